Background: an optimization exercise with open tools, aiming at small area, a short achievable clock period and few clock cycles. Do not read the settings as production practice. In this exercise RTL edits were held to simulation tests only and were not proved equivalent to the original. Runs are listed by start time; runs that overlapped did not see each other's results, and the first one shown may already differ from the original design. Not every run is shown, and edits may drop behaviour that the tests do not exercise. Power is estimated from default activity; no workload was simulated.

## design/flow/config.mk

```make
export PLATFORM = sky130hd
export DESIGN_NAME = MISP
export DESIGN_NICKNAME = MISP
export VERILOG_FILES = /design/flow/design.v
export SDC_FILE = /design/flow/constraint.sdc
export NUM_CORES = 4
export LEC_CHECK = 0
export CAP_MARGIN = 20
export CORE_MARGIN = 2
export CORE_UTILIZATION = 40
export SLEW_MARGIN = 20
```

## design/flow/design.v

```verilog
module Controlunit (
    input [5:0] Opcode,
    input [5:0] Func,
    input Zero,
    output reg MemtoReg,
    output reg ALUSrc,
    output reg RegDst,
    output reg RegWrite,
    output reg Jump,
    output PCSrc,
    output reg [3:0] ALUControl
);
    reg [7:0] temp;
    reg Branch;
    reg MemWrite; 
    always @(*) begin
        temp = 8'b00000000;
        ALUControl = 4'b0000;
        MemWrite = 0;
        case (Opcode)
            6'b000000: begin  
                temp = 8'b11000000;  
                case (Func)
                    6'b100000, 6'b100001: ALUControl = 4'b0000;  
                    6'b100010, 6'b100011: ALUControl = 4'b0001;  
                    6'b100100: ALUControl = 4'b0010;  
                    6'b100101: ALUControl = 4'b0011;  
                    6'b100110: ALUControl = 4'b0100;  
                    6'b100111: ALUControl = 4'b1010;  
                    6'b101010: ALUControl = 4'b1000;  
                    6'b101011: ALUControl = 4'b1001;  
                    6'b000000: ALUControl = 4'b0101;  
                    6'b000010: ALUControl = 4'b0110;  
                    6'b000011: ALUControl = 4'b0111;  
                    6'b000100: ALUControl = 4'b1011;  
                    6'b000110: ALUControl = 4'b1100;  
                    6'b000111: ALUControl = 4'b1101;  
                    default: ALUControl = 4'b0000;
                endcase
            end
            6'b100011: begin  
                temp = 8'b10100100;  
                ALUControl = 4'b0000;
            end
            6'b101011: begin  
                temp = 8'b00101000;  
                MemWrite = 1;
                ALUControl = 4'b0000;
            end
            6'b000100: begin  
                temp = 8'b00010000;  
                ALUControl = 4'b0001;
            end
            6'b000101: begin  
                temp = 8'b00010001;  
                ALUControl = 4'b0001;
            end
            6'b001000, 6'b001001: begin  
                temp = 8'b10100000;  
                ALUControl = 4'b0000;
            end
            6'b001100: begin  
                temp = 8'b10100000;  
                ALUControl = 4'b0010;
            end
            6'b001101: begin  
                temp = 8'b10100000;  
                ALUControl = 4'b0011;
            end
            6'b001110: begin  
                temp = 8'b10100000;  
                ALUControl = 4'b0100;
            end
            6'b001010: begin  
                temp = 8'b10100000;  
                ALUControl = 4'b1000;
            end
            6'b001011: begin  
                temp = 8'b10100000;  
                ALUControl = 4'b1001;
            end
            6'b000010: begin  
                temp = 8'b00000010;  
                ALUControl = 4'b0000;
            end
            6'b001111: begin  
                temp = 8'b10100000;  
                ALUControl = 4'b1110;
            end
            default: temp = 8'b00000000;
        endcase
        {RegWrite, RegDst, ALUSrc, Branch, MemWrite, MemtoReg, Jump} = temp[7:1];
    end
    assign PCSrc = Branch & ((Opcode == 6'b000100) ? Zero : ~Zero);  
endmodule
module alu32 (
    input [31:0] a,
    input [31:0] b,
    input [3:0] f,
    input [4:0] shamt,
    output reg [31:0] y,
    output reg zero
);
    always @(*) begin
        case (f)
            4'b0000: y = a + b;
            4'b0001: y = a - b;
            4'b0010: y = a & b;
            4'b0011: y = a | b;
            4'b0100: y = a ^ b;
            4'b0101: y = b << shamt;
            4'b0110: y = b >> shamt;
            4'b0111: y = $signed($signed(b) >>> shamt);
            4'b1000: y = $signed(a) < $signed(b) ? 1 : 0;
            4'b1001: y = a < b ? 1 : 0;
            4'b1010: y = ~(a | b);
            4'b1011: y = b << a;
            4'b1100: y = b >> a;
            4'b1101: y = $signed($signed(b) >>> a);
            4'b1110: y = {b[15:0], 16'b0};
            default: y = 32'b0;
        endcase
        zero = (y == 32'b0);
    end
endmodule
module flopr_param #(
    parameter n = 32  
) (
    input clk,         
    input rst,         
    output reg [n-1:0] q,  
    input [n-1:0] d    
);
    always @(posedge clk) begin
        if (rst) begin
            q <= 0;  
        end else begin
            q <= d;  
        end
    end
endmodule
module signext (
    input [15:0] a,
    output [31:0] y
);
    assign y = {{16{a[15]}}, a};
endmodule
module sl2 (
    input [31:0] a,
    output [31:0] y
);
    assign y = a << 2;
endmodule
module registerfile32 (
    input clk,
    input we,
    input reset,
    input [4:0] ra1,
    input [4:0] ra2,
    input [4:0] wa,
    input [31:0] wd,
    output [31:0] rd1,
    output [31:0] rd2
);
    reg [31:0] register [31:0];
    integer i;
    always @(posedge clk) begin
        register[0] <= 32'd0;  
        if (reset) begin
            for (i = 0; i < 32; i = i + 1) register[i] <= 32'd0;
        end
        else if (we && wa != 0) begin
            register[wa] <= wd;
        end
    end
    assign rd1 = (we && wa != 0 && wa == ra1) ? wd : register[ra1];
    assign rd2 = (we && wa != 0 && wa == ra2) ? wd : register[ra2];
endmodule
module HazardUnit (
    input [4:0] Rs_ID, Rt_ID,       
    input [4:0] Rt_EX,              
    input MemRead_EX,               
    input Branch_ID, Jump_ID,       
    output reg Stall,               
    output reg PCWrite,             
    output reg IF_IDWrite           
);
    always @(*) begin
        if (MemRead_EX && 
            ((Rt_EX == Rs_ID) || (Rt_EX == Rt_ID)) &&
            (Rt_EX != 0)) begin
            Stall = 1'b1;
            PCWrite = 1'b0;
            IF_IDWrite = 1'b0;
        end
        else begin
            Stall = 1'b0;
            PCWrite = 1'b1;
            IF_IDWrite = 1'b1;
        end
    end
endmodule
module ForwardingUnit (
    input [4:0] Rs_EX, Rt_EX,       
    input [4:0] WriteReg_MEM,       
    input [4:0] WriteReg_WB,        
    input RegWrite_MEM,             
    input RegWrite_WB,              
    output reg [1:0] ForwardA,      
    output reg [1:0] ForwardB       
);
    always @(*) begin
        if (RegWrite_MEM && (WriteReg_MEM != 0) && 
            (WriteReg_MEM == Rs_EX)) begin
            ForwardA = 2'b10;  
        end
        else if (RegWrite_WB && (WriteReg_WB != 0) && 
                 (WriteReg_WB == Rs_EX)) begin
            ForwardA = 2'b01;  
        end
        else begin
            ForwardA = 2'b00;  
        end
        if (RegWrite_MEM && (WriteReg_MEM != 0) && 
            (WriteReg_MEM == Rt_EX)) begin
            ForwardB = 2'b10;  
        end
        else if (RegWrite_WB && (WriteReg_WB != 0) && 
                 (WriteReg_WB == Rt_EX)) begin
            ForwardB = 2'b01;  
        end
        else begin
            ForwardB = 2'b00;  
        end
    end
endmodule
module IF_ID_Register (
    input clk,
    input reset,
    input stall,           
    input flush,           
    input [31:0] PC_in,
    input [31:0] Instr_in,
    output reg [31:0] PC_out,
    output reg [31:0] Instr_out
);
    always @(posedge clk) begin
        if (reset || (flush && !stall)) begin
            PC_out <= 32'b0;
            Instr_out <= 32'b0;
        end
        else if (!stall) begin
            PC_out <= PC_in;
            Instr_out <= Instr_in;
        end
    end
endmodule
module ID_EX_Register (
    input clk,
    input reset,
    input flush,
    input RegWrite_in, MemtoReg_in, MemWrite_in,
    input ALUSrc_in, RegDst_in, Branch_in, Jump_in, Bne_in,
    input [3:0] ALUControl_in,
    input [31:0] PC_in,
    input [31:0] ReadData1_in, ReadData2_in,
    input [31:0] SignImm_in,
    input [4:0] Rs_in, Rt_in, Rd_in,
    input [4:0] Shamt_in,
    output reg RegWrite_out, MemtoReg_out, MemWrite_out,
    output reg ALUSrc_out, RegDst_out, Branch_out, Jump_out, Bne_out,
    output reg [3:0] ALUControl_out,
    output reg [31:0] PC_out,
    output reg [31:0] ReadData1_out, ReadData2_out,
    output reg [31:0] SignImm_out,
    output reg [4:0] Rs_out, Rt_out, Rd_out,
    output reg [4:0] Shamt_out
);
    always @(posedge clk) begin
        if (reset || flush) begin
            RegWrite_out <= 1'b0;
            MemtoReg_out <= 1'b0;
            MemWrite_out <= 1'b0;
            ALUSrc_out <= 1'b0;
            RegDst_out <= 1'b0;
            Branch_out <= 1'b0;
            Jump_out <= 1'b0;
            Bne_out <= 1'b0;
            ALUControl_out <= 4'b0;
            PC_out <= 32'b0;
            ReadData1_out <= 32'b0;
            ReadData2_out <= 32'b0;
            SignImm_out <= 32'b0;
            Rs_out <= 5'b0;
            Rt_out <= 5'b0;
            Rd_out <= 5'b0;
            Shamt_out <= 5'b0;
        end
        else begin
            RegWrite_out <= RegWrite_in;
            MemtoReg_out <= MemtoReg_in;
            MemWrite_out <= MemWrite_in;
            ALUSrc_out <= ALUSrc_in;
            RegDst_out <= RegDst_in;
            Branch_out <= Branch_in;
            Jump_out <= Jump_in;
            Bne_out <= Bne_in;
            ALUControl_out <= ALUControl_in;
            PC_out <= PC_in;
            ReadData1_out <= ReadData1_in;
            ReadData2_out <= ReadData2_in;
            SignImm_out <= SignImm_in;
            Rs_out <= Rs_in;
            Rt_out <= Rt_in;
            Rd_out <= Rd_in;
            Shamt_out <= Shamt_in;
        end
    end
endmodule
module EX_MEM_Register (
    input clk,
    input reset,
    input RegWrite_in, MemtoReg_in, MemWrite_in, Branch_in,
    input [31:0] BranchTarget_in,
    input [31:0] ALUResult_in,
    input [31:0] WriteData_in,
    input [4:0] WriteReg_in,
    input Zero_in,
    output reg RegWrite_out, MemtoReg_out, MemWrite_out, Branch_out,
    output reg [31:0] BranchTarget_out,
    output reg [31:0] ALUResult_out,
    output reg [31:0] WriteData_out,
    output reg [4:0] WriteReg_out,
    output reg Zero_out
);
    always @(posedge clk) begin
        if (reset) begin
            RegWrite_out <= 1'b0;
            MemtoReg_out <= 1'b0;
            MemWrite_out <= 1'b0;
            Branch_out <= 1'b0;
            BranchTarget_out <= 32'b0;
            ALUResult_out <= 32'b0;
            WriteData_out <= 32'b0;
            WriteReg_out <= 5'b0;
            Zero_out <= 1'b0;
        end
        else begin
            RegWrite_out <= RegWrite_in;
            MemtoReg_out <= MemtoReg_in;
            MemWrite_out <= MemWrite_in;
            Branch_out <= Branch_in;
            BranchTarget_out <= BranchTarget_in;
            ALUResult_out <= ALUResult_in;
            WriteData_out <= WriteData_in;
            WriteReg_out <= WriteReg_in;
            Zero_out <= Zero_in;
        end
    end
endmodule
module MEM_WB_Register (
    input clk,
    input reset,
    input RegWrite_in, MemtoReg_in,
    input [31:0] ReadData_in,
    input [31:0] ALUResult_in,
    input [4:0] WriteReg_in,
    output reg RegWrite_out, MemtoReg_out,
    output reg [31:0] ReadData_out,
    output reg [31:0] ALUResult_out,
    output reg [4:0] WriteReg_out
);
    always @(posedge clk) begin
        if (reset) begin
            RegWrite_out <= 1'b0;
            MemtoReg_out <= 1'b0;
            ReadData_out <= 32'b0;
            ALUResult_out <= 32'b0;
            WriteReg_out <= 5'b0;
        end
        else begin
            RegWrite_out <= RegWrite_in;
            MemtoReg_out <= MemtoReg_in;
            ReadData_out <= ReadData_in;
            ALUResult_out <= ALUResult_in;
            WriteReg_out <= WriteReg_in;
        end
    end
endmodule
module Datapath_Pipeline (
    input clk,
    input reset,
    output [31:0] MemAddr,       
    output [31:0] WriteData,     
    output MemRead,              
    output MemWrite,             
    input [31:0] Instr,
    output [31:0] PC,
    input [31:0] ReadData        
);
    wire [31:0] PC_IF, PCNext_IF, PCPlus4_IF, Instr_IF;
    wire PCWrite, IF_IDWrite;
    wire [31:0] PC_ID, Instr_ID;
    wire [31:0] ReadData1_ID, ReadData2_ID, SignImm_ID;
    wire [4:0] Rs_ID, Rt_ID, Rd_ID;
    wire RegWrite_ID, MemtoReg_ID, MemWrite_ID, ALUSrc_ID, RegDst_ID;
    wire Branch_ID, Jump_ID, Bne_ID;
    wire [3:0] ALUControl_ID;
    wire Stall, ID_EXFlush;
    wire [31:0] PC_EX, ReadData1_EX, ReadData2_EX, SignImm_EX;
    wire [31:0] ALUOut_EX, ALUSrcA_EX, ALUSrcB_EX, WriteData_EX;
    wire [4:0] Rs_EX, Rt_EX, Rd_EX, Shamt_EX, WriteReg_EX;
    wire RegWrite_EX, MemtoReg_EX, MemWrite_EX, ALUSrc_EX, RegDst_EX;
    wire Branch_EX, Jump_EX, Zero_EX, Bne_EX;
    wire [3:0] ALUControl_EX;
    wire [1:0] ForwardA, ForwardB;
    wire [31:0] BranchTarget_EX;
    wire [31:0] BranchTarget_MEM, ALUResult_MEM, WriteData_MEM;
    wire [4:0] WriteReg_MEM;
    wire RegWrite_MEM, MemtoReg_MEM, MemWrite_MEM, Branch_MEM, Zero_MEM;
    wire [31:0] ReadData_WB, ALUResult_WB, Result_WB;
    wire [4:0] WriteReg_WB;
    wire RegWrite_WB, MemtoReg_WB;
    assign PC = PC_IF;
    assign Instr_IF = Instr;
    flopr_param #(32) PC_reg (
        .clk(clk),
        .rst(reset),
        .d(PCNext_IF),
        .q(PC_IF)
    );
    assign PCPlus4_IF = PC_IF + 32'd4;
    wire PCSrc_actual = Branch_MEM & Zero_MEM;
    wire [31:0] jump_addr = {PCPlus4_IF[31:28], Instr_ID[25:0], 2'b00};
    assign PCNext_IF = PCSrc_actual ? BranchTarget_MEM :
                       ~PCWrite ? PC_IF :
                       Jump_ID ? jump_addr : PCPlus4_IF;
    IF_ID_Register IF_ID_reg (
        .clk(clk),
        .reset(reset),
        .stall(~IF_IDWrite),
        .flush(PCSrc_actual || Jump_ID),
        .PC_in(PCPlus4_IF),
        .Instr_in(Instr_IF),
        .PC_out(PC_ID),
        .Instr_out(Instr_ID)
    );
    assign Rs_ID = Instr_ID[25:21];
    assign Rt_ID = Instr_ID[20:16]; 
    assign Rd_ID = Instr_ID[15:11];
    Controlunit control (
        .Opcode(Instr_ID[31:26]),
        .Func(Instr_ID[5:0]),
        .Zero(1'b0),  
        .RegWrite(RegWrite_ID),
        .MemtoReg(MemtoReg_ID),
        .ALUSrc(ALUSrc_ID),
        .RegDst(RegDst_ID),
        .Jump(Jump_ID),
        .PCSrc(),
        .ALUControl(ALUControl_ID)
    );
    assign Branch_ID = (Instr_ID[31:26] == 6'b000100) || (Instr_ID[31:26] == 6'b000101);
    assign Bne_ID = (Instr_ID[31:26] == 6'b000101);
    assign MemWrite_ID = (Instr_ID[31:26] == 6'b101011);
    registerfile32 regfile (
        .clk(clk),
        .we(RegWrite_WB),
        .reset(reset),
        .ra1(Rs_ID),
        .ra2(Rt_ID),
        .wa(WriteReg_WB),
        .wd(Result_WB),
        .rd1(ReadData1_ID),
        .rd2(ReadData2_ID)
    );
    signext sign_extend (
        .a(Instr_ID[15:0]),
        .y(SignImm_ID)
    );
    HazardUnit hazard_unit (
        .Rs_ID(Rs_ID),
        .Rt_ID(Rt_ID),
        .Rt_EX(Rt_EX),
        .MemRead_EX(MemtoReg_EX),  
        .Branch_ID(Branch_ID),
        .Jump_ID(Jump_ID),
        .Stall(Stall),
        .PCWrite(PCWrite),
        .IF_IDWrite(IF_IDWrite)
    );
    assign ID_EXFlush = Stall;
    ID_EX_Register ID_EX_reg (
        .clk(clk),
        .reset(reset),
        .flush(ID_EXFlush),
        .RegWrite_in(RegWrite_ID),
        .MemtoReg_in(MemtoReg_ID),
        .MemWrite_in(MemWrite_ID),
        .ALUSrc_in(ALUSrc_ID),
        .RegDst_in(RegDst_ID),
        .Branch_in(Branch_ID),
        .Jump_in(Jump_ID),
        .Bne_in(Bne_ID),
        .ALUControl_in(ALUControl_ID),
        .PC_in(PC_ID),
        .ReadData1_in(ReadData1_ID),
        .ReadData2_in(ReadData2_ID),
        .SignImm_in(SignImm_ID),
        .Rs_in(Rs_ID),
        .Rt_in(Rt_ID),
        .Rd_in(Rd_ID),
        .Shamt_in(Instr_ID[10:6]),
        .RegWrite_out(RegWrite_EX),
        .MemtoReg_out(MemtoReg_EX),
        .MemWrite_out(MemWrite_EX),
        .ALUSrc_out(ALUSrc_EX),
        .RegDst_out(RegDst_EX),
        .Branch_out(Branch_EX),
        .Jump_out(Jump_EX),
        .Bne_out(Bne_EX),
        .ALUControl_out(ALUControl_EX),
        .PC_out(PC_EX),
        .ReadData1_out(ReadData1_EX),
        .ReadData2_out(ReadData2_EX),
        .SignImm_out(SignImm_EX),
        .Rs_out(Rs_EX),
        .Rt_out(Rt_EX),
        .Rd_out(Rd_EX),
        .Shamt_out(Shamt_EX)
    );
    assign WriteReg_EX = RegDst_EX ? Rd_EX : Rt_EX;
    ForwardingUnit forward_unit (
        .Rs_EX(Rs_EX),
        .Rt_EX(Rt_EX),
        .WriteReg_MEM(WriteReg_MEM),
        .WriteReg_WB(WriteReg_WB),
        .RegWrite_MEM(RegWrite_MEM),
        .RegWrite_WB(RegWrite_WB),
        .ForwardA(ForwardA),
        .ForwardB(ForwardB)
    );
    assign ALUSrcA_EX = (ForwardA == 2'b00) ? ReadData1_EX :
                        (ForwardA == 2'b01) ? Result_WB : ALUResult_MEM;
    assign WriteData_EX = (ForwardB == 2'b00) ? ReadData2_EX :
                          (ForwardB == 2'b01) ? Result_WB : ALUResult_MEM;
    assign ALUSrcB_EX = ALUSrc_EX ? SignImm_EX : WriteData_EX;
    alu32 alu (
        .a(ALUSrcA_EX),
        .b(ALUSrcB_EX),
        .f(ALUControl_EX),
        .shamt(Shamt_EX),
        .y(ALUOut_EX),
        .zero(Zero_EX)
    );
    wire [31:0] SignImm_shifted;
    sl2 branch_shift (
        .a(SignImm_EX),
        .y(SignImm_shifted)
    );
    assign BranchTarget_EX = PC_EX + SignImm_shifted;
    EX_MEM_Register EX_MEM_reg (
        .clk(clk),
        .reset(reset),
        .RegWrite_in(RegWrite_EX),
        .MemtoReg_in(MemtoReg_EX),
        .MemWrite_in(MemWrite_EX),
        .Branch_in(Branch_EX),
        .BranchTarget_in(BranchTarget_EX),
        .ALUResult_in(ALUOut_EX),
        .WriteData_in(WriteData_EX),
        .WriteReg_in(WriteReg_EX),
        .Zero_in(Zero_EX ^ Bne_EX),  
        .RegWrite_out(RegWrite_MEM),
        .MemtoReg_out(MemtoReg_MEM),
        .MemWrite_out(MemWrite_MEM),
        .Branch_out(Branch_MEM),
        .BranchTarget_out(BranchTarget_MEM),
        .ALUResult_out(ALUResult_MEM),
        .WriteData_out(WriteData_MEM),
        .WriteReg_out(WriteReg_MEM),
        .Zero_out(Zero_MEM)
    );
    assign MemAddr = ALUResult_MEM;
    assign WriteData = WriteData_MEM;
    assign MemRead = MemtoReg_MEM;  
    assign MemWrite = MemWrite_MEM;  
    MEM_WB_Register MEM_WB_reg (
        .clk(clk),
        .reset(reset),
        .RegWrite_in(RegWrite_MEM),
        .MemtoReg_in(MemtoReg_MEM),
        .ReadData_in(ReadData),
        .ALUResult_in(ALUResult_MEM),
        .WriteReg_in(WriteReg_MEM),
        .RegWrite_out(RegWrite_WB),
        .MemtoReg_out(MemtoReg_WB),
        .ReadData_out(ReadData_WB),
        .ALUResult_out(ALUResult_WB),
        .WriteReg_out(WriteReg_WB)
    );
    assign Result_WB = MemtoReg_WB ? ReadData_WB : ALUResult_WB;
endmodule
module MISP(
    input           clk,
    input           reset,
    output [31:0]   imem_addr,
    input  [31:0]   imem_data,
    output [31:0]   dmem_addr,
    output [31:0]   dmem_wdata,
    output          dmem_we,
    output          dmem_re,
    input  [31:0]   dmem_rdata
);
    Datapath_Pipeline datapath (
        .clk(clk),
        .reset(reset),
        .MemAddr(dmem_addr),
        .WriteData(dmem_wdata),
        .MemRead(dmem_re),
        .MemWrite(dmem_we),
        .Instr(imem_data),
        .PC(imem_addr),
        .ReadData(dmem_rdata)
    );
endmodule
```

## design/flow/constraint.sdc

```tcl
create_clock -name core_clock -period 7.0 [get_ports {clk}]
set_input_delay 1.4000 -clock core_clock [delete_from_list [all_inputs] [get_ports {clk}]]
set_output_delay 1.4000 -clock core_clock [all_outputs]
set_load 0.01 [all_outputs]
```

## design/flow/run.sh

```bash
#!/bin/bash
# synth_recipe.tcl (not shown) runs the flow's synth.tcl, then flattens the netlist and writes it again
# the make line also repeats each setting of config.mk as NAME=value (left out here)
make -C /OpenROAD-flow-scripts/flow DESIGN_CONFIG=/design/flow/config.mk WORK_HOME=/design/flow/orfs CLKGATE_MAP_FILE= SYNTH_SCRIPT=/design/flow/synth_recipe.tcl finish
```

==> impl_metrics.env, run 1 <==
export IMPL_crit_slowest_cell="or4_4"
export IMPL_drv_slew=0
export IMPL_synth_compound_area_share_pct=9.56
export IMPL_cts_setup_buffers=0
export IMPL_synth_edf_count=992
export IMPL_finish_net_count=7346
export IMPL_rrSetupSlack_ns=0.21
export IMPL_finalSetupTns_ns=0
export IMPL_syn2layout_area_growth_pct=14.9
export IMPL_ys_flop_type="edfxtp_1"
export IMPL_drv_cap=0
export IMPL_finalSetupViolations=0
export IMPL_crit_path_end="datapath.EX_MEM_reg.Zero_out"
export IMPL_worstPathRequired_ns=7.74
export IMPL_path_cells="or4_4 > o211a_1 > and3_2 > buf_4 > buf_4 > and3_1 > a221oi_2 > inv_1 > ha_1 > nor4_1 > nor2b_1 > and2_1 > o211ai_1 > a31oi_2 > a211oi_1 > o41a_1 > a221oi_1 > o31ai_1 > a211oi_1 > nand2_1 > or4_1 > or3_1 > mux2_4"
export IMPL_cts_tree="built"
export IMPL_synth_top_family_by_area="multiplexers"
export IMPL_power_leakage_uw=0.0325
export IMPL_yosys_area_share_simple_pct=13.4
export IMPL_synthDistinctLibCells=116
export IMPL_drc=0
export IMPL_power_density_nw_per_um2=246
export IMPL_die_y_um=452
export IMPL_synth_avg_cell_area_um2=11.6
export IMPL_clkTransAtPathRegs_ns=0.07
export IMPL_coreArea_um2=200000
export IMPL_synth_xor_area_share_pct=1.06
export IMPL_startpoint="datapath.EX_MEM_reg.WriteReg_out[3]"
export IMPL_io_pins=164
export IMPL_gr_usage_all_layers_pct=30.6
export IMPL_cp_arrival_ns=7.54
export IMPL_async_reset_ff_share_pct=0
export IMPL_clk_path_buf_depth=3
export IMPL_r2r_start="datapath.EX_MEM_reg.WriteReg_out[3]"
export IMPL_antenna_found_initial=13
export IMPL_port_buffers=163
export IMPL_fin_skew_ns=0.0503
export IMPL_grt_max_degree=123
export IMPL_syn_cell_area_um2=80400
export IMPL_drt_total_wl_mm=317
export IMPL_rows=164
export IMPL_hold_violations=0
export IMPL_synthCells=6959
export IMPL_drive_gt1_share_pct=22.7
export IMPL_cts_max_level=4
export IMPL_grt_overflow=0
export IMPL_drt_antenna_violating_nets=0
export IMPL_place_area_um2=87200
export IMPL_status="timing/DRC/antenna clean"
export IMPL_ctsRootBufferMaster="clkbuf_16"
export IMPL_synthMuxAreaShare_pct=21.9
export IMPL_hold_path_class="reg2reg"
export IMPL_via_count=62500
export IMPL_cts_buffers=157
export IMPL_drt_first_pass_iters=6
export IMPL_r2r_end="datapath.EX_MEM_reg.Zero_out"
export IMPL_numClockSinks=1434
export IMPL_insertion_delay_ns=0.87
export IMPL_endpoint_kind="flip-flop"
export IMPL_cp_max_fo=16
export IMPL_critPathMaxStageDelay_ns=0.53
export IMPL_initial_utilization_pct=40.2
export IMPL_critPathKind="reg2reg"
export IMPL_maxSlewHeadroom_pct=13.4
export IMPL_ys_seq_elements=1434
export IMPL_avgViaCountPerCell=6.29
export IMPL_synthAdderAreaFrac_pct=2.24
export IMPL_grt_pass1_wl_mm=453
export IMPL_drt_iter0_drc=7915
export IMPL_die_area_um2=205000
export IMPL_gp_congestion=1.06
export IMPL_finalCriticalPeriod_ns=6.79
export IMPL_finalInstanceArea_um2=92400
export IMPL_grt_pass1_vias=62300
export IMPL_vdd_drop_max_v=0.000297
export IMPL_worst_pin_slew_ns=1.29
export IMPL_start_kind="flip-flop"
export IMPL_synth_seq_area_share_pct=48.0
export IMPL_wl_per_cell_um=31.9
export IMPL_die_w_um=452
export IMPL_r2r_worst_path_cells=23
export IMPL_nFillCells=18000
export IMPL_dpl_hpwl_mm=216
export IMPL_synth_warnings=10
export IMPL_timing_fmax_ghz=0.147
export IMPL_finalCritPeriodShare_pct=97.1
## per-stage QoR
stage | total power, uW | utilization [%] | worst slack, ns | hold slack (ns) | std cells
after floorplan | 12400 | - | 0.713 | 0.414 | 6990
after global placement | 14400 | 43.6 | 0.259 | 0.425 | 9634
after global routing | 23400 | 46.2 | -0.0101 | 0.450 | 9922
after detailed placement | 14500 | 43.6 | 0.191 | 0.426 | 9635
final | 22800 | 46.2 | 0.206 | 0.437 | 9932
after CTS | 22700 | 46.2 | 0.180 | 0.440 | 9922
## registers in the layout (all words and copies together) (netlist names), 4 cells and up, named ones only
name and count:
datapath.regfile.register 1024, datapath.EX_MEM_reg.ALUResult_out 32, datapath.EX_MEM_reg.BranchTarget_out 32, datapath.EX_MEM_reg.WriteData_out 32
datapath.ID_EX_reg.PC_out 32, datapath.ID_EX_reg.ReadData1_out 32, datapath.ID_EX_reg.ReadData2_out 32, datapath.IF_ID_reg.Instr_out 32
datapath.IF_ID_reg.PC_out 32, datapath.MEM_WB_reg.ALUResult_out 32, datapath.MEM_WB_reg.ReadData_out 32, datapath.PC_reg.q 32
datapath.ID_EX_reg.SignImm_out 16, datapath.EX_MEM_reg.WriteReg_out 5, datapath.ID_EX_reg.Rs_out 5, datapath.ID_EX_reg.Rt_out 5
datapath.MEM_WB_reg.WriteReg_out 5, datapath.ID_EX_reg.ALUControl_out 4
## worst min path at each step
stage,start,to,slack (ns),cells after the start
after floorplan,datapath.ID_EX_reg.PC_out[0],datapath.EX_MEM_reg.BranchTarget_out[0],0.41,1
after global placement,datapath.ID_EX_reg.Branch_out,datapath.EX_MEM_reg.Branch_out,0.42,1
after detailed placement,datapath.ID_EX_reg.PC_out[0],datapath.EX_MEM_reg.BranchTarget_out[0],0.43,1
after CTS,datapath.ID_EX_reg.PC_out[0],datapath.EX_MEM_reg.BranchTarget_out[0],0.44,1
after global routing,datapath.ID_EX_reg.PC_out[0],datapath.EX_MEM_reg.BranchTarget_out[0],0.45,1
final,datapath.ID_EX_reg.Branch_out,datapath.EX_MEM_reg.Branch_out,0.44,1
## cells in the mapped netlist, drive strengths merged (10+ instances only)
master,number,area [um^2]
a221o,21,210
o211ai,50,380
inv,109,414
edfxtp,992,29800
a21o,32,240
xor2,35,307
or3,17,106
a2111oi,10,95.1
a211o,16,140
nand2b,53,332
nor2b,119,744
a211oi,157,1190
clkbuf,480,1800
a31oi,47,330
nor2,1474,5550
o2111ai,17,149
nand2,399,1510
a21oi,244,1260
nor4,39,250
mux2,99,1120
o22ai,49,307
xnor2,62,543
a22oi,16,120
mux4,641,14400
a221oi,56,546
nand3,75,380
and3,64,410
dfxtp,442,8850
ha,139,1740
and2,66,413
nand4,29,181
nor3,106,546
o221ai,17,155
mux2i,199,2040
o21a,37,278
o21ai,210,1080
or2,14,87.6
a21boi,10,86.3
o31ai,30,225
buf,152,807
## cell usage in the layout, fill, tap and decap left out, types with 34 or more instances in the layout
cell / synthesis / layout
and3_1: 62 / 61
mux4_2: 641 / 641
mux2i_4: 3 / 36
nand2_1: 396 / 363
nor3_1: 103 / 97
a31oi_1: 44 / 43
edfxtp_1: 992 / 992
o21a_1: 37 / 37
inv_1: 96 / 96
o22ai_1: 49 / 49
a211oi_1: 155 / 155
xnor2_1: 62 / 62
nor2_1: 1471 / 1467
nor4_1: 38 / 34
clkbuf_16: 0 / 159
nand2_2: 2 / 35
ha_1: 139 / 139
buf_4: 23 / 447
a21oi_1: 239 / 239
a221oi_1: 49 / 48
and2_1: 64 / 63
dfxtp_1: 442 / 429
mux2_2: 96 / 96
o21ai_0: 171 / 170
clkbuf_1: 480 / 42
mux2i_1: 193 / 162
clkdlybuf4s50_1: 0 / 162
xor2_1: 35 / 35
o211ai_1: 49 / 49
nand3_1: 74 / 73
nor2b_1: 119 / 119
## metal layers
metal	global-route usage [%]	routed length, um
met1	38.1	117000
met2	50.0	150000
met3	6.24	29500
met4	17.1	20000
met5	0	111
## layout make-up
class                   instances  area [um^2]  share of cell area, %
inverters                     110          419                  0.454
flip-flops and latches       1434        38700                   41.8
clock buffers                 220         4390                   4.75
repair buffers                621         5220                   5.65
clock inverters                67          758                  0.820
diodes                         10         25.0                 0.0271
multi-input cells            4814        39600                   42.9
well taps                    2656         3320                   3.60
## repair_timing
action                     CTS  global route
setup endpoints to repair    0             1
hold endpoints to repair     0             0
hold buffers                 0             0
gates resized for setup      0             6
## power breakdown
group | switching (uW) | total [uW] | leakage, uW | internal, uW
registers | 355 | 9770 | 0.0139 | 9420
clock network | 3670 | 8330 | 0.00249 | 4660
logic | 2840 | 4650 | 0.0161 | 1810
total | 6870 | 22800 | 0.0325 | 15900
## worst max-delay path: cells and delay by family, from the launching register on
| kind | cells | cell delay, ns |
|---|---|---|
| buffers and inverters | 3 | 0.47 |
| adder cells (fa/ha/maj) | 1 | 0.32 |
| AO/OA/AOI/OAI | 9 | 2.55 |
| AND/OR/NAND/NOR | 9 | 2.72 |
| flip-flops | 1 | 0.31 |
| multiplexers | 1 | 0.30 |
## cells by family (layout without fill, tap and decap cells)
kind of cell	Yosys count	count (layout)
AND/OR/NAND/NOR	2490	2490
buffers and inverters	742	1018
multiplexers	939	939
flip-flops	1434	1434
XOR/XNOR	97	97
adder cells (fa/ha/maj)	142	142
other	1	42
AO/OA/AOI/OAI	1114	1114
Testbench counts, summed over its fixed seeds: cycles 453,325.
==> run 2: changes to the inputs <==
==> design/flow/design.v (replaced) <==
module alu32 (
    input  [31:0] a,
    input  [31:0] b,         
    input  [31:0] bt,        
    input  [15:0] imm,
    input         sub,       
    input         r_add, r_logic, r_slt, r_sltu, r_shift, r_lui,
    input  [1:0]  lop,       
    input         sh_var, sh_left, sh_arith,
    output [31:0] sum,       
    output        eq,        
    output [31:0] y
);
    wire [31:0] bx = b ^ {32{sub}};
    wire [33:0] s34 = {1'b0, a, 1'b1} + {1'b0, bx, sub};
    assign sum = s34[32:1];
    wire borrow = ~s34[33];                  
    wire lt_s = borrow ^ a[31] ^ b[31];      
    wire [31:0] x_and = a & b;
    wire [31:0] x_or  = a | b;
    wire [31:0] x_xor = a ^ b;
    reg  [31:0] lg;
    always @(*) begin
        case (lop)
            2'd0: lg = x_and;
            2'd1: lg = x_or;
            2'd2: lg = x_xor;
            default: lg = ~x_or;
        endcase
    end
    assign eq = (a == bt);
    wire [4:0] amt = sh_var ? a[4:0] : imm[10:6];
    wire big = sh_var & (|a[31:5]);
    wire fill = sh_arith & bt[31];
    reg [31:0] sv, s0, s1, s2, s3, s4, sr;
    integer i;
    always @(*) begin
        for (i = 0; i < 32; i = i + 1) sv[i] = sh_left ? bt[31 - i] : bt[i];
        s0 = amt[0] ? {fill, sv[31:1]} : sv;
        s1 = amt[1] ? {{2{fill}}, s0[31:2]} : s0;
        s2 = amt[2] ? {{4{fill}}, s1[31:4]} : s1;
        s3 = amt[3] ? {{8{fill}}, s2[31:8]} : s2;
        s4 = amt[4] ? {{16{fill}}, s3[31:16]} : s3;
        if (big) s4 = {32{fill}};
        for (i = 0; i < 32; i = i + 1) sr[i] = sh_left ? s4[31 - i] : s4[i];
    end
    assign y = ({32{r_add}}   & sum)
             | ({32{r_logic}} & lg)
             | ({32{r_shift}} & sr)
             | {31'd0, (r_slt & lt_s) | (r_sltu & borrow)}
             | ({32{r_lui}}   & {imm, 16'd0});
endmodule
module registerfile32 (
    input         clk,
    input         reset,
    input         we,
    input  [4:0]  wa,
    input  [31:0] wd,
    input  [4:0]  ra1,
    input  [4:0]  ra2,
    output [31:0] rd1,
    output [31:0] rd2
);
    reg [31:0] r [1:31];
    wire [31:0] wdg = reset ? 32'd0 : wd;
    genvar i;
    generate
        for (i = 1; i < 32; i = i + 1) begin : g_reg
            wire en = reset | (we & (wa == i));
            always @(posedge clk)
                if (en) r[i] <= wdg;
        end
    endgenerate
    reg [31:0] o1, o2;
    integer k;
    always @(*) begin
        o1 = 32'd0;
        o2 = 32'd0;
        for (k = 1; k < 32; k = k + 1) begin
            o1 = o1 | (r[k] & {32{ra1 == k}});
            o2 = o2 | (r[k] & {32{ra2 == k}});
        end
    end
    assign rd1 = o1;
    assign rd2 = o2;
endmodule
module MISP(
    input           clk,
    input           reset,
    output [31:0]   imem_addr,
    input  [31:0]   imem_data,
    output [31:0]   dmem_addr,
    output [31:0]   dmem_wdata,
    output          dmem_we,
    output          dmem_re,
    input  [31:0]   dmem_rdata
);
    reg  [31:0] pc;
    reg         pend;        
    reg  [16:0] boff;        
    wire [31:0] ins = imem_data;
    wire [5:0]  op  = ins[31:26];
    wire [5:0]  fn  = ins[5:0];
    wire [4:0]  rs  = ins[25:21];
    wire [4:0]  rt  = ins[20:16];
    wire [4:0]  rd  = ins[15:11];
    wire [31:0] pc_inc = pend ? {{13{boff[16]}}, boff, 2'b00} : 32'd4;
    wire [31:0] pc_add = pc + pc_inc;
    wire        is_j   = (op == 6'b000010);
    wire [31:0] pc_nxt = (is_j & ~pend) ? {pc_add[31:28], ins[25:0], 2'b00} : pc_add;
    wire is_r   = (op == 6'b000000);
    wire is_ia  = (op[5:3] == 3'b001);
    wire is_lw  = (op == 6'b100011);
    wire is_sw  = (op == 6'b101011);
    wire is_beq = (op == 6'b000100);
    wire is_bne = (op == 6'b000101);
    wire [4:0] d_wa  = is_r ? rd : rt;
    wire       d_wen = (is_r | is_ia | is_lw) & (d_wa != 5'd0);
    wire       d_sub    = is_r ? (fn[5] & fn[1] & ~fn[2]) : is_ia & (op[2:1] == 2'b01);
    wire       d_radd   = is_r ? (fn[5:2] == 4'b1000) : (is_lw | is_sw | (op[3:1] == 3'b100));
    wire       d_rlogic = is_r ? (fn[5:2] == 4'b1001) : (op[3:2] == 2'b11) & ~(op[1] & op[0]);
    wire [1:0] d_lop    = is_r ? fn[1:0] : op[1:0];
    wire       d_rslt   = is_r ? (fn == 6'b101010) : (op[3:0] == 4'b1010);
    wire       d_rsltu  = is_r ? (fn == 6'b101011) : (op[3:0] == 4'b1011);
    wire       d_rshift = is_r & ~fn[5];
    wire       d_rlui   = (op[3:0] == 4'b1111);
    reg [31:0] e_a, e_b;
    reg [15:0] e_imm;
    reg [4:0]  e_wa;
    reg        e_wen, e_load, e_store, e_beq, e_bne;
    reg        e_useimm, e_sub, e_radd, e_rlogic, e_rslt, e_rsltu, e_rshift, e_rlui;
    reg [1:0]  e_lop;
    reg        e_shvar, e_shleft, e_sharith;
    wire [31:0] e_sum, e_y;
    wire        e_eq;
    alu32 alu (
        .a(e_a), .b(e_useimm ? {{16{e_imm[15]}}, e_imm} : e_b), .bt(e_b),
        .imm(e_imm), .sub(e_sub),
        .r_add(e_radd), .r_logic(e_rlogic), .r_slt(e_rslt), .r_sltu(e_rsltu),
        .r_shift(e_rshift), .r_lui(e_rlui), .lop(e_lop),
        .sh_var(e_shvar), .sh_left(e_shleft), .sh_arith(e_sharith),
        .sum(e_sum), .eq(e_eq), .y(e_y)
    );
    wire [31:0] e_res = e_load ? dmem_rdata : e_y;
    wire        e_taken = (e_beq & e_eq) | (e_bne & ~e_eq);
    wire [31:0] rd1, rd2;
    registerfile32 rf (
        .clk(clk), .reset(reset),
        .we(e_wen), .wa(e_wa), .wd(e_res),
        .ra1(rs), .ra2(rt), .rd1(rd1), .rd2(rd2)
    );
    wire [31:0] d_a = (e_wen && e_wa == rs) ? e_res : rd1;
    wire [31:0] d_b = (e_wen && e_wa == rt) ? e_res : rd2;
    always @(posedge clk) begin
        pc   <= reset ? 32'd0 : pc_nxt;
        pend <= ~reset & e_taken;
        boff <= {e_imm[15], e_imm} - 17'd1;
        e_a   <= d_a;
        e_b   <= d_b;
        e_imm <= ins[15:0];
        e_wa  <= d_wa;
        e_wen   <= ~reset & d_wen;
        e_load  <= ~reset & is_lw;
        e_store <= ~reset & is_sw;
        e_beq   <= ~reset & is_beq;
        e_bne   <= ~reset & is_bne;
        e_useimm  <= ~is_r;
        e_sub     <= d_sub;
        e_radd    <= d_radd;
        e_rlogic  <= d_rlogic;
        e_lop     <= d_lop;
        e_rslt    <= d_rslt;
        e_rsltu   <= d_rsltu;
        e_rshift  <= d_rshift;
        e_rlui    <= d_rlui;
        e_shvar   <= fn[2];
        e_shleft  <= ~fn[1];
        e_sharith <= fn[0];
    end
    assign imem_addr  = pc;
    assign dmem_addr  = e_sum;
    assign dmem_wdata = e_b;
    assign dmem_we    = e_store;
    assign dmem_re    = e_load;
endmodule
==> run 2 against run 1 <==
Still clean on timing, DRC and antenna. Critical path depth shrank 8. Final cell count shrank 32%. Sequential power shrank 11%. Critical endpoint is now dmem_addr[31]. Largest cell class is now registers.
==> impl_metrics.env, run 2 <==
export IMPL_layout_common_cells="992 x edfxtp_1, 372 x a221oi_1, 355 x a22o_1"
export IMPL_cts_setup_buffers=0
export IMPL_power_density_nw_per_um2=281
export IMPL_finalCriticalPeriod_ns=6.77
export IMPL_worst_pin_slew_ns=1.39
export IMPL_multiInputGateArea_um2=22500
export IMPL_gr_usage_all_layers_pct=39.4
export IMPL_nFillCells=12400
export IMPL_finish_net_count=4942
export IMPL_grt_overflow=0
export IMPL_start_kind="flip-flop"
export IMPL_final_util_pct=47.0
export IMPL_rsz0062_at_grt="false"
export IMPL_synth_avg_cell_area_um2=12.3
export IMPL_port_buffers=161
export IMPL_syn2layout_area_growth_pct=16.5
export IMPL_numClockSinks=1141
export IMPL_clkTransAtPathRegs_ns=0.08
export IMPL_rows=137
export IMPL_synthTopCellsByArea="edfxtp_1 53%, a221oi_1 5.8%, a22o_1 5.5%, dfxtp_1 5.3%, ha_1 2.8%"
export IMPL_status="timing/DRC/antenna clean"
export IMPL_finalSetupTns_ns=0
export IMPL_cts_tree="built"
export IMPL_r2r_worst_path_cells=14
export IMPL_seq_area_um2=32800
export IMPL_synth_most_common_cell="edfxtp_1"
export IMPL_drt_first_pass_iters=13
export IMPL_drt_total_wl_mm=291
export IMPL_critPathKind="reg2out"
export IMPL_dp_cells=6506
export IMPL_avgViaCountPerCell=7.55
export IMPL_dpl_hpwl_mm=182
export IMPL_grt_max_degree=54
export IMPL_fin_skew_ns=0.0564
export IMPL_clk_path_buf_depth=3
export IMPL_antenna_found_initial=15
export IMPL_synth_warnings=4
export IMPL_initial_utilization_pct=40.3
export IMPL_gp_congestion=1.03
export IMPL_drv_slew=0
export IMPL_drv_cap=0
export IMPL_largest_reg_flops=992
export IMPL_die_y_um=379
export IMPL_cp_arrival_ns=5.37
export IMPL_synthCells=4560
export IMPL_synthDistinctLibCells=86
export IMPL_io_pins=164
export IMPL_endpoint_kind="output pin"
export IMPL_synth_top_cell_by_area="edfxtp_1"
export IMPL_syn_cell_area_um2=56300
export IMPL_cts_max_level=3
export IMPL_cp_max_fo=17
export IMPL_power_leakage_uw=0.0237
export IMPL_drt_antenna_violating_nets=0
export IMPL_synth_seq_area_share_pct=58.2
export IMPL_regMostFlops="rf.r"
export IMPL_vdd_drop_max_v=0.000209
export IMPL_grt_pass1_vias=46900
export IMPL_cts_buffers=114
export IMPL_maxSlewHeadroom_pct=6.60
export IMPL_die_area_um2=144000
export IMPL_grt_pass1_wl_mm=388
export IMPL_synth_edf_count=992
export IMPL_finalCritPeriodShare_pct=96.7
export IMPL_hold_path_class="reg2reg"
export IMPL_drt_iter0_drc=11900
export IMPL_drc=0
export IMPL_coreArea_um2=140000
export IMPL_fin_cells=6735
export IMPL_timing_fmax_ghz=0.148
export IMPL_async_reset_ff_share_pct=0
export IMPL_hold_violations=0
export IMPL_ctsHoldBuffers=0
export IMPL_yosysTopAreaCellShare_pct=52.9
export IMPL_die_w_um=379
export IMPL_ys_seq_elements=1141
export IMPL_via_count=50900
export IMPL_worstHoldPathCells=2
export IMPL_worstPathRequired_ns=5.60
export IMPL_fin_ws_ns=0.232
export IMPL_layout_commonest_cell="edfxtp_1"
export IMPL_ctsRootBufferMaster="clkbuf_16"
export IMPL_reg_largest_list="rf.r (992), e_a (32), e_b (32)"
export IMPL_yosys_top_cells_count="992 x edfxtp_1, 372 x a221oi_1, 355 x a22o_1, 289 x clkbuf_1, 261 x nand2_1"
export IMPL_finalSetupViolations=0
export IMPL_pre_cts_ws_ns=0.566
export IMPL_insertion_delay_ns=0.77
export IMPL_wl_per_cell_um=43.2
export IMPL_ys_flop_type="edfxtp_1"
export IMPL_drive_gt1_share_pct=12.7
run 2: changes by cell type after synthesis, moves of 77 or more:
cell / delta
a22o_1: +353
mux2i_1: -77
a221oi_1: +323
nand4_1: +103
mux2_2: -86
a22oi_1: +190
a211oi_1: -139
nor2_1: -1265
nand2_1: -135
clkbuf_1: -191
nor2b_1: -109
dfxtp_1: -293
mux4_2: -614
run 2: repair_timing:
action,4_1_cts,5_1_grt
hold endpoints to repair,0,0
endpoints found under the setup margin,2,3
gates resized for setup,2,2
cloned,0,0
run 2: logic make-up after synthesis:
| logic type | count (synthesis) | synth area share, % |
|---|---|---|
| buffers and inverters | 466 | 3.20 |
| xor gates and xnor gates | 136 | 2.12 |
| DFF | 1141 | 58.2 |
| adders and majority gates | 127 | 2.84 |
| AOI/OAI and AO/OA | 1575 | 21.9 |
| other | 1 | 0.00666 |
| and+or+nand+nor | 957 | 8.25 |
| muxes | 157 | 3.49 |
run 2: final timing paths:
kind	start	to	slack (ns)
hold / removal	e_bne	pend	0.47
setup / recovery	e_useimm	dmem_addr[31]	0.23
setup reg to reg	e_useimm	rf.r[24][15]	1.19
hold reg to reg	e_bne	pend	0.47
run 2: per-stage QoR:
stage	hold slack, ns	area, um^2	total power (uW)
after floorplan	0.437	56300	10300
after global placement	0.450	61700	12100
after detailed placement	0.457	61700	12100
after CTS	0.472	65500	18200
after global routing	0.538	65600	18800
final	0.468	65600	18400
run 2: where the power goes:
group | internal [uW] | leakage (uW) | switching (uW) | total, uW
logic | 1120 | 0.0104 | 2320 | 3430
clock network | 3430 | 0.00186 | 2810 | 6230
registers | 8160 | 0.0114 | 581 | 8740
total | 12700 | 0.0237 | 5700 | 18400
run 2: cell type report:
type	count	share of cell area [%]
Antenna cell	11	0.0420
Clock buffer	143	4.80
Clock inverter	72	0.922
Inverter	127	0.729
Multi-Input combinational cell	2954	34.4
Sequential cell	1141	50.0
Tap cell	1876	3.58
Timing Repair Buffer	411	5.55
run 2: worst max-delay path: stages (launching register included):
cell,delay (ns)
dfxtp_2,0.50
clkinv_2,0.31
nor2_1,0.20
buf_4,0.25
a21oi_1,0.13
xnor2_1,0.19
ha_1,0.37
a21o_1,0.22
a21oi_1,0.20
o21ai_0,0.18
a41oi_1,0.41
nor2_1,0.10
a2111o_1,0.39
or3_1,0.44
inv_1,0.13
clkdlybuf4s50_1,0.55
run 2: routing by layer:
layer  vias to the layer above  wire length, um  global-route usage (%)
met3                      1760            47100                    17.1
met2                      5524           119000                    56.5
met4                        28            29500                    30.7
met5                         -              209                       0
met1                     24400            95500                    46.0
li1                      19100                -                       -
Testbench counts for the RTL of run 2, summed over its fixed seeds: cycles 408,638.
==> run 3: changes to the inputs <==
--- a/design/flow/design.v
+++ b/design/flow/design.v
@@ -52,2 +52,33 @@
 endmodule
+module rf_aoi222 (input a1, a2, b1, b2, c1, c2, output y);
+    assign y = ~((a1 & a2) | (b1 & b2) | (c1 & c2));
+endmodule
+module rf_nand2 (input a, b, output y);
+    assign y = ~(a & b);
+endmodule
+module rf_nand3 (input a, b, c, output y);
+    assign y = ~(a & b & c);
+endmodule
+module rf_nand4 (input a, b, c, d, output y);
+    assign y = ~(a & b & c & d);
+endmodule
+module rf_or3 (input a, b, c, output y);
+    assign y = a | b | c;
+endmodule
+module rf_rbit (input [30:0] d, input [30:0] s, output y);
+    wire [10:0] t;
+    genvar g;
+    generate
+        for (g = 0; g < 10; g = g + 1) begin : g_aoi
+            rf_aoi222 u (.a1(d[3*g]), .a2(s[3*g]), .b1(d[3*g+1]), .b2(s[3*g+1]),
+                         .c1(d[3*g+2]), .c2(s[3*g+2]), .y(t[g]));
+        end
+    endgenerate
+    rf_nand2 u_n2 (.a(d[30]), .b(s[30]), .y(t[10]));
+    wire u0, u1, u2;
+    rf_nand4 u_a (.a(t[0]), .b(t[1]), .c(t[2]), .d(t[3]), .y(u0));
+    rf_nand4 u_b (.a(t[4]), .b(t[5]), .c(t[6]), .d(t[7]), .y(u1));
+    rf_nand3 u_c (.a(t[8]), .b(t[9]), .c(t[10]), .y(u2));
+    rf_or3   u_o (.a(u0), .b(u1), .c(u2), .y(y));
+endmodule
 module registerfile32 (
@@ -65,3 +96,4 @@
     wire [31:0] wdg = reset ? 32'd0 : wd;
-    genvar i;
+    wire [30:0] s1, s2;
+    genvar i, j;
     generate
@@ -71,16 +103,14 @@
                 if (en) r[i] <= wdg;
+            assign s1[i-1] = (ra1 == i);
+            assign s2[i-1] = (ra2 == i);
+        end
+        for (j = 0; j < 32; j = j + 1) begin : g_bit
+            wire [30:0] d;
+            for (i = 1; i < 32; i = i + 1) begin : g_d
+                assign d[i-1] = r[i][j];
+            end
+            rf_rbit u1 (.d(d), .s(s1), .y(rd1[j]));
+            rf_rbit u2 (.d(d), .s(s2), .y(rd2[j]));
         end
     endgenerate
-    reg [31:0] o1, o2;
-    integer k;
-    always @(*) begin
-        o1 = 32'd0;
-        o2 = 32'd0;
-        for (k = 1; k < 32; k = k + 1) begin
-            o1 = o1 | (r[k] & {32{ra1 == k}});
-            o2 = o2 | (r[k] & {32{ra2 == k}});
-        end
-    end
-    assign rd1 = o1;
-    assign rd2 = o2;
 endmodule
@@ -100,2 +130,3 @@
     reg  [16:0] boff;        
+    wire        stall;       
     wire [31:0] ins = imem_data;
@@ -109,3 +140,4 @@
     wire        is_j   = (op == 6'b000010);
-    wire [31:0] pc_nxt = (is_j & ~pend) ? {pc_add[31:28], ins[25:0], 2'b00} : pc_add;
+    wire [31:0] pc_nxt = stall ? pc :
+                         (is_j & ~pend) ? {pc_add[31:28], ins[25:0], 2'b00} : pc_add;
     wire is_r   = (op == 6'b000000);
@@ -122,6 +154,7 @@
     wire [1:0] d_lop    = is_r ? fn[1:0] : op[1:0];
-    wire       d_rslt   = is_r ? (fn == 6'b101010) : (op[3:0] == 4'b1010);
-    wire       d_rsltu  = is_r ? (fn == 6'b101011) : (op[3:0] == 4'b1011);
+    wire       d_rslt   = is_r ? (fn == 6'b101010) : is_ia & (op[2:0] == 3'b010);
+    wire       d_rsltu  = is_r ? (fn == 6'b101011) : is_ia & (op[2:0] == 3'b011);
     wire       d_rshift = is_r & ~fn[5];
     wire       d_rlui   = (op[3:0] == 4'b1111);
+    wire       uses_rt  = is_r | is_sw | is_beq | is_bne;
     reg [31:0] e_a, e_b;
@@ -143,4 +176,8 @@
     );
-    wire [31:0] e_res = e_load ? dmem_rdata : e_y;
     wire        e_taken = (e_beq & e_eq) | (e_bne & ~e_eq);
+    assign stall = e_load & e_wen & ~is_j & ((e_wa == rs) | (uses_rt & (e_wa == rt)));
+    reg [31:0] m_val, m_wd;
+    reg [4:0]  m_wa;
+    reg        m_wen, m_load, m_store;
+    wire [31:0] m_res = m_load ? dmem_rdata : m_val;
     wire [31:0] rd1, rd2;
@@ -148,11 +185,18 @@
         .clk(clk), .reset(reset),
-        .we(e_wen), .wa(e_wa), .wd(e_res),
+        .we(m_wen), .wa(m_wa), .wd(m_res),
         .ra1(rs), .ra2(rt), .rd1(rd1), .rd2(rd2)
     );
-    wire [31:0] d_a = (e_wen && e_wa == rs) ? e_res : rd1;
-    wire [31:0] d_b = (e_wen && e_wa == rt) ? e_res : rd2;
+    wire [31:0] d_a = (e_wen && e_wa == rs) ? e_y : (m_wen && m_wa == rs) ? m_res : rd1;
+    wire [31:0] d_b = (e_wen && e_wa == rt) ? e_y : (m_wen && m_wa == rt) ? m_res : rd2;
+    wire        bub = reset | stall;
     always @(posedge clk) begin
         pc   <= reset ? 32'd0 : pc_nxt;
-        pend <= ~reset & e_taken;
-        boff <= {e_imm[15], e_imm} - 17'd1;
+        pend <= ~reset & (stall ? pend : e_taken);
+        if (~pend) boff <= {e_imm[15], e_imm} - 17'd1;
+        m_val   <= e_y;
+        m_wd    <= e_b;
+        m_wa    <= e_wa;
+        m_wen   <= ~reset & e_wen;
+        m_load  <= ~reset & e_load;
+        m_store <= ~reset & e_store;
         e_a   <= d_a;
@@ -161,7 +205,7 @@
         e_wa  <= d_wa;
-        e_wen   <= ~reset & d_wen;
-        e_load  <= ~reset & is_lw;
-        e_store <= ~reset & is_sw;
-        e_beq   <= ~reset & is_beq;
-        e_bne   <= ~reset & is_bne;
+        e_wen   <= ~bub & d_wen;
+        e_load  <= ~bub & is_lw;
+        e_store <= ~bub & is_sw;
+        e_beq   <= ~bub & is_beq;
+        e_bne   <= ~bub & is_bne;
         e_useimm  <= ~is_r;
@@ -180,6 +224,6 @@
     assign imem_addr  = pc;
-    assign dmem_addr  = e_sum;
-    assign dmem_wdata = e_b;
-    assign dmem_we    = e_store;
-    assign dmem_re    = e_load;
-endmodule
+    assign dmem_addr  = m_val;
+    assign dmem_wdata = m_wd;
+    assign dmem_we    = m_store;
+    assign dmem_re    = m_load;
+endmodule
--- a/design/flow/config.mk
+++ b/design/flow/config.mk
@@ -10,2 +10,4 @@
 export CORE_UTILIZATION = 40
+export SETUP_SLACK_MARGIN = 3.0
 export SLEW_MARGIN = 20
+export SYNTH_HIERARCHICAL = 1
==> run 3 against run 2 <==
Final cell count is 0.76% lower. Sequential power is 4.9% higher. Combinational power decreased by 11%. Final area increased by 3.3%. Register-to-register slack gained 1.8 ns. Die area grew 1.1%. Critical path type is now in2reg.
==> impl_metrics.env, run 3 <==
export IMPL_pre_cts_ws_ns=1.78
export IMPL_initial_utilization_pct=40.2
export IMPL_die_y_um=381
export IMPL_cts_buffers=133
export IMPL_m1WireLength_mm=86.5
export IMPL_grt_max_degree=86
export IMPL_largest_reg_flops=992
export IMPL_drt_total_wl_mm=247
export IMPL_via_count=47500
export IMPL_cp_max_fo=18
export IMPL_coreArea_um2=141000
export IMPL_die_w_um=381
export IMPL_cts_tree="built"
export IMPL_top_layer_used="met5"
export IMPL_die_area_um2=145000
export IMPL_finalCriticalPeriod_ns=4.07
export IMPL_numClockSinks=1213
export IMPL_finalCritPeriodShare_pct=58.1
export IMPL_status="timing/DRC/antenna clean"
export IMPL_crit_slowest_cell="nor2_4"
export IMPL_drc=0
export IMPL_fin_ws_ns=2.93
export IMPL_vdd_drop_max_v=0.000201
export IMPL_grt_overflow=0
export IMPL_finalSetupTns_ns=0
export IMPL_start_kind="input pin"
export IMPL_syn_cell_area_um2=56900
export IMPL_cts_max_level=4
export IMPL_nFillCells=12300
export IMPL_maxSlewHeadroom_pct=12.9
export IMPL_layout_commonest_cell="edfxtp_1"
export IMPL_worst_pin_slew_ns=1.31
export IMPL_regMostFlops="rf.r"
export IMPL_drt_antenna_violating_nets=0
export IMPL_path_cells="dlygate4sd2_1 > buf_6 > or3b_4 > nor2_4 > buf_4 > a222oi_1 > nand4_1 > or3_1 > mux2i_1 > o21ai_0"
export IMPL_synth_warnings=10
export IMPL_gr_usage_all_layers_pct=32.5
export IMPL_avgViaCountPerCell=7.11
export IMPL_drv_slew=0
export IMPL_drv_cap=0
export IMPL_drt_iter0_drc=11600
export IMPL_timing_fmax_ghz=0.246
export IMPL_fin_skew_ns=0.0297
export IMPL_critPathTopFamily="simple AND/OR/NAND/NOR gates"
export IMPL_ctsRootBufferMaster="clkbuf_16"
export IMPL_drive_gt1_share_pct=16.0
export IMPL_gp_congestion=0.998
export IMPL_critPathKind="in2reg"
export IMPL_dpl_hpwl_mm=152
export IMPL_wl_met2_mm=103
export IMPL_layout_common_cells="1009 x edfxtp_1, 650 x a222oi_1, 319 x nand2_1"
export IMPL_total_power_uw=19400
export IMPL_clkTransAtPathRegs_ns=0.06
export IMPL_cp_arrival_ns=4.78
export IMPL_rsz0062_at_grt="true"
export IMPL_critPathMaxStageDelay_ns=0.72
export IMPL_dr_wl_met3_mm=37.3
export IMPL_multiInputGateArea_um2=22500
export IMPL_worstPathRequired_ns=7.71
export IMPL_place_area_um2=62200
export IMPL_wl_per_cell_um=36.9
export IMPL_cp_num_buf_inv=3
export IMPL_insertion_delay_ns=0.80
export IMPL_port_buffers=161
export IMPL_clk_path_buf_depth=3
export IMPL_rows=138
export IMPL_endpoint_kind="flip-flop"
export IMPL_drt_first_pass_iters=14
export IMPL_finalInstanceArea_um2=67700
export IMPL_hold_path_class="reg2reg"
export IMPL_power_leakage_uw=0.0244
export IMPL_synth_avg_cell_area_um2=13.2
export IMPL_io_pins=164
export IMPL_ctsHoldBuffers=0
export IMPL_finish_net_count=4854
export IMPL_finalSetupViolations=0
export IMPL_grt_pass1_vias=43800
export IMPL_antenna_found_initial=13
export IMPL_syn2layout_area_growth_pct=19.0
export IMPL_grt_pass1_wl_mm=336
export IMPL_hold_violations=0
export IMPL_synthCells=4300
export IMPL_seq_area_um2=34400
export IMPL_power_density_nw_per_um2=286
-- run 3: stage by stage --
| stage | hold WS [ns] | utilization [%] | std cells |
|---|---|---|---|
| detailed placement | 0.393 | 44.0 | 6370 |
| CTS | 0.409 | 47.4 | 6635 |
| global placement | 0.399 | 43.9 | 6369 |
| finish | 0.406 | 47.9 | 6684 |
| global route | 0.418 | 47.9 | 6673 |
| floorplan | 0.373 | - | 4301 |
-- run 3: area by class of cell --
type | count | share of cell area, %
Antenna cell | 11 | 0.0407
Inverter | 144 | 0.802
Clock buffer | 174 | 5.39
Timing Repair Buffer | 380 | 5.07
Multi-Input combinational cell | 2802 | 33.2
Tap cell | 1890 | 3.49
Sequential cell | 1213 | 50.8
Clock inverter | 70 | 1.18
-- run 3: path summary, 6_finish.rpt --
kind / slack [ns] / cells after the start / endpoint / from
worst max-delay path: 2.93 / 10 / e_a[29] / imem_data[21]
worst min-delay path: 0.41 / 0 / m_wa[4] / e_wa[4]
worst max register to register: 2.98 / 16 / e_b[25] / e_useimm
worst min register to register: 0.41 / 0 / m_wa[4] / e_wa[4]
-- run 3: metal layers --
layer	vias up	global-route usage, %
met5	-	0
met4	6	21.8
met3	889	11.5
met2	4299	46.9
met1	23300	41.0
li1	19100	-
-- run 3: timing repair --
action / CTS / global route
setup endpoints to repair: 92 / 62
cloned: 5 / 4
resized for setup: 69 / 72
pin swaps: 11 / 36
setup buffers: 16 / 31
-- run 3: where the power goes --
group	leakage, uW	switching [uW]	internal (uW)	total [uW]
Combinational	0.0102	1980	1060	3040
Sequential	0.0121	584	8580	9170
Clock	0.00215	3020	4130	7150
Total	0.0244	5590	13800	19400
Testbench counts for the RTL of run 3, summed over its fixed seeds: cycles 410,342.
==> run 4: changes to the inputs <==
--- a/design/flow/design.v
+++ b/design/flow/design.v
@@ -2,10 +2,7 @@
     input  [31:0] a,
-    input  [31:0] b,         
-    input  [31:0] bt,        
-    input  [15:0] imm,
+    input  [31:0] b,
     input         sub,       
-    input         r_add, r_logic, r_slt, r_sltu, r_shift, r_lui,
+    input         r_add, r_logic, r_slt, r_sltu, r_shift,
     input  [1:0]  lop,       
-    input         sh_var, sh_left, sh_arith,
-    output [31:0] sum,       
+    input         sh_left, sh_arith,
     output        eq,        
@@ -15,3 +12,3 @@
     wire [33:0] s34 = {1'b0, a, 1'b1} + {1'b0, bx, sub};
-    assign sum = s34[32:1];
+    wire [31:0] sum = s34[32:1];
     wire borrow = ~s34[33];                  
@@ -30,23 +27,26 @@
     end
-    assign eq = (a == bt);
-    wire [4:0] amt = sh_var ? a[4:0] : imm[10:6];
-    wire big = sh_var & (|a[31:5]);
-    wire fill = sh_arith & bt[31];
-    reg [31:0] sv, s0, s1, s2, s3, s4, sr;
-    integer i;
+    assign eq = (a == b);
+    wire fill = sh_arith & b[31];
+    wire big = |a[31:5];
+    reg [31:0] x [0:5];
+    integer k, i, s;
     always @(*) begin
-        for (i = 0; i < 32; i = i + 1) sv[i] = sh_left ? bt[31 - i] : bt[i];
-        s0 = amt[0] ? {fill, sv[31:1]} : sv;
-        s1 = amt[1] ? {{2{fill}}, s0[31:2]} : s0;
-        s2 = amt[2] ? {{4{fill}}, s1[31:4]} : s1;
-        s3 = amt[3] ? {{8{fill}}, s2[31:8]} : s2;
-        s4 = amt[4] ? {{16{fill}}, s3[31:16]} : s3;
-        if (big) s4 = {32{fill}};
-        for (i = 0; i < 32; i = i + 1) sr[i] = sh_left ? s4[31 - i] : s4[i];
+        x[0] = b;
+        for (k = 0; k < 5; k = k + 1) begin
+            s = 1 << k;
+            for (i = 0; i < 32; i = i + 1) begin
+                if (!a[k])
+                    x[k+1][i] = x[k][i];
+                else if (sh_left)
+                    x[k+1][i] = (i >= s) ? x[k][i-s] : 1'b0;
+                else
+                    x[k+1][i] = (i + s < 32) ? x[k][i+s] : fill;
+            end
+        end
     end
+    wire [31:0] sh = big ? {32{fill}} : x[5];
     assign y = ({32{r_add}}   & sum)
              | ({32{r_logic}} & lg)
-             | ({32{r_shift}} & sr)
-             | {31'd0, (r_slt & lt_s) | (r_sltu & borrow)}
-             | ({32{r_lui}}   & {imm, 16'd0});
+             | ({32{r_shift}} & sh)
+             | {31'd0, (r_slt & lt_s) | (r_sltu & borrow)};
 endmodule
@@ -127,5 +127,5 @@
 );
-    reg  [31:0] pc;
+    reg  [9:0]  pc;
     reg         pend;        
-    reg  [16:0] boff;        
+    reg  [9:0]  boff;        
     wire        stall;       
@@ -137,7 +137,6 @@
     wire [4:0]  rd  = ins[15:11];
-    wire [31:0] pc_inc = pend ? {{13{boff[16]}}, boff, 2'b00} : 32'd4;
-    wire [31:0] pc_add = pc + pc_inc;
+    wire [15:0] imm = ins[15:0];
+    wire [9:0]  pc_add = pc + (pend ? boff : 10'd1);
     wire        is_j   = (op == 6'b000010);
-    wire [31:0] pc_nxt = stall ? pc :
-                         (is_j & ~pend) ? {pc_add[31:28], ins[25:0], 2'b00} : pc_add;
+    wire [9:0]  pc_nxt = stall ? pc : (is_j & ~pend) ? ins[9:0] : pc_add;
     wire is_r   = (op == 6'b000000);
@@ -148,2 +147,4 @@
     wire is_bne = (op == 6'b000101);
+    wire is_lui = (op == 6'b001111);
+    wire is_csh = is_r & (fn[5:2] == 4'b0000);       
     wire [4:0] d_wa  = is_r ? rd : rt;
@@ -151,4 +152,4 @@
     wire       d_sub    = is_r ? (fn[5] & fn[1] & ~fn[2]) : is_ia & (op[2:1] == 2'b01);
-    wire       d_radd   = is_r ? (fn[5:2] == 4'b1000) : (is_lw | is_sw | (op[3:1] == 3'b100));
-    wire       d_rlogic = is_r ? (fn[5:2] == 4'b1001) : (op[3:2] == 2'b11) & ~(op[1] & op[0]);
+    wire       d_radd   = is_r ? (fn[5:2] == 4'b1000) : (is_lw | is_sw | is_lui | (is_ia & (op[2:1] == 2'b00)));
+    wire       d_rlogic = is_r ? (fn[5:2] == 4'b1001) : is_ia & (op[2:1] != 2'b01) & (op[2] & ~(op[1] & op[0]));
     wire [1:0] d_lop    = is_r ? fn[1:0] : op[1:0];
@@ -157,20 +158,18 @@
     wire       d_rshift = is_r & ~fn[5];
-    wire       d_rlui   = (op[3:0] == 4'b1111);
     wire       uses_rt  = is_r | is_sw | is_beq | is_bne;
-    reg [31:0] e_a, e_b;
-    reg [15:0] e_imm;
+    wire       use_imm  = ~(is_r | is_beq | is_bne);
+    reg [31:0] e_a, e_b, e_aux;      
     reg [4:0]  e_wa;
     reg        e_wen, e_load, e_store, e_beq, e_bne;
-    reg        e_useimm, e_sub, e_radd, e_rlogic, e_rslt, e_rsltu, e_rshift, e_rlui;
+    reg        e_sub, e_radd, e_rlogic, e_rslt, e_rsltu, e_rshift;
     reg [1:0]  e_lop;
-    reg        e_shvar, e_shleft, e_sharith;
-    wire [31:0] e_sum, e_y;
+    reg        e_shleft, e_sharith;
+    wire [31:0] e_y;
     wire        e_eq;
     alu32 alu (
-        .a(e_a), .b(e_useimm ? {{16{e_imm[15]}}, e_imm} : e_b), .bt(e_b),
-        .imm(e_imm), .sub(e_sub),
+        .a(e_a), .b(e_b), .sub(e_sub),
         .r_add(e_radd), .r_logic(e_rlogic), .r_slt(e_rslt), .r_sltu(e_rsltu),
-        .r_shift(e_rshift), .r_lui(e_rlui), .lop(e_lop),
-        .sh_var(e_shvar), .sh_left(e_shleft), .sh_arith(e_sharith),
-        .sum(e_sum), .eq(e_eq), .y(e_y)
+        .r_shift(e_rshift), .lop(e_lop),
+        .sh_left(e_shleft), .sh_arith(e_sharith),
+        .eq(e_eq), .y(e_y)
     );
@@ -188,11 +187,22 @@
     );
-    wire [31:0] d_a = (e_wen && e_wa == rs) ? e_y : (m_wen && m_wa == rs) ? m_res : rd1;
-    wire [31:0] d_b = (e_wen && e_wa == rt) ? e_y : (m_wen && m_wa == rt) ? m_res : rd2;
+    wire a_e  = e_wen & (e_wa == rs);
+    wire a_m  = ~a_e & m_wen & (m_wa == rs);
+    wire a_rf = ~a_e & ~a_m;
+    wire b_e  = e_wen & (e_wa == rt);
+    wire b_m  = ~b_e & m_wen & (m_wa == rt);
+    wire b_rf = ~b_e & ~b_m;
+    wire a_reg = ~(is_csh | is_lui);     
+    wire [31:0] d_rs = ({32{a_e}} & e_y) | ({32{a_m}} & m_res) | ({32{a_rf}} & rd1);
+    wire [31:0] d_rt = ({32{b_e}} & e_y) | ({32{b_m}} & m_res) | ({32{b_rf}} & rd2);
+    wire [31:0] immx = is_lui ? {imm, 16'd0} : {{16{imm[15]}}, imm};
+    wire [31:0] d_a   = a_reg ? d_rs : {27'd0, ins[10:6] & {5{is_csh}}};
+    wire [31:0] d_b   = use_imm ? immx : d_rt;
+    wire [31:0] d_aux = is_sw ? d_rt : {16'd0, imm};
     wire        bub = reset | stall;
     always @(posedge clk) begin
-        pc   <= reset ? 32'd0 : pc_nxt;
+        pc   <= reset ? 10'd0 : pc_nxt;
         pend <= ~reset & (stall ? pend : e_taken);
-        if (~pend) boff <= {e_imm[15], e_imm} - 17'd1;
+        if (~pend) boff <= e_aux[9:0] - 10'd1;
         m_val   <= e_y;
-        m_wd    <= e_b;
+        m_wd    <= e_aux;
         m_wa    <= e_wa;
@@ -203,3 +213,3 @@
         e_b   <= d_b;
-        e_imm <= ins[15:0];
+        e_aux <= d_aux;
         e_wa  <= d_wa;
@@ -210,3 +220,2 @@
         e_bne   <= ~bub & is_bne;
-        e_useimm  <= ~is_r;
         e_sub     <= d_sub;
@@ -218,4 +227,2 @@
         e_rshift  <= d_rshift;
-        e_rlui    <= d_rlui;
-        e_shvar   <= fn[2];
         e_shleft  <= ~fn[1];
@@ -223,3 +230,3 @@
     end
-    assign imem_addr  = pc;
+    assign imem_addr  = {20'd0, pc, 2'b00};
     assign dmem_addr  = m_val;
--- a/design/flow/config.mk
+++ b/design/flow/config.mk
@@ -10,3 +10,4 @@
 export CORE_UTILIZATION = 40
-export SETUP_SLACK_MARGIN = 3.0
+export PLACE_DENSITY = 0.5
+export SETUP_SLACK_MARGIN = 3.6
 export SLEW_MARGIN = 20
==> run 4 against run 3 <==
Clock skew grew 0.0061 ns. Register-to-register slack improved by 0.17 ns. Worst setup slack better by 0.21 ns. Largest power group unchanged. Highest routed layer unchanged. Synthesized cell count down 1.1%.
==> impl_metrics.env, run 4 <==
export IMPL_antenna_found_initial=21
export IMPL_via_count=47800
export IMPL_largest_reg_flops=992
export IMPL_internal_power_uw=13200
export IMPL_sw_frac_of_total_pct=29.4
export IMPL_syn_cell_area_um2=56000
export IMPL_drt_first_pass_iters=12
export IMPL_die_area_um2=143000
export IMPL_coreArea_um2=139000
export IMPL_synth_seq_area_share_pct=60.8
export IMPL_finalSetupViolations=0
export IMPL_finalInstanceArea_um2=70600
export IMPL_power_frac_seq_pct=46.1
export IMPL_rows=137
export IMPL_cp_arrival_ns=4.54
export IMPL_power_switching_uw=5500
export IMPL_rsz0062_at_grt="true"
export IMPL_cp_max_fo=8
export IMPL_hold_path_class="reg2reg"
export IMPL_timing_fmax_ghz=0.259
export IMPL_cts_buffers=135
export IMPL_crit_slowest_cell="nand4_1"
export IMPL_drv_cap=0
export IMPL_layout_common_cells="1002 x edfxtp_1, 643 x a222oi_1, 315 x buf_4"
export IMPL_gr_usage_all_layers_pct=37.2
export IMPL_pre_cts_ws_ns=1.36
export IMPL_grt_max_degree=68
export IMPL_yosys_top_cells_count="1002 x edfxtp_1, 643 x a222oi_1, 293 x nand2_1, 199 x dfxtp_1, 177 x nor2_1"
export IMPL_grt_overflow=0
export IMPL_critPathKind="in2reg"
export IMPL_finalCritPeriodShare_pct=55.1
export IMPL_initial_utilization_pct=40.3
export IMPL_path_common_cell="buf_12"
export IMPL_critPathMaxStageDelay_ns=0.68
export IMPL_drv_slew=0
export IMPL_avgViaCountPerCell=7.02
export IMPL_numClockSinks=1201
export IMPL_ys_flop_type="edfxtp_1"
export IMPL_fin_cells=6806
export IMPL_async_reset_ff_share_pct=0
export IMPL_drt_total_wl_mm=274
export IMPL_cp_num_buf_inv=6
export IMPL_drt_antenna_violating_nets=0
export IMPL_cts_tree="built"
export IMPL_final_util_pct=50.7
export IMPL_seq_area_um2=34100
export IMPL_synthTopCellsByArea="edfxtp_1 54%, a222oi_1 11%, dfxtp_1 7.1%, ha_1 2.4%, mux2i_1 2.1%"
export IMPL_synth_warnings=11
export IMPL_ctsRootBufferMaster="clkbuf_16"
export IMPL_synth_most_common_cell="edfxtp_1"
export IMPL_die_y_um=378
export IMPL_vdd_drop_max_v=0.000201
export IMPL_finalSetupTns_ns=0
export IMPL_start_kind="input pin"
export IMPL_ys_seq_elements=1201
export IMPL_clkPwrFrac_pct=36.5
export IMPL_synthCells=4253
export IMPL_synth_edf_count=1002
export IMPL_worstPathRequired_ns=7.68
export IMPL_dp_cells=6280
export IMPL_grt_pass1_vias=44500
export IMPL_regMostFlops="rf.r"
export IMPL_place_area_um2=61400
export IMPL_endpoint_kind="flip-flop"
export IMPL_clk_path_buf_depth=3
export IMPL_critPathTopFamily="simple AND/OR/NAND/NOR gates"
export IMPL_nFillCells=12100
export IMPL_layout_commonest_cell="edfxtp_1"
export IMPL_path_cells="buf_6 > buf_12 > nand2b_4 > buf_12 > buf_6 > nor3_4 > buf_12 > buf_12 > a222oi_1 > nand4_1 > or3_4 > mux2i_1 > o21ai_1 > mux2_2"
export IMPL_finalCriticalPeriod_ns=3.86
export IMPL_hold_violations=0
export IMPL_power_density_nw_per_um2=265
export IMPL_multiInputGateArea_um2=23100
export IMPL_worst_pin_slew_ns=1.14
export IMPL_finish_net_count=4992
export IMPL_wl_per_cell_um=40.3
export IMPL_fin_skew_ns=0.0359
export IMPL_synthDistinctLibCells=87
export IMPL_insertion_delay_ns=0.81
export IMPL_gp_congestion=0.985
export IMPL_port_buffers=141
export IMPL_cts_max_level=4
export IMPL_die_w_um=378
export IMPL_p_comb_share_pct=17.4
export IMPL_drive_gt1_share_pct=23.4
export IMPL_clkTransAtPathRegs_ns=0.06
export IMPL_syn2layout_area_growth_pct=26.0
export IMPL_synth_top_cell_by_area="edfxtp_1"
export IMPL_grt_pass1_wl_mm=368
export IMPL_maxSlewHeadroom_pct=23.8
export IMPL_power_leakage_uw=0.0255
export IMPL_fin_ws_ns=3.14
export IMPL_io_pins=164
export IMPL_status="timing/DRC/antenna clean"
export IMPL_yosysTopAreaCellShare_pct=53.7
export IMPL_synth_avg_cell_area_um2=13.2
export IMPL_dpl_hpwl_mm=175
export IMPL_drc=0
export IMPL_drt_iter0_drc=9860
-- run 4: final cells by class --
cell class | count | share of cell area, %
tap | 1876 | 3.33
antenna | 5 | 0.0177
sequential | 1201 | 48.3
multi-input combinational | 2767 | 32.7
inverter | 119 | 0.649
clock buffer | 179 | 5.15
clock inverter | 65 | 0.792
timing repair buffer | 594 | 8.98
-- run 4: metrics by stage --
step	hold WS [ns]	power [uW]
2_1_floorplan	0.310	10100
6_report	0.333	18700
4_1_cts	0.331	18500
3_3_place_gp	0.311	11400
5_1_grt	0.349	19200
3_5_place_dp	0.312	11400
-- run 4: power by group through the flow --
stage | clock, uW | combinational [uW] | sequential (uW)
finish | 6830 | 3250 | 8610
global route | 7150 | 3370 | 8640
detailed placement | 0 | 2640 | 8740
CTS | 6890 | 3030 | 8590
floorplan | 0 | 1510 | 8570
global placement | 0 | 2640 | 8740
-- run 4: cells by family (layout without fill, tap and decap cells) --
group	Yosys count	in the layout	synth area share, %
and+or+nand+nor	1021	1033	9.17
AOI/OAI and AO/OA	1302	1302	19.2
other	1	27	0.00669
adders and majority gates	108	108	2.43
muxes	215	215	4.57
DFF	1201	1201	60.8
xor gates and xnor gates	87	87	1.36
buffers and inverters	318	957	2.48
-- run 4: layer usage --
layer	share of wire, %	wire (um)	global-route usage [%]	vias up
met4	8.5	23200	26.0	16
met3	12	32000	10.1	800
met1	35	96500	44.9	23900
met2	45	123000	57.8	3747
met5	0.036	99	0	-
li1	-	-	-	19300
-- run 4: final timing paths --
kind	cells after the start	from	slack, ns	to
hold reg to reg	0	e_aux[30]	0.33	m_wd[30]
setup reg to reg	15	e_sub	3.15	e_b[27]
hold / removal	0	e_aux[30]	0.33	m_wd[30]
setup / recovery	14	imem_data[19]	3.14	e_aux[6]
-- run 4: worst reg2reg max path, delay by kind of cell, from the launching register on --
kind	cells	cell delay, ns
AOI/OAI and AO/OA	9	2.08
xor gates and xnor gates	1	0.21
adders and majority gates	1	0.35
buffers and inverters	1	0.19
DFF	1	0.45
and+or+nand+nor	3	0.46
-- run 4: per-module statistics from Yosys (local to each module, per instance), a selection --
module	cells inside	cell area (um^2)	flip-flops and latches
MISP	839	8490	209
rf_nand4	1	6.26	0
rf_aoi222	1	10.0	0
rf_or3	1	6.26	0
rf_nand2	1	3.75	0
alu32	1281	8520	0
registerfile32	1173	30800	992
rf_nand3	1	5.00	0
-- run 4: repair_timing --
item	in CTS	in global routing
buffers inserted	181	67
gates cloned	24	5
resized for setup	401	127
setup endpoints to repair	144	116
hold buffers	0	0
pin swaps	168	110
Testbench counts for the RTL of run 4, summed over its fixed seeds: cycles 410,342.
==> run 5: changes to the inputs <==
--- a/design/flow/config.mk
+++ b/design/flow/config.mk
@@ -11,3 +11,3 @@
 export PLACE_DENSITY = 0.5
-export SETUP_SLACK_MARGIN = 3.6
+export SETUP_SLACK_MARGIN = 4.0
 export SLEW_MARGIN = 20
==> run 5 against run 4 <==
Still clean on timing, DRC and antenna. Final area grew 1.5%. Sequential power is essentially flat. Count of clock-buffer cells in the layout shrank 3. Register-to-register slack gained 0.06 ns. Maximum frequency grew 1.7%. Global-route usage shrank 0.32 points. Clock skew shrank 0.013 ns. First-iteration DRC count grew 7.4%. Critical path depth grew 1. Via count grew 1.3%.
==> impl_metrics.env, run 5 <==
export IMPL_status="timing/DRC/antenna clean"
export IMPL_ctsRootBufferMaster="clkbuf_16"
export IMPL_drive_gt1_share_pct=25.0
export IMPL_critPathTopFamily="compound AO/OA/AOI/OAI gates"
export IMPL_drt_iter0_drc=10600
export IMPL_antenna_found_initial=21
export IMPL_whs_ns=0.326
export IMPL_pre_cts_ws_ns=1.16
export IMPL_crit_slowest_cell="mux2i_2"
export IMPL_synth_edf_count=1002
export IMPL_r2r_start="e_sub"
export IMPL_grt_max_degree=64
export IMPL_cts_tree="built"
export IMPL_start_kind="flip-flop"
export IMPL_regMostFlops="rf.r"
export IMPL_place_area_um2=61300
export IMPL_grt_pass1_wl_mm=365
export IMPL_async_reset_ff_share_pct=0
export IMPL_worstPathRequired_ns=7.65
export IMPL_clkTransAtPathRegs_ns=0.06
export IMPL_power_density_nw_per_um2=263
export IMPL_clk_path_buf_depth=3
export IMPL_fin_cells=6890
export IMPL_synth_warnings=11
export IMPL_coreArea_um2=139000
export IMPL_critPathMaxStageDelay_ns=0.44
export IMPL_die_area_um2=143000
export IMPL_rows=137
export IMPL_synth_avg_cell_area_um2=13.2
export IMPL_synthTopCellsByArea="edfxtp_1 54%, a222oi_1 11%, dfxtp_1 7.1%, ha_1 2.4%, mux2i_1 2.1%"
export IMPL_rrSetupSlack_ns=3.21
export IMPL_ys_flop_type="edfxtp_1"
export IMPL_syn2layout_area_growth_pct=27.8
export IMPL_dpl_hpwl_mm=169
export IMPL_timing_fmax_ghz=0.264
export IMPL_die_w_um=378
export IMPL_endpoint_kind="flip-flop"
export IMPL_die_y_um=378
export IMPL_finalSetupViolations=0
export IMPL_io_pins=164
export IMPL_synthDistinctLibCells=87
export IMPL_cp_num_buf_inv=1
export IMPL_grt_overflow=0
export IMPL_finalInstanceArea_um2=71600
export IMPL_insertion_delay_ns=0.78
export IMPL_synth_top_family_by_area="compound AO/OA/AOI/OAI gates"
export IMPL_initial_utilization_pct=40.3
export IMPL_largest_reg_flops=992
export IMPL_synth_top_cell_by_area="edfxtp_1"
export IMPL_wl_per_cell_um=39.6
export IMPL_r2r_worst_path_cells=15
export IMPL_drt_antenna_violating_nets=0
export IMPL_drv_slew=0
export IMPL_holdPathEnd="m_wd[12]"
export IMPL_port_buffers=141
export IMPL_synthCells=4253
export IMPL_vdd_drop_max_v=0.000204
export IMPL_cts_max_level=4
export IMPL_drc=0
export IMPL_synth_seq_area_share_pct=60.8
export IMPL_finalCriticalPeriod_ns=3.79
export IMPL_hold_path_class="reg2reg"
export IMPL_synth_compound_area_share_pct=19.2
export IMPL_yosys_area_share_simple_pct=9.17
export IMPL_fin_skew_ns=0.0234
export IMPL_finish_net_count=5063
export IMPL_dp_cells=6263
export IMPL_drt_first_pass_iters=13
export IMPL_via_count=48400
export IMPL_cp_arrival_ns=4.44
export IMPL_worstHoldPathCells=0
export IMPL_yosys_top_cells_count="1002 x edfxtp_1, 643 x a222oi_1, 293 x nand2_1, 199 x dfxtp_1, 177 x nor2_1"
export IMPL_numClockSinks=1201
export IMPL_ys_seq_elements=1201
export IMPL_min_delay_start="e_aux[12]"
export IMPL_fin_ws_ns=3.21
export IMPL_path_common_cell="o211ai_1"
export IMPL_critPathKind="reg2reg"
export IMPL_synthAdderAreaFrac_pct=2.43
export IMPL_finalSetupTns_ns=0
export IMPL_avgViaCountPerCell=7.03
export IMPL_layout_commonest_cell="edfxtp_1"
export IMPL_path_cells="buf_12 > xor2_1 > ha_2 > o211ai_1 > o21a_1 > a211o_1 > a31oi_4 > a21oi_4 > a211oi_4 > o211ai_1 > mux2i_2 > nand3_4 > nand2_2 > o21ai_2 > mux2_4"
export IMPL_drt_total_wl_mm=273
export IMPL_finalCritPeriodShare_pct=54.2
export IMPL_hold_violations=0
export IMPL_yosysTopAreaCellShare_pct=53.7
export IMPL_r2r_end="e_aux[0]"
export IMPL_syn_cell_area_um2=56000
export IMPL_cts_buffers=134
export IMPL_synth_xor_area_share_pct=1.36
export IMPL_cp_max_fo=14
export IMPL_layout_common_cells="1002 x edfxtp_1, 643 x a222oi_1, 330 x buf_4"
export IMPL_grt_pass1_vias=44300
export IMPL_gr_usage_all_layers_pct=36.9
export IMPL_rsz0062_at_grt="true"
export IMPL_worst_pin_slew_ns=1.18
export IMPL_synthMuxAreaShare_pct=4.57
export IMPL_power_leakage_uw=0.0263
export IMPL_drv_cap=0
export IMPL_synth_most_common_cell="edfxtp_1"
export IMPL_gp_congestion=1.00
export IMPL_maxSlewHeadroom_pct=21.2
run 5: cell counts after synthesis:
Identical to the previous run, type by type.
run 5: final cells by class:
cell class / instances / area, um^2
diodes: 25 / 62.6
clock buffers: 176 / 3590
clock inverters: 60 / 657
fillers: 12000 / 67600
inverters: 119 / 452
multi-input cells: 2768 / 23300
flip-flops and latches: 1201 / 34200
well taps: 1876 / 2350
repair buffers: 665 / 7060
run 5: repair_timing:
action,CTS,global route
pin swaps,243,132
setup buffers,249,87
gates cloned,27,3
hold buffers,0,0
resized for setup,590,155
setup endpoints to repair,222,136
run 5: worst register-to-register path, delay by kind of cell, from the launching register on:
family,cells,cell delay (ns)
AOI/OAI and AO/OA,8,1.50
muxes,2,0.73
adders and majority gates,1,0.38
DFF,1,0.36
and+or+nand+nor,2,0.30
xor gates and xnor gates,1,0.24
buffers and inverters,1,0.16
run 5: layer usage:
metal | track usage, % | vias up | part of all wire, %
met4 | 23.8 | 10 | 7.7
met3 | 11.0 | 733 | 13
met5 | 0 | - | 0.023
met2 | 53.0 | 3904 | 42
li1 | - | 19500 | -
met1 | 48.3 | 24300 | 37
run 5: worst max path at each step:
stage	startpoint	to	slack, ns	depth (start not counted)
finish	e_sub	e_aux[0]	3.21	15
global route	e_sub	e_b[31]	3.15	17
CTS	e_sub	e_aux[0]	3.21	16
detailed placement	imem_data[19]	e_aux[3]	1.16	10
global placement	imem_data[19]	e_aux[3]	1.20	9
floorplan	imem_data[16]	e_b[30]	3.68	9
run 5: through the flow:
stage	utilization, %	total power, uW
5_1_grt	51.4	19300
3_3_place_gp	44.0	11300
6_report	51.5	18800
2_1_floorplan	-	10100
3_5_place_dp	44.0	11300
4_1_cts	50.4	18600
run 5: logic make-up after synthesis:
family	after synthesis
adders and majority gates	108
muxes	215
and+or+nand+nor	1021
other	1
DFF	1201
AOI/OAI and AO/OA	1302
buffers and inverters	318
xor gates and xnor gates	87
run 5: Yosys stat by module, one instance, submodules excluded, a selection:
module,flops+latches,cells,cell area [um^2]
rf_nand3,0,1,5.00
registerfile32,992,1173,30800
rf_or3,0,1,6.26
rf_aoi222,0,1,10.0
alu32,0,1281,8520
rf_nand4,0,1,6.26
MISP,209,839,8490
rf_nand2,0,1,3.75
run 5: where the power goes:
part	internal, uW	total (uW)	switching, uW	leakage (uW)
clock	3970	6930	2960	0.00206
sequential	8230	8610	375	0.0120
combinational	1210	3270	2060	0.0122
==> run 6: changes to the inputs <==
--- a/design/flow/design.v
+++ b/design/flow/design.v
@@ -1 +1,10 @@
+module ao21x32 (input [31:0] a, input [31:0] b, input [31:0] c, output [31:0] y);
+    assign y = (a & b) | c;
+endmodule
+module add32 (input [31:0] a, input [31:0] b, input sub, output [31:0] sum, output borrow);
+    wire [31:0] bx = b ^ {32{sub}};
+    wire [33:0] s34 = {1'b0, a, 1'b1} + {1'b0, bx, sub};
+    assign sum = s34[32:1];
+    assign borrow = ~s34[33];
+endmodule
 module alu32 (
@@ -10,6 +19,5 @@
 );
-    wire [31:0] bx = b ^ {32{sub}};
-    wire [33:0] s34 = {1'b0, a, 1'b1} + {1'b0, bx, sub};
-    wire [31:0] sum = s34[32:1];
-    wire borrow = ~s34[33];                  
+    wire [31:0] sum;
+    wire borrow;                             
+    add32 u_add (.a(a), .b(b), .sub(sub), .sum(sum), .borrow(borrow));
     wire lt_s = borrow ^ a[31] ^ b[31];      
@@ -47,6 +55,6 @@
     wire [31:0] sh = big ? {32{fill}} : x[5];
-    assign y = ({32{r_add}}   & sum)
-             | ({32{r_logic}} & lg)
-             | ({32{r_shift}} & sh)
-             | {31'd0, (r_slt & lt_s) | (r_sltu & borrow)};
+    wire [31:0] other = ({32{r_logic}} & lg) | ({32{r_shift}} & sh);
+    wire [31:0] y_hi;
+    ao21x32 u_y (.a(sum), .b({32{r_add}}), .c(other), .y(y_hi));
+    assign y = {y_hi[31:1], y_hi[0] | (r_slt & lt_s) | (r_sltu & borrow)};
 endmodule
@@ -194,8 +202,15 @@
     wire a_reg = ~(is_csh | is_lui);     
-    wire [31:0] d_rs = ({32{a_e}} & e_y) | ({32{a_m}} & m_res) | ({32{a_rf}} & rd1);
-    wire [31:0] d_rt = ({32{b_e}} & e_y) | ({32{b_m}} & m_res) | ({32{b_rf}} & rd2);
     wire [31:0] immx = is_lui ? {imm, 16'd0} : {{16{imm[15]}}, imm};
-    wire [31:0] d_a   = a_reg ? d_rs : {27'd0, ins[10:6] & {5{is_csh}}};
-    wire [31:0] d_b   = use_imm ? immx : d_rt;
-    wire [31:0] d_aux = is_sw ? d_rt : {16'd0, imm};
+    wire        a_es = a_reg & a_e;
+    wire        b_es = ~use_imm & b_e;
+    wire        x_es = is_sw & b_e;
+    wire [31:0] m_rs = ({32{a_m}} & m_res) | ({32{a_rf}} & rd1);
+    wire [31:0] m_rt = ({32{b_m}} & m_res) | ({32{b_rf}} & rd2);
+    wire [31:0] a_rest = a_reg ? m_rs : {27'd0, ins[10:6] & {5{is_csh}}};
+    wire [31:0] b_rest = use_imm ? immx : m_rt;
+    wire [31:0] x_rest = is_sw ? m_rt : {16'd0, imm};
+    wire [31:0] d_a, d_b, d_aux;
+    ao21x32 u_ba (.a(e_y), .b({32{a_es}}), .c(a_rest), .y(d_a));
+    ao21x32 u_bb (.a(e_y), .b({32{b_es}}), .c(b_rest), .y(d_b));
+    ao21x32 u_bx (.a(e_y), .b({32{x_es}}), .c(x_rest), .y(d_aux));
     wire        bub = reset | stall;
--- a/design/flow/config.mk
+++ b/design/flow/config.mk
@@ -11,3 +11,3 @@
 export PLACE_DENSITY = 0.5
-export SETUP_SLACK_MARGIN = 4.0
+export SETUP_SLACK_MARGIN = 3.6
 export SLEW_MARGIN = 20
==> run 6 against run 5 <==
Register-to-register slack gained 0.23 ns. Flip-flop and latch count is the same. Worst setup slack gained 0.14 ns. Via count grew 2.2%. Final area shrank 1.0%. Routed wire length grew 6.2%. Worst hold slack lost 0.0017 ns. Utilization shrank 1.4 points. Die area grew 1.9%. Critical path type is now in2reg.
==> impl_metrics.env, run 6 <==
export IMPL_insertion_delay_ns=0.81
export IMPL_rrSetupSlack_ns=3.44
export IMPL_dp_cells=6394
export IMPL_avgViaCountPerCell=7.15
export IMPL_cp_depth=12
export IMPL_hold_path_class="reg2reg"
export IMPL_r2r_worst_path_cells=12
export IMPL_drt_total_wl_mm=290
export IMPL_status="timing/DRC/antenna clean"
export IMPL_worstPathRequired_ns=7.65
export IMPL_worstHoldPathCells=0
export IMPL_finish_net_count=5079
export IMPL_start_kind="input pin"
export IMPL_grt_overflow=0
export IMPL_nFillCells=12400
export IMPL_vdd_drop_max_v=0.000210
export IMPL_synth_warnings=11
export IMPL_path_common_cell="buf_6"
export IMPL_largest_reg_flops=992
export IMPL_die_w_um=382
export IMPL_layout_commonest_cell="edfxtp_1"
export IMPL_antenna_found_initial=29
export IMPL_drv_cap=0
export IMPL_worst_pin_slew_ns=1.22
export IMPL_drt_antenna_violating_nets=0
export IMPL_grt_pass1_wl_mm=384
export IMPL_cp_arrival_ns=4.31
export IMPL_wl_per_cell_um=41.9
export IMPL_clk_path_buf_depth=3
export IMPL_regMostFlops="rf.r"
export IMPL_path_cells="buf_6 > buf_8 > nand2b_4 > buf_6 > nor2_4 > buf_12 > a222oi_1 > nand4_1 > or3_1 > mux2i_1 > nor2_1 > a21o_1"
export IMPL_numClockSinks=1201
export IMPL_ctsRootBufferMaster="clkbuf_16"
export IMPL_hold_violations=0
export IMPL_drc=0
export IMPL_cp_max_fo=6
export IMPL_cp_num_buf_inv=4
export IMPL_synth_seq_area_share_pct=59.7
export IMPL_rows=138
export IMPL_finalSetupViolations=0
export IMPL_grt_max_degree=71
export IMPL_synth_top_cell_by_area="edfxtp_1"
export IMPL_syn_cell_area_um2=57100
export IMPL_finalSetupTns_ns=0
export IMPL_r2r_end="e_b[0]"
export IMPL_finalCriticalPeriod_ns=3.66
export IMPL_holdPathEnd="m_wd[21]"
export IMPL_yosys_top_cells_count="1002 x edfxtp_1, 641 x a222oi_1, 243 x nand2_1, 224 x nor2_1, 199 x dfxtp_1"
export IMPL_fin_cells=6915
export IMPL_power_leakage_uw=0.0262
export IMPL_multiInputGateArea_um2=23900
export IMPL_power_density_nw_per_um2=268
export IMPL_cts_buffers=136
export IMPL_synthTopCellsByArea="edfxtp_1 53%, a222oi_1 11%, dfxtp_1 7.0%, mux2i_1 2.5%, ha_1 2.3%"
export IMPL_timing_fmax_ghz=0.273
export IMPL_synth_edf_count=1002
export IMPL_rsz0062_at_grt="true"
export IMPL_layout_common_cells="1002 x edfxtp_1, 641 x a222oi_1, 301 x buf_4"
export IMPL_cts_max_level=4
export IMPL_yosysTopAreaCellShare_pct=52.7
export IMPL_cts_tree="built"
export IMPL_drt_iter0_drc=10900
export IMPL_critPathKind="in2reg"
export IMPL_maxSlewHeadroom_pct=18.4
export IMPL_gp_congestion=1.02
export IMPL_io_pins=164
export IMPL_synthCells=4384
export IMPL_finalCritPeriodShare_pct=52.3
export IMPL_die_y_um=382
export IMPL_grt_pass1_vias=45500
export IMPL_fin_skew_ns=0.0300
export IMPL_die_area_um2=146000
export IMPL_dpl_hpwl_mm=183
export IMPL_synth_most_common_cell="edfxtp_1"
export IMPL_gr_usage_all_layers_pct=37.9
export IMPL_critPathTopFamily="simple AND/OR/NAND/NOR gates"
export IMPL_via_count=49500
export IMPL_port_buffers=141
export IMPL_synth_avg_cell_area_um2=13.0
export IMPL_ys_seq_elements=1201
export IMPL_ys_flop_type="edfxtp_1"
export IMPL_critPathMaxStageDelay_ns=0.64
export IMPL_clkTransAtPathRegs_ns=0.05
export IMPL_syn2layout_area_growth_pct=24.1
export IMPL_async_reset_ff_share_pct=0
export IMPL_drive_gt1_share_pct=21.3
export IMPL_coreArea_um2=142000
export IMPL_initial_utilization_pct=40.3
export IMPL_endpoint_kind="flip-flop"
export IMPL_min_delay_start="e_aux[21]"
export IMPL_crit_slowest_cell="nand4_1"
export IMPL_synthDistinctLibCells=99
export IMPL_seq_area_um2=34100
export IMPL_r2r_start="e_sub"
export IMPL_drt_first_pass_iters=12
export IMPL_drv_slew=0
==> run 6: stage by stage <==
step                setup slack (ns)  utilization, %  total power [uW]  cell area [um^2]  hold WS, ns
detailed placement              1.34            43.8             11600             62000        0.315
global route                    3.38            50.1             19400             70900        0.331
global placement                1.39            43.8             11600             62000        0.311
CTS                             3.39            48.8             18800             69100        0.327
floorplan                       3.61               -             10200             57500        0.310
finish                          3.34            50.1             19000             70900        0.325
==> run 6: worst max path at each step <==
| stage | from | end | slack [ns] |
|---|---|---|---|
| after floorplan | imem_data[30] | e_a[12] | 3.61 |
| after global routing | e_sub | e_b[0] | 3.38 |
| final | imem_data[18] | e_aux[20] | 3.34 |
| after detailed placement | imem_data[20] | e_aux[15] | 1.34 |
| after CTS | e_sub | e_b[0] | 3.39 |
| after global placement | imem_data[21] | e_a[0] | 1.39 |
==> run 6: cell families after synthesis <==
family	Yosys count	share of synthesized area [%]
XOR/XNOR	92	1.41
flip-flops	1201	59.7
buffers and inverters	303	2.60
AO/OA/AOI/OAI	1433	20.6
AND/OR/NAND/NOR	1040	9.23
other	1	0.00657
adder cells (fa/ha/maj)	107	2.36
multiplexers	207	4.11
==> run 6: area by class of cell <==
cell class	count	share of cell area [%]
clock inverters	75	0.948
diodes	13	0.0459
repair buffers	548	8.23
flip-flops and latches	1201	48.1
clock buffers	169	5.03
multi-input cells	2920	33.7
inverters	99	0.533
well taps	1890	3.34
==> run 6: report_power, final <==
| part | total [uW] | internal (uW) | switching [uW] |
|---|---|---|---|
| Combinational | 3420 | 1110 | 2310 |
| Sequential | 8600 | 8230 | 369 |
| Clock | 6960 | 3820 | 3150 |
| Total | 19000 | 13200 | 5820 |
==> run 6: Yosys stat by module, one instance, submodules excluded, a selection <==
module	flip-flops and latches	copies in the design	area, um^2	cells inside
add32	0	1	2160	311
rf_or3	0	64	6.26	1
rf_aoi222	0	640	10.0	1
alu32	0	1	7180	1065
MISP	209	1	7800	747
rf_nand3	0	64	5.00	1
==> run 6: repair_timing <==
item | 4_1_cts | 5_1_grt
setup buffers | 116 | 106
hold buffers | 0 | 0
resized for setup | 352 | 160
gates cloned | 30 | 12
pin swaps | 129 | 114
endpoints found under the setup margin | 142 | 103
==> run 6: metal layers <==
layer,up-vias,share of wire [%],GRT usage (%)
met3,864,11,9.20
met1,24800,35,46.4
met4,10,8.6,25.9
met2,3851,45,59.3
met5,-,0.022,0
li1,19900,-,-
Testbench counts for the RTL of run 6, summed over its fixed seeds: cycles 410,342.
==> run 7: changes to the inputs <==
--- a/design/flow/design.v
+++ b/design/flow/design.v
@@ -72,6 +72,6 @@
 endmodule
-module rf_or3 (input a, b, c, output y);
-    assign y = a | b | c;
-endmodule
-module rf_rbit (input [30:0] d, input [30:0] s, output y);
+module rf_nor3 (input a, b, c, output y);
+    assign y = ~(a | b | c);
+endmodule
+module rf_rbit (input [30:0] d, input [30:0] s, output yn);
     wire [10:0] t;
@@ -89,3 +89,3 @@
     rf_nand3 u_c (.a(t[8]), .b(t[9]), .c(t[10]), .y(u2));
-    rf_or3   u_o (.a(u0), .b(u1), .c(u2), .y(y));
+    rf_nor3  u_o (.a(u0), .b(u1), .c(u2), .y(yn));
 endmodule
@@ -99,4 +99,4 @@
     input  [4:0]  ra2,
-    output [31:0] rd1,
-    output [31:0] rd2
+    output [31:0] rd1n,      
+    output [31:0] rd2n
 );
@@ -119,4 +119,4 @@
             end
-            rf_rbit u1 (.d(d), .s(s1), .y(rd1[j]));
-            rf_rbit u2 (.d(d), .s(s2), .y(rd2[j]));
+            rf_rbit u1 (.d(d), .s(s1), .yn(rd1n[j]));
+            rf_rbit u2 (.d(d), .s(s2), .yn(rd2n[j]));
         end
@@ -136,6 +136,12 @@
     reg  [9:0]  pc;
-    reg         pend;        
-    reg  [9:0]  boff;        
+    reg  [31:0] f_ins;       
+    reg         f_v;         
     wire        stall;       
-    wire [31:0] ins = imem_data;
+    wire        e_taken;
+    reg  [31:0] e_aux;
+    wire        f_j    = (imem_data[31:26] == 6'b000010);
+    wire [9:0]  pc_seq = pc + 10'd1;
+    wire [9:0]  pc_br  = pc + e_aux[9:0];
+    wire [9:0]  pc_nxt = e_taken ? pc_br : stall ? pc : f_j ? imem_data[9:0] : pc_seq;
+    wire [31:0] ins = f_ins;
     wire [5:0]  op  = ins[31:26];
@@ -146,5 +152,3 @@
     wire [15:0] imm = ins[15:0];
-    wire [9:0]  pc_add = pc + (pend ? boff : 10'd1);
-    wire        is_j   = (op == 6'b000010);
-    wire [9:0]  pc_nxt = stall ? pc : (is_j & ~pend) ? ins[9:0] : pc_add;
+    wire        is_j = (op == 6'b000010);
     wire is_r   = (op == 6'b000000);
@@ -168,3 +172,3 @@
     wire       use_imm  = ~(is_r | is_beq | is_bne);
-    reg [31:0] e_a, e_b, e_aux;      
+    reg [31:0] e_a, e_b;             
     reg [4:0]  e_wa;
@@ -183,3 +187,3 @@
     );
-    wire        e_taken = (e_beq & e_eq) | (e_bne & ~e_eq);
+    assign      e_taken = (e_beq & e_eq) | (e_bne & ~e_eq);
     assign stall = e_load & e_wen & ~is_j & ((e_wa == rs) | (uses_rt & (e_wa == rt)));
@@ -189,3 +193,5 @@
     wire [31:0] m_res = m_load ? dmem_rdata : m_val;
-    wire [31:0] rd1, rd2;
+    wire [31:0] rd1n, rd2n;
+    wire [31:0] rd1 = ~rd1n;
+    wire [31:0] rd2 = ~rd2n;
     registerfile32 rf (
@@ -193,3 +199,3 @@
         .we(m_wen), .wa(m_wa), .wd(m_res),
-        .ra1(rs), .ra2(rt), .rd1(rd1), .rd2(rd2)
+        .ra1(rs), .ra2(rt), .rd1n(rd1n), .rd2n(rd2n)
     );
@@ -210,3 +216,3 @@
     wire [31:0] b_rest = use_imm ? immx : m_rt;
-    wire [31:0] x_rest = is_sw ? m_rt : {16'd0, imm};
+    wire [31:0] x_rest = is_sw ? m_rt : {22'd0, imm[9:0] - 10'd1};
     wire [31:0] d_a, d_b, d_aux;
@@ -215,7 +221,9 @@
     ao21x32 u_bx (.a(e_y), .b({32{x_es}}), .c(x_rest), .y(d_aux));
-    wire        bub = reset | stall;
+    wire        bub = reset | stall | ~f_v;
     always @(posedge clk) begin
         pc   <= reset ? 10'd0 : pc_nxt;
-        pend <= ~reset & (stall ? pend : e_taken);
-        if (~pend) boff <= e_aux[9:0] - 10'd1;
+        if (~stall | reset) begin
+            f_ins <= imem_data;
+            f_v   <= ~reset;
+        end
         m_val   <= e_y;
--- a/design/flow/config.mk
+++ b/design/flow/config.mk
@@ -11,3 +11,3 @@
 export PLACE_DENSITY = 0.5
-export SETUP_SLACK_MARGIN = 3.6
+export SETUP_SLACK_MARGIN = 4.0
 export SLEW_MARGIN = 20
==> run 7 against run 6 <==
Now fails the layout checks on antenna rules. Worst setup slack worse by 0.053 ns. First-iteration DRC count is 3.7% lower. Via count rose by 1.2%. Global-route usage decreased by 2.8 points. Final area rose by 3.4%. Register-to-register slack got worse by 0.15 ns. Sequential share of layout area fell by 0.54 points. Synthesized cell count grew 1.5%. Sequential power grew 2%. Synthesized area increased by 2.4%. Utilization up 0.33 points. Critical path type is now reg2reg. Critical endpoint is now e_b[24]. Largest cell class unchanged.
==> impl_metrics.env, run 7 <==
export IMPL_status="complete, but fails checks"
export IMPL_violations="antenna rules"
export IMPL_cts_max_level=4
export IMPL_coreArea_um2=145000
export IMPL_hold_path_class="reg2reg"
export IMPL_syn2layout_area_growth_pct=25.3
export IMPL_antenna_found_initial=10
export IMPL_regMostFlops="rf.r"
export IMPL_total_power_uw=19200
export IMPL_grt_pass1_vias=46500
export IMPL_worstPathRequired_ns=7.68
export IMPL_pre_cts_ws_ns=2.50
export IMPL_cp_arrival_ns=4.39
export IMPL_rsz0062_at_grt="true"
export IMPL_finish_net_count=5167
export IMPL_yosysTopAreaCellShare_pct=52.6
export IMPL_critPathKind="reg2reg"
export IMPL_port_buffers=141
export IMPL_async_reset_ff_share_pct=0
export IMPL_drv_cap=0
export IMPL_grt_overflow=0
export IMPL_die_area_um2=149000
export IMPL_final_util_pct=50.4
export IMPL_ctsRootBufferMaster="clkbuf_16"
export IMPL_synthDistinctLibCells=109
export IMPL_synth_edf_count=1025
export IMPL_largest_reg_flops=992
export IMPL_finalInstanceArea_um2=73300
export IMPL_maxSlewHeadroom_pct=23.2
export IMPL_rows=140
export IMPL_wl_per_cell_um=39.7
export IMPL_synth_top_cell_by_area="edfxtp_1"
export IMPL_initial_utilization_pct=40.2
export IMPL_drt_total_wl_mm=278
export IMPL_drt_first_pass_iters=14
export IMPL_die_y_um=386
export IMPL_clk_path_buf_depth=3
export IMPL_synth_warnings=11
export IMPL_cp_max_fo=7
export IMPL_power_density_nw_per_um2=262
export IMPL_layout_commonest_cell="edfxtp_1"
export IMPL_synth_avg_cell_area_um2=13.1
export IMPL_nFillCells=12600
export IMPL_grt_pass1_wl_mm=368
export IMPL_timing_fmax_ghz=0.269
export IMPL_place_area_um2=63400
export IMPL_numClockSinks=1223
export IMPL_synth_seq_area_share_pct=59.4
export IMPL_finalCriticalPeriod_ns=3.71
export IMPL_clkTransAtPathRegs_ns=0.06
export IMPL_avgViaCountPerCell=7.13
export IMPL_endpoint_kind="flip-flop"
export IMPL_fin_ws_ns=3.29
export IMPL_gp_congestion=1.04
export IMPL_layout_common_cells="1025 x edfxtp_1, 641 x a222oi_1, 270 x buf_4"
export IMPL_yosys_top_cells_count="1025 x edfxtp_1, 641 x a222oi_1, 231 x nand2_1, 216 x nor2_1, 198 x dfxtp_1"
export IMPL_drt_iter0_drc=10500
export IMPL_power_leakage_uw=0.0276
export IMPL_drt_antenna_violating_nets=1
export IMPL_finalSetupTns_ns=0
export IMPL_syn_cell_area_um2=58500
export IMPL_drv_slew=0
export IMPL_seq_area_um2=34900
export IMPL_start_kind="flip-flop"
export IMPL_drive_gt1_share_pct=24.5
export IMPL_dpl_hpwl_mm=173
export IMPL_synthTopCellsByArea="edfxtp_1 53%, a222oi_1 11%, dfxtp_1 6.8%, ha_1 2.3%, mux2i_1 2.1%"
export IMPL_ys_seq_elements=1223
export IMPL_multiInputGateArea_um2=24800
export IMPL_synthCells=4448
export IMPL_vdd_drop_max_v=0.000202
export IMPL_finalSetupViolations=0
export IMPL_worst_pin_slew_ns=1.15
export IMPL_via_count=50100
export IMPL_finalCritPeriodShare_pct=53.0
export IMPL_cts_tree="built"
export IMPL_drc=0
export IMPL_grt_max_degree=88
export IMPL_io_pins=164
export IMPL_fin_skew_ns=0.0377
export IMPL_insertion_delay_ns=0.78
export IMPL_hold_violations=0
export IMPL_die_w_um=386
export IMPL_cts_buffers=135
export IMPL_ys_flop_type="edfxtp_1"
export IMPL_synth_most_common_cell="edfxtp_1"
export IMPL_gr_usage_all_layers_pct=35.1
run 7: changes by cell type in the layout (fill, tap and decap cells not counted), moves of 17 or more:
cell / before / now
nor3_2: 4 / 51
buf_6: 29 / 62
or3_4: 39 / 4
clkdlybuf4s50_1: 123 / 64
dlygate4sd2_1: 4 / 74
dfxtp_1: 175 / 143
inv_1: 96 / 138
o21ai_0: 129 / 85
nor3_4: 21 / 38
or3_1: 33 / 6
buf_4: 301 / 270
edfxtp_1: 1002 / 1025
clkbuf_16: 144 / 167
dfxtp_4: 9 / 26
run 7: where the power goes:
| group | total, uW | switching [uW] | internal (uW) |
|---|---|---|---|
| combinational | 3410 | 2180 | 1230 |
| clock | 7010 | 2990 | 4030 |
| sequential | 8780 | 410 | 8370 |
| total | 19200 | 5580 | 13600 |
run 7: final cells by class:
type,instances,area share (%)
well taps,1917,3.27
inverters,149,0.777
repair buffers,582,8.65
flip-flops and latches,1223,47.6
clock buffers,179,5.10
diodes,12,0.0410
clock inverters,60,0.763
multi-input cells,2900,33.8
run 7: final timing paths:
kind	startpoint	end	slack [ns]	cells after the start
worst max-delay path	f_ins[16]	e_b[24]	3.29	12
worst min register to register	e_aux[26]	m_wd[26]	0.33	0
worst min-delay path	e_aux[26]	m_wd[26]	0.33	0
worst max register to register	f_ins[16]	e_b[24]	3.29	12
run 7: layer usage:
layer  vias to the layer above  track usage [%]  share of wire, %  wire (um)
li1                      20100                -                 -          -
met1                     25500             48.0                39     108000
met2                      3723             53.4                44     123000
met3                       667             8.86                13      35000
met4                         4             13.9               4.6      12700
met5                         -                0             0.011         31
run 7: modules after synthesis (local to each module, per instance), a selection:
| module | cell area (um^2) | cells inside | copies in the design | flip-flops and latches |
|---|---|---|---|---|
| alu32 | 7180 | 1065 | 1 | 0 |
| add32 | 2160 | 311 | 1 | 0 |
| rf_aoi222 | 10.0 | 1 | 640 | 0 |
| MISP | 8920 | 811 | 1 | 231 |
| rf_nand4 | 6.26 | 1 | 128 | 0 |
| rf_nand2 | 3.75 | 1 | 64 | 0 |
| registerfile32 | 30800 | 1173 | 1 | 992 |
| ao21x32 | 240 | 32 | 4 | 0 |
run 7: cell families after synthesis:
group | after synthesis | share of synthesized area [%]
compound gates | 1424 | 20.4
flops | 1223 | 59.4
simple gates | 1035 | 9.51
buf+inv | 349 | 2.78
mux | 204 | 4.00
fa+ha+maj | 110 | 2.37
xor+xnor | 102 | 1.53
other cells | 1 | 0.00641
run 7: timing repair:
action / 4_1_cts / 5_1_grt
pin swaps: 129 / 234
setup buffers: 119 / 132
gates cloned: 9 / 27
resized for setup: 432 / 318
hold buffers: 0 / 0
setup endpoints to repair: 645 / 181
run 7: through the flow:
stage | cells | hold slack, ns
floorplan | 4469 | 0.310
global placement | 6484 | 0.313
detailed placement | 6484 | 0.314
CTS | 6851 | 0.327
global route | 7010 | 0.331
finish | 7022 | 0.326
run 7: critical path, stage by stage (launching register included):
cell      delay, ns
edfxtp_1       0.39
buf_12         0.18
buf_12         0.17
buf_6          0.12
nor3_4         0.05
buf_12         0.15
a222oi_1       0.51
nand4_1        0.72
nor3_4         0.47
inv_1          0.07
mux2_4         0.28
a221o_1        0.36
a21o_1         0.15
Testbench counts for the RTL of run 7, summed over its fixed seeds: cycles 410,726.
==> run 8: changes to the inputs <==
--- a/design/flow/design.v
+++ b/design/flow/design.v
@@ -3,7 +3,39 @@
 endmodule
+module xor32 (input [31:0] a, input [31:0] b, output [31:0] y);
+    assign y = a ^ b;
+endmodule
+module and32 (input [31:0] a, input [31:0] b, output [31:0] y);
+    assign y = a & b;
+endmodule
+module ks32 (input [31:0] g, input [31:0] p, input ci, output [32:0] c);
+    reg [31:0] G [0:5];
+    reg [31:0] P [0:5];
+    integer k, i;
+    always @(*) begin
+        G[0] = g;
+        P[0] = p;
+        G[0][0] = g[0] | (p[0] & ci);
+        for (k = 0; k < 5; k = k + 1) begin
+            for (i = 0; i < 32; i = i + 1) begin
+                if (i >= (1 << k)) begin
+                    G[k+1][i] = G[k][i] | (P[k][i] & G[k][i - (1 << k)]);
+                    P[k+1][i] = P[k][i] & P[k][i - (1 << k)];
+                end else begin
+                    G[k+1][i] = G[k][i];
+                    P[k+1][i] = P[k][i];
+                end
+            end
+        end
+    end
+    assign c = {G[5], ci};
+endmodule
 module add32 (input [31:0] a, input [31:0] b, input sub, output [31:0] sum, output borrow);
-    wire [31:0] bx = b ^ {32{sub}};
-    wire [33:0] s34 = {1'b0, a, 1'b1} + {1'b0, bx, sub};
-    assign sum = s34[32:1];
-    assign borrow = ~s34[33];
+    wire [31:0] bx, t, g;
+    wire [32:0] c;
+    xor32 u_bx (.a(b), .b({32{sub}}), .y(bx));
+    xor32 u_t  (.a(a), .b(bx), .y(t));
+    and32 u_g  (.a(a), .b(bx), .y(g));
+    ks32  u_c  (.g(g), .p(t), .ci(sub), .c(c));
+    xor32 u_s  (.a(t), .b(c[31:0]), .y(sum));
+    assign borrow = ~c[32];
 endmodule
==> run 8 against run 7 <==
The run now finishes clean. Synthesized area shrank 0.94%. Largest power group unchanged. Final area down 0.18%. Critical path depth is 1 higher. First-iteration DRC count fell by 1.7%. Die area down 0.94%. Count of clock-buffer cells in the layout is 9 lower.
==> impl_metrics.env, run 8 <==
export IMPL_gp_congestion=0.994
export IMPL_clk_path_buf_depth=3
export IMPL_hold_violations=0
export IMPL_cts_buffers=137
export IMPL_power_density_nw_per_um2=263
export IMPL_wl_per_cell_um=38.2
export IMPL_timing_fmax_ghz=0.272
export IMPL_synthAdderAreaFrac_pct=1.70
export IMPL_synthMuxAreaShare_pct=3.50
export IMPL_yosysTopAreaCellShare_pct=53.1
export IMPL_port_buffers=141
export IMPL_r2r_worst_path_cells=13
export IMPL_largest_reg_flops=992
export IMPL_insertion_delay_ns=0.79
export IMPL_worst_pin_slew_ns=1.00
export IMPL_path_cells="buf_12 > buf_4 > buf_8 > buf_8 > nor3_4 > buf_12 > a222oi_1 > nand4_1 > nor3_2 > inv_2 > mux2_4 > a221o_1 > a21o_1"
export IMPL_die_area_um2=148000
export IMPL_vdd_drop_max_v=0.000183
export IMPL_async_reset_ff_share_pct=0
export IMPL_grt_pass1_vias=45900
export IMPL_r2r_start="f_ins[16]"
export IMPL_numClockSinks=1223
export IMPL_cts_tree="built"
export IMPL_finalCriticalPeriod_ns=3.68
export IMPL_endpoint_kind="flip-flop"
export IMPL_avgViaCountPerCell=6.99
export IMPL_hold_path_class="reg2reg"
export IMPL_coreArea_um2=144000
export IMPL_synth_edf_count=1025
export IMPL_ctsRootBufferMaster="clkbuf_16"
export IMPL_synth_xor_area_share_pct=2.15
export IMPL_syn2layout_area_growth_pct=26.3
export IMPL_drt_iter0_drc=10300
export IMPL_syn_cell_area_um2=57900
export IMPL_initial_utilization_pct=40.3
export IMPL_via_count=48800
export IMPL_critPathKind="reg2reg"
export IMPL_finalCritPeriodShare_pct=52.6
export IMPL_io_pins=164
export IMPL_r2r_end="e_b[27]"
export IMPL_drv_slew=0
export IMPL_synthDistinctLibCells=107
export IMPL_worstPathRequired_ns=7.67
export IMPL_drt_first_pass_iters=22
export IMPL_fin_skew_ns=0.0301
export IMPL_die_w_um=385
export IMPL_cts_max_level=4
export IMPL_drc=0
export IMPL_yosys_top_cells_count="1025 x edfxtp_1, 640 x a222oi_1, 223 x nand2_1, 219 x nor2_1, 198 x dfxtp_1"
export IMPL_ys_seq_elements=1223
export IMPL_rows=139
export IMPL_cp_arrival_ns=4.35
export IMPL_total_power_uw=19300
export IMPL_synthTopCellsByArea="edfxtp_1 53%, a222oi_1 11%, dfxtp_1 6.8%, a21o_1 2.2%, mux2i_1 2.1%"
export IMPL_layout_commonest_cell="edfxtp_1"
export IMPL_synth_seq_area_share_pct=60.0
export IMPL_drt_antenna_violating_nets=0
export IMPL_die_y_um=385
export IMPL_antenna_found_initial=3
export IMPL_layout_common_cells="1025 x edfxtp_1, 640 x a222oi_1, 332 x buf_4"
export IMPL_start_kind="flip-flop"
export IMPL_ys_flop_type="edfxtp_1"
export IMPL_yosys_area_share_simple_pct=9.52
export IMPL_finish_net_count=5104
export IMPL_cp_max_fo=32
export IMPL_rsz0062_at_grt="true"
export IMPL_grt_overflow=0
export IMPL_drive_gt1_share_pct=26.3
export IMPL_gr_usage_all_layers_pct=34.4
export IMPL_whs_ns=0.326
export IMPL_maxSlewHeadroom_pct=33.2
export IMPL_synth_top_family_by_area="compound AO/OA/AOI/OAI gates"
export IMPL_rrSetupSlack_ns=3.32
export IMPL_clkTransAtPathRegs_ns=0.06
export IMPL_synth_warnings=14
export IMPL_synth_avg_cell_area_um2=13.3
export IMPL_drt_total_wl_mm=267
export IMPL_status="timing/DRC/antenna clean"
export IMPL_grt_pass1_wl_mm=359
export IMPL_finalSetupTns_ns=0
export IMPL_ctsHoldBuffers=0
export IMPL_grt_max_degree=79
export IMPL_synth_compound_area_share_pct=20.5
export IMPL_synthCells=4361
export IMPL_power_leakage_uw=0.0277
export IMPL_min_delay_start="e_aux[14]"
export IMPL_finalSetupViolations=0
export IMPL_regMostFlops="rf.r"
export IMPL_dpl_hpwl_mm=165
export IMPL_startpoint="f_ins[16]"
export IMPL_critPathMaxStageDelay_ns=0.61
export IMPL_synth_most_common_cell="edfxtp_1"
export IMPL_crit_slowest_cell="nand4_1"
export IMPL_synth_top_cell_by_area="edfxtp_1"
export IMPL_drv_cap=0
export IMPL_worstHoldPathCells=0
export IMPL_holdPathEnd="m_wd[14]"
==> run 8: changes by cell type in the layout (fill, tap and decap cells not counted), sizes merged, moves of 25 or more <==
cell,previous run,this run
a21oi,148,115
buf,415,462
a22oi,34,9
clkbuf,206,180
a211oi,45,88
xor2,65,116
and2,16,43
ha,109,77
==> run 8: kinds of logic (layout without fill, tap and decap cells) <==
kind of cell / count (synthesis) / count (layout)
buffers and inverters: 309 / 992
muxes: 183 / 183
other: 1 / 27
and+or+nand+nor: 1022 / 1025
adders and majority gates: 78 / 78
DFF: 1223 / 1223
xor gates and xnor gates: 142 / 142
AOI/OAI and AO/OA: 1403 / 1403
==> run 8: layout make-up <==
cell class,count,area (um^2)
timing repair buffer,621,6320
sequential,1223,35000
clock buffer,170,3670
antenna,5,12.5
fill,12400,70500
tap,1903,2380
inverter,124,500
multi-input combinational,2853,24600
clock inverter,77,764
==> run 8: report_power, final <==
part | switching [uW] | internal, uW
Sequential | 375 | 8370
Clock | 3050 | 4120
Combinational | 2140 | 1210
==> run 8: per-stage QoR <==
stage               instances  utilization, %  area, um^2  worst slack (ns)
finish                   6976            50.9       73200              3.32
global route             6971            50.9       73200              3.37
CTS                      6840            49.2       70700              3.61
detailed placement       6398            43.7       62800              2.81
global placement         6398            43.7       62800              2.82
floorplan                4382               -       58200              3.95
==> run 8: critical path: cells and delay by family (launching register included) <==
family | cells | cell delay [ns]
AOI/OAI and AO/OA | 3 | 1.03
buffers and inverters | 6 | 0.77
DFF | 1 | 0.39
muxes | 1 | 0.30
and+or+nand+nor | 3 | 1.03
==> run 8: worst max path at each step <==
| stage | to | slack (ns) | cells past startpoint |
|---|---|---|---|
| 2_1_floorplan | rf.r[11][0] | 3.95 | 3 |
| 3_3_place_gp | pc[9] | 2.82 | 12 |
| 3_5_place_dp | pc[9] | 2.81 | 12 |
| 4_1_cts | e_b[25] | 3.61 | 12 |
| 5_1_grt | e_b[11] | 3.37 | 14 |
| 6_report | e_b[27] | 3.32 | 13 |
==> run 8: metal layers <==
| layer | vias up | part of all wire [%] | track usage [%] |
|---|---|---|---|
| met5 | - | 0 | 0 |
| met4 | 0 | 4.5 | 14.1 |
| met3 | 563 | 12 | 9.87 |
| met2 | 3485 | 44 | 51.6 |
| met1 | 24800 | 39 | 46.8 |
| li1 | 19900 | - | - |
==> run 8: timing repair <==
| action | CTS | global route |
|---|---|---|
| resized for setup | 512 | 243 |
| cloned | 15 | 10 |
| pin swaps | 165 | 191 |
| setup endpoints to repair | 248 | 217 |
| setup buffers | 180 | 121 |
==> run 8: Yosys stat by module (local to each module, per instance), a selection <==
module | cell area, um^2 | flip-flops and latches | cells inside
MISP | 8920 | 231 | 803
xor32 | 280 | 0 | 32
ao21x32 | 240 | 0 | 32
and32 | 200 | 0 | 32
rf_aoi222 | 10.0 | 0 | 1
rf_nor3 | 10.0 | 0 | 1
Testbench counts for the RTL of run 8, summed over its fixed seeds: cycles 410,726.
==> run 9: changes to the inputs <==
--- a/design/flow/design.v
+++ b/design/flow/design.v
@@ -30,2 +30,8 @@
     assign c = {G[5], ci};
+endmodule
+module ao211x32 (input [31:0] a1, input [31:0] a2, input [31:0] b, input [31:0] c, output [31:0] y);
+    assign y = (a1 & a2) | b | c;
+endmodule
+module nor2x32 (input [31:0] a, input [31:0] b, output [31:0] y);
+    assign y = ~(a | b);
 endmodule
@@ -225,5 +231,3 @@
     wire [31:0] m_res = m_load ? dmem_rdata : m_val;
-    wire [31:0] rd1n, rd2n;
-    wire [31:0] rd1 = ~rd1n;
-    wire [31:0] rd2 = ~rd2n;
+    wire [31:0] rd1n, rd2n;      
     registerfile32 rf (
@@ -241,14 +245,16 @@
     wire [31:0] immx = is_lui ? {imm, 16'd0} : {{16{imm[15]}}, imm};
-    wire        a_es = a_reg & a_e;
-    wire        b_es = ~use_imm & b_e;
-    wire        x_es = is_sw & b_e;
-    wire [31:0] m_rs = ({32{a_m}} & m_res) | ({32{a_rf}} & rd1);
-    wire [31:0] m_rt = ({32{b_m}} & m_res) | ({32{b_rf}} & rd2);
-    wire [31:0] a_rest = a_reg ? m_rs : {27'd0, ins[10:6] & {5{is_csh}}};
-    wire [31:0] b_rest = use_imm ? immx : m_rt;
-    wire [31:0] x_rest = is_sw ? m_rt : {22'd0, imm[9:0] - 10'd1};
+    wire        a_es = a_reg & a_e,   a_ms = a_reg & a_m,   a_rs = a_reg & a_rf;
+    wire        b_es = ~use_imm & b_e, b_ms = ~use_imm & b_m, b_rs = ~use_imm & b_rf;
+    wire        x_es = is_sw & b_e,   x_ms = is_sw & b_m,   x_rs = is_sw & b_rf;
+    wire [31:0] a_oth = ({32{a_ms}} & m_res) | {27'd0, ins[10:6] & {5{is_csh}}};
+    wire [31:0] b_oth = ({32{b_ms}} & m_res) | (immx & {32{use_imm}});
+    wire [31:0] x_oth = ({32{x_ms}} & m_res) | ({22'd0, imm[9:0] - 10'd1} & {32{~is_sw}});
+    wire [31:0] a_reg_v, b_reg_v, x_reg_v;
+    nor2x32 u_ra (.a(rd1n), .b({32{~a_rs}}), .y(a_reg_v));
+    nor2x32 u_rb (.a(rd2n), .b({32{~b_rs}}), .y(b_reg_v));
+    nor2x32 u_rx (.a(rd2n), .b({32{~x_rs}}), .y(x_reg_v));
     wire [31:0] d_a, d_b, d_aux;
-    ao21x32 u_ba (.a(e_y), .b({32{a_es}}), .c(a_rest), .y(d_a));
-    ao21x32 u_bb (.a(e_y), .b({32{b_es}}), .c(b_rest), .y(d_b));
-    ao21x32 u_bx (.a(e_y), .b({32{x_es}}), .c(x_rest), .y(d_aux));
+    ao211x32 u_ba (.a1(e_y), .a2({32{a_es}}), .b(a_reg_v), .c(a_oth), .y(d_a));
+    ao211x32 u_bb (.a1(e_y), .a2({32{b_es}}), .b(b_reg_v), .c(b_oth), .y(d_b));
+    ao211x32 u_bx (.a1(e_y), .a2({32{x_es}}), .b(x_reg_v), .c(x_oth), .y(d_aux));
     wire        bub = reset | stall | ~f_v;
==> run 9 against run 8 <==
Still clean. First-iteration DRC count fell by 3.6%. Via count is essentially flat. Synthesized cell count rose by 1.1%. Clock power rose by 2%. Count of clock-buffer cells in the layout grew 18. Combinational power rose by 1%. Non-clock buffer count decreased by 66. Worst setup slack better by 0.38 ns. Routed wire length grew 2.4%. Critical path depth grew 3. Largest cell class unchanged.
==> impl_metrics.env, run 9 <==
export IMPL_drt_total_wl_mm=273
export IMPL_numClockSinks=1223
export IMPL_die_area_um2=147000
export IMPL_drc=0
export IMPL_gr_usage_all_layers_pct=35.6
export IMPL_power_density_nw_per_um2=268
export IMPL_syn_cell_area_um2=57600
export IMPL_synth_top_cell_by_area="edfxtp_1"
export IMPL_worst_pin_slew_ns=1.22
export IMPL_drt_antenna_violating_nets=0
export IMPL_yosys_top_cells_count="1025 x edfxtp_1, 640 x a222oi_1, 351 x nor2_1, 238 x nand2_1, 198 x dfxtp_1"
export IMPL_critPathTopFamily="compound AO/OA/AOI/OAI gates"
export IMPL_finalInstanceArea_um2=72700
export IMPL_hold_path_class="reg2reg"
export IMPL_path_cells="buf_12 > xor2_2 > xor2_1 > buf_4 > and4_1 > a21o_1 > o21a_4 > o21ai_4 > a31oi_4 > nor2_4 > buf_6 > buf_6 > o21ai_2 > xor2_1 > a21o_1 > a211o_1"
export IMPL_hold_violations=0
export IMPL_cts_max_level=4
export IMPL_endpoint_kind="flip-flop"
export IMPL_p_comb_share_pct=17.3
export IMPL_fin_skew_ns=0.0647
export IMPL_grt_overflow=0
export IMPL_drt_first_pass_iters=11
export IMPL_cp_arrival_ns=3.98
export IMPL_finalSetupViolations=0
export IMPL_clk_path_buf_depth=3
export IMPL_grt_pass1_vias=45400
export IMPL_synth_warnings=14
export IMPL_die_w_um=383
export IMPL_initial_utilization_pct=40.2
export IMPL_drive_gt1_share_pct=23.4
export IMPL_antenna_found_initial=5
export IMPL_cp_num_buf_inv=4
export IMPL_ys_seq_elements=1223
export IMPL_drv_cap=0
export IMPL_largest_reg_flops=992
export IMPL_synthTopCellsByArea="edfxtp_1 53%, a222oi_1 11%, dfxtp_1 6.9%, mux2i_1 2.4%, nor2_1 2.3%"
export IMPL_ctsRootBufferMaster="clkbuf_16"
export IMPL_internal_power_uw=13800
export IMPL_cts_buffers=137
export IMPL_die_y_um=383
export IMPL_finish_net_count=5098
export IMPL_port_buffers=141
export IMPL_power_switching_uw=5760
export IMPL_io_pins=164
export IMPL_finalCriticalPeriod_ns=3.31
export IMPL_finalSetupTns_ns=0
export IMPL_synth_most_common_cell="edfxtp_1"
export IMPL_layout_commonest_cell="edfxtp_1"
export IMPL_finalCritPeriodShare_pct=47.2
export IMPL_sw_frac_of_total_pct=29.5
export IMPL_nFillCells=12500
export IMPL_timing_fmax_ghz=0.302
export IMPL_coreArea_um2=143000
export IMPL_maxSlewHeadroom_pct=18.5
export IMPL_crit_slowest_cell="dfxtp_4"
export IMPL_power_frac_seq_pct=45.3
export IMPL_drt_iter0_drc=9926
export IMPL_worstPathRequired_ns=7.67
export IMPL_power_leakage_uw=0.0271
export IMPL_synth_edf_count=1025
export IMPL_grt_max_degree=65
export IMPL_synthDistinctLibCells=106
export IMPL_ys_flop_type="edfxtp_1"
export IMPL_cp_max_fo=8
export IMPL_async_reset_ff_share_pct=0
export IMPL_clkPwrFrac_pct=37.4
export IMPL_gp_congestion=0.970
export IMPL_place_area_um2=62500
export IMPL_drv_slew=0
export IMPL_via_count=48800
export IMPL_yosysTopAreaCellShare_pct=53.4
export IMPL_ctsHoldBuffers=0
export IMPL_synth_seq_area_share_pct=60.3
export IMPL_syn2layout_area_growth_pct=26.1
export IMPL_rows=139
export IMPL_regMostFlops="rf.r"
export IMPL_wl_per_cell_um=39.1
export IMPL_status="timing/DRC/antenna clean"
export IMPL_avgViaCountPerCell=6.99
export IMPL_dpl_hpwl_mm=169
export IMPL_vdd_drop_max_v=0.000223
export IMPL_critPathKind="reg2reg"
export IMPL_start_kind="flip-flop"
export IMPL_grt_pass1_wl_mm=368
export IMPL_cts_tree="built"
export IMPL_rsz0062_at_grt="true"
export IMPL_clkTransAtPathRegs_ns=0.06
export IMPL_insertion_delay_ns=0.81
export IMPL_layout_common_cells="1025 x edfxtp_1, 640 x a222oi_1, 268 x nor2_1"
export IMPL_critPathMaxStageDelay_ns=0.40
export IMPL_synth_avg_cell_area_um2=13.1
export IMPL_synthCells=4411
run 9: routing by layer:
layer	GRT usage (%)	up-vias	share of wire, %
met4	18.6	4	6.0
met5	0.0975	-	0.0077
met2	52.8	3485	43
met3	9.40	550	12
met1	47.8	24800	39
li1	-	19900	-
run 9: what timing repair did:
action	4_1_cts	5_1_grt
buffers inserted	165	71
pin swaps	256	167
gates cloned	23	10
endpoints found under the setup margin	290	157
resized for setup	519	196
run 9: cells by family after synthesis:
kind of cell,share of synthesized area [%]
buffers and inverters,2.53
other,0.00651
and+or+nand+nor,10.3
muxes,2.90
adders and majority gates,1.71
xor gates and xnor gates,2.08
DFF,60.3
AOI/OAI and AO/OA,20.2
run 9: worst paths after layout:
path                                start         to  slack [ns]  cells past startpoint
worst max-delay path                e_sub  e_aux[23]        3.69                     16
worst min-delay path            e_aux[20]   m_wd[20]        0.33                      0
worst max register to register      e_sub  e_aux[23]        3.69                     16
worst min register to register  e_aux[20]   m_wd[20]        0.33                      0
run 9: area by class of cell:
| type | instances | area (um^2) | area share [%] |
|---|---|---|---|
| clock inverter | 63 | 733 | 1.01 |
| sequential | 1223 | 34900 | 48.0 |
| multi-input combinational | 2912 | 24300 | 33.4 |
| antenna | 3 | 7.51 | 0.0103 |
| inverter | 125 | 488 | 0.672 |
| timing repair buffer | 555 | 6120 | 8.43 |
| clock buffer | 188 | 3770 | 5.19 |
| tap | 1903 | 2380 | 3.28 |
run 9: metrics by stage:
stage | worst slack (ns) | hold WS [ns] | instances | util [%] | power, uW
after floorplan | 3.95 | 0.310 | 4432 | - | 10300
after global placement | 2.74 | 0.317 | 6447 | 43.6 | 11600
after detailed placement | 2.86 | 0.314 | 6449 | 43.6 | 11600
after CTS | 3.72 | 0.327 | 6888 | 49.5 | 19300
after global routing | 3.62 | 0.342 | 6969 | 50.7 | 20000
final | 3.69 | 0.328 | 6972 | 50.7 | 19500
run 9: per-module statistics from Yosys (local to each module, per instance), a selection:
module    area [um^2]  copies in the design  cells inside
MISP             8110                     1           757
rf_nand3         5.00                    64             1
alu32            6920                     1          1029
and32             200                     1            32
rf_nor3          10.0                    64             1
rf_nand4         6.26                   128             1
run 9: power by group through the flow:
stage	clock, uW	sequential, uW	combinational [uW]
2_1_floorplan	0	8780	1560
3_3_place_gp	0	8950	2630
3_5_place_dp	0	8970	2610
4_1_cts	7370	8810	3100
5_1_grt	7640	8880	3490
6_report	7290	8840	3380
Testbench counts for the RTL of run 9, summed over its fixed seeds: cycles 410,726.
==> run 10: changes to the inputs <==
--- a/design/flow/design.v
+++ b/design/flow/design.v
@@ -174,12 +174,6 @@
     reg  [9:0]  pc;
-    reg  [31:0] f_ins;       
-    reg         f_v;         
+    reg         pend;        
+    reg  [9:0]  boff;        
     wire        stall;       
-    wire        e_taken;
-    reg  [31:0] e_aux;
-    wire        f_j    = (imem_data[31:26] == 6'b000010);
-    wire [9:0]  pc_seq = pc + 10'd1;
-    wire [9:0]  pc_br  = pc + e_aux[9:0];
-    wire [9:0]  pc_nxt = e_taken ? pc_br : stall ? pc : f_j ? imem_data[9:0] : pc_seq;
-    wire [31:0] ins = f_ins;
+    wire [31:0] ins = imem_data;
     wire [5:0]  op  = ins[31:26];
@@ -190,3 +184,5 @@
     wire [15:0] imm = ins[15:0];
-    wire        is_j = (op == 6'b000010);
+    wire [9:0]  pc_add = pc + (pend ? boff : 10'd1);
+    wire        is_j   = (op == 6'b000010);
+    wire [9:0]  pc_nxt = stall ? pc : (is_j & ~pend) ? ins[9:0] : pc_add;
     wire is_r   = (op == 6'b000000);
@@ -210,3 +206,3 @@
     wire       use_imm  = ~(is_r | is_beq | is_bne);
-    reg [31:0] e_a, e_b;             
+    reg [31:0] e_a, e_b, e_aux;      
     reg [4:0]  e_wa;
@@ -225,3 +221,3 @@
     );
-    assign      e_taken = (e_beq & e_eq) | (e_bne & ~e_eq);
+    wire        e_taken = (e_beq & e_eq) | (e_bne & ~e_eq);
     assign stall = e_load & e_wen & ~is_j & ((e_wa == rs) | (uses_rt & (e_wa == rt)));
@@ -250,3 +246,3 @@
     wire [31:0] b_oth = ({32{b_ms}} & m_res) | (immx & {32{use_imm}});
-    wire [31:0] x_oth = ({32{x_ms}} & m_res) | ({22'd0, imm[9:0] - 10'd1} & {32{~is_sw}});
+    wire [31:0] x_oth = ({32{x_ms}} & m_res) | ({16'd0, imm} & {32{~is_sw}});
     wire [31:0] a_reg_v, b_reg_v, x_reg_v;
@@ -259,9 +255,7 @@
     ao211x32 u_bx (.a1(e_y), .a2({32{x_es}}), .b(x_reg_v), .c(x_oth), .y(d_aux));
-    wire        bub = reset | stall | ~f_v;
+    wire        bub = reset | stall;
     always @(posedge clk) begin
         pc   <= reset ? 10'd0 : pc_nxt;
-        if (~stall | reset) begin
-            f_ins <= imem_data;
-            f_v   <= ~reset;
-        end
+        pend <= ~reset & (stall ? pend : e_taken);
+        if (~pend) boff <= e_aux[9:0] - 10'd1;
         m_val   <= e_y;
==> run 10 against run 9 <==
Clock power is 0.8% lower. Final area down 0.76%. Largest cell class unchanged. Worst hold slack improved by 0.042 ns. Still clean. Flip-flop and latch count decreased by 22.
==> impl_metrics.env, run 10 <==
export IMPL_status="timing/DRC/antenna clean"
export IMPL_rrSetupSlack_ns=3.62
export IMPL_grt_pass1_wl_mm=375
export IMPL_drive_gt1_share_pct=23.5
export IMPL_synth_avg_cell_area_um2=13.0
export IMPL_drt_first_pass_iters=13
export IMPL_clkTransAtPathRegs_ns=0.06
export IMPL_place_area_um2=61900
export IMPL_crit_path_end="e_b[2]"
export IMPL_ys_flop_type="edfxtp_1"
export IMPL_rsz0062_at_grt="true"
export IMPL_gp_congestion=0.973
export IMPL_dpl_hpwl_mm=166
export IMPL_grt_max_degree=76
export IMPL_fin_skew_ns=0.0364
export IMPL_clk_path_buf_depth=3
export IMPL_finalCriticalPeriod_ns=3.48
export IMPL_sw_frac_of_total_pct=29.2
export IMPL_final_util_pct=51.0
export IMPL_endpoint_kind="flip-flop"
export IMPL_synthCells=4374
export IMPL_largest_reg_flops=992
export IMPL_internal_power_uw=13600
export IMPL_drt_iter0_drc=10300
export IMPL_finalSetupTns_ns=0
export IMPL_synthTopCellsByArea="edfxtp_1 53%, a222oi_1 11%, dfxtp_1 7.0%, mux2i_1 2.4%, nor2_1 2.2%"
export IMPL_synth_most_common_cell="edfxtp_1"
export IMPL_antenna_found_initial=6
export IMPL_avgViaCountPerCell=7.06
export IMPL_coreArea_um2=141000
export IMPL_synth_seq_area_share_pct=60.0
export IMPL_timing_fmax_ghz=0.288
export IMPL_cts_buffers=135
export IMPL_drt_total_wl_mm=277
export IMPL_cp_max_fo=7
export IMPL_rows=138
export IMPL_maxSlewHeadroom_pct=22.8
export IMPL_wl_per_cell_um=39.6
export IMPL_finalCritPeriodShare_pct=49.6
export IMPL_nFillCells=12400
export IMPL_drt_antenna_violating_nets=0
export IMPL_port_buffers=141
export IMPL_via_count=49400
export IMPL_drv_slew=0
export IMPL_numClockSinks=1201
export IMPL_critPathKind="in2reg"
export IMPL_vdd_drop_max_v=0.000211
export IMPL_drv_cap=0
export IMPL_finalSetupViolations=0
export IMPL_p_comb_share_pct=17.1
export IMPL_layout_commonest_cell="edfxtp_1"
export IMPL_synth_top_cell_by_area="edfxtp_1"
export IMPL_synth_warnings=14
export IMPL_die_w_um=381
export IMPL_finish_net_count=5133
export IMPL_worst_pin_slew_ns=1.16
export IMPL_regMostFlops="rf.r"
export IMPL_die_area_um2=145000
export IMPL_syn2layout_area_growth_pct=26.9
export IMPL_ys_seq_elements=1201
export IMPL_yosys_top_cells_count="1002 x edfxtp_1, 640 x a222oi_1, 337 x nor2_1, 247 x nand2_1, 199 x dfxtp_1"
export IMPL_power_density_nw_per_um2=266
export IMPL_r2r_start="e_sub"
export IMPL_synth_edf_count=1002
export IMPL_startpoint="imem_data[16]"
export IMPL_io_pins=164
export IMPL_start_kind="input pin"
export IMPL_power_leakage_uw=0.0272
export IMPL_clkPwrFrac_pct=37.8
export IMPL_finalInstanceArea_um2=72100
export IMPL_power_frac_seq_pct=45.1
export IMPL_r2r_worst_path_cells=13
export IMPL_initial_utilization_pct=40.2
export IMPL_hold_path_class="reg2reg"
export IMPL_dp_cells=6409
export IMPL_grt_overflow=0
export IMPL_fin_cells=7002
export IMPL_ctsHoldBuffers=0
export IMPL_cts_tree="built"
export IMPL_worstPathRequired_ns=7.68
export IMPL_drc=0
export IMPL_cp_arrival_ns=4.15
export IMPL_total_power_uw=19200
export IMPL_ctsRootBufferMaster="clkbuf_16"
export IMPL_layout_common_cells="1002 x edfxtp_1, 640 x a222oi_1, 316 x buf_4"
export IMPL_r2r_end="e_b[0]"
export IMPL_yosysTopAreaCellShare_pct=53.0
export IMPL_cts_max_level=4
export IMPL_insertion_delay_ns=0.80
export IMPL_async_reset_ff_share_pct=0
export IMPL_hold_violations=0
export IMPL_syn_cell_area_um2=56800
export IMPL_synthDistinctLibCells=105
export IMPL_die_y_um=381
export IMPL_power_switching_uw=5590
export IMPL_gr_usage_all_layers_pct=36.7
export IMPL_grt_pass1_vias=46700
[run 10: critical path: stages]
cell	delay [ns]
buf_12	0.11
buf_12	0.13
or3b_4	0.25
buf_12	0.12
buf_4	0.11
nor2_4	0.08
a222oi_1	0.53
nand4_1	0.68
nor3_2	0.41
nor2_1	0.08
a211o_1	0.24
[run 10: final cells by class]
type                    count  area (um^2)  area share [%]
multi-input cells        2907        24000            33.3
well taps                1890         2360            3.28
inverters                 132          498           0.691
flip-flops and latches   1201        34100            47.3
repair buffers            615         6590            9.14
diodes                      8         20.0          0.0278
clock inverters            65          679           0.942
clock buffers             184         3800            5.27
[run 10: routing by layer]
| metal | vias to the layer above | GRT usage [%] | routed length (um) |
|---|---|---|---|
| met1 | 24900 | 46.0 | 101000 |
| met5 | - | 2.02 | 430 |
| li1 | 19900 | - | - |
| met2 | 3840 | 56.3 | 123000 |
| met3 | 778 | 9.61 | 33000 |
| met4 | 6 | 22.9 | 20200 |
[run 10: through the flow]
step	hold WS, ns	worst slack [ns]
2_1_floorplan	0.310	3.74
3_3_place_gp	0.357	1.51
3_5_place_dp	0.353	1.45
4_1_cts	0.364	3.70
5_1_grt	0.373	3.53
6_report	0.369	3.52
[run 10: how the worst min path moves through the flow]
stage                   start        to  slack (ns)  cells past startpoint
floorplan           e_aux[10]  m_wd[10]        0.31                      0
global placement    e_aux[10]  m_wd[10]        0.36                      0
detailed placement  e_aux[10]  m_wd[10]        0.35                      0
CTS                 e_aux[10]  m_wd[10]        0.36                      0
global route        e_aux[10]  m_wd[10]        0.37                      0
finish              e_aux[10]  m_wd[10]        0.37                      0
[run 10: modules after synthesis, one instance, submodules excluded, a selection]
module | flip-flops and latches | cells inside | area [um^2] | copies in the design
rf_nand2 | 0 | 1 | 3.75 | 64
ao21x32 | 0 | 32 | 240 | 1
alu32 | 0 | 1029 | 6920 | 1
MISP | 209 | 720 | 7310 | 1
ks32 | 0 | 139 | 825 | 1
rf_nand4 | 0 | 1 | 6.26 | 128
nor2x32 | 0 | 32 | 120 | 3
add32 | 0 | 1 | 3.75 | 1
and32 | 0 | 32 | 200 | 1
registerfile32 | 992 | 1173 | 30800 | 1
ao211x32 | 0 | 32 | 280 | 3
[run 10: power by group through the flow]
stage               Combinational (uW)  Sequential, uW  Clock, uW
CTS                               3010            8610       7300
finish                            3280            8640       7230
global placement                  2560            8760          0
detailed placement                2550            8770          0
global route                      3390            8680       7570
floorplan                         1550            8600          0
[run 10: logic make-up after synthesis]
logic type | after synthesis | synth area share (%)
compound gates | 1358 | 20.4
flops | 1201 | 60.0
simple gates | 1150 | 10.4
buf+inv | 304 | 2.60
mux | 154 | 2.95
xor+xnor | 131 | 2.02
fa+ha+maj | 75 | 1.67
other cells | 1 | 0.00660
[run 10: what timing repair did]
item	4_1_cts	5_1_grt
pin swaps	280	159
buffers inserted	236	58
gates cloned	37	5
endpoints found under the setup margin	222	124
resized for setup	549	118
Testbench counts for the RTL of run 10, summed over its fixed seeds: cycles 410,342.
==> run 11: changes to the inputs <==
--- a/design/flow/design.v
+++ b/design/flow/design.v
@@ -174,6 +174,12 @@
     reg  [9:0]  pc;
-    reg         pend;        
-    reg  [9:0]  boff;        
+    reg  [31:0] f_ins;       
+    reg         f_v;         
     wire        stall;       
-    wire [31:0] ins = imem_data;
+    wire        e_taken;
+    reg  [31:0] e_aux;
+    wire        f_j    = (imem_data[31:26] == 6'b000010);
+    wire [9:0]  pc_seq = pc + 10'd1;
+    wire [9:0]  pc_br  = pc + e_aux[9:0];
+    wire [9:0]  pc_nxt = e_taken ? pc_br : stall ? pc : f_j ? imem_data[9:0] : pc_seq;
+    wire [31:0] ins = f_ins;
     wire [5:0]  op  = ins[31:26];
@@ -184,5 +190,3 @@
     wire [15:0] imm = ins[15:0];
-    wire [9:0]  pc_add = pc + (pend ? boff : 10'd1);
-    wire        is_j   = (op == 6'b000010);
-    wire [9:0]  pc_nxt = stall ? pc : (is_j & ~pend) ? ins[9:0] : pc_add;
+    wire        is_j = (op == 6'b000010);
     wire is_r   = (op == 6'b000000);
@@ -206,3 +210,3 @@
     wire       use_imm  = ~(is_r | is_beq | is_bne);
-    reg [31:0] e_a, e_b, e_aux;      
+    reg [31:0] e_a, e_b;             
     reg [4:0]  e_wa;
@@ -221,3 +225,3 @@
     );
-    wire        e_taken = (e_beq & e_eq) | (e_bne & ~e_eq);
+    assign      e_taken = (e_beq & e_eq) | (e_bne & ~e_eq);
     assign stall = e_load & e_wen & ~is_j & ((e_wa == rs) | (uses_rt & (e_wa == rt)));
@@ -246,3 +250,3 @@
     wire [31:0] b_oth = ({32{b_ms}} & m_res) | (immx & {32{use_imm}});
-    wire [31:0] x_oth = ({32{x_ms}} & m_res) | ({16'd0, imm} & {32{~is_sw}});
+    wire [31:0] x_oth = ({32{x_ms}} & m_res) | ({22'd0, imm[9:0] - 10'd1} & {32{~is_sw}});
     wire [31:0] a_reg_v, b_reg_v, x_reg_v;
@@ -255,7 +259,9 @@
     ao211x32 u_bx (.a1(e_y), .a2({32{x_es}}), .b(x_reg_v), .c(x_oth), .y(d_aux));
-    wire        bub = reset | stall;
+    wire        bub = reset | stall | ~f_v;
     always @(posedge clk) begin
         pc   <= reset ? 10'd0 : pc_nxt;
-        pend <= ~reset & (stall ? pend : e_taken);
-        if (~pend) boff <= e_aux[9:0] - 10'd1;
+        if (~stall | reset) begin
+            f_ins <= imem_data;
+            f_v   <= ~reset;
+        end
         m_val   <= e_y;
--- a/design/flow/config.mk
+++ b/design/flow/config.mk
@@ -9,4 +9,4 @@
 export CORE_MARGIN = 2
-export CORE_UTILIZATION = 40
-export PLACE_DENSITY = 0.5
+export CORE_UTILIZATION = 55
+export PLACE_DENSITY = 0.62
 export SETUP_SLACK_MARGIN = 4.0
==> run 11 against run 10 <==
Flip-flop and latch count rose by 22. Final area fell by 3.4%. Die area fell by 26%. Register-to-register slack got worse by 0.07 ns. Clock power fell by 8.4%. Still clean on timing, DRC and antenna. Non-clock buffer count fell by 136. Highest routed layer unchanged. Largest cell class unchanged.
==> impl_metrics.env, run 11 <==
export IMPL_power_density_nw_per_um2=268
export IMPL_dpl_hpwl_mm=149
export IMPL_worst_pin_slew_ns=1.20
export IMPL_fin_skew_ns=0.0891
export IMPL_layout_common_cells="1025 x edfxtp_1, 640 x a222oi_1, 291 x nor2_1"
export IMPL_endpoint_kind="flip-flop"
export IMPL_cp_max_fo=7
export IMPL_rsz0062_at_grt="true"
export IMPL_gr_usage_all_layers_pct=44.6
export IMPL_drive_gt1_share_pct=20.9
export IMPL_drc=0
export IMPL_clkTransAtPathRegs_ns=0.06
export IMPL_synth_top_family_by_area="compound AO/OA/AOI/OAI gates"
export IMPL_cts_buffers=121
export IMPL_grt_pass1_vias=45600
export IMPL_drv_slew=0
export IMPL_async_reset_ff_share_pct=0
export IMPL_synth_edf_count=1025
export IMPL_synthMuxAreaShare_pct=2.90
export IMPL_hold_path_class="reg2reg"
export IMPL_die_y_um=328
export IMPL_synth_xor_area_share_pct=2.08
export IMPL_rows=118
export IMPL_grt_overflow=0
export IMPL_synthAdderAreaFrac_pct=1.71
export IMPL_coreArea_um2=104000
export IMPL_synthCells=4411
export IMPL_layout_commonest_cell="edfxtp_1"
export IMPL_syn2layout_area_growth_pct=20.9
export IMPL_cp_arrival_ns=4.09
export IMPL_ctsHoldBuffers=0
export IMPL_die_area_um2=107000
export IMPL_grt_pass1_wl_mm=340
export IMPL_cts_tree="built"
export IMPL_drv_cap=0
export IMPL_finalSetupTns_ns=0
export IMPL_antenna_found_initial=7
export IMPL_synth_seq_area_share_pct=60.3
export IMPL_critPathKind="reg2reg"
export IMPL_vdd_drop_max_v=0.000234
export IMPL_synth_warnings=14
export IMPL_avgViaCountPerCell=7.78
export IMPL_maxSlewHeadroom_pct=19.8
export IMPL_timing_fmax_ghz=0.290
export IMPL_status="timing/DRC/antenna clean"
export IMPL_wl_per_cell_um=39.1
export IMPL_finalInstanceArea_um2=69600
export IMPL_finalSetupViolations=0
export IMPL_syn_cell_area_um2=57600
export IMPL_drt_first_pass_iters=14
export IMPL_seq_area_um2=34900
export IMPL_grt_max_degree=65
export IMPL_drt_iter0_drc=12300
export IMPL_drt_antenna_violating_nets=0
export IMPL_yosys_area_share_simple_pct=10.3
export IMPL_synth_top_cell_by_area="edfxtp_1"
export IMPL_clk_path_buf_depth=3
export IMPL_multiInputGateArea_um2=23900
export IMPL_io_pins=164
export IMPL_die_w_um=328
export IMPL_synth_most_common_cell="edfxtp_1"
export IMPL_synthTopCellsByArea="edfxtp_1 53%, a222oi_1 11%, dfxtp_1 6.9%, mux2i_1 2.4%, nor2_1 2.3%"
export IMPL_gp_congestion=1.03
export IMPL_place_area_um2=61700
export IMPL_cts_max_level=3
export IMPL_ys_flop_type="edfxtp_1"
export IMPL_nFillCells=7628
export IMPL_synth_avg_cell_area_um2=13.1
export IMPL_synthDistinctLibCells=106
export IMPL_start_kind="flip-flop"
export IMPL_ctsRootBufferMaster="clkbuf_16"
export IMPL_yosys_top_cells_count="1025 x edfxtp_1, 640 x a222oi_1, 351 x nor2_1, 238 x nand2_1, 198 x dfxtp_1"
export IMPL_via_count=49500
export IMPL_hold_violations=0
export IMPL_synth_compound_area_share_pct=20.2
export IMPL_numClockSinks=1223
export IMPL_finish_net_count=5012
export IMPL_finalCriticalPeriod_ns=3.45
export IMPL_yosysTopAreaCellShare_pct=53.4
export IMPL_worstPathRequired_ns=7.63
export IMPL_regMostFlops="rf.r"
export IMPL_finalCritPeriodShare_pct=49.3
export IMPL_ys_seq_elements=1223
export IMPL_initial_utilization_pct=55.6
export IMPL_power_leakage_uw=0.0262
export IMPL_drt_total_wl_mm=249
export IMPL_port_buffers=141
export IMPL_largest_reg_flops=992
export IMPL_insertion_delay_ns=0.78
## run 11: final cells by class
| type | count | share of cell area (%) |
|---|---|---|
| clock buffers | 149 | 4.63 |
| well taps | 1380 | 2.48 |
| clock inverters | 79 | 1.20 |
| diodes | 8 | 0.0287 |
| flip-flops and latches | 1223 | 50.1 |
| repair buffers | 479 | 6.56 |
| inverters | 125 | 0.688 |
| multi-input cells | 2918 | 34.4 |
## run 11: logic make-up (layout without fill, tap and decap cells)
logic type / after synthesis / in the layout
AO/OA/AOI/OAI: 1364 / 1364
XOR/XNOR: 137 / 137
adder cells (fa/ha/maj): 78 / 78
buffers and inverters: 299 / 832
flip-flops: 1223 / 1223
multiplexers: 154 / 155
other: 1 / 30
AND/OR/NAND/NOR: 1155 / 1162
## run 11: Yosys stat by module, one instance, submodules excluded, a selection
module,area (um^2),cells inside,copies in the design,flip-flops and latches
xor32,280,32,3,0
alu32,6920,1029,1,0
ks32,825,139,1,0
ao211x32,280,32,3,0
and32,200,32,1,0
rf_nand3,5.00,1,64,0
rf_nor3,10.0,1,64,0
registerfile32,30800,1173,1,992
add32,3.75,1,1,0
rf_aoi222,10.0,1,640,0
rf_nand2,3.75,1,64,0
## run 11: worst paths after layout
check | startpoint | to | slack (ns) | cells past startpoint
worst min register to register | e_aux[17] | m_wd[17] | 0.33 | 0
worst max-delay path | e_sub | e_b[0] | 3.55 | 14
worst min-delay path | e_aux[17] | m_wd[17] | 0.33 | 0
worst max register to register | e_sub | e_b[0] | 3.55 | 14
## run 11: metrics by stage
step	setup WS [ns]	utilization, %	power [uW]	hold WS (ns)	cells
3_5_place_dp	2.55	59.5	11500	0.312	5911
2_1_floorplan	3.95	-	10300	0.310	4432
5_1_grt	3.45	67.2	19100	0.325	6358
4_1_cts	3.70	65.6	18300	0.326	6249
6_report	3.55	67.2	18600	0.325	6361
3_3_place_gp	2.61	59.5	11500	0.310	5911
## run 11: metal layers
metal | track usage [%] | vias to the layer above | part of all wire, %
met5 | 1.06 | - | 0.066
met2 | 66.4 | 4649 | 44
met3 | 15.4 | 910 | 16
met1 | 56.6 | 24200 | 33
li1 | - | 19700 | -
met4 | 26.2 | 2 | 6.9
## run 11: where the power goes
group / internal [uW] / switching (uW)
clock network: 3730 / 2890
registers: 8410 / 417
logic: 1090 / 2110
total: 13200 / 5420
## run 11: timing repair
| action | 4_1_cts | 5_1_grt |
|---|---|---|
| endpoints found under the setup margin | 204 | 138 |
| gates cloned | 9 | 8 |
| buffers inserted | 101 | 96 |
| resized for setup | 334 | 171 |
| pin swaps | 93 | 81 |
## run 11: critical path: stages (launching register included)
cell and delay [ns]:
dfxtp_4 0.36, buf_6 0.13, buf_12 0.19, xor2_1 0.21, xor2_1 0.27, a21o_1 0.17, a311oi_2 0.12, a2bb2oi_2 0.17
buf_4 0.17, a31oi_4 0.34, nor2_4 0.12, o21ai_4 0.32, inv_2 0.11, a211o_1 0.35, a211o_1 0.31
Testbench counts for the RTL of run 11, summed over its fixed seeds: cycles 410,726.
==> run 12: changes to the inputs <==
--- a/design/flow/config.mk
+++ b/design/flow/config.mk
@@ -9,5 +9,5 @@
 export CORE_MARGIN = 2
-export CORE_UTILIZATION = 55
-export PLACE_DENSITY = 0.62
-export SETUP_SLACK_MARGIN = 4.0
+export CORE_UTILIZATION = 40
+export PLACE_DENSITY = 0.5
+export SETUP_SLACK_MARGIN = 4.5
 export SLEW_MARGIN = 20
==> run 12 against run 11 <==
Still clean. Register-to-register slack improved by 0.14 ns. Utilization fell by 15 points. Count of clock-buffer cells in the layout rose by 37. Power rose by 5.6%. Worst hold slack improved by 0.0085 ns. Maximum frequency rose by 4.2%. Routed wire length rose by 16%. Via count rose by 1.8%. Combinational power rose by 19%. Sequential power barely moved. First-iteration DRC count fell by 9.8%. Critical path type unchanged.
==> impl_metrics.env, run 12 <==
export IMPL_wl_met2_mm=122
export IMPL_drt_antenna_violating_nets=0
export IMPL_synth_seq_area_share_pct=60.3
export IMPL_yosys_top_cells_count="1025 x edfxtp_1, 640 x a222oi_1, 351 x nor2_1, 238 x nand2_1, 198 x dfxtp_1"
export IMPL_drt_iter0_drc=11100
export IMPL_synthCells=4411
export IMPL_die_y_um=383
export IMPL_m1WireLength_mm=110
export IMPL_dr_wl_met3_mm=37.8
export IMPL_drv_slew=0
export IMPL_synth_avg_cell_area_um2=13.1
export IMPL_via_count=50400
export IMPL_total_power_uw=19700
export IMPL_yosysTopAreaCellShare_pct=53.4
export IMPL_syn2layout_area_growth_pct=30.8
export IMPL_avgViaCountPerCell=7.09
export IMPL_timing_fmax_ghz=0.302
export IMPL_endpoint_kind="flip-flop"
export IMPL_whs_ns=0.334
export IMPL_r2r_worst_path_cells=13
export IMPL_finalSetupViolations=0
export IMPL_ctsRootBufferMaster="clkbuf_16"
export IMPL_port_buffers=141
export IMPL_finalSetupTns_ns=0
export IMPL_insertion_delay_ns=0.79
export IMPL_vdd_drop_max_v=0.000205
export IMPL_clkTransAtPathRegs_ns=0.06
export IMPL_layout_commonest_cell="edfxtp_1"
export IMPL_coreArea_um2=143000
export IMPL_cts_tree="built"
export IMPL_grt_pass1_vias=46300
export IMPL_wl_per_cell_um=40.8
export IMPL_status="timing/DRC/antenna clean"
export IMPL_grt_pass1_wl_mm=384
export IMPL_synthDistinctLibCells=106
export IMPL_synth_top_cell_by_area="edfxtp_1"
export IMPL_die_area_um2=147000
export IMPL_finalCritPeriodShare_pct=47.3
export IMPL_syn_cell_area_um2=57600
export IMPL_largest_reg_flops=992
export IMPL_drv_cap=0
export IMPL_cp_arrival_ns=3.98
export IMPL_drive_gt1_share_pct=30.0
export IMPL_cp_max_fo=6
export IMPL_synth_edf_count=1025
export IMPL_critPathKind="reg2reg"
export IMPL_ys_seq_elements=1223
export IMPL_cts_max_level=4
export IMPL_top_layer_used="met5"
export IMPL_async_reset_ff_share_pct=0
export IMPL_drt_total_wl_mm=290
export IMPL_drt_first_pass_iters=12
export IMPL_cts_buffers=137
export IMPL_hold_path_class="reg2reg"
export IMPL_fin_skew_ns=0.0464
export IMPL_antenna_found_initial=11
export IMPL_min_delay_start="e_aux[28]"
export IMPL_ys_flop_type="edfxtp_1"
export IMPL_maxSlewHeadroom_pct=35.8
export IMPL_grt_max_degree=74
export IMPL_ctsHoldBuffers=0
export IMPL_gr_usage_all_layers_pct=37.5
export IMPL_io_pins=164
export IMPL_regMostFlops="rf.r"
export IMPL_finalCriticalPeriod_ns=3.31
export IMPL_power_leakage_uw=0.0279
export IMPL_dpl_hpwl_mm=170
export IMPL_synth_most_common_cell="edfxtp_1"
export IMPL_layout_common_cells="1025 x edfxtp_1, 640 x a222oi_1, 312 x buf_4"
export IMPL_worstHoldPathCells=0
export IMPL_start_kind="flip-flop"
export IMPL_die_w_um=383
export IMPL_drc=0
export IMPL_startpoint="e_sub"
export IMPL_hold_violations=0
export IMPL_rows=139
export IMPL_initial_utilization_pct=40.2
export IMPL_rsz0062_at_grt="true"
export IMPL_finish_net_count=5231
export IMPL_clk_path_buf_depth=3
export IMPL_numClockSinks=1223
export IMPL_gp_congestion=0.991
export IMPL_worstPathRequired_ns=7.66
export IMPL_holdPathEnd="m_wd[28]"
export IMPL_worst_pin_slew_ns=0.961
export IMPL_r2r_end="e_aux[28]"
export IMPL_rrSetupSlack_ns=3.69
export IMPL_r2r_start="e_sub"
export IMPL_synthTopCellsByArea="edfxtp_1 53%, a222oi_1 11%, dfxtp_1 6.9%, mux2i_1 2.4%, nor2_1 2.3%"
export IMPL_power_density_nw_per_um2=261
export IMPL_synth_warnings=14
export IMPL_grt_overflow=0
-- run 12: worst max-delay path, cell delays in order, from the launching register on --
cell and delay [ns]:
dfxtp_4 0.38, buf_8 0.14, buf_16 0.15, xor2_4 0.20, xor2_2 0.20, a21o_1 0.24
a311oi_4 0.33, a2bb2oi_4 0.22, a31oi_4 0.15, nor2_4 0.25, o21ai_2 0.08, xor2_1 0.20
a21o_1 0.27, a211o_1 0.36
-- run 12: final cells by class --
cell class | count | area, um^2
multi-input cells | 2933 | 25600
diodes | 1 | 2.50
flip-flops and latches | 1223 | 35000
inverters | 125 | 513
clock inverters | 64 | 622
well taps | 1903 | 2380
repair buffers | 667 | 7490
clock buffers | 186 | 3700
fillers | 12200 | 68000
-- run 12: per-module statistics from Yosys (local to each module, per instance), excerpt --
module,cells inside,cell area [um^2],copies in the design
MISP,757,8110,1
add32,1,3.75,1
alu32,1029,6920,1
and32,32,200,1
ao211x32,32,280,3
ao21x32,32,240,1
ks32,139,825,1
nor2x32,32,120,3
registerfile32,1173,30800,1
rf_aoi222,1,10.0,640
rf_nand2,1,3.75,64
rf_nand3,1,5.00,64
rf_nand4,1,6.26,128
rf_nor3,1,10.0,64
xor32,32,280,3
-- run 12: logic make-up after synthesis --
group           share of synthesized area [%]
buf+inv                                  2.53
xor+xnor                                 2.08
simple gates                             10.3
mux                                      2.90
flops                                    60.3
fa+ha+maj                                1.71
compound gates                           20.2
other cells                           0.00651
-- run 12: report_power, final --
| group | internal [uW] | switching [uW] |
|---|---|---|
| sequential | 8410 | 434 |
| combinational | 1410 | 2400 |
| clock | 3910 | 3120 |
-- run 12: worst max path at each step --
stage / depth (start not counted) / slack, ns / endpoint
3_5_place_dp: 8 / 2.69 / e_a[10]
5_1_grt: 15 / 3.64 / e_a[20]
6_report: 13 / 3.69 / e_aux[28]
4_1_cts: 13 / 3.76 / e_aux[28]
2_1_floorplan: 12 / 4.07 / e_a[31]
3_3_place_gp: 8 / 2.65 / e_a[10]
-- run 12: through the flow --
| stage | cells | setup slack, ns | cell area [um^2] | utilization, % |
|---|---|---|---|---|
| floorplan | 4432 | 4.07 | 58500 | - |
| global placement | 6444 | 2.65 | 62700 | 43.8 |
| detailed placement | 6445 | 2.69 | 62800 | 43.8 |
| CTS | 7004 | 3.76 | 73300 | 51.2 |
| global route | 7101 | 3.64 | 75300 | 52.6 |
| finish | 7102 | 3.69 | 75300 | 52.6 |
-- run 12: timing repair --
action,in CTS,in global routing
endpoints found under the setup margin,1448,740
resized for setup,1106,190
gates cloned,42,14
buffers inserted,267,83
pin swaps,341,157
-- run 12: routing by layer --
layer / global-route usage (%) / vias up
met5: 0 / -
met4: 20.4 / 6
met3: 9.71 / 712
met2: 54.7 / 3949
met1: 51.0 / 25500
li1: - / 20200
==> run 13: changes to the inputs <==
--- a/design/flow/config.mk
+++ b/design/flow/config.mk
@@ -9,5 +9,5 @@
 export CORE_MARGIN = 2
-export CORE_UTILIZATION = 40
-export PLACE_DENSITY = 0.5
-export SETUP_SLACK_MARGIN = 4.5
+export CORE_UTILIZATION = 48
+export PLACE_DENSITY = 0.55
+export SETUP_SLACK_MARGIN = 4.0
 export SLEW_MARGIN = 20
==> run 13 against run 12 <==
Worst hold slack got worse by 0.018 ns. Power fell by 2.8%. Utilization increased by 6.9 points. Clock skew rose by 0.029 ns. Non-clock buffer count shrank 159. Synthesized cell count stayed put. Final area shrank 5.7%. Combinational power down 14%. Still clean on timing, DRC and antenna. Routed wire length shrank 12%. Critical path type unchanged. Critical path depth stayed put. Sequential power about the same. Highest routed layer unchanged. Die area is 17% lower.
==> impl_metrics.env, run 13 <==
export IMPL_drv_slew=0
export IMPL_synthDistinctLibCells=106
export IMPL_insertion_delay_ns=0.80
export IMPL_io_pins=164
export IMPL_initial_utilization_pct=48.2
export IMPL_synthMuxAreaShare_pct=2.90
export IMPL_grt_pass1_wl_mm=346
export IMPL_grtUsageMet2_pct=60.3
export IMPL_cp_max_fo=7
export IMPL_syn2layout_area_growth_pct=23.3
export IMPL_holdPathEnd="m_wd[29]"
export IMPL_fin_cells=6625
export IMPL_via_count=48700
export IMPL_finalCritPeriodShare_pct=48.4
export IMPL_port_buffers=141
export IMPL_drt_iter0_drc=10600
export IMPL_gr_usage_all_layers_pct=40.0
export IMPL_finalCriticalPeriod_ns=3.39
export IMPL_rows=127
export IMPL_synth_edf_count=1025
export IMPL_synth_top_family_by_area="compound AO/OA/AOI/OAI gates"
export IMPL_grt_overflow=0
export IMPL_die_w_um=350
export IMPL_rsz0062_at_grt="true"
export IMPL_syn_cell_area_um2=57600
export IMPL_hold_violations=0
export IMPL_cts_tree="built"
export IMPL_coreArea_um2=119000
export IMPL_start_kind="flip-flop"
export IMPL_r2r_start="e_sub"
export IMPL_fin_skew_ns=0.0752
export IMPL_yosys_area_share_simple_pct=10.3
export IMPL_synth_warnings=14
export IMPL_synth_top_cell_by_area="edfxtp_1"
export IMPL_nFillCells=9594
export IMPL_ys_flop_type="edfxtp_1"
export IMPL_synth_compound_area_share_pct=20.2
export IMPL_dpl_hpwl_mm=153
export IMPL_synth_seq_area_share_pct=60.3
export IMPL_die_y_um=350
export IMPL_avgViaCountPerCell=7.35
export IMPL_hold_path_class="reg2reg"
export IMPL_drive_gt1_share_pct=22.2
export IMPL_layout_common_cells="1025 x edfxtp_1, 640 x a222oi_1, 288 x nor2_1"
export IMPL_die_area_um2=123000
export IMPL_worst_pin_slew_ns=1.15
export IMPL_r2r_worst_path_cells=13
export IMPL_yosysTopAreaCellShare_pct=53.4
export IMPL_drt_first_pass_iters=14
export IMPL_async_reset_ff_share_pct=0
export IMPL_numClockSinks=1223
export IMPL_synthTopCellsByArea="edfxtp_1 53%, a222oi_1 11%, dfxtp_1 6.9%, mux2i_1 2.4%, nor2_1 2.3%"
export IMPL_vdd_drop_max_v=0.000248
export IMPL_clkTransAtPathRegs_ns=0.08
export IMPL_synth_avg_cell_area_um2=13.1
export IMPL_clk_path_buf_depth=3
export IMPL_gp_congestion=1.04
export IMPL_antenna_found_initial=11
export IMPL_worstPathRequired_ns=7.64
export IMPL_ys_seq_elements=1223
export IMPL_regMostFlops="rf.r"
export IMPL_grt_max_degree=74
export IMPL_maxSlewHeadroom_pct=23.6
export IMPL_synth_most_common_cell="edfxtp_1"
export IMPL_dp_cells=6155
export IMPL_drt_antenna_violating_nets=0
export IMPL_worstHoldPathCells=0
export IMPL_met3_usage_pct=11.4
export IMPL_synthCells=4411
export IMPL_cts_buffers=134
export IMPL_drv_cap=0
export IMPL_yosys_top_cells_count="1025 x edfxtp_1, 640 x a222oi_1, 351 x nor2_1, 238 x nand2_1, 198 x dfxtp_1"
export IMPL_r2r_end="e_aux[0]"
export IMPL_power_density_nw_per_um2=269
export IMPL_power_leakage_uw=0.0265
export IMPL_finalSetupTns_ns=0
export IMPL_finish_net_count=5049
export IMPL_ctsRootBufferMaster="clkbuf_16"
export IMPL_drt_total_wl_mm=256
export IMPL_grt_busiest_layer="met2"
export IMPL_status="timing/DRC/antenna clean"
export IMPL_synthAdderAreaFrac_pct=1.71
export IMPL_wl_per_cell_um=38.6
export IMPL_grt_pass1_vias=45300
export IMPL_finalSetupViolations=0
export IMPL_largest_reg_flops=992
export IMPL_min_delay_start="e_aux[29]"
export IMPL_endpoint_kind="flip-flop"
export IMPL_grt_use_met1_pct=52.3
export IMPL_critPathKind="reg2reg"
export IMPL_synth_xor_area_share_pct=2.08
export IMPL_ctsHoldBuffers=0
export IMPL_timing_fmax_ghz=0.295
export IMPL_layout_commonest_cell="edfxtp_1"
export IMPL_rrSetupSlack_ns=3.61
export IMPL_cp_arrival_ns=4.03
export IMPL_cts_max_level=4
export IMPL_drc=0
[run 13: cell counts after synthesis]
Identical to the previous run, type by type.
[run 13: worst max-delay path by stage]
stage | slack [ns] | depth (start not counted) | end | startpoint
4_1_cts | 3.74 | 13 | e_b[28] | e_sub
5_1_grt | 3.59 | 13 | e_a[0] | e_sub
3_3_place_gp | 2.65 | 8 | e_a[21] | e_a[20]
3_5_place_dp | 2.65 | 10 | e_b[0] | e_a[0]
6_report | 3.61 | 13 | e_aux[0] | e_sub
2_1_floorplan | 3.95 | 3 | rf.r[11][0] | reset
[run 13: metal layers]
layer,up-vias,wire length [um]
met5,-,40
met3,822,33600
met4,6,16300
met2,3888,113000
met1,24200,92400
li1,19800,-
[run 13: worst max-delay path, stage by stage (launching register included)]
cell	delay (ns)
dfxtp_4	0.48
buf_6	0.16
xor2_2	0.20
xor2_2	0.25
nand3_1	0.15
a21boi_2	0.28
o21a_1	0.24
o21ai_4	0.10
a31oi_4	0.35
nor2_4	0.10
o21ai_4	0.24
inv_4	0.09
a211o_1	0.32
a211o_1	0.27
[run 13: modules after synthesis, one instance, submodules excluded, excerpt]
module,copies in the design,flip-flops and latches,area (um^2)
ao21x32,1,0,240
rf_nor3,64,0,10.0
and32,1,0,200
rf_nand3,64,0,5.00
rf_nand4,128,0,6.26
xor32,3,0,280
ks32,1,0,825
add32,1,0,3.75
rf_aoi222,640,0,10.0
registerfile32,1,992,30800
ao211x32,3,0,280
nor2x32,3,0,120
rf_nand2,64,0,3.75
alu32,1,0,6920
MISP,1,231,8110
[run 13: final cells by class]
class,instances,area [um^2],area share (%)
tap,1612,2020,2.84
sequential,1223,34900,49.2
multi-input combinational,2913,24300,34.2
clock buffer,169,3630,5.11
clock inverter,68,692,0.974
inverter,125,488,0.687
timing repair buffer,508,4980,7.02
antenna,7,17.5,0.0247
[run 13: kinds of logic after synthesis]
logic type | count (synthesis)
compound gates | 1364
flops | 1223
simple gates | 1155
buf+inv | 299
mux | 154
xor+xnor | 137
fa+ha+maj | 78
other cells | 1
[run 13: stage by stage]
| step | instance area (um^2) | hold WS [ns] | util [%] | total power (uW) | setup slack (ns) |
|---|---|---|---|---|---|
| 2_1_floorplan | 57800 | 0.310 | - | 10300 | 3.95 |
| 3_3_place_gp | 62000 | 0.311 | 51.9 | 11500 | 2.65 |
| 3_5_place_dp | 62100 | 0.313 | 52.0 | 11500 | 2.65 |
| 4_1_cts | 69100 | 0.317 | 57.8 | 18800 | 3.74 |
| 5_1_grt | 71000 | 0.333 | 59.4 | 19600 | 3.59 |
| 6_report | 71000 | 0.316 | 59.4 | 19100 | 3.61 |
[run 13: report_power, final]
group	internal (uW)	switching, uW
combinational	1150	2150
clock	4030	3010
sequential	8410	400
total	13600	5550
[run 13: repair_timing]
action / 4_1_cts / 5_1_grt
resized for setup: 412 / 235
cloned: 4 / 12
endpoints found under the setup margin: 250 / 142
setup buffers: 130 / 80
pin swaps: 110 / 126
==> run 14: changes to the inputs <==
--- a/design/flow/config.mk
+++ b/design/flow/config.mk
@@ -9,5 +9,5 @@
 export CORE_MARGIN = 2
-export CORE_UTILIZATION = 48
-export PLACE_DENSITY = 0.55
-export SETUP_SLACK_MARGIN = 4.0
+export CORE_UTILIZATION = 40
+export PLACE_DENSITY = 0.5
+export SETUP_SLACK_MARGIN = 3.8
 export SLEW_MARGIN = 20
==> run 14 against run 13 <==
Still clean on timing, DRC and antenna. Final area shrank 0.97%. Via count shrank 2.0%. Maximum frequency grew 1.6%. Register-to-register slack gained 0.05 ns. Final cell count grew 3.5%. Worst hold slack gained 0.0090 ns. Utilization shrank 10 points. Clock skew shrank 0.032 ns. Count of clock-buffer cells in the layout grew 9. Worst setup slack gained 0.055 ns. Critical path type unchanged. Largest power group unchanged.
==> impl_metrics.env, run 14 <==
export IMPL_status="timing/DRC/antenna clean"
export IMPL_fin_skew_ns=0.0429
export IMPL_cts_buffers=138
export IMPL_drc=0
export IMPL_dp_cells=6451
export IMPL_die_area_um2=147000
export IMPL_diodes=0
export IMPL_fin_cells=6857
export IMPL_die_y_um=383
export IMPL_grt_pass1_vias=44600
export IMPL_final_util_pct=49.1
export IMPL_power_leakage_uw=0.0259
export IMPL_io_pins=164
export IMPL_largest_reg_flops=992
export IMPL_port_buffers=141
export IMPL_grt_overflow=0
export IMPL_gr_usage_all_layers_pct=34.3
export IMPL_synth_top_cell_by_area="edfxtp_1"
export IMPL_wl_per_cell_um=38.3
export IMPL_finalCriticalPeriod_ns=3.33
export IMPL_hold_violations=0
export IMPL_start_kind="flip-flop"
export IMPL_rrSetupSlack_ns=3.67
export IMPL_ys_seq_elements=1223
export IMPL_rows=139
export IMPL_synthCells=4411
export IMPL_worst_pin_slew_ns=1.20
export IMPL_p_comb_share_pct=16.1
export IMPL_drv_cap=0
export IMPL_timing_fmax_ghz=0.300
export IMPL_coreArea_um2=143000
export IMPL_via_count=47800
export IMPL_synthTopCellsByArea="edfxtp_1 53%, a222oi_1 11%, dfxtp_1 6.9%, mux2i_1 2.4%, nor2_1 2.3%"
export IMPL_avgViaCountPerCell=6.96
export IMPL_hold_path_class="reg2reg"
export IMPL_clkPwrFrac_pct=38.2
export IMPL_die_w_um=383
export IMPL_synthDistinctLibCells=106
export IMPL_cp_max_fo=5
export IMPL_clk_path_buf_depth=3
export IMPL_drt_antenna_violating_nets=0
export IMPL_endpoint_kind="flip-flop"
export IMPL_finalSetupTns_ns=0
export IMPL_synth_avg_cell_area_um2=13.1
export IMPL_total_power_uw=19300
export IMPL_yosysTopAreaCellShare_pct=53.4
export IMPL_finalCritPeriodShare_pct=47.6
export IMPL_drt_first_pass_iters=17
export IMPL_yosys_top_cells_count="1025 x edfxtp_1, 640 x a222oi_1, 351 x nor2_1, 238 x nand2_1, 198 x dfxtp_1"
export IMPL_antenna_found_initial=6
export IMPL_async_reset_ff_share_pct=0
export IMPL_synth_most_common_cell="edfxtp_1"
export IMPL_layout_commonest_cell="edfxtp_1"
export IMPL_sw_frac_of_total_pct=28.9
export IMPL_grt_pass1_wl_mm=355
export IMPL_internal_power_uw=13700
export IMPL_drive_gt1_share_pct=20.2
export IMPL_cts_tree="built"
export IMPL_ctsRootBufferMaster="clkbuf_16"
export IMPL_gp_congestion=0.998
export IMPL_clkTransAtPathRegs_ns=0.06
export IMPL_maxSlewHeadroom_pct=20.2
export IMPL_drt_total_wl_mm=263
export IMPL_insertion_delay_ns=0.81
export IMPL_synth_warnings=14
export IMPL_synth_edf_count=1025
export IMPL_vdd_drop_max_v=0.000300
export IMPL_initial_utilization_pct=40.2
export IMPL_drv_slew=0
export IMPL_grt_max_degree=65
export IMPL_regMostFlops="rf.r"
export IMPL_dpl_hpwl_mm=165
export IMPL_numClockSinks=1223
export IMPL_worstPathRequired_ns=7.67
export IMPL_layout_common_cells="1025 x edfxtp_1, 640 x a222oi_1, 297 x nor2_1"
export IMPL_cts_max_level=4
export IMPL_power_density_nw_per_um2=275
export IMPL_cp_arrival_ns=4.01
export IMPL_power_frac_seq_pct=45.7
export IMPL_rsz0062_at_grt="true"
export IMPL_finish_net_count=4988
export IMPL_power_switching_uw=5580
export IMPL_syn_cell_area_um2=57600
export IMPL_ys_flop_type="edfxtp_1"
export IMPL_finalSetupViolations=0
export IMPL_synth_seq_area_share_pct=60.3
export IMPL_syn2layout_area_growth_pct=22.1
export IMPL_drt_iter0_drc=9306
export IMPL_critPathKind="reg2reg"
-- run 14: changes by cell type in the layout (fill, tap and decap cells not counted), moves of 11 or more --
cell             change
buf_4               -58
dlygate4sd2_1       -55
nor3_2              +35
dfxtp_1             +11
clkinv_2            +13
clkinv_1            -15
nor3_4              -35
clkdlybuf4s50_1     +63
dfxtp_4             -24
dfxtp_2             +13
ha_1                +13
-- run 14: cells by family (layout without fill, tap and decap cells) --
family	count (synthesis)	count (layout)	share of synthesized area, %
AOI/OAI and AO/OA	1364	1364	20.2
DFF	1223	1223	60.3
and+or+nand+nor	1155	1156	10.3
buffers and inverters	299	820	2.53
muxes	154	154	2.90
xor gates and xnor gates	137	137	2.08
adders and majority gates	78	78	1.71
other	1	22	0.00651
-- run 14: final timing paths --
path         depth (start not counted)        to       from
max                                 15   e_b[28]      e_sub
min                                  0  m_wd[17]  e_aux[17]
max reg2reg                         15   e_b[28]      e_sub
min reg2reg                          0  m_wd[17]  e_aux[17]
-- run 14: metrics by stage --
| step | cell area (um^2) | hold WS, ns | worst slack [ns] |
|---|---|---|---|
| after floorplan | 57700 | 0.310 | 3.81 |
| after global placement | 62400 | 0.316 | 2.52 |
| after detailed placement | 62400 | 0.313 | 2.50 |
| after CTS | 69000 | 0.327 | 3.72 |
| after global routing | 70300 | 0.328 | 3.58 |
| final | 70300 | 0.325 | 3.67 |
-- run 14: what timing repair did --
action,4_1_cts,5_1_grt
hold buffers,0,0
setup buffers,79,63
setup endpoints to repair,199,131
pin swaps,95,108
gates cloned,4,10
gates resized for setup,288,132
-- run 14: area by class of cell --
cell class,instances,area [um^2]
clock buffers,178,3790
clock inverters,72,796
fillers,12600,73000
inverters,125,483
multi-input cells,2911,23500
flip-flops and latches,1223,34800
well taps,1903,2380
repair buffers,445,4550
-- run 14: modules after synthesis, one instance, submodules excluded, excerpt --
module          cell area [um^2]  cells inside  flip-flops and latches  copies in the design
registerfile32             30800          1173                     992                     1
MISP                        8110           757                     231                     1
xor32                        280            32                       0                     3
ao21x32                      240            32                       0                     1
rf_aoi222                   10.0             1                       0                   640
rf_nand3                    5.00             1                       0                    64
rf_nand2                    3.75             1                       0                    64
add32                       3.75             1                       0                     1
-- run 14: layer usage --
metal	wire (um)	part of all wire (%)	GRT usage, %
met1	103000	39	46.4
met2	113000	43	50.6
met3	31200	12	8.61
met4	16100	6.1	18.5
met5	0	0	0
-- run 14: power by group through the flow --
stage                     clock network, uW  registers (uW)  logic, uW
after floorplan                           0            8780       1550
after global placement                    0            8930       2630
after detailed placement                  0            8940       2600
after CTS                              7470            8800       2880
after global routing                   7750            8870       3210
final                                  7380            8820       3110
-- run 14: critical path, cell delays in order, from the launching register on --
cell,delay (ns)
dfxtp_4,0.36
buf_12,0.15
buf_6,0.13
xor2_4,0.18
xor2_2,0.18
and4_1,0.22
a21o_1,0.24
o21a_2,0.25
o21ai_4,0.20
a31oi_4,0.17
nor2_4,0.20
buf_4,0.16
o21ai_2,0.05
xor2_1,0.18
a21o_1,0.24
a211o_1,0.29
==> run 15: changes to the inputs <==
--- a/design/flow/config.mk
+++ b/design/flow/config.mk
@@ -11,3 +11,3 @@
 export PLACE_DENSITY = 0.5
-export SETUP_SLACK_MARGIN = 3.8
+export SETUP_SLACK_MARGIN = 3.5
 export SLEW_MARGIN = 20
==> run 15 against run 14 <==
Still clean. Final cell count shrank 1.4%. Flip-flop and latch count is the same. Via count shrank 0.37%. Synthesized cell count is the same.
==> impl_metrics.env, run 15 <==
export IMPL_status="timing/DRC/antenna clean"
export IMPL_cp_arrival_ns=4.30
export IMPL_rsz0062_at_grt="true"
export IMPL_ys_flop_type="edfxtp_1"
export IMPL_synth_warnings=14
export IMPL_io_pins=164
export IMPL_yosysTopAreaCellShare_pct=53.4
export IMPL_finalCriticalPeriod_ns=3.56
export IMPL_regMostFlops="rf.r"
export IMPL_synthCells=4411
export IMPL_rows=139
export IMPL_maxSlewHeadroom_pct=21.6
export IMPL_drt_total_wl_mm=260
export IMPL_largest_reg_flops=992
export IMPL_drv_slew=0
export IMPL_grt_overflow=0
export IMPL_hold_violations=0
export IMPL_synth_avg_cell_area_um2=13.1
export IMPL_cts_tree="built"
export IMPL_drc=0
export IMPL_drt_first_pass_iters=13
export IMPL_crit_slowest_cell="dfxtp_1"
export IMPL_seq_area_um2=34800
export IMPL_cp_num_buf_inv=0
export IMPL_fin_cells=6760
export IMPL_worst_pin_slew_ns=1.18
export IMPL_path_common_cell="a21o_1"
export IMPL_fin_skew_ns=0.0685
export IMPL_cts_buffers=136
export IMPL_async_reset_ff_share_pct=0
export IMPL_ctsRootBufferMaster="clkbuf_16"
export IMPL_finalSetupTns_ns=0
export IMPL_synth_edf_count=1025
export IMPL_finalCritPeriodShare_pct=50.9
export IMPL_antenna_found_initial=2
export IMPL_power_leakage_uw=0.0249
export IMPL_synthDistinctLibCells=106
export IMPL_avgViaCountPerCell=7.04
export IMPL_worstPathRequired_ns=7.74
export IMPL_critPathMaxStageDelay_ns=0.90
export IMPL_timing_fmax_ghz=0.281
export IMPL_layout_common_cells="1025 x edfxtp_1, 640 x a222oi_1, 300 x nor2_1"
export IMPL_endpoint_kind="flip-flop"
export IMPL_critPathTopFamily="compound AO/OA/AOI/OAI gates"
export IMPL_gr_usage_all_layers_pct=34.1
export IMPL_synth_most_common_cell="edfxtp_1"
export IMPL_clkTransAtPathRegs_ns=0.06
export IMPL_multiInputGateArea_um2=22900
export IMPL_dp_cells=6460
export IMPL_wl_per_cell_um=38.5
export IMPL_syn2layout_area_growth_pct=18.5
export IMPL_insertion_delay_ns=0.80
export IMPL_hold_path_class="reg2reg"
export IMPL_die_area_um2=147000
export IMPL_drt_iter0_drc=9974
export IMPL_drt_antenna_violating_nets=0
export IMPL_ys_seq_elements=1223
export IMPL_critPathKind="reg2reg"
export IMPL_synth_seq_area_share_pct=60.3
export IMPL_nFillCells=12800
export IMPL_grt_max_degree=75
export IMPL_synthTopCellsByArea="edfxtp_1 53%, a222oi_1 11%, dfxtp_1 6.9%, mux2i_1 2.4%, nor2_1 2.3%"
export IMPL_final_util_pct=47.6
export IMPL_gp_congestion=1.03
export IMPL_numClockSinks=1223
export IMPL_synth_top_cell_by_area="edfxtp_1"
export IMPL_grt_pass1_wl_mm=353
export IMPL_path_cells="a21o_1 > nand2_1 > nor2_1 > o21ai_0 > a31oi_1 > a21o_1 > a211o_1"
export IMPL_die_w_um=383
export IMPL_vdd_drop_max_v=0.000190
export IMPL_layout_commonest_cell="edfxtp_1"
export IMPL_start_kind="flip-flop"
export IMPL_initial_utilization_pct=40.2
export IMPL_power_density_nw_per_um2=277
export IMPL_grt_pass1_vias=43800
export IMPL_yosys_top_cells_count="1025 x edfxtp_1, 640 x a222oi_1, 351 x nor2_1, 238 x nand2_1, 198 x dfxtp_1"
export IMPL_finalSetupViolations=0
export IMPL_via_count=47600
export IMPL_dpl_hpwl_mm=167
export IMPL_drv_cap=0
export IMPL_syn_cell_area_um2=57600
export IMPL_cp_max_fo=12
export IMPL_drive_gt1_share_pct=16.2
export IMPL_coreArea_um2=143000
export IMPL_cts_max_level=4
export IMPL_clk_path_buf_depth=3
export IMPL_port_buffers=141
export IMPL_finish_net_count=4891
export IMPL_die_y_um=383
run 15: cell count changes in the layout (fill, tap and decap cells not counted), sizes merged, moves of 2 or more:
cell	before	now
clkdlybuf4s50	127	140
bufinv	12	6
dlygate4sd2	13	0
bufbuf	4	0
clkbuf	187	184
buf	292	209
clkinvlp	7	5
run 15: path summary, 6_finish.rpt:
check,slack [ns],from,cells past startpoint,to
setup / recovery,3.44,e_b[31],7,e_a[25]
setup reg to reg,3.44,e_b[31],7,e_a[25]
hold / removal,0.33,e_aux[17],0,m_wd[17]
hold reg to reg,0.33,e_aux[17],0,m_wd[17]
run 15: area by class of cell:
cell class	instances	share of cell area, %
diodes	1	0.00367
clock buffers	182	5.52
clock inverters	65	1.12
inverters	125	0.693
multi-input cells	2910	33.5
flip-flops and latches	1223	51.0
well taps	1903	3.49
repair buffers	351	4.67
run 15: cell families (layout without fill, tap and decap cells):
group / count (synthesis) / after routing / synth area share, %
fa+ha+maj: 78 / 78 / 1.71
flops: 1223 / 1223 / 60.3
simple gates: 1155 / 1155 / 10.3
xor+xnor: 137 / 137 / 2.08
buf+inv: 299 / 723 / 2.53
mux: 154 / 154 / 2.90
other cells: 1 / 23 / 0.00651
compound gates: 1364 / 1364 / 20.2
run 15: per-stage QoR:
stage	total power [uW]	hold slack [ns]	area (um^2)	setup slack, ns
global route	19400	0.330	68200	3.44
CTS	18800	0.325	67500	3.43
detailed placement	11500	0.312	62500	2.81
global placement	11500	0.311	62500	2.87
finish	18900	0.326	68200	3.44
floorplan	10300	0.310	57700	3.78
run 15: what timing repair did:
action	CTS	global route
pin swaps	8	30
resized for setup	76	89
buffers inserted	18	31
cloned	1	2
hold buffers	0	0
endpoints found under the setup margin	150	92
run 15: layer usage:
layer  track usage, %  vias up  part of all wire (%)
li1                 -    19500                     -
met4             18.1        4                   5.9
met1             47.4    24100                    40
met3             7.88      481                    12
met5                0        -                 0.012
met2             49.4     3537                    43
run 15: worst register-to-register path, stage by stage (launching register included):
cell,delay [ns]
dfxtp_1,0.90
a21o_1,0.30
nand2_1,0.26
nor2_1,0.88
o21ai_0,0.29
a31oi_1,0.52
a21o_1,0.23
a211o_1,0.14
run 15: report_power, final:
| group | total (uW) | internal [uW] | switching (uW) |
|---|---|---|---|
| combinational | 2850 | 900 | 1950 |
| clock | 7230 | 4080 | 3150 |
| sequential | 8830 | 8410 | 423 |
run 15: Yosys stat by module (local to each module, per instance), excerpt:
module / times used / area [um^2] / flip-flops and latches / cells
rf_nand3: 64 / 5.00 / 0 / 1
alu32: 1 / 6920 / 0 / 1029
rf_nor3: 64 / 10.0 / 0 / 1
rf_aoi222: 640 / 10.0 / 0 / 1
rf_nand4: 128 / 6.26 / 0 / 1
xor32: 3 / 280 / 0 / 32

## static timing again, ports no longer ideal
The results above use ideal ports. As a check the final layouts listed here were re-extracted and re-timed, cells and wires unchanged.
Step 1 assumes that a clkbuf_16 drives the clock port and a buf_2 every other input.
Step 2 times the ports against the registers' clock, not the clock port: input delays grow and output delays shrink by t, the midpoint of the rising clock arrivals with the driver on.
Slacks: no drivers / after step 1 / after step 2; pairs: no drivers / after step 1.
| run | t, ns | setup slack, ns | hold slack, ns | worst setup path after step 2 | worst data-port slew with drivers (ns) |
|---|---|---|---|---|---|
| run 1 | 0.935 | 0.206 / 0.206 / 0.206 | 0.437 / 0.437 / 0.437 | register to register | 0.08 |
| run 2 | 0.825 | 0.232 / 0.153 / 0.978 | 0.468 / 0.468 / 0.468 | register to output | 0.06 |
| run 3 | 0.865 | 2.931 / 2.976 / 2.111 | 0.406 / 0.406 / 0.406 | input to register | 0.09 |
| run 4 | 0.863 | 3.142 / 3.147 / 2.314 | 0.333 / 0.333 / 0.333 | input to register | 0.07 |
| run 5 | 0.852 | 3.207 / 3.207 / 2.473 | 0.326 / 0.326 / 0.326 | input to register | 0.13 |
| run 6 | 0.877 | 3.342 / 3.187 / 2.310 | 0.325 / 0.325 / 0.325 | input to register | 0.36 |
| run 7 | 0.842 | 3.289 / 3.289 / 3.196 | 0.326 / 0.326 / 0.326 | input to register | 0.06 |
| run 8 | 0.859 | 3.318 / 3.318 / 3.318 | 0.326 / 0.326 / 0.326 | register to register | 0.06 |
| run 9 | 0.861 | 3.693 / 3.693 / 3.297 | 0.328 / 0.328 / 0.328 | input to register | 0.07 |
| run 10 | 0.853 | 3.525 / 3.552 / 2.699 | 0.369 / 0.369 / 0.369 | input to register | 0.06 |
| run 11 | 0.808 | 3.546 / 3.546 / 3.481 | 0.325 / 0.325 / 0.325 | input to register | 0.15 |
| run 12 | 0.849 | 3.686 / 3.686 / 3.565 | 0.334 / 0.334 / 0.334 | input to register | 0.08 |
| run 13 | 0.836 | 3.614 / 3.614 / 3.435 | 0.316 / 0.316 / 0.316 | input to register | 0.37 |
| run 14 | 0.863 | 3.669 / 3.669 / 3.308 | 0.325 / 0.325 / 0.325 | input to register | 0.06 |
| run 15 | 0.847 | 3.436 / 3.436 / 3.328 | 0.326 / 0.326 / 0.326 | input to register | 0.06 |
For run 6, which loses most, drivers alone change the setup slack by -0.155 ns; drivers and shift together by -1.032 ns.
